From an optimization exercise on the open Yosys and OpenROAD flow, aimed at small area and a short achievable clock period; shortcuts taken in it are not production practice.
Only simulation tests tie the RTL to the original design; equivalence was not proved.
Runs are listed by start time; runs that overlapped did not see each other's results, and the first one shown may already differ from the original design.
Some runs may be left out. An edit can pass the tests and still lose a function that they never use.
Power figures rest on the tool's default switching activity, not on a simulated workload.

File: design.v
module dp_ram #(
    DATA_WIDTH = 32,
    ADDR_WIDTH = 32) (
    input  logic clkIn,
    input  logic wrEnIn,
    input  logic [ADDR_WIDTH-1:0] wrAddrIn,
    input  logic [DATA_WIDTH-1:0] wrDataIn,
    input  logic [ADDR_WIDTH-1:0] rdAddrIn,
    output logic [DATA_WIDTH-1:0] rdDataOut);
    localparam DEPTH = 1 << ADDR_WIDTH;
    logic [DEPTH-1:0][DATA_WIDTH-1:0] dataR;
    logic [DATA_WIDTH-1:0] rdDataR;
    always @(posedge clkIn) begin
        if (wrEnIn) begin
            dataR[wrAddrIn] = wrDataIn;  
        end
        rdDataR             <= dataR[rdAddrIn];
    end
    assign rdDataOut = rdDataR;
endmodule
module fifo #(
    DATA_WIDTH = 32,
    DEPTH      = 32,
    SKID       = 0) (
    input  logic clkIn,
    input  logic rstIn,
    input  logic wrValidIn,
    output logic wrConsentOut,
    input  logic [DATA_WIDTH-1:0] wrDataIn,
    output logic rdValidOut,
    input  logic rdConsentIn,
    output logic [DATA_WIDTH-1:0] rdDataOut);
    localparam ADDR_WIDTH = $clog2(DEPTH);
    logic [ADDR_WIDTH-1:0] rdAddrR;
    logic [ADDR_WIDTH-1:0] wrAddrR;
    logic [ADDR_WIDTH:0] countR;
    logic rdValidR;
    logic wrConsentR;
    logic rstR;
    logic wrValid;
    logic rdValid;
    logic [ADDR_WIDTH-1:0] rdAddrNext;
    assign wrValid = wrValidIn & wrConsentR;
    assign rdValid = rdValidR & rdConsentIn;
    assign rdAddrNext = rdValid ? rdAddrR + 1 : rdAddrR;
    always @(posedge clkIn) begin
        rstR                    <= rstIn;
        if (rstIn) begin
            wrAddrR             <= 0;
            rdAddrR             <= 0;
            countR              <= 0;
            rdValidR            <= 0;
            wrConsentR          <= 0;
        end else begin
            if (rstR) begin
                wrConsentR      <= 1;
            end
            if (wrValid) begin
                wrAddrR         <= wrAddrR + 1;
            end
            if (rdValid) begin
                rdAddrR         <= rdAddrR + 1;
            end
            if (wrValid && !rdValid) begin
                countR          <= countR + 1;
                rdValidR        <= 1;
                if (countR == (DEPTH - SKID - 1)) begin
                    wrConsentR  <= 0;
                end
            end else if (!wrValid && rdValid) begin
                countR          <= countR - 1;
                wrConsentR      <= 1;
                if (countR == 1) begin
                    rdValidR    <= 0;
                end
            end
        end
    end
    assign rdValidOut = rdValidR;
    assign wrConsentOut = wrConsentR;
    dp_ram #(
        .ADDR_WIDTH(ADDR_WIDTH),
        .DATA_WIDTH(DATA_WIDTH))
        ram (
        .clkIn(clkIn),
        .wrEnIn(wrValid),
        .wrAddrIn(wrAddrR),
        .wrDataIn(wrDataIn),
        .rdAddrIn(rdAddrNext),
        .rdDataOut(rdDataOut));
endmodule
File: run.sh
#!/bin/bash
# synth_recipe.tcl (not shown) runs the flow's synth.tcl, then flattens the netlist and writes it again
# the make line also repeats each setting of config.mk as NAME=value (left out here)
make -C /OpenROAD-flow-scripts/flow DESIGN_CONFIG=/design/flow/config.mk WORK_HOME=/design/flow/orfs CLKGATE_MAP_FILE= SYNTH_SCRIPT=/design/flow/synth_recipe.tcl finish
File: config.mk
export PLATFORM = sky130hd
export DESIGN_NAME = fifo
export DESIGN_NICKNAME = fifo
export VERILOG_FILES = /design/flow/design.v
export SDC_FILE = /design/flow/constraint.sdc
export NUM_CORES = 4
export LEC_CHECK = 0
export CAP_MARGIN = 20
export CORE_MARGIN = 2
export CORE_UTILIZATION = 40
export SLEW_MARGIN = 20
File: constraint.sdc
create_clock -name core_clock -period 4.5 [get_ports {clkIn}]
set_input_delay 0.9000 -clock core_clock [delete_from_list [all_inputs] [get_ports {clkIn}]]
set_output_delay 0.9000 -clock core_clock [all_outputs]
set_load 0.01 [all_outputs]
==> out/metrics.csv, run 1 <==
stage;metric;value;unit
global_route;grt_pass1_wl;248000;microns
power_and_ir_drop;power-per-cell-area;395;nW/um^2
die;io_pins;70;
critical_path;start_kind;register;
global_route;grt_pass1_vias;39000;
critical_path;path_buf_inv;2;
die;initial_utilization;40.2;%
clock_network;clk_pin_slew;0.06;ns
global_route;globalRouteMet3Util;3.90;%
clock_network;cts_buffers;113;
global_route;grt.overflow.total;0;
clock_network;cts_max_level;3;
logic_synthesis;synth_edf_count;0;
clock_network;clock_path_buffers;3;
final_layout;layout-drive-gt1-share;17.9;%
timing;maxSlewViolCount;0;
logic_synthesis;ys.flop_type;dfxtp_1;
critical_path;critPathCaptureType;register;
power_and_ir_drop;vdd_drop_max;0.292;mV
timing;rsz0062_at_grt;false;
timing;fmax;236;MHz
min_path;min_path_type;register to register;
clock_network;hold_buffers;0;
logic_synthesis;yosysMostFrequentCell;nand2_1;
placed_design;io_buffers;69;
global_route;grt_max_degree;82;
critical_path;rrSetupSlack;0.27;ns
logic_synthesis;seq_area_frac_synth;45.3;%
clock_network;root_buffer;clkbuf_16;
clock_network;cts_tree;yes;
critical_path;cp-endpoint;ram.rdDataR[3]$_DFF_P_;
drt;routed_wl;163000;microns
clock_network;cts_resized;0;
power_and_ir_drop;p_leak;0.0229;uW
global_route;met1_usage;37.5;%
critical_path;crit_arrival;4.78;ns
placed_design;dp.cells;6980;
logic_synthesis;synth_nets;5702;
logic_synthesis;async_reset_ff_share;0;%
run;cap_viol_max_count;0;
drt;dr.pass1.iters;6;
placed_design;gp_congestion;0.974;
die;fp-row-count;126;
logic_synthesis;ys_ff_latch;1075;
logic_synthesis;yosys_warnings;2;
critical_path;crit_start;wrAddrR[4]$_SDFFE_PP0P_;
timing;fin_tns_setup;0;ns
timing;clock_skew;0.0273;ns
final_layout;area_growth;14.4;%
final_layout;fill_cells;11300;
drt;drt-initial-drc-count;4267;
global_route;grt_usage;26.1;%
run_status;outcome;no timing/DRC/antenna violations;
critical_path;worstSetupPathType;register to register;
timing;hold_violations;0;
drt;drc;0;
clock_network;postCtsSetupBuffers;0;
critical_path;cp.depth;10;
critical_path;cpPeakStageDelay;0.77;ns
logic_synthesis;synth_cell_types;96;
drt;num_vias;42000;
global_route;busiest_layer;met2;
critical_path;critPathMaxFanout;16;
logic_synthesis;yosysTopAreaCell;dfxtp_1;
critical_path;reg2reg_to;ram.rdDataR[3]$_DFF_P_;
critical_path;cpMostUsedCell;or3_2;
final_layout;final_nets;5604;
logic_synthesis;synthesis.area;47500;sq um
global_route;met2_usage;40.7;%
logic_synthesis;avgSynthCellArea;8.39;sq um
critical_path;worst_ep_required_time;5.05;ns
die;core_area;118000;sq um
logic_synthesis;synth_top_area_share;45.3;%
final_layout;fin_cells;7191;
critical_path;slowest_stage;or3_2;
drt;wl_per_cell;22.7;microns
logic_synthesis;synthCells;5657;
drt;vias_per_cell;5.84;
timing;period_share;94.0;%
timing;setup_viol;0;
critical_path;cp_top_family;simple AND/OR/NAND/NOR gates;
critical_path;r2r-start;wrAddrR[4]$_SDFFE_PP0P_;
drt;ant_nets;0;
die;die_h;348;microns
clock_network;clock_sinks;1075;
critical_path;r2r_cells;10;
timing;worst_pin_slew;1.02;ns
clock_network;insertion_delay;0.71;ns
timing;slew_headroom;31.6;%
die;die_w;348;microns
placed_design;place_hpwl;109000;microns
critical_path;critical_path.cell_chain;inv_1 > ha_1 > or3_2 > buf_4 > or3_2 > mux2_2 > a221oi_1 > o21ai_0 > o211ai_1 > a22oi_1;
die;fp.dieArea;121000;sq um
logic_synthesis;synth_area_leaders;dfxtp_1 (45%), nand2_1 (14%), mux2_2 (9.0%);
logic_synthesis;synth_common_cells;nand2_1 (1830), dfxtp_1 (1075), clkbuf_1 (394);
global_route;antenna_found_initial;8;
timing;fin_crit;4.23;ns
where the power goes:
group | switching (uW) | internal, uW | total (uW)
Combinational | 1040 | 661 | 1700
Sequential | 291 | 9800 | 10100
Clock | 4010 | 5640 | 9650
Total | 5340 | 16100 | 21400
registers in the layout (all words and copies together) (netlist names):
register	count
wrConsentR	1
countR	6
wrAddrR	5
rstR	1
ram.rdDataR	32
rdValidR	1
rdAddrR	5
ram.dataR	1024
routing by layer:
metal | up-vias | wire length [microns]
met5 | - | 27
li1 | 19700 | -
met2 | 1665 | 72200
met4 | 4 | 3560
met3 | 251 | 12400
met1 | 20400 | 74800
cell type report:
cell class	count	area (sq um)	area share, %
diodes	1	2.50	0.00461
repair buffers	344	3010	5.54
inverters	15	56.3	0.104
clock buffers	177	3440	6.34
clock inverters	33	388	0.714
flip-flops and latches	1075	21500	39.6
multi-input cells	4010	24000	44.1
well taps	1536	1920	3.54
worst min-delay path by stage:
| stage | depth (start not counted) | to | from | slack, ns |
|---|---|---|---|---|
| 3_5_place_dp | 2 | ram.dataR[971]$_DFF_P_ | ram.dataR[971]$_DFF_P_ | 0.42 |
| 3_3_place_gp | 2 | ram.dataR[975]$_DFF_P_ | ram.dataR[975]$_DFF_P_ | 0.42 |
| 2_1_floorplan | 2 | ram.dataR[962]$_DFF_P_ | ram.dataR[962]$_DFF_P_ | 0.41 |
| 6_report | 2 | ram.dataR[967]$_DFF_P_ | ram.dataR[967]$_DFF_P_ | 0.43 |
| 4_1_cts | 2 | ram.dataR[971]$_DFF_P_ | ram.dataR[971]$_DFF_P_ | 0.43 |
| 5_1_grt | 2 | ram.dataR[236]$_DFF_P_ | ram.dataR[236]$_DFF_P_ | 0.45 |
kinds of logic (layout without fill, tap and decap cells):
kind of cell	count (synthesis)	count (layout)	synth area share [%]
AOI/OAI and AO/OA	1117	1117	17.7
xor gates and xnor gates	18	18	0.403
adders and majority gates	9	9	0.237
buffers and inverters	572	569	4.98
DFF	1075	1075	45.3
muxes	422	422	10.1
other	0	1	0
and+or+nand+nor	2444	2444	21.2
worst min-delay path: cells and delay by family, from the launching register on:
family / cells / cell delay [ns]
DFF: 1 / 0.30
and+or+nand+nor: 2 / 0.09
per-stage QoR:
step	power [uW]	setup WS (ns)	utilization (%)	hold WS, ns	instance area (sq um)
floorplan	11000	0.809	-	0.407	47500
global placement	11900	0.0985	42.8	0.416	50500
detailed placement	11900	0.0376	42.8	0.422	50500
CTS	21500	0.346	46.0	0.434	54300
global route	22100	0.123	46.0	0.449	54300
finish	21400	0.268	46.0	0.435	54300
layout by cell type, fill, tap and decap left out, types with 11 or more instances in the layout:
cell	n
o221ai_1	249
nor2_1	251
o31ai_1	13
clkbuf_8	31
nand2_1	1829
nand3_1	133
mux2_4	14
a311o_1	20
nand4_1	17
nor3_1	53
o221a_2	49
buf_4	243
clkbuf_1	30
dfxtp_1	1075
o2111ai_1	31
o22ai_1	55
nor2b_1	24
buf_12	32
clkdlybuf4s50_1	40
mux2_1	15
inv_1	13
clkinv_2	21
a32oi_1	26
o311ai_0	24
a21oi_1	132
a31oi_1	22
buf_2	29
or3_1	26
clkbuf_16	116
a221oi_1	116
mux2i_1	11
mux2_2	378
o21ai_1	27
o21ai_0	184
o211ai_1	55
==> run 2: changes to the inputs <==
==> design.v (replaced) <==
module dp_ram #(
    DATA_WIDTH = 32,
    ADDR_WIDTH = 32) (
    input  logic clkIn,
    input  logic wrEnIn,
    input  logic [ADDR_WIDTH-1:0] wrAddrIn,
    input  logic [DATA_WIDTH-1:0] wrDataIn,
    input  logic [ADDR_WIDTH-1:0] rdAddrIn,
    output logic [DATA_WIDTH-1:0] rdDataOut);
    localparam DEPTH = 1 << ADDR_WIDTH;
    logic [DEPTH-1:0][DATA_WIDTH-1:0] dataR;
    logic [DATA_WIDTH-1:0] rdDataR;
    always @(posedge clkIn) begin
        if (wrEnIn) begin
            dataR[wrAddrIn] <= wrDataIn;
        end
        rdDataR <= dataR[rdAddrIn];
    end
    assign rdDataOut = rdDataR;
endmodule
module fifo #(
    DATA_WIDTH = 32,
    DEPTH      = 32,
    SKID       = 0) (
    input  logic clkIn,
    input  logic rstIn,
    input  logic wrValidIn,
    output logic wrConsentOut,
    input  logic [DATA_WIDTH-1:0] wrDataIn,
    output logic rdValidOut,
    input  logic rdConsentIn,
    output logic [DATA_WIDTH-1:0] rdDataOut);
    localparam MDEPTH = DEPTH - 1;
    localparam PW = $clog2(MDEPTH);
    localparam CW = $clog2(DEPTH + 1);
    logic [DATA_WIDTH-1:0] headR;
    logic [DATA_WIDTH-1:0] memR [0:MDEPTH-1];
    logic [PW-1:0] wrPtrR, rdPtrR;
    logic [CW-1:0] countR;
    logic rdValidR, wrConsentR, oneR;
    logic wr, rd, wrMem, rdMem;
    logic [CW-1:0] countNext;
    logic [DATA_WIDTH-1:0] memOut;
    assign wr = wrValidIn & wrConsentR;
    assign rd = rdConsentIn & rdValidR;
    assign wrMem = wr & rdValidR & ~(rdConsentIn & oneR);
    assign rdMem = rd & ~oneR;
    assign countNext = countR + {{(CW-1){1'b0}}, wr} - {{(CW-1){1'b0}}, rd};
    always_comb begin
        memOut = '0;
        for (int i = 0; i < MDEPTH; i++)
            memOut = memOut | (memR[i] & {DATA_WIDTH{rdPtrR == PW'(i)}});
    end
    always_ff @(posedge clkIn) begin
        if (rstIn) begin
            wrPtrR     <= '0;
            rdPtrR     <= '0;
            countR     <= '0;
            rdValidR   <= 1'b0;
            wrConsentR <= 1'b0;
            oneR       <= 1'b0;
        end else begin
            if (wrMem) wrPtrR <= (wrPtrR == PW'(MDEPTH - 1)) ? '0 : wrPtrR + 1'b1;
            if (rdMem) rdPtrR <= (rdPtrR == PW'(MDEPTH - 1)) ? '0 : rdPtrR + 1'b1;
            countR     <= countNext;
            rdValidR   <= countNext != 0;
            wrConsentR <= countNext != CW'(DEPTH);
            oneR       <= countNext == 1;
        end
    end
    always_ff @(posedge clkIn) begin
        if (~rdValidR | (rdConsentIn & oneR))
            headR <= wrDataIn;
        else if (rdConsentIn)
            headR <= memOut;
    end
    for (genvar i = 0; i < MDEPTH; i++) begin : g_mem
        always_ff @(posedge clkIn) begin
            if (wrConsentR && wrPtrR == PW'(i))
                memR[i] <= wrDataIn;
        end
    end
    assign rdValidOut = rdValidR;
    assign wrConsentOut = wrConsentR;
    assign rdDataOut = headR;
endmodule
==> run 2 against run 1 <==
Net effect:
- still clean
- cell count down 47%
- combinational power down 4%
- utilization up 0.17 points
- sequential power up 9%
==> out/metrics.csv, run 2 <==
stage;metric;value;unit;change
clock_network;hold_buffers;0;;unchanged
final_layout;final_common_cell;edfxtp_1;;was nand2_1
die;core_area;98300;sq um;was 118000 sq um
power_and_ir_drop;power-per-cell-area;456;nW/um^2;was 395 nW/um^2
final_layout;fin_cells;3779;;was 7191
critical_path;worstSetupPathType;register to register;;unchanged
timing;rsz0062_at_grt;false;;unchanged
logic_synthesis;synth_area_leaders;edfxtp_1 (78%), a22oi_1 (3.9%), mux2i_1 (2.1%);;was dfxtp_1 (45%), nand2_1 (14%), mux2_2 (9.0%)
timing;finalWorstSetupSlack;0.688;ns;was 0.268 ns
drt;wl_per_cell;39.2;microns;was 22.7 microns
logic_synthesis;yosys_warnings;2;;unchanged
min_path;min_path_type;register to register;;unchanged
final_layout;final_nets;2464;;was 5604
clock_network;clock_sinks;1043;;was 1075
clock_network;root_buffer;clkbuf_16;;unchanged
timing;slew_headroom;21.1;%;was 31.6%
timing;hold_violations;0;;unchanged
drt;drc;0;;unchanged
timing;fin_tns_setup;0;ns;unchanged
critical_path;crit_arrival;4.19;ns;was 4.78 ns
global_route;antenna_found_initial;5;;was 8
timing;fmax;262;MHz;was 236 MHz
run_status;outcome;no timing/DRC/antenna violations;;unchanged
global_route;grt.overflow.total;0;;unchanged
min_path;hold_path_depth;2;;unchanged
logic_synthesis;synth_common_cells;edfxtp_1 (1024), a22oi_1 (205), nand2_1 (102);;was nand2_1 (1830), dfxtp_1 (1075), clkbuf_1 (394)
final_layout;largest_reg_flops;992;;was 1024
drt;routed_wl;148000;microns;was 163000 microns
clock_network;cts_tree;yes;;unchanged
final_layout;multi_input_area;8090;sq um;was 24000 sq um
drt;drt-initial-drc-count;4530;;was 4267
drt;dr.pass1.iters;6;;unchanged
run;cap_viol_max_count;0;;unchanged
clock_network;clock_path_buffers;3;;unchanged
logic_synthesis;synth_edf_count;1024;;was 0
placed_design;gp_congestion;0.863;;was 0.974
critical_path;reg2reg_to;headR[0]$_DFFE_PP_;;was ram.rdDataR[3]$_DFF_P_
logic_synthesis;synth_cell_types;75;;was 96
timing;clock_skew;0.0339;ns;was 0.0273 ns
final_layout;fill_cells;8238;;was 11300
timing;period_share;84.7;%;was 94.0%
logic_synthesis;avgSynthCellArea;17.5;sq um;was 8.39 sq um
critical_path;slowest_stage;a2111oi_0;;was or3_2
logic_synthesis;seq_area_frac_synth;78.5;%;was 45.3%
timing;fin_crit;3.81;ns;was 4.23 ns
critical_path;start_kind;register;;unchanged
drt;num_vias;25200;;was 42000
power_and_ir_drop;p_leak;0.0140;uW;was 0.0229 uW
critical_path;critPathMaxFanout;23;;was 16
global_route;grt_usage;28.6;%;was 26.1%
die;die_h;319;microns;was 348 microns
logic_synthesis;synth_top_area_share;77.6;%;was 45.3%
critical_path;rrSetupSlack;0.69;ns;was 0.27 ns
final_layout;area_growth;14.6;%;was 14.4%
logic_synthesis;ys_ff_latch;1043;;was 1075
clock_network;clk_pin_slew;0.06;ns;about the same
logic_synthesis;yosysTopAreaCell;edfxtp_1;;was dfxtp_1
clock_network;cts_resized;0;;unchanged
final_layout;layout-drive-gt1-share;14.7;%;was 17.9%
placed_design;io_buffers;69;;unchanged
die;die_w;319;microns;was 348 microns
power_and_ir_drop;vdd_drop_max;0.285;mV;was 0.292 mV
final_layout;seqCellArea;31100;sq um;was 21500 sq um
critical_path;crit_start;rdPtrR[0]$_SDFFE_PP0P_;;was wrAddrR[4]$_SDFFE_PP0P_
timing;maxSlewViolCount;0;;unchanged
logic_synthesis;synthCells;2269;;was 5657
clock_network;cts_max_level;3;;unchanged
global_route;grt_max_degree;75;;was 82
logic_synthesis;synthesis.area;39600;sq um;was 47500 sq um
clock_network;postCtsSetupBuffers;0;;unchanged
die;initial_utilization;40.3;%;was 40.2%
critical_path;cp-endpoint;headR[0]$_DFFE_PP_;;was ram.rdDataR[3]$_DFF_P_
timing;setup_viol;0;;unchanged
global_route;grt_pass1_wl;200000;microns;was 248000 microns
placed_design;place_hpwl;83300;microns;was 109000 microns
die;fp.dieArea;102000;sq um;was 121000 sq um
critical_path;critical_path.cell_chain;ha_1 > and3_1 > ha_2 > buf_4 > a221o_1 > a2111oi_0 > a31oi_1;;was inv_1 > ha_1 > or3_2 > buf_4 > or3_2 > mux2_2 > a221oi_1 > o21ai_0 > o211ai_1 > a22oi_1
critical_path;cpPeakStageDelay;0.76;ns;was 0.77 ns
final_layout;final_cell_mix;edfxtp_1 (1024), a22oi_1 (205), clkbuf_16 (103);;was nand2_1 (1829), dfxtp_1 (1075), mux2_2 (378)
critical_path;r2r_cells;7;;was 10
timing;worst_pin_slew;1.18;ns;was 1.02 ns
global_route;grt_pass1_vias;24300;;was 39000
critical_path;critPathCaptureType;register;;unchanged
die;io_pins;70;;unchanged
drt;ant_nets;0;;unchanged
clock_network;cts_buffers;102;;was 113
die;fp-row-count;115;;was 126
placed_design;dp_slack;0.673;ns;was 0.0376 ns
drt;vias_per_cell;6.67;;was 5.84
critical_path;r2r-start;rdPtrR[0]$_SDFFE_PP0P_;;was wrAddrR[4]$_SDFFE_PP0P_
logic_synthesis;synth_nets;2322;;was 5702
logic_synthesis;ys.flop_type;edfxtp_1;;was dfxtp_1
logic_synthesis;async_reset_ff_share;0;%;unchanged
placed_design;dp.cells;3593;;was 6980
logic_synthesis;yosysMostFrequentCell;edfxtp_1;;was nand2_1
critical_path;worst_ep_required_time;4.88;ns;was 5.05 ns
clock_network;insertion_delay;0.69;ns;was 0.71 ns
[run 2: routing by layer]
metal | wire length [microns] | GRT usage (%)
met5 | 35 | 0
met4 | 8710 | 16.3
met3 | 18000 | 6.75
met2 | 67900 | 44.5
met1 | 53300 | 36.9
[run 2: cell families after synthesis]
kind of cell	after synthesis	synth area share, %
AOI/OAI and AO/OA	568	10.9
xor gates and xnor gates	3	0.0663
adders and majority gates	17	0.556
buffers and inverters	151	1.75
DFF	1043	78.5
muxes	121	3.18
and+or+nand+nor	366	5.00
[run 2: through the flow]
step | hold WS [ns] | utilization [%] | area (sq um) | power, uW
detailed placement | 0.564 | 43.1 | 42400 | 12800
global route | 0.608 | 46.2 | 45400 | 21100
floorplan | 0.506 | - | 39600 | 11900
global placement | 0.540 | 43.1 | 42400 | 12800
finish | 0.574 | 46.2 | 45400 | 20700
CTS | 0.576 | 46.2 | 45400 | 20600
[run 2: worst min-delay path by stage]
stage | from | to
after floorplan | wrPtrR[3]$_SDFFE_PP0P_ | wrPtrR[3]$_SDFFE_PP0P_
after global placement | wrPtrR[3]$_SDFFE_PP0P_ | wrPtrR[3]$_SDFFE_PP0P_
final | wrPtrR[1]$_SDFFE_PP0P_ | wrPtrR[1]$_SDFFE_PP0P_
after global routing | wrPtrR[1]$_SDFFE_PP0P_ | wrPtrR[1]$_SDFFE_PP0P_
after detailed placement | wrPtrR[1]$_SDFFE_PP0P_ | wrPtrR[1]$_SDFFE_PP0P_
after CTS | wrPtrR[1]$_SDFFE_PP0P_ | wrPtrR[1]$_SDFFE_PP0P_
[run 2: final cells by class]
type	instances	share of cell area [%]
clock inverter	49	0.769
inverter	18	0.149
tap	1287	3.55
sequential	1043	68.6
timing repair buffer	171	3.22
antenna	7	0.0386
multi-input combinational	1075	17.8
clock buffer	129	5.89
[run 2: power breakdown]
group          internal [uW]  switching (uW)
sequential             10900             129
clock                   4370            3660
combinational            572            1060
total                  15800            4850
[run 2: worst max-delay path, delay by kind of cell (launching register included)]
kind	cells	cell delay [ns]
adders and majority gates	2	1.09
DFF	1	0.37
buffers and inverters	1	0.35
AOI/OAI and AO/OA	3	1.29
and+or+nand+nor	1	0.39
==> run 3: changes to the inputs <==
--- a/design.v
+++ b/design.v
@@ -35,37 +35,56 @@
     localparam CW = $clog2(DEPTH + 1);
     logic [DATA_WIDTH-1:0] headR;
     logic [DATA_WIDTH-1:0] memR [0:MDEPTH-1];
-    logic [PW-1:0] wrPtrR, rdPtrR;
+    logic [PW-1:0] wrPtrR;
+    logic [MDEPTH-1:0] rdSelR;
     logic [CW-1:0] countR;
     logic rdValidR, wrConsentR, oneR;
-    logic wr, rd, wrMem, rdMem;
-    logic [CW-1:0] countNext;
+    logic wr, rd, inc, dec, wrMem, rdMem;
+    logic is2, is31, is32;
+    logic [PW-1:0] wrPtrInc;
+    logic [CW-1:0] countInc, countDec;
     logic [DATA_WIDTH-1:0] memOut;
-    assign wr = wrValidIn & wrConsentR;
-    assign rd = rdConsentIn & rdValidR;
+    assign wr  = wrValidIn & wrConsentR;
+    assign rd  = rdConsentIn & rdValidR;
+    assign inc = wr & ~rd;
+    assign dec = rd & ~wr;
     assign wrMem = wr & rdValidR & ~(rdConsentIn & oneR);
     assign rdMem = rd & ~oneR;
-    assign countNext = countR + {{(CW-1){1'b0}}, wr} - {{(CW-1){1'b0}}, rd};
+    assign is2  = countR == CW'(2);
+    assign is31 = countR == CW'(DEPTH - 1);
+    assign is32 = countR == CW'(DEPTH);
+    assign countInc = countR + 1'b1;
+    assign countDec = countR - 1'b1;
+    assign wrPtrInc = (wrPtrR == PW'(MDEPTH - 1)) ? '0 : wrPtrR + 1'b1;
     always_comb begin
         memOut = '0;
         for (int i = 0; i < MDEPTH; i++)
-            memOut = memOut | (memR[i] & {DATA_WIDTH{rdPtrR == PW'(i)}});
+            memOut = memOut | (memR[i] & {DATA_WIDTH{rdSelR[i]}});
     end
     always_ff @(posedge clkIn) begin
         if (rstIn) begin
             wrPtrR     <= '0;
-            rdPtrR     <= '0;
+            rdSelR     <= MDEPTH'(1);
             countR     <= '0;
             rdValidR   <= 1'b0;
             wrConsentR <= 1'b0;
             oneR       <= 1'b0;
         end else begin
-            if (wrMem) wrPtrR <= (wrPtrR == PW'(MDEPTH - 1)) ? '0 : wrPtrR + 1'b1;
-            if (rdMem) rdPtrR <= (rdPtrR == PW'(MDEPTH - 1)) ? '0 : rdPtrR + 1'b1;
-            countR     <= countNext;
-            rdValidR   <= countNext != 0;
-            wrConsentR <= countNext != CW'(DEPTH);
-            oneR       <= countNext == 1;
+            if (wrMem) wrPtrR <= wrPtrInc;
+            if (rdMem) rdSelR <= {rdSelR[MDEPTH-2:0], rdSelR[MDEPTH-1]};
+            if (inc) begin
+                countR     <= countInc;
+                rdValidR   <= 1'b1;
+                oneR       <= ~rdValidR;
+                wrConsentR <= ~is31;
+            end else if (dec) begin
+                countR     <= countDec;
+                rdValidR   <= ~oneR;
+                oneR       <= is2;
+                wrConsentR <= 1'b1;
+            end else begin
+                wrConsentR <= ~is32;
+            end
         end
     end
     always_ff @(posedge clkIn) begin
--- a/config.mk
+++ b/config.mk
@@ -8,4 +8,5 @@
 export CAP_MARGIN = 20
 export CORE_MARGIN = 2
 export CORE_UTILIZATION = 40
+export SETUP_SLACK_MARGIN = 2.3
 export SLEW_MARGIN = 20
==> run 3 against run 2 <==
Net effect:
- first-iteration DRC count decreased by 18%
- via count decreased by 6.5%
- clock skew increased by 0.0074 ns
- sequential share of layout area increased by 1.8 points
- global-route usage decreased by 3.1 points
- largest power group unchanged
- worst setup slack improved by 1.5 ns
- cell count decreased by 1.8%
- still clean on timing, DRC and antenna
- utilization increased by 1.2 points
- area after synthesis decreased by 2.9%
- final area decreased by 0.68%
- sequential cell count increased by 26
- combinational power decreased by 47%
==> out/metrics.csv, run 3 <==
stage;metric;value;unit;change
drt;wl_per_cell;34.3;microns;was 39.2 microns
timing;finalWorstSetupSlack;2.23;ns;was 0.688 ns
timing;fmax;441;MHz;was 262 MHz
die;die_h;314;microns;was 319 microns
placed_design;io_buffers;69;;unchanged
logic_synthesis;synth_nets;2237;;was 2322
timing;slew_headroom;21.6;%;was 21.1%
power_and_ir_drop;p_leak;0.0140;uW;about the same
logic_synthesis;ys.flop_type;edfxtp_1;;unchanged
timing;rsz0062_at_grt;true;;was false
clock_network;insertion_delay;0.69;ns;about the same
drt;drt-initial-drc-count;3707;;was 4530
logic_synthesis;yosysTopAreaCell;edfxtp_1;;unchanged
power_and_ir_drop;vdd_drop_max;0.280;mV;was 0.285 mV
min_path;hp-start;countR[5]$_SDFFE_PP0P_;;was wrPtrR[1]$_SDFFE_PP0P_
clock_network;root_buffer;clkbuf_16;;unchanged
clock_network;cts_buffers;105;;was 102
placed_design;place_hpwl;66600;microns;was 83300 microns
critical_path;rrSetupSlack;2.23;ns;was 0.69 ns
logic_synthesis;yosysMostFrequentCell;edfxtp_1;;unchanged
die;die_w;314;microns;was 319 microns
critical_path;cpPeakStageDelay;1.02;ns;was 0.76 ns
logic_synthesis;seq_area_frac_synth;82.3;%;was 78.5%
global_route;grt.overflow.total;0;;unchanged
critical_path;crit_arrival;2.76;ns;was 4.19 ns
final_layout;final_cell_mix;edfxtp_1 (1024), a22oi_1 (442), buf_4 (112);;was edfxtp_1 (1024), a22oi_1 (205), clkbuf_16 (103)
drt;vias_per_cell;6.35;;was 6.67
logic_synthesis;synth_edf_count;1024;;unchanged
critical_path;reg2reg_to;headR[25]$_DFFE_PP_;;was headR[0]$_DFFE_PP_
critical_path;r2r-start;rdSelR[13]$_SDFFE_PP0P_;;was rdPtrR[0]$_SDFFE_PP0P_
final_layout;diodes;0;;was 7
final_layout;layout-drive-gt1-share;17.2;%;was 14.7%
global_route;grt_max_degree;67;;was 75
logic_synthesis;synth_common_cells;edfxtp_1 (1024), a22oi_1 (442), clkbuf_1 (145);;was edfxtp_1 (1024), a22oi_1 (205), nand2_1 (102)
timing;worst_pin_slew;1.17;ns;was 1.18 ns
logic_synthesis;synth_area_leaders;edfxtp_1 (80%), a22oi_1 (8.6%), dfxtp_1 (2.3%);;was edfxtp_1 (78%), a22oi_1 (3.9%), mux2i_1 (2.1%)
drt;dr.pass1.iters;7;;was 6
clock_network;cts_max_level;3;;unchanged
timing;fin_tns_setup;0;ns;unchanged
run;cap_viol_max_count;0;;unchanged
critical_path;critical_path.cell_chain;buf_4 > a22oi_1 > nand4_1 > nor2_1 > a31oi_1;;was ha_1 > and3_1 > ha_2 > buf_4 > a221o_1 > a2111oi_0 > a31oi_1
critical_path;r2r_cells;5;;was 7
final_layout;final_nets;2409;;was 2464
global_route;grt_usage;25.5;%;was 28.6%
logic_synthesis;ys_ff_latch;1069;;was 1043
timing;setup_viol;0;;unchanged
clock_network;clock_sinks;1069;;was 1043
drt;ant_nets;0;;unchanged
global_route;grt_pass1_wl;176000;microns;was 200000 microns
clock_network;clock_path_buffers;3;;unchanged
run_status;outcome;no timing/DRC/antenna violations;;unchanged
logic_synthesis;yosys_warnings;2;;unchanged
logic_synthesis;synth_cell_types;48;;was 75
placed_design;gp_congestion;0.799;;was 0.863
clock_network;cts_tree;yes;;unchanged
critical_path;worst_ep_required_time;5.00;ns;was 4.88 ns
logic_synthesis;synth_top_area_share;79.9;%;was 77.6%
power_and_ir_drop;power-per-cell-area;453;nW/um^2;was 456 nW/um^2
die;fp.dieArea;98700;sq um;was 102000 sq um
logic_synthesis;synthesis.area;38500;sq um;was 39600 sq um
critical_path;critPathCaptureType;register;;unchanged
final_layout;fill_cells;7835;;was 8238
critical_path;slowest_stage;dfxtp_2;;was a2111oi_0
timing;period_share;50.3;%;was 84.7%
critical_path;critPathMaxFanout;24;;was 23
drt;drc;0;;unchanged
logic_synthesis;async_reset_ff_share;0;%;unchanged
clock_network;hold_buffers;0;;unchanged
critical_path;worstSetupPathType;register to register;;unchanged
final_layout;final_common_cell;edfxtp_1;;unchanged
logic_synthesis;avgSynthCellArea;17.6;sq um;was 17.5 sq um
global_route;antenna_found_initial;0;;was 5
final_layout;largest_reg_flops;992;;unchanged
timing;clock_skew;0.0414;ns;was 0.0339 ns
logic_synthesis;synthCells;2189;;was 2269
die;io_pins;70;;unchanged
die;initial_utilization;40.4;%;was 40.3%
drt;routed_wl;127000;microns;was 148000 microns
timing;fin_crit;2.27;ns;was 3.81 ns
final_layout;area_growth;17.2;%;was 14.6%
min_path;min_path_type;register to register;;unchanged
min_path;hold_path_depth;1;;was 2
drt;num_vias;23600;;was 25200
timing;hold_violations;0;;unchanged
min_path;whs_endpoint;wrConsentR$_SDFF_PP0_;;was wrPtrR[1]$_SDFFE_PP0P_
critical_path;start_kind;register;;unchanged
timing;maxSlewViolCount;0;;unchanged
die;fp-row-count;113;;was 115
placed_design;dp_slack;1.19;ns;was 0.673 ns
die;core_area;95200;sq um;was 98300 sq um
global_route;grt_pass1_vias;22800;;was 24300
clock_network;clk_pin_slew;0.06;ns;about the same
==> run 3: layout make-up <==
class	instances	area [sq um]	share of cell area [%]
sequential	1069	31700	70.3
timing repair buffer	215	1910	4.23
multi-input combinational	963	6570	14.6
tap	1265	1580	3.51
clock buffer	132	2790	6.19
inverter	7	36.3	0.0804
clock inverter	59	482	1.07
==> run 3: cells by family after synthesis <==
group / share of synthesized area, %
xor+xnor: 0.0683
flops: 82.3
compound gates: 11.0
buf+inv: 1.57
fa+ha+maj: 0.410
simple gates: 4.67
mux: 0.0553
==> run 3: timing repair <==
action                                  CTS  global route
setup buffers                            39            19
pin swaps                                19             9
cloned                                    1             0
endpoints found under the setup margin  783           304
endpoints found under the hold margin     0             0
gates resized for setup                 162            25
==> run 3: stage by stage <==
stage / util (%) / area [sq um] / cells / power [uW] / hold WS, ns
after detailed placement: 43.4 / 41300 / 3460 / 12200 / 0.501
after CTS: 47.3 / 45000 / 3691 / 20500 / 0.518
after floorplan: - / 38600 / 2189 / 11700 / 0.467
after global placement: 43.2 / 41200 / 3455 / 12200 / 0.501
after global routing: 47.4 / 45100 / 3710 / 20900 / 0.546
final: 47.4 / 45100 / 3710 / 20400 / 0.520
==> run 3: critical path: cells and delay by family (launching register included) <==
kind,cells,cell delay (ns)
AND/OR/NAND/NOR,2,0.23
flip-flops,1,1.02
buffers and inverters,1,0.42
AO/OA/AOI/OAI,2,0.37
==> run 3: routing by layer <==
layer	vias up	track usage [%]	part of all wire, %
li1	9328	-	-
met1	12300	33.9	37
met2	1660	42.0	48
met5	-	0	0
met3	321	4.16	11
met4	0	9.94	4.3
==> run 3: where the power goes <==
part           switching (uW)  total [uW]  internal [uW]  leakage, uW
combinational             559         870            311      0.00274
clock                    3710        8390           4680      0.00160
sequential                110       11200          11000      0.00965
==> run 3: worst max path at each step <==
stage,slack [ns],endpoint,startpoint
after floorplan,1.86,memR[20][0]$_DFFE_PP_,wrPtrR[3]$_SDFFE_PP0P_
after CTS,1.97,wrConsentOut,wrConsentR$_SDFF_PP0_
after detailed placement,1.19,countR[5]$_SDFFE_PP0P_,rdConsentIn
after global routing,2.26,wrConsentOut,wrConsentR$_SDFF_PP0_
after global placement,1.19,countR[5]$_SDFFE_PP0P_,wrValidIn
final,2.23,headR[25]$_DFFE_PP_,rdSelR[13]$_SDFFE_PP0P_
==> run 4: changes to the inputs <==
--- a/config.mk
+++ b/config.mk
@@ -7,6 +7,6 @@
 export LEC_CHECK = 0
 export CAP_MARGIN = 20
 export CORE_MARGIN = 2
-export CORE_UTILIZATION = 40
+export CORE_UTILIZATION = 65
 export SETUP_SLACK_MARGIN = 2.3
 export SLEW_MARGIN = 20
==> run 4 against run 3 <==
Net effect:
- clock skew down 0.022 ns
- maximum frequency down 0.79%
- global-route usage rose by 15 points
- worst setup slack got worse by 0.018 ns
- critical path type unchanged
- non-clock buffer count is the same
- routed wire length is 3.7% lower
- synthesized cell count unchanged
- total power barely moved
- via count rose by 0.92%
- register-to-register slack worse by 0.02 ns
- area after synthesis is the same
==> out/metrics.csv, run 4 <==
stage;metric;value;unit;change
min_path;min_path_type;register to register;;unchanged
logic_synthesis;yosys_warnings;2;;unchanged
power_and_ir_drop;p_leak;0.0140;uW;about the same
critical_path;critPathMaxFanout;23;;was 24
logic_synthesis;synth_cell_types;48;;unchanged
power_and_ir_drop;power-per-cell-area;459;nW/um^2;was 453 nW/um^2
power_and_ir_drop;vdd_drop_max;0.354;mV;was 0.280 mV
clock_network;root_buffer;clkbuf_16;;unchanged
logic_synthesis;synthCells;2189;;unchanged
placed_design;dp.cells;2964;;was 3460
min_path;hold_path_depth;2;;was 1
global_route;grt_pass1_vias;22900;;was 22800
logic_synthesis;synth_common_cells;edfxtp_1 (1024), a22oi_1 (442), clkbuf_1 (145);;unchanged
drt;routed_wl;122000;microns;was 127000 microns
drt;dr.pass1.iters;6;;was 7
critical_path;worstSetupPathType;register to register;;unchanged
drt;ant_nets;0;;unchanged
critical_path;critPathCaptureType;register;;unchanged
clock_network;cts_max_level;3;;unchanged
critical_path;crit_arrival;2.74;ns;was 2.76 ns
critical_path;start_kind;register;;unchanged
run;cap_viol_max_count;0;;unchanged
clock_network;insertion_delay;0.65;ns;was 0.69 ns
timing;worst_pin_slew;1.21;ns;was 1.17 ns
global_route;grt_max_degree;48;;was 67
placed_design;gp_congestion;0.853;;was 0.799
final_layout;fin_cells;3214;;was 3710
final_layout;final_nets;2405;;was 2409
logic_synthesis;avgSynthCellArea;17.6;sq um;unchanged
timing;fin_crit;2.28;ns;was 2.27 ns
timing;maxSlewViolCount;0;;unchanged
timing;setup_viol;0;;unchanged
final_layout;final_common_cell;edfxtp_1;;unchanged
logic_synthesis;synthesis.area;38500;sq um;unchanged
placed_design;dp_slack;1.22;ns;was 1.19 ns
final_layout;area_growth;15.6;%;was 17.2%
clock_network;cts_tree;yes;;unchanged
global_route;antenna_found_initial;6;;was 0
global_route;grt_pass1_wl;170000;microns;was 176000 microns
logic_synthesis;ys.flop_type;edfxtp_1;;unchanged
die;core_area;58800;sq um;was 95200 sq um
final_layout;layout-drive-gt1-share;16.1;%;was 17.2%
die;initial_utilization;65.4;%;was 40.4%
timing;slew_headroom;19.2;%;was 21.6%
die;fp.dieArea;61200;sq um;was 98700 sq um
logic_synthesis;seq_area_frac_synth;82.3;%;unchanged
global_route;grt.overflow.total;0;;unchanged
clock_network;hold_buffers;0;;unchanged
clock_network;clock_sinks;1069;;unchanged
placed_design;io_buffers;69;;unchanged
timing;fin_tns_setup;0;ns;unchanged
logic_synthesis;synth_area_leaders;edfxtp_1 (80%), a22oi_1 (8.6%), dfxtp_1 (2.3%);;unchanged
placed_design;place_hpwl;63200;microns;was 66600 microns
logic_synthesis;synth_nets;2237;;unchanged
drt;drc;0;;unchanged
final_layout;fill_cells;3396;;was 7835
logic_synthesis;synth_edf_count;1024;;unchanged
final_layout;largest_reg_flops;992;;unchanged
clock_network;clk_pin_slew;0.06;ns;about the same
timing;period_share;50.7;%;was 50.3%
drt;wl_per_cell;38.1;microns;was 34.3 microns
logic_synthesis;ys_ff_latch;1069;;unchanged
final_layout;final_cell_mix;edfxtp_1 (1024), a22oi_1 (442), buf_4 (120);;was edfxtp_1 (1024), a22oi_1 (442), buf_4 (112)
timing;rsz0062_at_grt;true;;unchanged
logic_synthesis;yosysTopAreaCell;edfxtp_1;;unchanged
die;fp-row-count;89;;was 113
timing;hold_violations;0;;unchanged
logic_synthesis;synth_top_area_share;79.9;%;unchanged
logic_synthesis;async_reset_ff_share;0;%;unchanged
run_status;outcome;no timing/DRC/antenna violations;;unchanged
timing;clock_skew;0.0196;ns;was 0.0414 ns
logic_synthesis;yosysMostFrequentCell;edfxtp_1;;unchanged
timing;finalWorstSetupSlack;2.22;ns;was 2.23 ns
die;die_w;247;microns;was 314 microns
die;die_h;247;microns;was 314 microns
critical_path;r2r_cells;5;;unchanged
drt;num_vias;23800;;was 23600
drt;vias_per_cell;7.40;;was 6.35
clock_network;clock_path_buffers;3;;unchanged
timing;fmax;438;MHz;was 441 MHz
critical_path;rrSetupSlack;2.22;ns;was 2.23 ns
drt;drt-initial-drc-count;3968;;was 3707
die;io_pins;70;;unchanged
global_route;grt_usage;40.8;%;was 25.5%
clock_network;cts_buffers;100;;was 105
final_layout;fin_util;75.7;%;was 47.4%
critical_path;worst_ep_required_time;4.96;ns;was 5.00 ns
-- run 4: worst max-delay path: stages (launching register included) --
cell	delay, ns
dfxtp_2	1.07
buf_4	0.44
a22oi_1	0.15
nand4_1	0.14
nor2_1	0.06
a31oi_1	0.22
-- run 4: where the power goes --
part           internal, uW  switching (uW)
clock network          4880            3530
logic                   317             538
registers             11000             106
total                 16200            4170
-- run 4: path summary, 6_finish.rpt --
kind,start,to
worst max-delay path,rdSelR[8]$_SDFFE_PP0P_,headR[1]$_DFFE_PP_
worst min-delay path,countR[2]$_SDFFE_PP0P_,countR[2]$_SDFFE_PP0P_
worst max register to register,rdSelR[8]$_SDFFE_PP0P_,headR[1]$_DFFE_PP_
worst min register to register,countR[2]$_SDFFE_PP0P_,countR[2]$_SDFFE_PP0P_
-- run 4: kinds of logic (layout without fill, tap and decap cells) --
kind of cell             after synthesis  count (layout)  share of synthesized area (%)
XOR/XNOR                               3               3                         0.0683
other                                  0               6                              0
AND/OR/NAND/NOR                      377             379                           4.67
buffers and inverters                158             402                           1.57
AO/OA/AOI/OAI                        568             568                           11.0
adder cells (fa/ha/maj)               12              12                          0.410
flip-flops                          1069            1069                           82.3
multiplexers                           2               2                         0.0553
-- run 4: what timing repair did --
item                       4_1_cts  5_1_grt
setup endpoints to repair      832      329
resized for setup              130       29
setup buffers                   45       17
cloned                           2        0
pin swaps                       22        9
-- run 4: through the flow --
stage / power, uW / cell area, sq um / hold WS [ns]
floorplan: 11700 / 38600 / 0.467
global placement: 12200 / 40500 / 0.506
detailed placement: 12200 / 40600 / 0.515
CTS: 20400 / 44300 / 0.537
global route: 20900 / 44500 / 0.575
finish: 20400 / 44500 / 0.544
-- run 4: per-layer routing --
layer	track usage, %	vias up	wire length [microns]
met5	0	-	23
met4	17.8	4	5740
met3	10.6	388	18100
met2	62.9	2172	56500
met1	56.0	11900	42000
li1	-	9350	-
-- run 4: cell type report --
class | instances | area, sq um | area share (%)
clock inverters | 56 | 563 | 1.27
multi-input cells | 964 | 6590 | 14.8
inverters | 7 | 36.3 | 0.0816
repair buffers | 215 | 1910 | 4.29
flip-flops and latches | 1069 | 31700 | 71.3
well taps | 773 | 967 | 2.17
clock buffers | 124 | 2680 | 6.02
diodes | 6 | 15.0 | 0.0337
==> run 5: changes to the inputs <==
--- a/design.v
+++ b/design.v
@@ -30,18 +30,21 @@
     output logic rdValidOut,
     input  logic rdConsentIn,
     output logic [DATA_WIDTH-1:0] rdDataOut);
-    localparam MDEPTH = DEPTH - 1;
-    localparam PW = $clog2(MDEPTH);
+    localparam MDEPTH = DEPTH - 1;               
+    localparam NLO = 4;                          
+    localparam NHI = (MDEPTH + NLO - 1) / NLO;   
+    localparam LASTLO = (MDEPTH - 1) % NLO;
+    localparam LASTHI = (MDEPTH - 1) / NLO;
     localparam CW = $clog2(DEPTH + 1);
     logic [DATA_WIDTH-1:0] headR;
     logic [DATA_WIDTH-1:0] memR [0:MDEPTH-1];
-    logic [PW-1:0] wrPtrR;
+    logic [NLO-1:0] wrLoR;
+    logic [NHI-1:0] wrHiR;
     logic [MDEPTH-1:0] rdSelR;
     logic [CW-1:0] countR;
     logic rdValidR, wrConsentR, oneR;
-    logic wr, rd, inc, dec, wrMem, rdMem;
+    logic wr, rd, inc, dec, wrMem, rdMem, wrWrap, headLoad;
     logic is2, is31, is32;
-    logic [PW-1:0] wrPtrInc;
     logic [CW-1:0] countInc, countDec;
     logic [DATA_WIDTH-1:0] memOut;
     assign wr  = wrValidIn & wrConsentR;
@@ -50,12 +53,12 @@
     assign dec = rd & ~wr;
     assign wrMem = wr & rdValidR & ~(rdConsentIn & oneR);
     assign rdMem = rd & ~oneR;
+    assign wrWrap = wrLoR[LASTLO] & wrHiR[LASTHI];
     assign is2  = countR == CW'(2);
     assign is31 = countR == CW'(DEPTH - 1);
     assign is32 = countR == CW'(DEPTH);
     assign countInc = countR + 1'b1;
     assign countDec = countR - 1'b1;
-    assign wrPtrInc = (wrPtrR == PW'(MDEPTH - 1)) ? '0 : wrPtrR + 1'b1;
     always_comb begin
         memOut = '0;
         for (int i = 0; i < MDEPTH; i++)
@@ -63,14 +66,24 @@
     end
     always_ff @(posedge clkIn) begin
         if (rstIn) begin
-            wrPtrR     <= '0;
+            wrLoR      <= NLO'(1);
+            wrHiR      <= NHI'(1);
             rdSelR     <= MDEPTH'(1);
             countR     <= '0;
             rdValidR   <= 1'b0;
             wrConsentR <= 1'b0;
             oneR       <= 1'b0;
         end else begin
-            if (wrMem) wrPtrR <= wrPtrInc;
+            if (wrMem) begin
+                if (wrWrap) begin
+                    wrLoR <= NLO'(1);
+                    wrHiR <= NHI'(1);
+                end else begin
+                    wrLoR <= {wrLoR[NLO-2:0], wrLoR[NLO-1]};
+                    if (wrLoR[NLO-1])
+                        wrHiR <= {wrHiR[NHI-2:0], wrHiR[NHI-1]};
+                end
+            end
             if (rdMem) rdSelR <= {rdSelR[MDEPTH-2:0], rdSelR[MDEPTH-1]};
             if (inc) begin
                 countR     <= countInc;
@@ -87,15 +100,16 @@
             end
         end
     end
+    assign headLoad = ~rdValidR | (rdConsentIn & oneR);
     always_ff @(posedge clkIn) begin
-        if (~rdValidR | (rdConsentIn & oneR))
+        if (headLoad)
             headR <= wrDataIn;
         else if (rdConsentIn)
             headR <= memOut;
     end
     for (genvar i = 0; i < MDEPTH; i++) begin : g_mem
         always_ff @(posedge clkIn) begin
-            if (wrConsentR && wrPtrR == PW'(i))
+            if (wrConsentR && wrLoR[i % NLO] && wrHiR[i / NLO])
                 memR[i] <= wrDataIn;
         end
     end
--- a/config.mk
+++ b/config.mk
@@ -8,5 +8,7 @@
 export CAP_MARGIN = 20
 export CORE_MARGIN = 2
 export CORE_UTILIZATION = 65
-export SETUP_SLACK_MARGIN = 2.3
+export CTS_CLUSTER_DIAMETER = 100
+export CTS_CLUSTER_SIZE = 30
+export SETUP_SLACK_MARGIN = 2.4
 export SLEW_MARGIN = 20
==> run 5 against run 4 <==
Net effect:
- worst setup slack gained 0.11 ns
- via count down 4.2%
- first-iteration DRC count up 1.1%
- final area fell by 6.5%
- combinational power rose by 4.9%
- die area is 0.38% higher
- clock skew grew 0.0088 ns
- critical path depth fell by 4
- maximum frequency up 5.2%
- hold slack got worse by 0.057 ns
- critical path type is now register to output pin
- largest power group unchanged
- highest routed layer is now met4
==> out/metrics.csv, run 5 <==
stage;metric;value;unit;change
critical_path;crit_arrival;1.27;ns;was 2.74 ns
power_and_ir_drop;vdd_drop_max;0.382;mV;was 0.354 mV
final_layout;final_common_cell;edfxtp_1;;unchanged
timing;period_share;48.2;%;was 50.7%
logic_synthesis;synth_common_cells;edfxtp_1 (1024), a22oi_1 (454), clkbuf_1 (124);;was edfxtp_1 (1024), a22oi_1 (442), clkbuf_1 (145)
drt;vias_per_cell;7.57;;was 7.40
logic_synthesis;synth_compound_area_share;11.0;%;about the same
critical_path;path_buf_inv;1;;unchanged
timing;worst_pin_slew;1.07;ns;was 1.21 ns
final_layout;largest_reg_flops;992;;unchanged
clock_network;clock_path_buffers;3;;unchanged
critical_path;critPathMaxFanout;1;;was 23
logic_synthesis;synth-adder-area-share;0.246;%;was 0.410%
timing;maxSlewViolCount;0;;unchanged
final_layout;final_cell_mix;edfxtp_1 (1024), a22oi_1 (454), nor2_1 (108);;was edfxtp_1 (1024), a22oi_1 (442), buf_4 (120)
logic_synthesis;yosysTopAreaCell;edfxtp_1;;unchanged
critical_path;r2r-start;rdSelR[13]$_SDFFE_PP0P_;;was rdSelR[8]$_SDFFE_PP0P_
timing;finalWorstSetupSlack;2.33;ns;was 2.22 ns
logic_synthesis;synthCells;2186;;was 2189
final_layout;layout-drive-gt1-share;11.2;%;was 16.1%
global_route;antenna_found_initial;2;;was 6
final_layout;fin_area;41600;sq um;was 44500 sq um
critical_path;cp-endpoint;rdDataOut[16];;was headR[1]$_DFFE_PP_
critical_path;start_kind;register;;unchanged
drt;num_vias;22800;;was 23800
critical_path;slowest_stage;edfxtp_1;;was dfxtp_2
die;fp-row-count;89;;unchanged
timing;clock_skew;0.0284;ns;was 0.0196 ns
critical_path;cp.depth;1;;was 5
clock_network;root_buffer;clkbuf_16;;unchanged
logic_synthesis;async_reset_ff_share;0;%;unchanged
placed_design;io_buffers;69;;unchanged
global_route;grt_pass1_wl;163000;microns;was 170000 microns
global_route;grt_usage;39.3;%;was 40.8%
critical_path;crit_start;headR[16]$_DFFE_PP_;;was rdSelR[8]$_SDFFE_PP0P_
die;initial_utilization;65.6;%;was 65.4%
clock_network;cts_buffers;41;;was 100
drt;dr.pass1.iters;8;;was 6
logic_synthesis;ys.flop_type;edfxtp_1;;unchanged
logic_synthesis;seq_area_frac_synth;82.3;%;about the same
global_route;grt_pass1_vias;21600;;was 22900
global_route;grt_max_degree;55;;was 48
logic_synthesis;synth_nets;2229;;was 2237
global_route;grt.overflow.total;0;;unchanged
logic_synthesis;synth_mux_area_share;0.0551;%;was 0.0553%
critical_path;critPathCaptureType;output pin;;was register
clock_network;cts_tree;yes;;unchanged
logic_synthesis;synth_cell_types;43;;was 48
die;core_area;58900;sq um;was 58800 sq um
die;io_pins;70;;unchanged
drt;ant_nets;0;;unchanged
final_layout;area_growth;7.74;%;was 15.6%
power_and_ir_drop;power;16700;uW;was 20400 uW
power_and_ir_drop;power-per-cell-area;402;nW/um^2;was 459 nW/um^2
placed_design;place_area;40400;sq um;was 40600 sq um
min_path;min_path_type;register to register;;unchanged
clock_network;clk_pin_slew;0.11;ns;was 0.06 ns
critical_path;worst_ep_required_time;3.60;ns;was 4.96 ns
final_layout;final_nets;2268;;was 2405
die;die_w;248;microns;was 247 microns
drt;drt-initial-drc-count;4012;;was 3968
logic_synthesis;yosys.area_share.xor_xnor;0.0680;%;was 0.0683%
logic_synthesis;synth_top_area_share;79.6;%;was 79.9%
placed_design;gp_congestion;0.839;;was 0.853
critical_path;critical_path.cell_chain;buf_2;;was buf_4 > a22oi_1 > nand4_1 > nor2_1 > a31oi_1
timing;fin_tns_setup;0;ns;unchanged
run;cap_viol_max_count;0;;unchanged
timing;fin_crit;2.17;ns;was 2.28 ns
timing;fmax;461;MHz;was 438 MHz
logic_synthesis;yosysMostFrequentCell;edfxtp_1;;unchanged
timing;slew_headroom;28.7;%;was 19.2%
clock_network;cts_max_level;2;;was 3
drt;wl_per_cell;39.6;microns;was 38.1 microns
logic_synthesis;yosys_warnings;2;;unchanged
die;die_h;248;microns;was 247 microns
critical_path;rrSetupSlack;2.38;ns;was 2.22 ns
critical_path;r2r_cells;5;;unchanged
clock_network;insertion_delay;0.64;ns;was 0.65 ns
logic_synthesis;ys_ff_latch;1076;;was 1069
critical_path;cp_top_family;flip-flops;;unchanged
logic_synthesis;synthesis.area;38600;sq um;was 38500 sq um
final_layout;fin_util;70.6;%;was 75.7%
clock_network;hold_buffers;0;;unchanged
logic_synthesis;yosys.area_share.simple;4.66;%;was 4.67%
drt;routed_wl;119000;microns;was 122000 microns
logic_synthesis;synth_top_family_by_area;compound AO/OA/AOI/OAI gates;;unchanged
drt;drc;0;;unchanged
timing;hold_violations;0;;unchanged
run_status;outcome;no timing/DRC/antenna violations;;unchanged
critical_path;worstSetupPathType;register to output pin;;was register to register
power_and_ir_drop;p_leak;0.0126;uW;was 0.0140 uW
placed_design;dp_slack;1.26;ns;was 1.22 ns
placed_design;place_hpwl;60300;microns;was 63200 microns
clock_network;clock_sinks;1076;;was 1069
timing;setup_viol;0;;unchanged
logic_synthesis;avgSynthCellArea;17.7;sq um;was 17.6 sq um
logic_synthesis;synth_area_leaders;edfxtp_1 (80%), a22oi_1 (8.8%), dfxtp_1 (2.7%);;was edfxtp_1 (80%), a22oi_1 (8.6%), dfxtp_1 (2.3%)
logic_synthesis;synth_edf_count;1024;;unchanged
critical_path;reg2reg_to;headR[12]$_DFFE_PP_;;was headR[1]$_DFFE_PP_
die;fp.dieArea;61400;sq um;was 61200 sq um
timing;rsz0062_at_grt;true;;unchanged
critical_path;cpPeakStageDelay;0.47;ns;was 1.07 ns
## run 5: layer usage
metal / wire length, microns / GRT usage (%) / share of wire, % / vias up
met5: 0 / 0 / 0 / -
met2: 56100 / 61.9 / 47 / 1887
met3: 16400 / 7.43 / 14 / 298
li1: - / - / - / 9019
met1: 41400 / 55.6 / 35 / 11600
met4: 5350 / 15.2 / 4.5 / 0
## run 5: cell type report
type | count | area, sq um
clock buffers | 50 | 1110
repair buffers | 146 | 1160
well taps | 773 | 967
flip-flops and latches | 1076 | 31900
clock inverters | 2 | 12.5
inverters | 6 | 37.5
multi-input cells | 954 | 6460
fillers | 3760 | 17300
diodes | 2 | 5.00
## run 5: how the worst min path moves through the flow
stage	start	to	cells past startpoint
3_5_place_dp	rdSelR[10]$_SDFFE_PP0P_	rdSelR[11]$_SDFFE_PP0P_	2
4_1_cts	rdSelR[10]$_SDFFE_PP0P_	rdSelR[11]$_SDFFE_PP0P_	2
5_1_grt	rdSelR[10]$_SDFFE_PP0P_	rdSelR[10]$_SDFFE_PP0P_	2
3_3_place_gp	rdSelR[10]$_SDFFE_PP0P_	rdSelR[11]$_SDFFE_PP0P_	2
6_report	rdSelR[10]$_SDFFE_PP0P_	rdSelR[11]$_SDFFE_PP0P_	2
2_1_floorplan	countR[5]$_SDFFE_PP0P_	wrConsentR$_SDFF_PP0_	1
## run 5: cell families after synthesis
| logic type | Yosys count |
|---|---|
| flops | 1076 |
| compound gates | 574 |
| simple gates | 367 |
| buf+inv | 157 |
| fa+ha+maj | 7 |
| xor+xnor | 3 |
| mux | 2 |
## run 5: report_power, final
group | switching (uW) | internal (uW)
Combinational | 575 | 322
Sequential | 99.1 | 11100
Clock | 2870 | 1770
## run 5: repair_timing
| action | in CTS | in global routing |
|---|---|---|
| gates resized for setup | 183 | 15 |
| pin swaps | 3 | 7 |
| endpoints found under the setup margin | 1056 | 106 |
| gates cloned | 1 | 0 |
| buffers inserted | 8 | 7 |
## run 5: stage by stage
stage / instances / hold slack (ns)
after floorplan: 2186 / 0.459
after global placement: 2939 / 0.463
after detailed placement: 2939 / 0.473
after CTS: 3000 / 0.486
after global routing: 3008 / 0.522
final: 3009 / 0.487
==> run 6: changes to the inputs <==
--- a/config.mk
+++ b/config.mk
@@ -10,5 +10,5 @@
 export CORE_UTILIZATION = 65
 export CTS_CLUSTER_DIAMETER = 100
 export CTS_CLUSTER_SIZE = 30
-export SETUP_SLACK_MARGIN = 2.4
+export SETUP_SLACK_MARGIN = 2.6
 export SLEW_MARGIN = 20
==> run 6 against run 5 <==
Net effect:
- worst setup slack worse by 0.035 ns
- final area up 2.9%
- clock skew down 0.0037 ns
- combinational power up 7.2%
- clock-buffer cell count unchanged
- non-clock buffer count up 77
- total power up 0.63%
- critical path depth unchanged
- synthesized cell count unchanged
- utilization up 2.0 points
==> out/metrics.csv, run 6 <==
stage;metric;value;unit;change
run_status;outcome;no timing/DRC/antenna violations;;unchanged
die;fp-row-count;89;;unchanged
drt;routed_wl;131000;microns;was 119000 microns
global_route;grt_usage;41.7;%;was 39.3%
timing;period_share;49.0;%;was 48.2%
clock_network;cts_buffers;41;;unchanged
global_route;grt_max_degree;55;;unchanged
die;io_pins;70;;unchanged
logic_synthesis;yosysTopAreaCell;edfxtp_1;;unchanged
timing;clock_skew;0.0247;ns;was 0.0284 ns
critical_path;path_buf_inv;1;;unchanged
clock_network;cts_max_level;2;;unchanged
clock_network;clock_sinks;1076;;unchanged
timing;fin_crit;2.21;ns;was 2.17 ns
logic_synthesis;synth_area_leaders;edfxtp_1 (80%), a22oi_1 (8.8%), dfxtp_1 (2.7%);;unchanged
timing;fmax;453;MHz;was 461 MHz
logic_synthesis;synth_edf_count;1024;;unchanged
logic_synthesis;seq_area_frac_synth;82.3;%;unchanged
power_and_ir_drop;power;16800;uW;was 16700 uW
die;die_w;248;microns;unchanged
final_layout;fill_cells;3621;;was 3760
logic_synthesis;yosysMostFrequentCell;edfxtp_1;;unchanged
logic_synthesis;synth_cell_types;43;;unchanged
logic_synthesis;synth_common_cells;edfxtp_1 (1024), a22oi_1 (454), clkbuf_1 (124);;unchanged
logic_synthesis;async_reset_ff_share;0;%;unchanged
logic_synthesis;avgSynthCellArea;17.7;sq um;unchanged
logic_synthesis;yosys_warnings;2;;unchanged
power_and_ir_drop;p_leak;0.0135;uW;was 0.0126 uW
logic_synthesis;synth_top_area_share;79.6;%;unchanged
clock_network;clock_path_buffers;3;;unchanged
global_route;grt_pass1_wl;172000;microns;was 163000 microns
final_layout;area_growth;10.8;%;was 7.74%
power_and_ir_drop;vdd_drop_max;0.344;mV;was 0.382 mV
timing;setup_viol;0;;unchanged
placed_design;gp_congestion;0.847;;was 0.839
timing;slew_headroom;25.3;%;was 28.7%
clock_network;cts_tree;yes;;unchanged
clock_network;clk_pin_slew;0.11;ns;about the same
final_layout;final_nets;2361;;was 2268
logic_synthesis;synthesis.area;38600;sq um;unchanged
timing;worst_pin_slew;1.12;ns;was 1.07 ns
power_and_ir_drop;power-per-cell-area;393;nW/um^2;was 402 nW/um^2
critical_path;critical_path.cell_chain;buf_2;;unchanged
drt;drt-initial-drc-count;4586;;was 4012
final_layout;final_common_cell;edfxtp_1;;unchanged
drt;dr.pass1.iters;7;;was 8
final_layout;final_cell_mix;edfxtp_1 (1024), a22oi_1 (454), nor2_1 (108), buf_4 (108), nand4_1 (98);;was edfxtp_1 (1024), a22oi_1 (454), nor2_1 (108)
global_route;antenna_found_initial;8;;was 2
critical_path;slowest_stage;edfxtp_1;;unchanged
die;initial_utilization;65.6;%;unchanged
critical_path;cp_top_family;flip-flops;;unchanged
placed_design;io_buffers;69;;unchanged
drt;wl_per_cell;42.2;microns;was 39.6 microns
clock_network;insertion_delay;0.64;ns;about the same
placed_design;place_hpwl;61200;microns;was 60300 microns
die;die_h;248;microns;unchanged
drt;num_vias;24200;;was 22800
logic_synthesis;synth_nets;2229;;unchanged
final_layout;largest_reg_flops;992;;unchanged
logic_synthesis;synthCells;2186;;unchanged
clock_network;root_buffer;clkbuf_16;;unchanged
logic_synthesis;ys.flop_type;edfxtp_1;;unchanged
timing;hold_ws;0.528;ns;was 0.487 ns
global_route;grt_pass1_vias;22200;;was 21600
critical_path;cpPeakStageDelay;0.49;ns;was 0.47 ns
drt;ant_nets;0;;unchanged
drt;vias_per_cell;7.78;;was 7.57
min_path;min_path_type;register to register;;unchanged
critical_path;critPathMaxFanout;1;;unchanged
logic_synthesis;ys_ff_latch;1076;;unchanged
die;core_area;58900;sq um;unchanged
die;fp.dieArea;61400;sq um;unchanged
critical_path;crit_arrival;1.31;ns;was 1.27 ns
timing;hold_violations;0;;unchanged
critical_path;critPathCaptureType;output pin;;unchanged
critical_path;worstSetupPathType;register to output pin;;unchanged
timing;maxSlewViolCount;0;;unchanged
drt;drc;0;;unchanged
timing;rsz0062_at_grt;true;;unchanged
critical_path;worst_ep_required_time;3.60;ns;about the same
final_layout;layout-drive-gt1-share;14.9;%;was 11.2%
timing;fin_tns_setup;0;ns;unchanged
critical_path;start_kind;register;;unchanged
global_route;grt.overflow.total;0;;unchanged
run;cap_viol_max_count;0;;unchanged
run 6: cell families after synthesis:
| family | Yosys count | synth area share [%] |
|---|---|---|
| muxes | 2 | 0.0551 |
| DFF | 1076 | 82.3 |
| buffers and inverters | 157 | 1.62 |
| and+or+nand+nor | 367 | 4.66 |
| AOI/OAI and AO/OA | 574 | 11.0 |
| adders and majority gates | 7 | 0.246 |
| xor gates and xnor gates | 3 | 0.0680 |
run 6: final cells by class:
type | count | area (sq um) | share of cell area [%]
multi-input cells | 970 | 6630 | 15.5
well taps | 773 | 967 | 2.26
flip-flops and latches | 1076 | 31900 | 74.5
clock buffers | 50 | 1100 | 2.57
repair buffers | 223 | 2110 | 4.93
diodes | 7 | 17.5 | 0.0409
inverters | 6 | 37.5 | 0.0877
clock inverters | 2 | 38.8 | 0.0906
run 6: repair_timing:
action	in CTS	in global routing
resized for setup	234	56
hold buffers	0	0
pin swaps	11	14
setup endpoints to repair	1085	377
setup buffers	33	54
cloned	8	10
run 6: path summary, 6_finish.rpt:
check,cells past startpoint,from,slack (ns),to
max,1,headR[16]$_DFFE_PP_,2.29,rdDataOut[16]
min,1,countR[5]$_SDFFE_PP0P_,0.53,wrConsentR$_SDFF_PP0_
max reg2reg,10,wrConsentR$_SDFF_PP0_,2.41,countR[5]$_SDFFE_PP0P_
min reg2reg,1,countR[5]$_SDFFE_PP0P_,0.53,wrConsentR$_SDFF_PP0_
run 6: where the power goes:
group	internal [uW]	leakage (uW)	switching, uW
Combinational	346	0.00320	616
Clock	1810	0.000557	2870
Sequential	11100	0.00971	107
Total	13200	0.0135	3590
run 6: per-stage QoR:
stage | utilization [%] | std cells | cell area [sq um] | worst slack, ns
6_report | 72.7 | 3107 | 42800 | 2.29
5_1_grt | 72.6 | 3101 | 42800 | 2.30
4_1_cts | 71.4 | 3036 | 42100 | 2.29
3_5_place_dp | 68.5 | 2943 | 40400 | 1.27
3_3_place_gp | 68.5 | 2943 | 40400 | 1.24
2_1_floorplan | - | 2186 | 38700 | 2.02
run 6: layer usage:
metal	track usage [%]	routed length (microns)	vias up	part of all wire (%)
met5	0	17	-	0.013
met4	17.5	7370	4	5.6
met3	10.7	21800	413	17
met2	63.4	58800	2361	45
met1	58.5	43000	12100	33
li1	-	-	9251	-
==> run 7: changes to the inputs <==
==> design.v (replaced) <==
module dp_ram #(
    DATA_WIDTH = 32,
    ADDR_WIDTH = 32) (
    input  logic clkIn,
    input  logic wrEnIn,
    input  logic [ADDR_WIDTH-1:0] wrAddrIn,
    input  logic [DATA_WIDTH-1:0] wrDataIn,
    input  logic [ADDR_WIDTH-1:0] rdAddrIn,
    output logic [DATA_WIDTH-1:0] rdDataOut);
    localparam DEPTH = 1 << ADDR_WIDTH;
    logic [DEPTH-1:0][DATA_WIDTH-1:0] dataR;
    logic [DATA_WIDTH-1:0] rdDataR;
    always @(posedge clkIn) begin
        if (wrEnIn) begin
            dataR[wrAddrIn] <= wrDataIn;
        end
        rdDataR <= dataR[rdAddrIn];
    end
    assign rdDataOut = rdDataR;
endmodule
module fifo #(
    DATA_WIDTH = 32,
    DEPTH      = 32,
    SKID       = 0) (
    input  logic clkIn,
    input  logic rstIn,
    input  logic wrValidIn,
    output logic wrConsentOut,
    input  logic [DATA_WIDTH-1:0] wrDataIn,
    output logic rdValidOut,
    input  logic rdConsentIn,
    output logic [DATA_WIDTH-1:0] rdDataOut);
    localparam MDEPTH = DEPTH - 1;   
    localparam CW = $clog2(DEPTH + 1);
    logic [DATA_WIDTH-1:0] headR;
    logic [DATA_WIDTH-1:0] memR [0:MDEPTH-1];
    logic [MDEPTH-1:0] wrEnR, rdSelR, wrPos;
    logic [CW-1:0] countR;
    logic rdValidR, wrConsentR, oneR;
    logic wr, rd, inc, dec, wrMem, rdMem, headLoad, consentNext;
    logic is2, is31, is32;
    logic [CW-1:0] countInc, countDec;
    logic [DATA_WIDTH-1:0] memOut;
    assign wr  = wrValidIn & wrConsentR;
    assign rd  = rdConsentIn & rdValidR;
    assign inc = wr & ~rd;
    assign dec = rd & ~wr;
    assign wrMem = wr & rdValidR & ~(rdConsentIn & oneR);
    assign rdMem = rd & ~oneR;
    assign is2  = countR == CW'(2);
    assign is31 = countR == CW'(DEPTH - 1);
    assign is32 = countR == CW'(DEPTH);
    assign countInc = countR + 1'b1;
    assign countDec = countR - 1'b1;
    assign consentNext = inc ? ~is31 : (dec | ~is32);
    always_comb begin
        if (!wrConsentR)
            wrPos = rdSelR;
        else if (wrMem)
            wrPos = {wrEnR[MDEPTH-2:0], wrEnR[MDEPTH-1]};
        else
            wrPos = wrEnR;
    end
    always_comb begin
        memOut = '0;
        for (int i = 0; i < MDEPTH; i++)
            memOut = memOut | (memR[i] & {DATA_WIDTH{rdSelR[i]}});
    end
    always_ff @(posedge clkIn) begin
        if (rstIn) begin
            wrEnR      <= '0;
            rdSelR     <= MDEPTH'(1);
            countR     <= '0;
            rdValidR   <= 1'b0;
            wrConsentR <= 1'b0;
            oneR       <= 1'b0;
        end else begin
            wrEnR      <= consentNext ? wrPos : '0;
            wrConsentR <= consentNext;
            if (rdMem) rdSelR <= {rdSelR[MDEPTH-2:0], rdSelR[MDEPTH-1]};
            if (inc) begin
                countR     <= countInc;
                rdValidR   <= 1'b1;
                oneR       <= ~rdValidR;
            end else if (dec) begin
                countR     <= countDec;
                rdValidR   <= ~oneR;
                oneR       <= is2;
            end
        end
    end
    assign headLoad = ~rdValidR | (rdConsentIn & oneR);
    always_ff @(posedge clkIn) begin
        if (rstIn)
            headR <= '0;
        else if (headLoad)
            headR <= wrDataIn;
        else if (rdConsentIn)
            headR <= memOut;
    end
    for (genvar i = 0; i < MDEPTH; i++) begin : g_mem
        always_ff @(posedge clkIn) begin
            if (wrEnR[i])
                memR[i] <= wrDataIn;
        end
    end
    assign rdValidOut = rdValidR;
    assign wrConsentOut = wrConsentR;
    assign rdDataOut = headR;
endmodule
--- a/config.mk
+++ b/config.mk
@@ -8,7 +8,7 @@
 export CAP_MARGIN = 20
 export CORE_MARGIN = 2
 export CORE_UTILIZATION = 65
-export CTS_CLUSTER_DIAMETER = 100
-export CTS_CLUSTER_SIZE = 30
-export SETUP_SLACK_MARGIN = 2.6
+export CTS_CLUSTER_DIAMETER = 80
+export CTS_CLUSTER_SIZE = 24
+export SETUP_SLACK_MARGIN = 2.5
 export SLEW_MARGIN = 20
==> run 7 against run 6 <==
Net effect:
- maximum frequency grew 1.5%
- total power grew 24%
- clock power grew 14%
- worst setup slack gained 0.033 ns
- largest cell class unchanged
- utilization shrank 0.16 points
- global-route usage shrank 1.3 points
- hold slack lost 0.0014 ns
- final area grew 2.2%
- still clean on timing, DRC and antenna
==> out/metrics.csv, run 7 <==
stage;metric;value;unit;change
run_status;outcome;no timing/DRC/antenna violations;;unchanged
die;io_pins;70;;unchanged
timing;rsz0062_at_grt;true;;unchanged
critical_path;critPathMaxFanout;7;;was 1
logic_synthesis;ys.flop_type;edfxtp_1;;unchanged
critical_path;cpMostUsedCell;buf_12;;
power_and_ir_drop;p_int;15400;uW;was 13300 uW
final_layout;area_growth;10.5;%;was 10.8%
critical_path;start_kind;register;;unchanged
critical_path;path_buf_inv;5;;was 1
power_and_ir_drop;p_leak;0.0139;uW;was 0.0135 uW
global_route;met2_usage;62.8;%;was 63.4%
timing;period_share;48.3;%;was 49.0%
clock_network;cts_tree;yes;;unchanged
final_layout;fin_area;43800;sq um;was 42800 sq um
critical_path;cp_top_family;simple AND/OR/NAND/NOR gates;;was flip-flops
logic_synthesis;seq_area_frac_synth;80.4;%;was 82.3%
logic_synthesis;yosys.area_share.simple;3.73;%;was 4.66%
logic_synthesis;synth_area_leaders;edfxtp_1 (75%), dfxtp_1 (5.2%), a221oi_1 (4.3%);;was edfxtp_1 (80%), a22oi_1 (8.8%), dfxtp_1 (2.7%)
drt;drt-initial-drc-count;4114;;was 4586
placed_design;gp_congestion;0.820;;was 0.847
logic_synthesis;synth-adder-area-share;0.240;%;was 0.246%
logic_synthesis;async_reset_ff_share;0;%;unchanged
critical_path;crit_start;wrConsentR$_SDFF_PP0_;;was headR[16]$_DFFE_PP_
critical_path;cp.depth;11;;was 1
die;fp.dieArea;62900;sq um;was 61400 sq um
power_and_ir_drop;combPwrFrac;9.3;%;was 5.7%
logic_synthesis;ys_ff_latch;1095;;was 1076
final_layout;largest_reg_flops;992;;unchanged
die;initial_utilization;65.6;%;about the same
global_route;busiest_layer;met2;;unchanged
global_route;grt.overflow.total;0;;unchanged
critical_path;critPathCaptureType;register;;was output pin
global_route;grt_pass1_vias;22400;;was 22200
clock_network;insertion_delay;0.66;ns;was 0.64 ns
drt;dr.pass1.iters;5;;was 7
clock_network;clock_sinks;1095;;was 1076
final_layout;fill_cells;3750;;was 3621
clock_network;hold_buffers;0;;unchanged
min_path;min_path_type;register to register;;unchanged
clock_network;cts_max_level;2;;unchanged
timing;hold_violations;0;;unchanged
power_and_ir_drop;clock_power_share;25.7;%;was 27.8%
timing;fin_crit;2.17;ns;was 2.21 ns
placed_design;place_hpwl;63100;microns;was 61200 microns
drt;drc;0;;unchanged
logic_synthesis;synth_cell_types;42;;was 43
logic_synthesis;synthesis.area;39600;sq um;was 38600 sq um
critical_path;crit_arrival;2.68;ns;was 1.31 ns
timing;clock_skew;0.0293;ns;was 0.0247 ns
critical_path;rrSetupSlack;2.33;ns;was 2.41 ns
clock_network;cts_buffers;52;;was 41
global_route;globalRouteMet3Util;7.84;%;was 10.7%
drt;vias_per_cell;7.66;;was 7.78
global_route;grt_pass1_wl;174000;microns;was 172000 microns
timing;setup_viol;0;;unchanged
power_and_ir_drop;p_seq_share;65.1;%;was 66.5%
logic_synthesis;synth_compound_area_share;12.7;%;was 11.0%
logic_synthesis;synthCells;2246;;was 2186
logic_synthesis;synth_common_cells;edfxtp_1 (992), a221oi_1 (193), a22o_1 (192);;was edfxtp_1 (1024), a22oi_1 (454), clkbuf_1 (124)
critical_path;r2r-start;wrConsentR$_SDFF_PP0_;;unchanged
drt;num_vias;24100;;was 24200
critical_path;r2r_cells;11;;was 10
die;die_w;251;microns;was 248 microns
power_and_ir_drop;power;20900;uW;was 16800 uW
logic_synthesis;yosysMostFrequentCell;edfxtp_1;;unchanged
power_and_ir_drop;switchingPower;5470;uW;was 3590 uW
logic_synthesis;synth_top_area_share;75.2;%;was 79.6%
clock_network;root_buffer;clkbuf_16;;unchanged
timing;slew_headroom;19.5;%;was 25.3%
clock_network;clock_path_buffers;3;;unchanged
logic_synthesis;synth_edf_count;992;;was 1024
logic_synthesis;synth_nets;2289;;was 2229
drt;routed_wl;127000;microns;was 131000 microns
placed_design;io_buffers;69;;unchanged
power_and_ir_drop;power-per-cell-area;478;nW/um^2;was 393 nW/um^2
run;cap_viol_max_count;0;;unchanged
critical_path;critical_path.cell_chain;buf_12 > buf_8 > nand2_8 > inv_4 > ha_4 > or4_4 > nor2_4 > a311o_2 > buf_4 > buf_12 > a211oi_2;;was buf_2
global_route;grt_max_degree;65;;was 55
logic_synthesis;yosysTopAreaCell;edfxtp_1;;unchanged
logic_synthesis;synth_mux_area_share;0.808;%;was 0.0551%
logic_synthesis;synth_top_family_by_area;compound AO/OA/AOI/OAI gates;;unchanged
critical_path;slowest_stage;or4_4;;was edfxtp_1
power_and_ir_drop;vdd_drop_max;0.460;mV;was 0.344 mV
global_route;antenna_found_initial;3;;was 8
final_layout;final_common_cell;edfxtp_1;;unchanged
critical_path;cp-endpoint;wrEnR[19]$_SDFFE_PP0P_;;was rdDataOut[16]
drt;wl_per_cell;40.4;microns;was 42.2 microns
critical_path;worst_ep_required_time;5.00;ns;was 3.60 ns
final_layout;final_cell_mix;edfxtp_1 (992), a22o_1 (192), a221oi_1 (191);;was edfxtp_1 (1024), a22oi_1 (454), nor2_1 (108), buf_4 (108), nand4_1 (98)
critical_path;reg2reg_to;wrEnR[19]$_SDFFE_PP0P_;;was countR[5]$_SDFFE_PP0P_
die;die_h;251;microns;was 248 microns
timing;fmax;460;MHz;was 453 MHz
global_route;met1_usage;57.9;%;was 58.5%
drt;ant_nets;0;;unchanged
timing;worst_pin_slew;1.21;ns;was 1.12 ns
clock_network;clk_pin_slew;0.09;ns;was 0.11 ns
critical_path;cpPeakStageDelay;0.44;ns;was 0.49 ns
power_and_ir_drop;p_sw_share;26.1;%;was 21.3%
final_layout;layout-drive-gt1-share;15.8;%;was 14.9%
logic_synthesis;yosys.area_share.xor_xnor;0.0884;%;was 0.0680%
timing;maxSlewViolCount;0;;unchanged
die;fp-row-count;90;;was 89
global_route;grt_usage;40.4;%;was 41.7%
placed_design;place_area;41300;sq um;was 40400 sq um
die;core_area;60400;sq um;was 58900 sq um
timing;fin_tns_setup;0;ns;unchanged
critical_path;worstSetupPathType;register to register;;was register to output pin
logic_synthesis;yosys_warnings;2;;unchanged
logic_synthesis;avgSynthCellArea;17.6;sq um;was 17.7 sq um
final_layout;final_nets;2365;;was 2361
-- run 7: through the flow --
step                utilization, %  worst slack [ns]  instances  hold slack (ns)
detailed placement            68.4              1.16       3002            0.530
finish                        72.5              2.33       3147            0.527
floorplan                        -              2.17       2246            0.486
global placement              68.4              1.24       3002            0.522
CTS                           72.0              2.28       3126            0.543
global route                  72.5              2.26       3144            0.531
-- run 7: per-layer routing --
layer / routed length [microns] / vias to the layer above
li1: - / 9390
met1: 44500 / 12400
met2: 58000 / 1989
met3: 18700 / 350
met4: 6090 / 4
met5: 34 / -
-- run 7: logic make-up after synthesis --
logic type      count (synthesis)
mux                            32
buf+inv                       170
simple gates                  317
fa+ha+maj                       7
xor+xnor                        4
compound gates                621
flops                        1095
-- run 7: how the worst min path moves through the flow --
stage,startpoint,endpoint,depth (start not counted)
2_1_floorplan,oneR$_SDFFE_PP0P_,oneR$_SDFFE_PP0P_,2
3_3_place_gp,countR[4]$_SDFFE_PP0P_,countR[4]$_SDFFE_PP0P_,2
3_5_place_dp,countR[4]$_SDFFE_PP0P_,countR[4]$_SDFFE_PP0P_,2
4_1_cts,rdSelR[11]$_SDFFE_PP0P_,rdSelR[11]$_SDFFE_PP0P_,2
5_1_grt,rdSelR[21]$_SDFFE_PP0P_,rdSelR[21]$_SDFFE_PP0P_,2
6_report,rdSelR[21]$_SDFFE_PP0P_,rdSelR[21]$_SDFFE_PP0P_,2
-- run 7: layout make-up --
type | count | area (sq um) | area share (%)
diodes | 4 | 10.0 | 0.0229
inverters | 6 | 32.5 | 0.0743
clock inverters | 6 | 77.6 | 0.177
multi-input cells | 981 | 7180 | 16.4
well taps | 782 | 978 | 2.24
clock buffers | 87 | 1460 | 3.34
flip-flops and latches | 1095 | 32100 | 73.3
repair buffers | 186 | 1960 | 4.48
-- run 7: tightest hold or removal path, delay by kind of cell (launching register included) --
family	cells	cell delay (ns)
AO/OA/AOI/OAI	1	0.05
flip-flops	1	0.38
AND/OR/NAND/NOR	1	0.06
-- run 7: power by group through the flow --
stage	registers [uW]	logic, uW	clock network (uW)
floorplan	13500	601	0
global placement	13700	1710	0
detailed placement	13800	1740	0
CTS	13600	1870	5360
global route	13700	2000	5700
finish	13600	1940	5370
-- run 7: repair_timing --
action | in CTS | in global routing
gates cloned | 4 | 0
setup endpoints to repair | 103 | 99
gates resized for setup | 271 | 28
endpoints found under the hold margin | 0 | 0
pin swaps | 9 | 6
setup buffers | 27 | 17
==> run 8: changes to the inputs <==
--- a/config.mk
+++ b/config.mk
@@ -7,8 +7,8 @@
 export LEC_CHECK = 0
 export CAP_MARGIN = 20
 export CORE_MARGIN = 2
-export CORE_UTILIZATION = 65
+export CORE_UTILIZATION = 75
 export CTS_CLUSTER_DIAMETER = 80
 export CTS_CLUSTER_SIZE = 24
-export SETUP_SLACK_MARGIN = 2.5
+export SETUP_SLACK_MARGIN = 2.6
 export SLEW_MARGIN = 20
==> run 8 against run 7 <==
Net effect:
- first-iteration DRC count is 18% higher
- sequential cell count stayed put
- utilization is 12 points higher
- area after synthesis stayed put
- synthesized cell count stayed put
- combinational power is 8% higher
- die area is 13% lower
- clock-buffer cell count is 2 higher
- critical path depth is 1 lower
- routed wire length is 0.61% higher
- clock skew is 0.0037 ns lower
- sequential power hardly changed
==> out/metrics.csv, run 8 <==
stage;metric;value;unit;change
power_and_ir_drop;p_sw_share;26.3;%;was 26.1%
logic_synthesis;ys.flop_type;edfxtp_1;;unchanged
power_and_ir_drop;p_seq_share;65.3;%;was 65.1%
die;io_pins;70;;unchanged
clock_network;clock_sinks;1095;;unchanged
critical_path;critPathMaxFanout;8;;was 7
die;core_area;52400;sq um;was 60400 sq um
timing;period_share;46.9;%;was 48.3%
timing;setup_viol;0;;unchanged
die;fp.dieArea;54700;sq um;was 62900 sq um
final_layout;seqCellArea;32100;sq um;about the same
power_and_ir_drop;switchingPower;5470;uW;about the same
final_layout;fill_cells;2402;;was 3750
final_layout;multi_input_area;7270;sq um;was 7180 sq um
drt;dr.pass1.iters;7;;was 5
logic_synthesis;synth_cell_types;42;;unchanged
die;die_h;234;microns;was 251 microns
clock_network;clock_path_buffers;3;;unchanged
critical_path;worstSetupPathType;register to register;;unchanged
clock_network;insertion_delay;0.65;ns;was 0.66 ns
critical_path;worst_ep_required_time;4.99;ns;was 5.00 ns
critical_path;slowest_stage;or4_4;;unchanged
logic_synthesis;async_reset_ff_share;0;%;unchanged
power_and_ir_drop;power-per-cell-area;471;nW/um^2;was 478 nW/um^2
final_layout;fin_area;44200;sq um;was 43800 sq um
clock_network;cts_buffers;51;;was 52
global_route;grt_usage;46.6;%;was 40.4%
run;cap_viol_max_count;0;;unchanged
min_path;whs_endpoint;rdSelR[20]$_SDFFE_PP0P_;;was rdSelR[21]$_SDFFE_PP0P_
clock_network;cts_tree;yes;;unchanged
timing;rsz0062_at_grt;true;;unchanged
min_path;hp-start;rdSelR[20]$_SDFFE_PP0P_;;was rdSelR[21]$_SDFFE_PP0P_
logic_synthesis;yosysTopAreaCell;edfxtp_1;;unchanged
clock_network;cts_max_level;2;;unchanged
timing;finalWorstSetupSlack;2.39;ns;was 2.33 ns
global_route;grt_pass1_vias;23200;;was 22400
global_route;grt_max_degree;63;;was 65
critical_path;start_kind;register;;unchanged
critical_path;rrSetupSlack;2.39;ns;was 2.33 ns
logic_synthesis;synth_area_leaders;edfxtp_1 (75%), dfxtp_1 (5.2%), a221oi_1 (4.3%);;unchanged
logic_synthesis;ys_ff_latch;1095;;unchanged
placed_design;place_area;41200;sq um;was 41300 sq um
power_and_ir_drop;vdd_drop_max;0.459;mV;was 0.460 mV
critical_path;critical_path.cell_chain;buf_6 > nand2_8 > inv_4 > ha_4 > or4_4 > nor2_4 > a311o_2 > buf_12 > buf_12 > a211oi_1;;was buf_12 > buf_8 > nand2_8 > inv_4 > ha_4 > or4_4 > nor2_4 > a311o_2 > buf_4 > buf_12 > a211oi_2
clock_network;root_buffer;clkbuf_16;;unchanged
drt;vias_per_cell;8.10;;was 7.66
placed_design;dp_slack;1.24;ns;was 1.16 ns
drt;num_vias;25100;;was 24100
logic_synthesis;synth_top_area_share;75.2;%;unchanged
timing;clock_skew;0.0255;ns;was 0.0293 ns
logic_synthesis;synth_common_cells;edfxtp_1 (992), a221oi_1 (193), a22o_1 (192);;unchanged
timing;fin_tns_setup;0;ns;unchanged
timing;worst_pin_slew;1.26;ns;was 1.21 ns
drt;ant_nets;0;;unchanged
timing;fin_crit;2.11;ns;was 2.17 ns
global_route;grt.overflow.total;0;;unchanged
critical_path;critPathCaptureType;register;;unchanged
die;initial_utilization;75.5;%;was 65.6%
placed_design;place_hpwl;62300;microns;was 63100 microns
logic_synthesis;synth_nets;2289;;unchanged
placed_design;gp_congestion;0.863;;was 0.820
logic_synthesis;synth_edf_count;992;;unchanged
power_and_ir_drop;combPwrFrac;10.0;%;was 9.3%
clock_network;hold_buffers;0;;unchanged
critical_path;cpPeakStageDelay;0.44;ns;about the same
final_layout;largest_reg_flops;992;;unchanged
logic_synthesis;yosys_warnings;2;;unchanged
timing;hold_violations;0;;unchanged
global_route;antenna_found_initial;4;;was 3
logic_synthesis;yosysMostFrequentCell;edfxtp_1;;unchanged
critical_path;r2r_cells;10;;was 11
critical_path;crit_arrival;2.60;ns;was 2.68 ns
die;die_w;234;microns;was 251 microns
logic_synthesis;seq_area_frac_synth;80.4;%;unchanged
power_and_ir_drop;p_leak;0.0142;uW;was 0.0139 uW
clock_network;clk_pin_slew;0.09;ns;about the same
global_route;grt_pass1_wl;172000;microns;was 174000 microns
timing;slew_headroom;16.1;%;was 19.5%
final_layout;layout-drive-gt1-share;17.5;%;was 15.8%
critical_path;r2r-start;wrConsentR$_SDFF_PP0_;;unchanged
run_status;outcome;no timing/DRC/antenna violations;;unchanged
drt;drc;0;;unchanged
final_layout;final_cell_mix;edfxtp_1 (992), a22o_1 (192), a221oi_1 (179);;was edfxtp_1 (992), a22o_1 (192), a221oi_1 (191)
critical_path;reg2reg_to;wrEnR[1]$_SDFFE_PP0P_;;was wrEnR[19]$_SDFFE_PP0P_
placed_design;io_buffers;69;;unchanged
logic_synthesis;synthCells;2246;;unchanged
power_and_ir_drop;clock_power_share;24.7;%;was 25.7%
drt;drt-initial-drc-count;4855;;was 4114
timing;maxSlewViolCount;0;;unchanged
logic_synthesis;avgSynthCellArea;17.6;sq um;unchanged
power_and_ir_drop;p_int;15300;uW;was 15400 uW
power_and_ir_drop;power;20800;uW;was 20900 uW
final_layout;final_nets;2406;;was 2365
critical_path;cpMostUsedCell;buf_12;;unchanged
min_path;min_path_type;register to register;;unchanged
final_layout;final_common_cell;edfxtp_1;;unchanged
final_layout;area_growth;11.4;%;was 10.5%
logic_synthesis;synthesis.area;39600;sq um;unchanged
drt;wl_per_cell;41.4;microns;was 40.4 microns
min_path;hold_path_depth;2;;unchanged
die;fp-row-count;84;;was 90
timing;fmax;474;MHz;was 460 MHz
drt;routed_wl;128000;microns;was 127000 microns
==> run 8: what timing repair did <==
action | in CTS | in global routing
cloned | 4 | 0
gates resized for setup | 289 | 45
pin swaps | 14 | 14
endpoints found under the setup margin | 135 | 102
setup buffers | 29 | 52
==> run 8: worst max-delay path by stage <==
| stage | cells after the start | endpoint | slack, ns | from |
|---|---|---|---|---|
| after floorplan | 11 | countR[5]$_SDFFE_PP0P_ | 2.17 | wrValidIn |
| after global placement | 9 | wrEnR[0]$_SDFFE_PP0P_ | 1.35 | wrValidIn |
| after detailed placement | 9 | wrEnR[1]$_SDFFE_PP0P_ | 1.24 | wrValidIn |
| after CTS | 1 | rdDataOut[25] | 2.45 | headR[25]$_SDFFE_PP0P_ |
| after global routing | 10 | wrEnR[1]$_SDFFE_PP0P_ | 2.39 | wrConsentR$_SDFF_PP0_ |
| final | 10 | wrEnR[1]$_SDFFE_PP0P_ | 2.39 | wrConsentR$_SDFF_PP0_ |
==> run 8: logic make-up (layout without fill, tap and decap cells) <==
group,count (synthesis),in the layout,share of synthesized area [%]
other,0,3,0
multiplexers,32,32,0.808
AO/OA/AOI/OAI,621,621,12.7
XOR/XNOR,4,4,0.0884
adder cells (fa/ha/maj),7,7,0.240
flip-flops,1095,1095,80.4
AND/OR/NAND/NOR,317,317,3.73
buffers and inverters,170,326,2.01
==> run 8: area by class of cell <==
type	count	area share, %
flip-flops and latches	1095	72.6
well taps	688	1.95
repair buffers	228	5.62
multi-input cells	981	16.5
diodes	3	0.0170
inverters	6	0.0737
clock inverters	3	0.0510
clock buffers	89	3.21
==> run 8: metrics by stage <==
step           cells  hold slack (ns)  utilization, %
2_1_floorplan   2246            0.486               -
3_5_place_dp    2913            0.517            78.5
5_1_grt         3091            0.560            84.2
6_report        3093            0.535            84.2
4_1_cts         3038            0.527            82.8
3_3_place_gp    2913            0.502            78.5
==> run 8: critical path: cells and delay by family (launching register included) <==
family / cells / cell delay (ns)
AO/OA/AOI/OAI: 2 / 0.29
adder cells (fa/ha/maj): 1 / 0.18
buffers and inverters: 4 / 0.48
flip-flops: 1 / 0.36
AND/OR/NAND/NOR: 3 / 0.63
==> run 8: layer usage <==
| metal | routed length [microns] | GRT usage, % |
|---|---|---|
| met4 | 8590 | 24.6 |
| met2 | 56300 | 68.8 |
| met3 | 23800 | 13.8 |
| met1 | 39300 | 64.1 |
| met5 | 62 | 0 |
==> run 8: power groups by stage <==
stage	sequential, uW	clock, uW	combinational (uW)
3_3_place_gp	13600	0	1710
5_1_grt	13600	5430	2120
3_5_place_dp	13700	0	1760
4_1_cts	13500	5090	1940
6_report	13600	5140	2090
2_1_floorplan	13500	0	601
==> run 9: changes to the inputs <==
--- a/design.v
+++ b/design.v
@@ -30,14 +30,20 @@
     output logic rdValidOut,
     input  logic rdConsentIn,
     output logic [DATA_WIDTH-1:0] rdDataOut);
-    localparam MDEPTH = DEPTH - 1;   
+    localparam MDEPTH = DEPTH - 1;               
+    localparam NLO = 4;                          
+    localparam NHI = (MDEPTH + NLO - 1) / NLO;   
+    localparam LASTLO = (MDEPTH - 1) % NLO;
+    localparam LASTHI = (MDEPTH - 1) / NLO;
     localparam CW = $clog2(DEPTH + 1);
     logic [DATA_WIDTH-1:0] headR;
     logic [DATA_WIDTH-1:0] memR [0:MDEPTH-1];
-    logic [MDEPTH-1:0] wrEnR, rdSelR, wrPos;
+    logic [NLO-1:0] wrLoR;
+    logic [NHI-1:0] wrHiR;
+    logic [MDEPTH-1:0] rdSelR;
     logic [CW-1:0] countR;
     logic rdValidR, wrConsentR, oneR;
-    logic wr, rd, inc, dec, wrMem, rdMem, headLoad, consentNext;
+    logic wr, rd, inc, dec, wrMem, rdMem, wrWrap, headLoad;
     logic is2, is31, is32;
     logic [CW-1:0] countInc, countDec;
     logic [DATA_WIDTH-1:0] memOut;
@@ -47,20 +53,12 @@
     assign dec = rd & ~wr;
     assign wrMem = wr & rdValidR & ~(rdConsentIn & oneR);
     assign rdMem = rd & ~oneR;
+    assign wrWrap = wrLoR[LASTLO] & wrHiR[LASTHI];
     assign is2  = countR == CW'(2);
     assign is31 = countR == CW'(DEPTH - 1);
     assign is32 = countR == CW'(DEPTH);
     assign countInc = countR + 1'b1;
     assign countDec = countR - 1'b1;
-    assign consentNext = inc ? ~is31 : (dec | ~is32);
-    always_comb begin
-        if (!wrConsentR)
-            wrPos = rdSelR;
-        else if (wrMem)
-            wrPos = {wrEnR[MDEPTH-2:0], wrEnR[MDEPTH-1]};
-        else
-            wrPos = wrEnR;
-    end
     always_comb begin
         memOut = '0;
         for (int i = 0; i < MDEPTH; i++)
@@ -68,24 +66,37 @@
     end
     always_ff @(posedge clkIn) begin
         if (rstIn) begin
-            wrEnR      <= '0;
+            wrLoR      <= NLO'(1);
+            wrHiR      <= NHI'(1);
             rdSelR     <= MDEPTH'(1);
             countR     <= '0;
             rdValidR   <= 1'b0;
             wrConsentR <= 1'b0;
             oneR       <= 1'b0;
         end else begin
-            wrEnR      <= consentNext ? wrPos : '0;
-            wrConsentR <= consentNext;
+            if (wrMem) begin
+                if (wrWrap) begin
+                    wrLoR <= NLO'(1);
+                    wrHiR <= NHI'(1);
+                end else begin
+                    wrLoR <= {wrLoR[NLO-2:0], wrLoR[NLO-1]};
+                    if (wrLoR[NLO-1])
+                        wrHiR <= {wrHiR[NHI-2:0], wrHiR[NHI-1]};
+                end
+            end
             if (rdMem) rdSelR <= {rdSelR[MDEPTH-2:0], rdSelR[MDEPTH-1]};
             if (inc) begin
                 countR     <= countInc;
                 rdValidR   <= 1'b1;
                 oneR       <= ~rdValidR;
+                wrConsentR <= ~is31;
             end else if (dec) begin
                 countR     <= countDec;
                 rdValidR   <= ~oneR;
                 oneR       <= is2;
+                wrConsentR <= 1'b1;
+            end else begin
+                wrConsentR <= ~is32;
             end
         end
     end
@@ -100,7 +111,7 @@
     end
     for (genvar i = 0; i < MDEPTH; i++) begin : g_mem
         always_ff @(posedge clkIn) begin
-            if (wrEnR[i])
+            if (wrConsentR && wrLoR[i % NLO] && wrHiR[i / NLO])
                 memR[i] <= wrDataIn;
         end
     end
--- a/config.mk
+++ b/config.mk
@@ -7,8 +7,8 @@
 export LEC_CHECK = 0
 export CAP_MARGIN = 20
 export CORE_MARGIN = 2
-export CORE_UTILIZATION = 75
-export CTS_CLUSTER_DIAMETER = 80
-export CTS_CLUSTER_SIZE = 24
-export SETUP_SLACK_MARGIN = 2.6
+export CORE_UTILIZATION = 65
+export CTS_CLUSTER_DIAMETER = 100
+export CTS_CLUSTER_SIZE = 30
+export SETUP_SLACK_MARGIN = 2.4
 export SLEW_MARGIN = 20
==> run 9 against run 8 <==
Net effect:
- clock-buffer cell count shrank 23
- die area grew 13%
- routed wire length fell by 1.8%
- clock power down 8.9%
- critical path depth decreased by 7
- critical path type unchanged
- critical endpoint is now memR[28][8]$_DFFE_PP_
==> out/metrics.csv, run 9 <==
stage;metric;value;unit;change
placed_design;dp_slack;1.20;ns;was 1.24 ns
global_route;grt_pass1_vias;22400;;was 23200
final_layout;final_cell_mix;edfxtp_1 (992), a22oi_1 (358), nand2_1 (150);;was edfxtp_1 (992), a22o_1 (192), a221oi_1 (179)
drt;routed_wl;126000;microns;was 128000 microns
clock_network;clock_path_buffers;3;;unchanged
logic_synthesis;avgSynthCellArea;17.4;sq um;was 17.6 sq um
final_layout;final_common_cell;edfxtp_1;;unchanged
timing;setup_viol;0;;unchanged
logic_synthesis;synth_edf_count;992;;unchanged
logic_synthesis;ys.flop_type;edfxtp_1;;unchanged
timing;finalWorstSetupSlack;2.33;ns;was 2.39 ns
drt;vias_per_cell;7.71;;was 8.10
drt;num_vias;23700;;was 25100
critical_path;worst_ep_required_time;4.76;ns;was 4.99 ns
final_layout;largest_reg_flops;992;;unchanged
drt;met1_length;42800;microns;was 39300 microns
critical_path;rrSetupSlack;2.33;ns;was 2.39 ns
drt;topRoutingLayerUsed;met5;;unchanged
clock_network;cts_max_level;2;;unchanged
placed_design;dp.cells;2983;;was 2913
logic_synthesis;ys_ff_latch;1076;;was 1095
logic_synthesis;synth_nets;2275;;was 2289
final_layout;layout-drive-gt1-share;12.1;%;was 17.5%
run_status;outcome;no timing/DRC/antenna violations;;unchanged
timing;maxSlewViolCount;0;;unchanged
global_route;grt_usage;40.7;%;was 46.6%
logic_synthesis;seq_area_frac_synth;80.9;%;was 80.4%
logic_synthesis;async_reset_ff_share;0;%;unchanged
die;fp-row-count;89;;was 84
clock_network;root_buffer;clkbuf_16;;unchanged
logic_synthesis;synthesis.area;38900;sq um;was 39600 sq um
logic_synthesis;synthCells;2232;;was 2246
logic_synthesis;synth_top_area_share;76.6;%;was 75.2%
critical_path;critPathCaptureType;register;;unchanged
global_route;grt.overflow.total;0;;unchanged
placed_design;gp_congestion;0.825;;was 0.863
clock_network;cts_buffers;41;;was 51
final_layout;fin_cells;3076;;was 3093
timing;clock_skew;0.0154;ns;was 0.0255 ns
critical_path;start_kind;register;;unchanged
critical_path;slowest_stage;and3_4;;was or4_4
critical_path;path_buf_inv;2;;was 4
clock_network;clock_sinks;1076;;was 1095
logic_synthesis;synth_common_cells;edfxtp_1 (992), a22oi_1 (358), nand2_1 (152);;was edfxtp_1 (992), a221oi_1 (193), a22o_1 (192)
final_layout;fill_cells;3699;;was 2402
critical_path;worstSetupPathType;register to register;;unchanged
critical_path;critPathMaxFanout;32;;was 8
timing;fin_tns_setup;0;ns;unchanged
timing;rsz0062_at_grt;true;;unchanged
die;initial_utilization;65.8;%;was 75.5%
drt;ant_nets;0;;unchanged
global_route;grt_pass1_wl;173000;microns;was 172000 microns
drt;drc;0;;unchanged
placed_design;place_hpwl;62100;microns;was 62300 microns
logic_synthesis;yosys_warnings;2;;unchanged
run;cap_viol_max_count;0;;unchanged
power_and_ir_drop;power-per-cell-area;399;nW/um^2;was 471 nW/um^2
power_and_ir_drop;power;16800;uW;was 20800 uW
logic_synthesis;synth_cell_types;44;;was 42
global_route;grt_max_degree;56;;was 63
critical_path;critical_path.cell_chain;bufbuf_16 > buf_4 > and3_4;;was buf_6 > nand2_8 > inv_4 > ha_4 > or4_4 > nor2_4 > a311o_2 > buf_12 > buf_12 > a211oi_1
logic_synthesis;synth_area_leaders;edfxtp_1 (77%), a22oi_1 (6.9%), dfxtp_1 (4.3%);;was edfxtp_1 (75%), dfxtp_1 (5.2%), a221oi_1 (4.3%)
drt;wl_per_cell;40.9;microns;was 41.4 microns
die;io_pins;70;;unchanged
critical_path;crit_arrival;2.43;ns;was 2.60 ns
timing;slew_headroom;20.8;%;was 16.1%
critical_path;cp_top_family;simple AND/OR/NAND/NOR gates;;unchanged
global_route;antenna_found_initial;2;;was 4
timing;period_share;48.1;%;was 46.9%
die;core_area;59100;sq um;was 52400 sq um
drt;drt-initial-drc-count;4174;;was 4855
min_path;min_path_type;register to register;;unchanged
timing;worst_pin_slew;1.19;ns;was 1.26 ns
clock_network;insertion_delay;0.62;ns;was 0.65 ns
drt;dr.pass1.iters;23;;was 7
timing;fin_crit;2.17;ns;was 2.11 ns
die;die_h;249;microns;was 234 microns
timing;hold_ws;0.509;ns;was 0.535 ns
logic_synthesis;yosysTopAreaCell;edfxtp_1;;unchanged
die;fp.dieArea;61800;sq um;was 54700 sq um
drt;wl_met2;59100;microns;was 56300 microns
final_layout;final_nets;2315;;was 2406
die;die_w;249;microns;was 234 microns
clock_network;clk_pin_slew;0.11;ns;was 0.09 ns
drt;wl_met3;18000;microns;was 23800 microns
placed_design;io_buffers;69;;unchanged
logic_synthesis;yosysMostFrequentCell;edfxtp_1;;unchanged
power_and_ir_drop;p_leak;0.0128;uW;was 0.0142 uW
final_layout;area_growth;8.05;%;was 11.4%
clock_network;cts_tree;yes;;unchanged
critical_path;cpPeakStageDelay;0.87;ns;was 0.44 ns
power_and_ir_drop;vdd_drop_max;0.492;mV;was 0.459 mV
timing;hold_violations;0;;unchanged
timing;fmax;462;MHz;was 474 MHz
## run 9: tightest hold or removal path, stage by stage (launching register included)
cell and delay [ns]:
dfxtp_1 0.33, nand2_1 0.07, a22oi_1 0.07
## run 9: area by class of cell
class                           count  area, sq um  share of cell area, %
Timing Repair Buffer              153         1200                   2.85
Clock buffer                       66         1160                   2.77
Tap cell                          773          967                   2.30
Antenna cell                        6         15.0                 0.0357
Inverter                            7         41.3                 0.0982
Sequential cell                  1076        31600                   75.2
Multi-Input combinational cell    993         7010                   16.7
Clock inverter                      2         13.8                 0.0327
## run 9: stage by stage
stage | utilization (%) | area [sq um]
finish | 71.1 | 42000
global route | 71.1 | 42000
CTS | 71.0 | 42000
detailed placement | 68.7 | 40600
global placement | 68.7 | 40600
floorplan | - | 39000
## run 9: worst paths after layout
kind / from / endpoint / depth (start not counted)
min reg2reg: headR[2]$_SDFFE_PP0P_ / headR[2]$_SDFFE_PP0P_ / 2
max: wrConsentR$_SDFF_PP0_ / memR[28][8]$_DFFE_PP_ / 3
max reg2reg: wrConsentR$_SDFF_PP0_ / memR[28][8]$_DFFE_PP_ / 3
min: headR[2]$_SDFFE_PP0P_ / headR[2]$_SDFFE_PP0P_ / 2
## run 9: power breakdown
part	total, uW	internal (uW)	switching (uW)
logic	945	349	596
clock network	4680	1810	2870
registers	11200	11000	127
total	16800	13200	3590
## run 9: repair_timing
action | 4_1_cts | 5_1_grt
hold buffers | 0 | 0
setup buffers | 16 | 2
resized for setup | 203 | 29
setup endpoints to repair | 1064 | 291
pin swaps | 3 | 2
gates cloned | 1 | 0
## run 9: layer usage
| layer | up-vias | global-route usage (%) |
|---|---|---|
| met1 | 12000 | 56.9 |
| met5 | - | 0 |
| met2 | 2085 | 64.7 |
| met3 | 355 | 8.05 |
| met4 | 2 | 15.5 |
| li1 | 9241 | - |
## run 9: kinds of logic after synthesis
| logic type | after synthesis | share of synthesized area, % |
|---|---|---|
| AOI/OAI and AO/OA | 575 | 11.5 |
| adders and majority gates | 7 | 0.244 |
| xor gates and xnor gates | 3 | 0.0676 |
| and+or+nand+nor | 406 | 5.51 |
| muxes | 2 | 0.0547 |
| DFF | 1076 | 80.9 |
| buffers and inverters | 163 | 1.73 |
==> run 10: changes to the inputs <==
--- a/design.v
+++ b/design.v
@@ -102,9 +102,7 @@
     end
     assign headLoad = ~rdValidR | (rdConsentIn & oneR);
     always_ff @(posedge clkIn) begin
-        if (rstIn)
-            headR <= '0;
-        else if (headLoad)
+        if (headLoad)
             headR <= wrDataIn;
         else if (rdConsentIn)
             headR <= memOut;
--- a/config.mk
+++ b/config.mk
@@ -10,5 +10,5 @@
 export CORE_UTILIZATION = 65
 export CTS_CLUSTER_DIAMETER = 100
 export CTS_CLUSTER_SIZE = 30
-export SETUP_SLACK_MARGIN = 2.4
+export SETUP_SLACK_MARGIN = 2.2
 export SLEW_MARGIN = 20
==> run 10 against run 9 <==
Net effect:
- still clean
- via count is 3.8% lower
- maximum frequency decreased by 9.0%
- hold slack gained 0.020 ns
- critical path depth is 1 lower
- sequential cell count unchanged
- sequential power hardly changed
- register-to-register slack got worse by 0.21 ns
- total power shrank 1.1%
- combinational power down about 10%
- first-iteration DRC count down 3.7%
- worst setup slack worse by 0.21 ns
- critical endpoint is now memR[6][0]$_DFFE_PP_
- highest routed layer unchanged
==> out/metrics.csv, run 10 <==
stage;metric;value;unit;change
global_route;grt_usage;39.3;%;was 40.7%
global_route;grt_pass1_vias;21500;;was 22400
logic_synthesis;synth_cell_types;43;;was 44
global_route;grt_pass1_wl;163000;microns;was 173000 microns
logic_synthesis;synthCells;2186;;was 2232
run;cap_viol_max_count;0;;unchanged
drt;routed_wl;119000;microns;was 126000 microns
min_path;min_path_type;register to register;;unchanged
run_status;outcome;no timing/DRC/antenna violations;;unchanged
logic_synthesis;synthesis.area;38600;sq um;was 38900 sq um
power_and_ir_drop;vdd_drop_max;0.398;mV;was 0.492 mV
clock_network;clk_pin_slew;0.11;ns;about the same
critical_path;critPathMaxFanout;19;;was 32
drt;wl_per_cell;39.6;microns;was 40.9 microns
clock_network;cts_max_level;2;;unchanged
final_layout;final_common_cell;edfxtp_1;;unchanged
final_layout;largest_reg_flops;992;;unchanged
final_layout;fin_util;70.4;%;was 71.1%
critical_path;worstSetupPathType;register to register;;unchanged
logic_synthesis;avgSynthCellArea;17.7;sq um;was 17.4 sq um
timing;worst_pin_slew;1.24;ns;was 1.19 ns
timing;rsz0062_at_grt;true;;unchanged
drt;dr.pass1.iters;6;;was 23
logic_synthesis;seq_area_frac_synth;82.3;%;was 80.9%
placed_design;gp_congestion;0.822;;was 0.825
timing;maxSlewViolCount;0;;unchanged
critical_path;worst_ep_required_time;4.76;ns;about the same
final_layout;layout-drive-gt1-share;8.69;%;was 12.1%
drt;num_vias;22800;;was 23700
logic_synthesis;synth_common_cells;edfxtp_1 (1024), a22oi_1 (454), clkbuf_1 (124);;was edfxtp_1 (992), a22oi_1 (358), nand2_1 (152)
critical_path;slowest_stage;and3_2;;was and3_4
power_and_ir_drop;p_leak;0.0126;uW;was 0.0128 uW
logic_synthesis;async_reset_ff_share;0;%;unchanged
timing;period_share;52.9;%;was 48.1%
critical_path;start_kind;register;;unchanged
logic_synthesis;synth_area_leaders;edfxtp_1 (80%), a22oi_1 (8.8%), dfxtp_1 (2.7%);;was edfxtp_1 (77%), a22oi_1 (6.9%), dfxtp_1 (4.3%)
logic_synthesis;synth_edf_count;1024;;was 992
drt;drt-initial-drc-count;4020;;was 4174
placed_design;io_buffers;69;;unchanged
power_and_ir_drop;power-per-cell-area;400;nW/um^2;was 399 nW/um^2
power_and_ir_drop;power;16600;uW;was 16800 uW
die;fp.dieArea;61400;sq um;was 61800 sq um
final_layout;area_growth;7.39;%;was 8.05%
drt;drc;0;;unchanged
timing;setup_viol;0;;unchanged
timing;fmax;420;MHz;was 462 MHz
critical_path;cpPeakStageDelay;0.84;ns;was 0.87 ns
placed_design;place_hpwl;60700;microns;was 62100 microns
timing;fin_crit;2.38;ns;was 2.17 ns
die;initial_utilization;65.6;%;was 65.8%
timing;clock_skew;0.0265;ns;was 0.0154 ns
die;core_area;58900;sq um;was 59100 sq um
drt;vias_per_cell;7.62;;was 7.71
final_layout;final_nets;2256;;was 2315
critical_path;crit_arrival;2.64;ns;was 2.43 ns
die;fp-row-count;89;;unchanged
timing;hold_violations;0;;unchanged
clock_network;clock_sinks;1076;;unchanged
global_route;grt.overflow.total;0;;unchanged
clock_network;insertion_delay;0.62;ns;about the same
logic_synthesis;ys_ff_latch;1076;;unchanged
clock_network;clock_path_buffers;3;;unchanged
clock_network;cts_buffers;41;;unchanged
critical_path;critPathCaptureType;register;;unchanged
critical_path;critical_path.cell_chain;and3_2 > buf_4;;was bufbuf_16 > buf_4 > and3_4
logic_synthesis;ys.flop_type;edfxtp_1;;unchanged
global_route;antenna_found_initial;2;;unchanged
die;io_pins;70;;unchanged
clock_network;root_buffer;clkbuf_16;;unchanged
logic_synthesis;yosysTopAreaCell;edfxtp_1;;unchanged
global_route;grt_max_degree;55;;was 56
timing;slew_headroom;17.5;%;was 20.8%
clock_network;cts_tree;yes;;unchanged
logic_synthesis;yosys_warnings;2;;unchanged
final_layout;final_cell_mix;edfxtp_1 (1024), a22oi_1 (454), nor2_1 (108);;was edfxtp_1 (992), a22oi_1 (358), nand2_1 (150)
logic_synthesis;synth_top_area_share;79.6;%;was 76.6%
logic_synthesis;yosysMostFrequentCell;edfxtp_1;;unchanged
die;die_h;248;microns;was 249 microns
timing;fin_tns_setup;0;ns;unchanged
die;die_w;248;microns;was 249 microns
drt;ant_nets;0;;unchanged
logic_synthesis;synth_nets;2229;;was 2275
run 10: cell types whose count changed after synthesis, moves of 17 or more:
| cell | change |
|---|---|
| a22o_1 | -64 |
| nor2_1 | +96 |
| and4_1 | -32 |
| a31oi_1 | +32 |
| buf_2 | -20 |
| nand2b_1 | -32 |
| nand2_1 | -76 |
| a22oi_1 | +96 |
| nand4_1 | +38 |
| clkbuf_1 | +17 |
| nor3_1 | -26 |
| dfxtp_1 | -32 |
| a221oi_1 | -64 |
| edfxtp_1 | +32 |
run 10: where the power goes:
| group | switching, uW | total, uW | internal [uW] | leakage, uW |
|---|---|---|---|---|
| combinational | 547 | 847 | 300 | 0.00235 |
| clock | 2800 | 4540 | 1740 | 0.000529 |
| sequential | 104 | 11200 | 11100 | 0.00970 |
run 10: cells by family after synthesis:
family          synth area share, %
xor+xnor                     0.0680
buf+inv                        1.62
mux                          0.0551
flops                          82.3
compound gates                 11.0
fa+ha+maj                     0.246
simple gates                   4.66
run 10: final cells by class:
cell class                      instances  area (sq um)
Sequential cell                      1076         31800
Multi-Input combinational cell        953          6390
Fill cell                            3732         17400
Timing Repair Buffer                  135          1170
Inverter                                6          30.0
Tap cell                              773           967
Antenna cell                            1          2.50
Clock buffer                           49          1060
Clock inverter                          1          30.0
run 10: path summary, 6_finish.rpt:
| kind | from | endpoint | slack, ns | cells after the start |
|---|---|---|---|---|
| min reg2reg | countR[2]$_SDFFE_PP0P_ | countR[2]$_SDFFE_PP0P_ | 0.53 | 2 |
| min | countR[2]$_SDFFE_PP0P_ | countR[2]$_SDFFE_PP0P_ | 0.53 | 2 |
| max reg2reg | wrLoR[2]$_SDFFE_PP0P_ | memR[6][0]$_DFFE_PP_ | 2.12 | 2 |
| max | wrLoR[2]$_SDFFE_PP0P_ | memR[6][0]$_DFFE_PP_ | 2.12 | 2 |
run 10: worst max-delay path: cells and delay by family, from the launching register on:
family,cells,cell delay [ns]
flops,1,0.59
simple gates,1,0.84
buf+inv,1,0.56
run 10: repair_timing:
action | CTS | global route
endpoints found under the setup margin | 516 | 129
pin swaps | 2 | 1
hold buffers | 0 | 0
cloned | 0 | 0
gates resized for setup | 59 | 8
buffers inserted | 6 | 0
run 10: stage by stage:
step | cell area (sq um) | std cells | hold WS [ns] | setup WS (ns)
after floorplan | 38700 | 2186 | 0.459 | 1.99
after global placement | 40300 | 2937 | 0.502 | 1.30
after detailed placement | 40300 | 2937 | 0.521 | 1.32
after CTS | 41500 | 2993 | 0.536 | 2.07
after global routing | 41500 | 2994 | 0.569 | 2.14
final | 41500 | 2994 | 0.530 | 2.12
run 10: per-layer routing:
layer / up-vias / share of wire, % / track usage, %
met1: 11600 / 36 / 57.4
li1: 8986 / - / -
met2: 1898 / 46 / 61.0
met3: 277 / 14 / 6.88
met5: - / 0.011 / 0
met4: 2 / 4.2 / 13.8
==> run 11: changes to the inputs <==
--- a/design.v
+++ b/design.v
@@ -102,7 +102,9 @@
     end
     assign headLoad = ~rdValidR | (rdConsentIn & oneR);
     always_ff @(posedge clkIn) begin
-        if (headLoad)
+        if (rstIn)
+            headR <= '0;
+        else if (headLoad)
             headR <= wrDataIn;
         else if (rdConsentIn)
             headR <= memOut;
--- a/config.mk
+++ b/config.mk
@@ -8,7 +8,7 @@
 export CAP_MARGIN = 20
 export CORE_MARGIN = 2
 export CORE_UTILIZATION = 65
-export CTS_CLUSTER_DIAMETER = 100
-export CTS_CLUSTER_SIZE = 30
-export SETUP_SLACK_MARGIN = 2.2
-export SLEW_MARGIN = 20
+export CTS_CLUSTER_DIAMETER = 90
+export CTS_CLUSTER_SIZE = 28
+export SETUP_SLACK_MARGIN = 2.4
+export SLEW_MARGIN = 70
==> run 11 against run 10 <==
Net effect:
- first-iteration DRC count grew 8.7%
- clock power increased by 6.6%
- die area increased by 0.70%
- final area up 7.2%
- sequential power hardly changed
- sequential share of layout area shrank 5.6 points
- maximum frequency increased by 11%
- largest power group unchanged
- highest routed layer is now met4
==> out/metrics.csv, run 11 <==
stage;metric;value;unit;change
logic_synthesis;synth_cell_types;44;;was 43
critical_path;r2r_cells;10;;was 2
global_route;grt_usage;41.3;%;was 39.3%
logic_synthesis;synth_nets;2275;;was 2229
critical_path;crit_arrival;1.24;ns;was 2.64 ns
timing;fmax;468;MHz;was 420 MHz
power_and_ir_drop;vdd_drop_max;0.448;mV;was 0.398 mV
clock_network;insertion_delay;0.64;ns;was 0.62 ns
timing;worst_pin_slew;0.492;ns;was 1.24 ns
timing;maxSlewViolCount;0;;unchanged
final_layout;largest_reg_flops;992;;unchanged
logic_synthesis;synth_top_area_share;76.6;%;was 79.6%
final_layout;area_growth;14.3;%;was 7.39%
placed_design;gp_congestion;0.825;;was 0.822
critical_path;reg2reg_to;countR[5]$_SDFFE_PP0P_;;was memR[6][0]$_DFFE_PP_
global_route;grt.overflow.total;0;;unchanged
final_layout;final_common_cell;edfxtp_1;;unchanged
global_route;antenna_found_initial;0;;was 2
logic_synthesis;ys_ff_latch;1076;;unchanged
final_layout;fin_area;44500;sq um;was 41500 sq um
placed_design;place_area;43000;sq um;was 40300 sq um
logic_synthesis;synth_edf_count;992;;was 1024
logic_synthesis;yosysMostFrequentCell;edfxtp_1;;unchanged
logic_synthesis;synth_area_leaders;edfxtp_1 (77%), a22oi_1 (6.9%), dfxtp_1 (4.3%);;was edfxtp_1 (80%), a22oi_1 (8.8%), dfxtp_1 (2.7%)
die;io_pins;70;;unchanged
clock_network;clk_pin_slew;0.11;ns;about the same
clock_network;root_buffer;clkbuf_16;;unchanged
placed_design;io_buffers;69;;unchanged
clock_network;cts_tree;yes;;unchanged
clock_network;cts_buffers;44;;was 41
final_layout;diodes;0;;was 1
drt;drc;0;;unchanged
timing;clock_skew;0.0476;ns;was 0.0265 ns
logic_synthesis;seq_area_frac_synth;80.9;%;was 82.3%
drt;ant_nets;0;;unchanged
critical_path;critPathCaptureType;output pin;;was register
die;fp-row-count;89;;unchanged
logic_synthesis;synthesis.area;38900;sq um;was 38600 sq um
critical_path;cpPeakStageDelay;0.37;ns;was 0.84 ns
critical_path;path_buf_inv;1;;unchanged
drt;drt-initial-drc-count;4368;;was 4020
logic_synthesis;yosysTopAreaCell;edfxtp_1;;unchanged
placed_design;dp.cells;3080;;was 2937
critical_path;cp_top_family;flip-flops;;was simple AND/OR/NAND/NOR gates
timing;hold_violations;0;;unchanged
timing;period_share;47.5;%;was 52.9%
min_path;min_path_type;register to register;;unchanged
final_layout;final_nets;2417;;was 2256
placed_design;place_hpwl;78400;microns;was 60700 microns
critical_path;r2r-start;wrConsentR$_SDFF_PP0_;;was wrLoR[2]$_SDFFE_PP0P_
critical_path;cp-endpoint;wrConsentOut;;was memR[6][0]$_DFFE_PP_
final_layout;layout-drive-gt1-share;17.0;%;was 8.69%
drt;num_vias;24300;;was 22800
timing;setup_viol;0;;unchanged
drt;wl_per_cell;40.1;microns;was 39.6 microns
critical_path;slowest_stage;dfxtp_4;;was and3_2
final_layout;final_cell_mix;edfxtp_1 (992), a22oi_1 (358), nand2_1 (150);;was edfxtp_1 (1024), a22oi_1 (454), nor2_1 (108)
critical_path;critPathMaxFanout;2;;was 19
critical_path;worstSetupPathType;register to output pin;;was register to register
logic_synthesis;synthCells;2232;;was 2186
die;die_h;249;microns;was 248 microns
clock_network;clock_path_buffers;3;;unchanged
drt;vias_per_cell;7.64;;was 7.62
die;core_area;59100;sq um;was 58900 sq um
critical_path;cp.depth;1;;was 2
min_path;hold_path_depth;2;;unchanged
die;die_w;249;microns;was 248 microns
logic_synthesis;ys.flop_type;edfxtp_1;;unchanged
critical_path;rrSetupSlack;2.37;ns;was 2.12 ns
run_status;outcome;no timing/DRC/antenna violations;;unchanged
logic_synthesis;yosys_warnings;2;;unchanged
die;initial_utilization;65.8;%;was 65.6%
global_route;grt_pass1_wl;176000;microns;was 163000 microns
timing;slew_headroom;67.2;%;was 17.5%
die;fp.dieArea;61800;sq um;was 61400 sq um
power_and_ir_drop;power;17000;uW;was 16600 uW
critical_path;worst_ep_required_time;3.60;ns;was 4.76 ns
critical_path;crit_start;wrConsentR$_SDFF_PP0_;;was wrLoR[2]$_SDFFE_PP0P_
clock_network;clock_sinks;1076;;unchanged
global_route;grt_max_degree;56;;was 55
power_and_ir_drop;power-per-cell-area;382;nW/um^2;was 400 nW/um^2
run;cap_viol_max_count;0;;unchanged
logic_synthesis;async_reset_ff_share;0;%;unchanged
global_route;grt_pass1_vias;23100;;was 21500
drt;routed_wl;127000;microns;was 119000 microns
final_layout;fill_cells;3347;;was 3732
critical_path;start_kind;register;;unchanged
power_and_ir_drop;p_leak;0.0139;uW;was 0.0126 uW
min_path;hp-start;headR[7]$_SDFFE_PP0P_;;was countR[2]$_SDFFE_PP0P_
timing;fin_tns_setup;0;ns;unchanged
timing;fin_crit;2.14;ns;was 2.38 ns
logic_synthesis;synth_common_cells;edfxtp_1 (992), a22oi_1 (358), nand2_1 (152);;was edfxtp_1 (1024), a22oi_1 (454), clkbuf_1 (124)
clock_network;cts_max_level;2;;unchanged
final_layout;fin_cells;3180;;was 2994
drt;dr.pass1.iters;26;;was 6
timing;rsz0062_at_grt;true;;unchanged
logic_synthesis;avgSynthCellArea;17.4;sq um;was 17.7 sq um
critical_path;critical_path.cell_chain;clkdlybuf4s15_1;;was and3_2 > buf_4
[run 11: changes by cell type after synthesis, moves of 20 or more]
cell | before | now
nor3_1 | 1 | 27
nand4_1 | 98 | 60
a221oi_1 | 1 | 65
nor2_1 | 109 | 13
and4_1 | 1 | 33
a31oi_1 | 33 | 1
nand2b_1 | 2 | 34
a22o_1 | 0 | 64
dfxtp_1 | 52 | 84
a22oi_1 | 454 | 358
buf_2 | 26 | 46
nand2_1 | 76 | 152
edfxtp_1 | 1024 | 992
[run 11: per-layer routing]
metal	share of wire [%]	global-route usage [%]
met1	34	56.5
met2	47	65.2
met3	14	9.26
met4	5.2	17.8
met5	0	0
[run 11: final cells by class]
| class | instances | area [sq um] | share of cell area, % |
|---|---|---|---|
| repair buffers | 252 | 3510 | 7.89 |
| clock buffers | 78 | 1250 | 2.81 |
| flip-flops and latches | 1076 | 31600 | 71.2 |
| clock inverters | 1 | 16.3 | 0.0366 |
| inverters | 7 | 46.3 | 0.104 |
| multi-input cells | 993 | 7030 | 15.8 |
| well taps | 773 | 967 | 2.17 |
[run 11: repair_timing]
item,4_1_cts,5_1_grt
hold buffers,0,0
setup endpoints to repair,64,18
setup buffers,8,11
gates resized for setup,180,14
pin swaps,2,4
hold endpoints to repair,0,0
[run 11: worst min-delay path by stage]
stage | slack (ns) | to
2_1_floorplan | 0.46 | wrConsentR$_SDFF_PP0_
3_3_place_gp | 0.49 | headR[7]$_SDFFE_PP0P_
3_5_place_dp | 0.49 | headR[23]$_SDFFE_PP0P_
4_1_cts | 0.50 | headR[7]$_SDFFE_PP0P_
5_1_grt | 0.53 | headR[23]$_SDFFE_PP0P_
6_report | 0.50 | headR[7]$_SDFFE_PP0P_
[run 11: worst register-to-register path: stages (launching register included)]
cell	delay, ns
dfxtp_4	0.37
buf_12	0.11
nand2_8	0.05
clkinv_8	0.05
ha_4	0.16
inv_8	0.05
ha_4	0.15
or4_4	0.52
a21oi_2	0.13
nand4b_1	0.14
mux2_4	0.31
[run 11: kinds of logic after synthesis]
logic type / synth area share [%]
AO/OA/AOI/OAI: 11.5
buffers and inverters: 1.73
XOR/XNOR: 0.0676
AND/OR/NAND/NOR: 5.51
multiplexers: 0.0547
flip-flops: 80.9
adder cells (fa/ha/maj): 0.244
[run 11: stage by stage]
step / worst slack [ns] / utilization [%] / hold WS (ns)
floorplan: 2.02 / - / 0.459
detailed placement: 1.23 / 72.7 / 0.491
global placement: 1.21 / 68.7 / 0.486
CTS: 2.34 / 74.9 / 0.502
global route: 2.30 / 75.2 / 0.526
finish: 2.36 / 75.2 / 0.502
[run 11: power by group]
group          switching [uW]  internal, uW  leakage [uW]
logic                     647           401       0.00361
registers                 106         11000       0.00966
clock network            2920          1920      0.000601
total                    3670         13300        0.0139
==> run 12: changes to the inputs <==
--- a/config.mk
+++ b/config.mk
@@ -11,4 +11,4 @@
 export CTS_CLUSTER_DIAMETER = 90
 export CTS_CLUSTER_SIZE = 28
 export SETUP_SLACK_MARGIN = 2.4
-export SLEW_MARGIN = 70
+export SLEW_MARGIN = 85
==> run 12 against run 11 <==
Net effect:
- maximum frequency down 4.7%
- total power up 0.76%
- hold slack worse by 0.023 ns
- still clean
- largest cell class unchanged
- critical path depth up 8
- worst setup slack worse by 0.11 ns
- synthesized cell count unchanged
- clock power about the same
- non-clock buffer count up 213
- sequential cell count unchanged
==> out/metrics.csv, run 12 <==
stage;metric;value;unit;change
logic_synthesis;yosysMostFrequentCell;edfxtp_1;;unchanged
logic_synthesis;avgSynthCellArea;17.4;sq um;unchanged
power_and_ir_drop;vdd_drop_max;0.412;mV;was 0.448 mV
critical_path;critPathMaxFanout;7;;was 2
final_layout;area_growth;18.9;%;was 14.3%
clock_network;cts_tree;yes;;unchanged
clock_network;root_buffer;clkbuf_16;;unchanged
drt;drc;0;;unchanged
final_layout;final_common_cell;edfxtp_1;;unchanged
critical_path;critical_path.cell_chain;buf_4 > buf_8 > buf_8 > a22oi_1 > nand2_1 > nor4_4 > buf_2 > clkdlybuf4s50_1 > a22oi_1;;was clkdlybuf4s15_1
timing;setup_viol;0;;unchanged
timing;fmax;445;MHz;was 468 MHz
min_path;whs_endpoint;memR[12][0]$_DFFE_PP_;;was headR[7]$_SDFFE_PP0P_
clock_network;insertion_delay;0.64;ns;about the same
final_layout;final_nets;2630;;was 2417
placed_design;gp_congestion;0.825;;unchanged
timing;clock_skew;0.0396;ns;was 0.0476 ns
final_layout;largest_reg_flops;992;;unchanged
die;die_w;249;microns;unchanged
clock_network;cts_buffers;44;;unchanged
critical_path;reg2reg_to;headR[4]$_SDFFE_PP0P_;;was countR[5]$_SDFFE_PP0P_
run_status;outcome;no timing/DRC/antenna violations;;unchanged
clock_network;clk_pin_slew;0.11;ns;about the same
logic_synthesis;synth_common_cells;edfxtp_1 (992), a22oi_1 (358), nand2_1 (152);;unchanged
logic_synthesis;yosys_warnings;2;;unchanged
logic_synthesis;ys_ff_latch;1076;;unchanged
die;fp-row-count;89;;unchanged
die;core_area;59100;sq um;unchanged
min_path;hp-start;wrDataIn[0];;was headR[7]$_SDFFE_PP0P_
die;initial_utilization;65.8;%;unchanged
global_route;grt_usage;42.0;%;was 41.3%
power_and_ir_drop;power-per-cell-area;371;nW/um^2;was 382 nW/um^2
final_layout;final_cell_mix;edfxtp_1 (992), a22oi_1 (352), buf_4 (196);;was edfxtp_1 (992), a22oi_1 (358), nand2_1 (150)
critical_path;critPathCaptureType;register;;was output pin
critical_path;crit_arrival;2.77;ns;was 1.24 ns
drt;drt-initial-drc-count;4489;;was 4368
drt;vias_per_cell;7.55;;was 7.64
critical_path;r2r-start;rdSelR[19]$_SDFFE_PP0P_;;was wrConsentR$_SDFF_PP0_
clock_network;hold_buffers;0;;unchanged
global_route;globalRouteMet3Util;8.43;%;was 9.26%
power_and_ir_drop;p_leak;0.0150;uW;was 0.0139 uW
die;die_h;249;microns;unchanged
critical_path;worst_ep_required_time;5.02;ns;was 3.60 ns
logic_synthesis;ys.flop_type;edfxtp_1;;unchanged
drt;routed_wl;131000;microns;was 127000 microns
logic_synthesis;synth_area_leaders;edfxtp_1 (77%), a22oi_1 (6.9%), dfxtp_1 (4.3%);;unchanged
timing;fin_crit;2.25;ns;was 2.14 ns
critical_path;slowest_stage;clkdlybuf4s50_1;;was dfxtp_4
critical_path;worstSetupPathType;register to register;;was register to output pin
drt;ant_nets;0;;unchanged
die;io_pins;70;;unchanged
min_path;hold_path_depth;1;;was 2
logic_synthesis;yosysTopAreaCell;edfxtp_1;;unchanged
final_layout;layout-drive-gt1-share;26.5;%;was 17.0%
timing;fin_tns_setup;0;ns;unchanged
global_route;busiest_layer;met2;;unchanged
logic_synthesis;synth_cell_types;44;;unchanged
logic_synthesis;async_reset_ff_share;0;%;unchanged
critical_path;rrSetupSlack;2.25;ns;was 2.37 ns
clock_network;clock_sinks;1076;;unchanged
placed_design;io_buffers;69;;unchanged
timing;rsz0062_at_grt;true;;unchanged
critical_path;path_buf_inv;5;;was 1
timing;slew_headroom;79.1;%;was 67.2%
logic_synthesis;synth_top_area_share;76.6;%;unchanged
power_and_ir_drop;power;17100;uW;was 17000 uW
critical_path;start_kind;register;;unchanged
critical_path;cp_top_family;buffers and inverters;;was flip-flops
global_route;grt_pass1_vias;23800;;was 23100
global_route;grt_pass1_wl;180000;microns;was 176000 microns
run;cap_viol_max_count;0;;unchanged
placed_design;place_hpwl;91500;microns;was 78400 microns
global_route;grt.overflow.total;0;;unchanged
global_route;antenna_found_initial;1;;was 0
timing;worst_pin_slew;0.314;ns;was 0.492 ns
logic_synthesis;synth_nets;2275;;unchanged
logic_synthesis;seq_area_frac_synth;80.9;%;unchanged
clock_network;cts_max_level;2;;unchanged
global_route;grt_max_degree;33;;was 56
drt;dr.pass1.iters;22;;was 26
logic_synthesis;synth_edf_count;992;;unchanged
logic_synthesis;synthCells;2232;;unchanged
min_path;min_path_type;primary input to register;;was register to register
timing;hold_violations;0;;unchanged
drt;wl_per_cell;38.6;microns;was 40.1 microns
clock_network;clock_path_buffers;3;;unchanged
die;fp.dieArea;61800;sq um;unchanged
timing;period_share;49.9;%;was 47.5%
logic_synthesis;synthesis.area;38900;sq um;unchanged
global_route;met1_usage;57.0;%;was 56.5%
global_route;met2_usage;66.6;%;was 65.2%
final_layout;diodes;0;;unchanged
drt;num_vias;25600;;was 24300
timing;maxSlewViolCount;0;;unchanged
critical_path;cpPeakStageDelay;0.48;ns;was 0.37 ns
critical_path;r2r_cells;9;;was 10
run 12: cell counts after synthesis:
Identical to the previous run, type by type.
run 12: metrics by stage:
stage / instance area (sq um) / std cells / setup slack, ns / util [%] / hold WS (ns)
finish: 46200 / 3387 / 2.25 / 78.2 / 0.479
global route: 46200 / 3387 / 2.26 / 78.2 / 0.477
CTS: 45700 / 3375 / 2.31 / 77.3 / 0.494
detailed placement: 44200 / 3276 / 1.02 / 74.7 / 0.477
global placement: 40600 / 2983 / 1.21 / 68.7 / 0.486
floorplan: 39000 / 2232 / 2.02 / - / 0.459
run 12: where the power goes:
group / switching, uW / leakage (uW) / internal, uW
Clock: 2920 / 0.000594 / 1900
Combinational: 704 / 0.00474 / 491
Sequential: 107 / 0.00966 / 11000
run 12: kinds of logic (layout without fill, tap and decap cells):
logic type | count (synthesis) | count (layout) | synth area share, %
multiplexers | 2 | 2 | 0.0547
buffers and inverters | 163 | 545 | 1.73
adder cells (fa/ha/maj) | 7 | 7 | 0.244
AND/OR/NAND/NOR | 406 | 406 | 5.51
flip-flops | 1076 | 1076 | 80.9
AO/OA/AOI/OAI | 575 | 575 | 11.5
XOR/XNOR | 3 | 3 | 0.0676
run 12: repair_timing:
action,in CTS,in global routing
setup endpoints to repair,50,22
cloned,0,0
gates resized for setup,207,18
pin swaps,13,10
buffers inserted,26,2
run 12: worst max-delay path by stage:
stage                            start                     end  slack, ns  cells past startpoint
5_1_grt        rdSelR[19]$_SDFFE_PP0P_   headR[4]$_SDFFE_PP0P_       2.26                      9
4_1_cts        rdSelR[24]$_SDFFE_PP0P_   headR[4]$_SDFFE_PP0P_       2.31                      9
3_3_place_gp               rdConsentIn  countR[5]$_SDFFE_PP0P_       1.21                      9
3_5_place_dp               rdConsentIn   headR[4]$_SDFFE_PP0P_       1.02                     10
2_1_floorplan                wrValidIn  countR[5]$_SDFFE_PP0P_       2.02                      9
6_report       rdSelR[19]$_SDFFE_PP0P_   headR[4]$_SDFFE_PP0P_       2.25                      9
run 12: area by class of cell:
class | count | area (sq um)
Clock buffer | 72 | 1230
Clock inverter | 1 | 16.3
Timing Repair Buffer | 465 | 4770
Multi-Input combinational cell | 993 | 7540
Tap cell | 773 | 967
Inverter | 7 | 41.3
Sequential cell | 1076 | 31700
Fill cell | 3173 | 12900
run 12: per-layer routing:
layer  up-vias  share of wire, %
met2      2358                47
li1       9876                 -
met3       484                14
met4         0               6.2
met1     12800                33
met5         -                 0
==> run 13: changes to the inputs <==
--- a/design.v
+++ b/design.v
@@ -36,14 +36,15 @@
     localparam LASTLO = (MDEPTH - 1) % NLO;
     localparam LASTHI = (MDEPTH - 1) / NLO;
     localparam CW = $clog2(DEPTH + 1);
+    localparam HALF = DATA_WIDTH / 2;
     logic [DATA_WIDTH-1:0] headR;
     logic [DATA_WIDTH-1:0] memR [0:MDEPTH-1];
     logic [NLO-1:0] wrLoR;
     logic [NHI-1:0] wrHiR;
-    logic [MDEPTH-1:0] rdSelR;
+    logic [MDEPTH-1:0] rdSelR, rdSelBR;
     logic [CW-1:0] countR;
     logic rdValidR, wrConsentR, oneR;
-    logic wr, rd, inc, dec, wrMem, rdMem, wrWrap, headLoad;
+    logic wr, rd, inc, dec, wrMem, rdMem, wrWrap, headLoad, consentNext;
     logic is2, is31, is32;
     logic [CW-1:0] countInc, countDec;
     logic [DATA_WIDTH-1:0] memOut;
@@ -59,16 +60,22 @@
     assign is32 = countR == CW'(DEPTH);
     assign countInc = countR + 1'b1;
     assign countDec = countR - 1'b1;
+    assign consentNext = inc ? ~is31 : (dec | ~is32);
     always_comb begin
         memOut = '0;
-        for (int i = 0; i < MDEPTH; i++)
-            memOut = memOut | (memR[i] & {DATA_WIDTH{rdSelR[i]}});
+        for (int i = 0; i < MDEPTH; i++) begin
+            memOut[HALF-1:0] = memOut[HALF-1:0] |
+                (memR[i][HALF-1:0] & {HALF{rdSelR[i]}});
+            memOut[DATA_WIDTH-1:HALF] = memOut[DATA_WIDTH-1:HALF] |
+                (memR[i][DATA_WIDTH-1:HALF] & {(DATA_WIDTH-HALF){rdSelBR[i]}});
+        end
     end
     always_ff @(posedge clkIn) begin
         if (rstIn) begin
             wrLoR      <= NLO'(1);
             wrHiR      <= NHI'(1);
             rdSelR     <= MDEPTH'(1);
+            rdSelBR    <= MDEPTH'(1);
             countR     <= '0;
             rdValidR   <= 1'b0;
             wrConsentR <= 1'b0;
@@ -84,19 +91,19 @@
                         wrHiR <= {wrHiR[NHI-2:0], wrHiR[NHI-1]};
                 end
             end
-            if (rdMem) rdSelR <= {rdSelR[MDEPTH-2:0], rdSelR[MDEPTH-1]};
+            if (rdMem) begin
+                rdSelR  <= {rdSelR[MDEPTH-2:0], rdSelR[MDEPTH-1]};
+                rdSelBR <= {rdSelBR[MDEPTH-2:0], rdSelBR[MDEPTH-1]};
+            end
+            wrConsentR <= consentNext;
             if (inc) begin
                 countR     <= countInc;
                 rdValidR   <= 1'b1;
                 oneR       <= ~rdValidR;
-                wrConsentR <= ~is31;
             end else if (dec) begin
                 countR     <= countDec;
                 rdValidR   <= ~oneR;
                 oneR       <= is2;
-                wrConsentR <= 1'b1;
-            end else begin
-                wrConsentR <= ~is32;
             end
         end
     end
--- a/config.mk
+++ b/config.mk
@@ -11,4 +11,4 @@
 export CTS_CLUSTER_DIAMETER = 90
 export CTS_CLUSTER_SIZE = 28
 export SETUP_SLACK_MARGIN = 2.4
-export SLEW_MARGIN = 85
+export SLEW_MARGIN = 20
==> run 13 against run 12 <==
Net effect:
- still clean on timing, DRC and antenna
- first-iteration DRC count fell by 8.5%
- sequential cell count rose by 31
- clock power increased by 2%
- maximum frequency rose by 0.48%
- global-route usage shrank 2.3 points
- worst setup slack improved by 0.011 ns
- final area down 6.8%
- clock skew is 0.0035 ns lower
- combinational power down 27%
- routed wire length decreased by 4.2%
- sequential power about the same
- largest cell class unchanged
- largest power group unchanged
==> out/metrics.csv, run 13 <==
stage;metric;value;unit;change
timing;hold_violations;0;;unchanged
timing;finalWorstSetupSlack;2.27;ns;was 2.25 ns
placed_design;gp_congestion;0.880;;was 0.825
critical_path;worst_ep_required_time;4.77;ns;was 5.02 ns
global_route;grt.overflow.total;0;;unchanged
logic_synthesis;ys_ff_latch;1107;;was 1076
timing;hold_ws;0.548;ns;was 0.479 ns
logic_synthesis;avgSynthCellArea;17.1;sq um;was 17.4 sq um
final_layout;layout-drive-gt1-share;12.1;%;was 26.5%
timing;fmax;447;MHz;was 445 MHz
global_route;grt_pass1_vias;22600;;was 23800
timing;rsz0062_at_grt;true;;unchanged
critical_path;crit_arrival;2.51;ns;was 2.77 ns
clock_network;insertion_delay;0.65;ns;was 0.64 ns
die;io_pins;70;;unchanged
logic_synthesis;synthCells;2325;;was 2232
global_route;grt_max_degree;72;;was 33
drt;wl_met3;15700;microns;was 18900 microns
logic_synthesis;yosysTopAreaCell;edfxtp_1;;unchanged
drt;vias_per_cell;7.49;;was 7.55
critical_path;start_kind;register;;unchanged
logic_synthesis;synth_edf_count;992;;unchanged
power_and_ir_drop;p_sw_share;21.4;%;was 21.8%
timing;fin_tns_setup;0;ns;unchanged
placed_design;dp_slack;1.38;ns;was 1.02 ns
min_path;min_path_type;register to register;;was primary input to register
placed_design;place_area;41600;sq um;was 44200 sq um
min_path;hp-start;countR[2]$_SDFFE_PP0P_;;was wrDataIn[0]
drt;met1_length;44200;microns;was 42900 microns
drt;drt-initial-drc-count;4107;;was 4489
final_layout;area_growth;8.16;%;was 18.9%
logic_synthesis;yosys.area_share.simple;4.71;%;was 5.51%
power_and_ir_drop;p_leak;0.0134;uW;was 0.0150 uW
critical_path;critPathCaptureType;register;;unchanged
run;cap_viol_max_count;0;;unchanged
clock_network;cts_buffers;45;;was 44
clock_network;cts_tree;yes;;unchanged
clock_network;root_buffer;clkbuf_16;;unchanged
logic_synthesis;synth_mux_area_share;0.0251;%;was 0.0547%
final_layout;fin_util;71.3;%;was 78.2%
timing;worst_pin_slew;1.14;ns;was 0.314 ns
drt;routed_wl;125000;microns;was 131000 microns
die;fp.dieArea;63300;sq um;was 61800 sq um
logic_synthesis;synthesis.area;39900;sq um;was 38900 sq um
final_layout;largest_reg_flops;992;;unchanged
final_layout;fin_area;43100;sq um;was 46200 sq um
drt;wl_met2;59600;microns;was 61000 microns
final_layout;final_cell_mix;edfxtp_1 (992), nand2_1 (202), a22o_1 (192), a221oi_1 (192);;was edfxtp_1 (992), a22oi_1 (352), buf_4 (196)
timing;period_share;49.7;%;was 49.9%
logic_synthesis;yosys_warnings;2;;unchanged
timing;fin_crit;2.23;ns;was 2.25 ns
logic_synthesis;async_reset_ff_share;0;%;unchanged
logic_synthesis;synth_top_area_share;74.8;%;was 76.6%
global_route;grt_usage;39.7;%;was 42.0%
power_and_ir_drop;combPwrFrac;5.1;%;was 7.0%
power_and_ir_drop;switchingPower;3680;uW;was 3730 uW
drt;drc;0;;unchanged
power_and_ir_drop;vdd_drop_max;0.301;mV;was 0.412 mV
die;initial_utilization;65.9;%;was 65.8%
drt;ant_nets;0;;unchanged
logic_synthesis;synth_nets;2368;;was 2275
drt;dr.pass1.iters;6;;was 22
clock_network;hold_buffers;0;;unchanged
clock_network;clk_pin_slew;0.10;ns;was 0.11 ns
drt;wl_per_cell;39.1;microns;was 38.6 microns
drt;topRoutingLayerUsed;met4;;unchanged
final_layout;final_common_cell;edfxtp_1;;unchanged
logic_synthesis;yosysMostFrequentCell;edfxtp_1;;unchanged
timing;maxSlewViolCount;0;;unchanged
logic_synthesis;yosys.area_share.xor_xnor;0.0879;%;was 0.0675%
clock_network;cts_max_level;2;;unchanged
logic_synthesis;synth-adder-area-share;0.239;%;was 0.244%
timing;setup_viol;0;;unchanged
clock_network;clock_path_buffers;3;;unchanged
global_route;grt_pass1_wl;172000;microns;was 180000 microns
critical_path;r2r-start;wrLoR[0]$_SDFFE_PP1P_;;was rdSelR[19]$_SDFFE_PP0P_
power_and_ir_drop;power-per-cell-area;399;nW/um^2;was 371 nW/um^2
power_and_ir_drop;p_seq_share;66.2;%;was 64.9%
final_layout;final_nets;2430;;was 2630
placed_design;place_hpwl;66900;microns;was 91500 microns
power_and_ir_drop;clock_power_share;28.7;%;was 28.2%
logic_synthesis;synth_common_cells;edfxtp_1 (992), nand2_1 (204), a221oi_1 (192), a22o_1 (192), dfxtp_1 (115);;was edfxtp_1 (992), a22oi_1 (358), nand2_1 (152)
die;fp-row-count;90;;was 89
run_status;outcome;no timing/DRC/antenna violations;;unchanged
critical_path;crit_start;wrLoR[0]$_SDFFE_PP1P_;;was rdSelR[19]$_SDFFE_PP0P_
final_layout;multi_input_area;7230;sq um;was 7540 sq um
drt;num_vias;24000;;was 25600
logic_synthesis;seq_area_frac_synth;80.5;%;was 80.9%
die;die_w;252;microns;was 249 microns
logic_synthesis;synth_area_leaders;edfxtp_1 (75%), dfxtp_1 (5.8%), a221oi_1 (4.2%);;was edfxtp_1 (77%), a22oi_1 (6.9%), dfxtp_1 (4.3%)
global_route;antenna_found_initial;2;;was 1
power_and_ir_drop;p_int;13500;uW;was 13400 uW
final_layout;fill_cells;3803;;was 3173
critical_path;worstSetupPathType;register to register;;unchanged
placed_design;io_buffers;69;;unchanged
die;core_area;60500;sq um;was 59100 sq um
die;die_h;252;microns;was 249 microns
logic_synthesis;ys.flop_type;edfxtp_1;;unchanged
logic_synthesis;synth_compound_area_share;12.3;%;was 11.5%
timing;clock_skew;0.0362;ns;was 0.0396 ns
timing;slew_headroom;23.9;%;was 79.1%
logic_synthesis;synth_top_family_by_area;compound AO/OA/AOI/OAI gates;;unchanged
critical_path;critPathMaxFanout;20;;was 7
logic_synthesis;synth_cell_types;43;;was 44
clock_network;clock_sinks;1107;;was 1076
final_layout;seqCellArea;32200;sq um;was 31700 sq um
run 13: power groups by stage:
stage	clock network [uW]	registers (uW)	logic [uW]
2_1_floorplan	0	11600	404
3_3_place_gp	0	11600	812
3_5_place_dp	0	11600	836
4_1_cts	4900	11400	840
5_1_grt	5240	11400	918
6_report	4940	11400	869
run 13: layout make-up:
type / instances / area share [%]
clock inverters: 2 / 0.0406
repair buffers: 181 / 3.32
diodes: 3 / 0.0174
multi-input cells: 1047 / 16.8
clock buffers: 79 / 2.91
well taps: 782 / 2.27
flip-flops and latches: 1107 / 74.6
inverters: 5 / 0.0668
run 13: routing by layer:
metal,vias up,global-route usage (%)
met3,318,6.53
met5,-,0
met1,12200,55.5
li1,9581,-
met4,0,15.8
met2,1890,63.7
run 13: cells by family after synthesis:
group / count (synthesis)
mux: 1
flops: 1107
xor+xnor: 4
simple gates: 399
fa+ha+maj: 7
buf+inv: 172
compound gates: 635
run 13: final timing paths:
path         slack, ns  cells past startpoint                     end
max               2.27                      2    memR[0][5]$_DFFE_PP_
min               0.55                      2  countR[2]$_SDFFE_PP0P_
max reg2reg       2.27                      2    memR[0][5]$_DFFE_PP_
min reg2reg       0.55                      2  countR[2]$_SDFFE_PP0P_
run 13: what timing repair did:
item,in CTS,in global routing
cloned,0,1
buffers inserted,11,3
setup endpoints to repair,1000,292
pin swaps,0,2
resized for setup,183,28
run 13: worst max-delay path, cell delays in order, from the launching register on:
cell and delay, ns:
dfxtp_1 0.69, and3_4 0.63, buf_4 0.53
run 13: metrics by stage:
step	cells	power [uW]
CTS	3199	17100
global placement	3106	12400
finish	3206	17200
global route	3203	17600
detailed placement	3107	12500
floorplan	2325	12000
==> run 14: changes to the inputs <==
==> design.v: back to that of run 9 <==
--- a/config.mk
+++ b/config.mk
@@ -7,7 +7,7 @@
 export LEC_CHECK = 0
 export CAP_MARGIN = 20
 export CORE_MARGIN = 2
-export CORE_UTILIZATION = 65
+export CORE_UTILIZATION = 75
 export CTS_CLUSTER_DIAMETER = 90
 export CTS_CLUSTER_SIZE = 28
 export SETUP_SLACK_MARGIN = 2.4
==> run 14 against run 13 <==
Net effect:
- via count rose by 1.2%
- die area fell by 15%
- still clean
- critical path depth is 3 higher
- sequential cell count decreased by 31
==> out/metrics.csv, run 14 <==
stage;metric;value;unit;change
final_layout;layout-drive-gt1-share;12.5;%;was 12.1%
critical_path;slowest_stage;dfxtp_2;;was dfxtp_1
power_and_ir_drop;switchingPower;3610;uW;was 3680 uW
timing;maxSlewViolCount;0;;unchanged
die;fp.dieArea;53700;sq um;was 63300 sq um
timing;fin_crit;2.25;ns;was 2.23 ns
critical_path;path_buf_inv;1;;unchanged
power_and_ir_drop;p_seq_share;65.8;%;was 66.2%
drt;routed_wl;122000;microns;was 125000 microns
die;io_pins;70;;unchanged
logic_synthesis;async_reset_ff_share;0;%;unchanged
clock_network;cts_max_level;2;;unchanged
power_and_ir_drop;p_leak;0.0129;uW;was 0.0134 uW
final_layout;fin_cells;2999;;was 3206
critical_path;critPathCaptureType;register;;unchanged
drt;drt-initial-drc-count;5133;;was 4107
logic_synthesis;synthCells;2232;;was 2325
logic_synthesis;synth_compound_area_share;11.5;%;was 12.3%
timing;period_share;50.1;%;was 49.7%
logic_synthesis;yosys.area_share.xor_xnor;0.0675;%;was 0.0879%
timing;fin_tns_setup;0;ns;unchanged
drt;drc;0;;unchanged
timing;fmax;444;MHz;was 447 MHz
clock_network;root_buffer;clkbuf_16;;unchanged
logic_synthesis;synth_cell_types;44;;was 43
global_route;grt_max_degree;57;;was 72
final_layout;final_nets;2327;;was 2430
power_and_ir_drop;power-per-cell-area;403;nW/um^2;was 399 nW/um^2
clock_network;insertion_delay;0.63;ns;was 0.65 ns
clock_network;cts_tree;yes;;unchanged
clock_network;clock_sinks;1076;;was 1107
critical_path;cp-endpoint;headR[5]$_SDFFE_PP0P_;;was memR[0][5]$_DFFE_PP_
global_route;globalRouteMet3Util;10.8;%;was 6.53%
final_layout;fin_util;82.0;%;was 71.3%
power_and_ir_drop;p_sw_share;21.3;%;was 21.4%
timing;worst_pin_slew;1.21;ns;was 1.14 ns
drt;wl_per_cell;40.8;microns;was 39.1 microns
logic_synthesis;avgSynthCellArea;17.4;sq um;was 17.1 sq um
timing;clock_skew;0.0189;ns;was 0.0362 ns
critical_path;worstSetupPathType;register to register;;unchanged
die;core_area;51300;sq um;was 60500 sq um
placed_design;io_buffers;69;;unchanged
critical_path;worst_ep_required_time;5.03;ns;was 4.77 ns
logic_synthesis;yosys_warnings;2;;unchanged
drt;dr.pass1.iters;6;;unchanged
power_and_ir_drop;clock_power_share;28.6;%;was 28.7%
global_route;met1_usage;63.5;%;was 55.5%
timing;setup_viol;0;;unchanged
critical_path;cp.depth;5;;was 2
die;initial_utilization;75.8;%;was 65.9%
timing;hold_violations;0;;unchanged
drt;vias_per_cell;8.11;;was 7.49
critical_path;rrSetupSlack;2.25;ns;was 2.27 ns
logic_synthesis;synth_top_area_share;76.6;%;was 74.8%
clock_network;clk_pin_slew;0.10;ns;about the same
logic_synthesis;synth_area_leaders;edfxtp_1 (77%), a22oi_1 (6.9%), dfxtp_1 (4.3%);;was edfxtp_1 (75%), dfxtp_1 (5.8%), a221oi_1 (4.2%)
timing;rsz0062_at_grt;true;;unchanged
logic_synthesis;synth_edf_count;992;;unchanged
global_route;met2_usage;70.6;%;was 63.7%
critical_path;r2r-start;rdSelR[1]$_SDFFE_PP0P_;;was wrLoR[0]$_SDFFE_PP1P_
clock_network;cts_buffers;44;;was 45
placed_design;dp.cells;2898;;was 3107
power_and_ir_drop;p_int;13300;uW;was 13500 uW
critical_path;r2r_cells;5;;was 2
die;die_h;232;microns;was 252 microns
final_layout;final_common_cell;edfxtp_1;;unchanged
logic_synthesis;synth_nets;2275;;was 2368
logic_synthesis;yosysTopAreaCell;edfxtp_1;;unchanged
critical_path;cpPeakStageDelay;1.15;ns;was 0.69 ns
critical_path;cp_top_family;flip-flops;;unchanged
global_route;grt_usage;46.4;%;was 39.7%
critical_path;reg2reg_to;headR[5]$_SDFFE_PP0P_;;was memR[0][5]$_DFFE_PP_
global_route;grt_pass1_vias;23100;;was 22600
critical_path;critical_path.cell_chain;buf_4 > a22o_1 > a221oi_1 > and4_1 > a22oi_1;;was and3_4 > buf_4
power_and_ir_drop;power;17000;uW;was 17200 uW
global_route;grt_pass1_wl;169000;microns;was 172000 microns
critical_path;crit_arrival;2.78;ns;was 2.51 ns
placed_design;place_hpwl;64300;microns;was 66900 microns
die;fp-row-count;83;;was 90
logic_synthesis;synth-adder-area-share;0.244;%;was 0.239%
timing;slew_headroom;19.2;%;was 23.9%
logic_synthesis;yosysMostFrequentCell;edfxtp_1;;unchanged
logic_synthesis;synth_common_cells;edfxtp_1 (992), a22oi_1 (358), nand2_1 (152);;was edfxtp_1 (992), nand2_1 (204), a221oi_1 (192), a22o_1 (192), dfxtp_1 (115)
global_route;busiest_layer;met2;;unchanged
critical_path;crit_start;rdSelR[1]$_SDFFE_PP0P_;;was wrLoR[0]$_SDFFE_PP1P_
logic_synthesis;ys_ff_latch;1076;;was 1107
min_path;min_path_type;register to register;;unchanged
final_layout;final_cell_mix;edfxtp_1 (992), a22oi_1 (358), nand2_1 (150);;was edfxtp_1 (992), nand2_1 (202), a22o_1 (192), a221oi_1 (192)
global_route;antenna_found_initial;5;;was 2
critical_path;critPathMaxFanout;27;;was 20
power_and_ir_drop;vdd_drop_max;0.498;mV;was 0.301 mV
logic_synthesis;seq_area_frac_synth;80.9;%;was 80.5%
clock_network;clock_path_buffers;3;;unchanged
logic_synthesis;yosys.area_share.simple;5.51;%;was 4.71%
drt;num_vias;24300;;was 24000
placed_design;gp_congestion;0.872;;was 0.880
critical_path;start_kind;register;;unchanged
logic_synthesis;ys.flop_type;edfxtp_1;;unchanged
logic_synthesis;synthesis.area;38900;sq um;was 39900 sq um
drt;ant_nets;0;;unchanged
final_layout;area_growth;8.18;%;was 8.16%
logic_synthesis;synth_mux_area_share;0.0547;%;was 0.0251%
run;cap_viol_max_count;0;;unchanged
logic_synthesis;synth_top_family_by_area;compound AO/OA/AOI/OAI gates;;unchanged
run_status;outcome;no timing/DRC/antenna violations;;unchanged
die;die_w;232;microns;was 252 microns
power_and_ir_drop;combPwrFrac;5.7;%;was 5.1%
global_route;grt.overflow.total;0;;unchanged
final_layout;largest_reg_flops;992;;unchanged
[run 14: per-layer routing]
metal | vias up | wire length [microns]
met5 | - | 37
met4 | 4 | 8070
met3 | 554 | 20800
met2 | 2673 | 56000
met1 | 11800 | 37400
li1 | 9252 | -
[run 14: cells by family (layout without fill, tap and decap cells)]
family                     Yosys count  in the layout
other                                0              3
buffers and inverters              163            247
adders and majority gates            7              7
and+or+nand+nor                    406            406
xor gates and xnor gates             3              3
DFF                               1076           1076
AOI/OAI and AO/OA                  575            575
muxes                                2              2
[run 14: worst min path at each step]
stage,startpoint,to,slack (ns),depth (start not counted)
CTS,rdSelR[2]$_SDFFE_PP0P_,rdSelR[2]$_SDFFE_PP0P_,0.50,2
detailed placement,rdSelR[2]$_SDFFE_PP0P_,rdSelR[2]$_SDFFE_PP0P_,0.49,2
global route,rdSelR[2]$_SDFFE_PP0P_,rdSelR[2]$_SDFFE_PP0P_,0.53,2
finish,headR[1]$_SDFFE_PP0P_,headR[1]$_SDFFE_PP0P_,0.51,2
floorplan,countR[5]$_SDFFE_PP0P_,wrConsentR$_SDFF_PP0_,0.46,1
global placement,rdSelR[2]$_SDFFE_PP0P_,rdSelR[2]$_SDFFE_PP0P_,0.48,2
[run 14: timing repair]
| item | 4_1_cts | 5_1_grt |
|---|---|---|
| hold buffers | 0 | 0 |
| pin swaps | 5 | 3 |
| resized for setup | 227 | 23 |
| cloned | 0 | 0 |
| buffers inserted | 14 | 6 |
| endpoints found under the setup margin | 1018 | 137 |
[run 14: power by group through the flow]
stage          logic (uW)  clock network, uW  registers, uW
2_1_floorplan         437                  0          11300
3_3_place_gp          841                  0          11400
3_5_place_dp          880                  0          11400
4_1_cts               903               4790          11100
5_1_grt              1010               5090          11200
6_report              966               4840          11100
[run 14: worst min-delay path: cells and delay by family (launching register included)]
kind / cells / cell delay [ns]
AOI/OAI and AO/OA: 1 / 0.07
DFF: 1 / 0.33
and+or+nand+nor: 1 / 0.06
[run 14: layout make-up]
| cell class | instances | area [sq um] |
|---|---|---|
| clock inverter | 2 | 46.3 |
| antenna | 3 | 7.51 |
| fill | 2492 | 9220 |
| sequential | 1076 | 31600 |
| clock buffer | 76 | 1240 |
| multi-input combinational | 993 | 7030 |
| tap | 680 | 851 |
| timing repair buffer | 162 | 1270 |
| inverter | 7 | 41.3 |
[run 14: stage by stage]
stage               cell area, sq um  hold slack, ns  setup slack (ns)
floorplan                      39000           0.459              2.02
CTS                            42000           0.504              2.18
finish                         42100           0.509              2.25
detailed placement             40500           0.488              1.17
global placement               40500           0.476              1.24
global route                   42100           0.526              2.35
==> run 15: changes to the inputs <==
--- a/design.v
+++ b/design.v
@@ -36,14 +36,15 @@
     localparam LASTLO = (MDEPTH - 1) % NLO;
     localparam LASTHI = (MDEPTH - 1) / NLO;
     localparam CW = $clog2(DEPTH + 1);
+    localparam HALF = DATA_WIDTH / 2;
     logic [DATA_WIDTH-1:0] headR;
     logic [DATA_WIDTH-1:0] memR [0:MDEPTH-1];
-    logic [NLO-1:0] wrLoR;
-    logic [NHI-1:0] wrHiR;
-    logic [MDEPTH-1:0] rdSelR;
+    logic [NLO-1:0] wrLoR, wrLoBR;
+    logic [NHI-1:0] wrHiR, wrHiBR;
+    logic [MDEPTH-1:0] rdSelR, rdSelBR;
     logic [CW-1:0] countR;
     logic rdValidR, wrConsentR, oneR;
-    logic wr, rd, inc, dec, wrMem, rdMem, wrWrap, headLoad;
+    logic wr, rd, inc, dec, wrMem, rdMem, wrWrap, headLoad, consentNext;
     logic is2, is31, is32;
     logic [CW-1:0] countInc, countDec;
     logic [DATA_WIDTH-1:0] memOut;
@@ -59,16 +60,24 @@
     assign is32 = countR == CW'(DEPTH);
     assign countInc = countR + 1'b1;
     assign countDec = countR - 1'b1;
+    assign consentNext = inc ? ~is31 : (dec | ~is32);
     always_comb begin
         memOut = '0;
-        for (int i = 0; i < MDEPTH; i++)
-            memOut = memOut | (memR[i] & {DATA_WIDTH{rdSelR[i]}});
+        for (int i = 0; i < MDEPTH; i++) begin
+            memOut[HALF-1:0] = memOut[HALF-1:0] |
+                (memR[i][HALF-1:0] & {HALF{rdSelR[i]}});
+            memOut[DATA_WIDTH-1:HALF] = memOut[DATA_WIDTH-1:HALF] |
+                (memR[i][DATA_WIDTH-1:HALF] & {(DATA_WIDTH-HALF){rdSelBR[i]}});
+        end
     end
     always_ff @(posedge clkIn) begin
         if (rstIn) begin
             wrLoR      <= NLO'(1);
             wrHiR      <= NHI'(1);
+            wrLoBR     <= NLO'(1);
+            wrHiBR     <= NHI'(1);
             rdSelR     <= MDEPTH'(1);
+            rdSelBR    <= MDEPTH'(1);
             countR     <= '0;
             rdValidR   <= 1'b0;
             wrConsentR <= 1'b0;
@@ -76,27 +85,32 @@
         end else begin
             if (wrMem) begin
                 if (wrWrap) begin
-                    wrLoR <= NLO'(1);
-                    wrHiR <= NHI'(1);
+                    wrLoR  <= NLO'(1);
+                    wrHiR  <= NHI'(1);
+                    wrLoBR <= NLO'(1);
+                    wrHiBR <= NHI'(1);
                 end else begin
-                    wrLoR <= {wrLoR[NLO-2:0], wrLoR[NLO-1]};
-                    if (wrLoR[NLO-1])
-                        wrHiR <= {wrHiR[NHI-2:0], wrHiR[NHI-1]};
+                    wrLoR  <= {wrLoR[NLO-2:0], wrLoR[NLO-1]};
+                    wrLoBR <= {wrLoBR[NLO-2:0], wrLoBR[NLO-1]};
+                    if (wrLoR[NLO-1]) begin
+                        wrHiR  <= {wrHiR[NHI-2:0], wrHiR[NHI-1]};
+                        wrHiBR <= {wrHiBR[NHI-2:0], wrHiBR[NHI-1]};
+                    end
                 end
             end
-            if (rdMem) rdSelR <= {rdSelR[MDEPTH-2:0], rdSelR[MDEPTH-1]};
+            if (rdMem) begin
+                rdSelR  <= {rdSelR[MDEPTH-2:0], rdSelR[MDEPTH-1]};
+                rdSelBR <= {rdSelBR[MDEPTH-2:0], rdSelBR[MDEPTH-1]};
+            end
+            wrConsentR <= consentNext;
             if (inc) begin
                 countR     <= countInc;
                 rdValidR   <= 1'b1;
                 oneR       <= ~rdValidR;
-                wrConsentR <= ~is31;
             end else if (dec) begin
                 countR     <= countDec;
                 rdValidR   <= ~oneR;
                 oneR       <= is2;
-                wrConsentR <= 1'b1;
-            end else begin
-                wrConsentR <= ~is32;
             end
         end
     end
@@ -112,7 +126,9 @@
     for (genvar i = 0; i < MDEPTH; i++) begin : g_mem
         always_ff @(posedge clkIn) begin
             if (wrConsentR && wrLoR[i % NLO] && wrHiR[i / NLO])
-                memR[i] <= wrDataIn;
+                memR[i][HALF-1:0] <= wrDataIn[HALF-1:0];
+            if (wrConsentR && wrLoBR[i % NLO] && wrHiBR[i / NLO])
+                memR[i][DATA_WIDTH-1:HALF] <= wrDataIn[DATA_WIDTH-1:HALF];
         end
     end
     assign rdValidOut = rdValidR;
--- a/config.mk
+++ b/config.mk
@@ -7,7 +7,7 @@
 export LEC_CHECK = 0
 export CAP_MARGIN = 20
 export CORE_MARGIN = 2
-export CORE_UTILIZATION = 75
+export CORE_UTILIZATION = 65
 export CTS_CLUSTER_DIAMETER = 90
 export CTS_CLUSTER_SIZE = 28
 export SETUP_SLACK_MARGIN = 2.4
==> run 15 against run 14 <==
Net effect:
- still clean on timing, DRC and antenna
- sequential share of layout area decreased by 0.74 points
- non-clock buffer count increased by 20
- first-iteration DRC count decreased by 17%
- hold slack got worse by 0.00051 ns
==> out/metrics.csv, run 15 <==
stage;metric;value;unit;change
timing;fmax;475;MHz;was 444 MHz
logic_synthesis;yosysMostFrequentCell;edfxtp_1;;unchanged
final_layout;final_nets;2488;;was 2327
global_route;grt.overflow.total;0;;unchanged
logic_synthesis;synth_mux_area_share;0.0248;%;was 0.0547%
clock_network;clk_pin_slew;0.11;ns;was 0.10 ns
placed_design;io_buffers;69;;unchanged
final_layout;multi_input_area;7470;sq um;was 7030 sq um
timing;slew_headroom;24.8;%;was 19.2%
clock_network;hold_buffers;0;;unchanged
final_layout;seqCellArea;32400;sq um;was 31600 sq um
logic_synthesis;yosys_warnings;2;;unchanged
drt;ant_nets;0;;unchanged
critical_path;critical_path.cell_chain;clkbuf_2;;was buf_4 > a22o_1 > a221oi_1 > and4_1 > a22oi_1
critical_path;start_kind;register;;unchanged
critical_path;worstSetupPathType;register to output pin;;was register to register
critical_path;cp_top_family;flip-flops;;unchanged
critical_path;reg2reg_to;memR[21][21]$_DFFE_PP_;;was headR[5]$_SDFFE_PP0P_
die;fp.dieArea;64000;sq um;was 53700 sq um
min_path;hp-start;wrHiBR[7]$_SDFFE_PP0P_;;was headR[1]$_SDFFE_PP0P_
critical_path;cpPeakStageDelay;0.41;ns;was 1.15 ns
clock_network;root_buffer;clkbuf_16;;unchanged
final_layout;layout-drive-gt1-share;12.0;%;was 12.5%
critical_path;rrSetupSlack;2.43;ns;was 2.25 ns
logic_synthesis;yosysTopAreaCell;edfxtp_1;;unchanged
drt;dr.pass1.iters;8;;was 6
timing;fin_tns_setup;0;ns;unchanged
placed_design;place_area;42300;sq um;was 40500 sq um
timing;fin_crit;2.11;ns;was 2.25 ns
global_route;antenna_found_initial;1;;was 5
global_route;grt_pass1_vias;23100;;about the same
die;initial_utilization;65.6;%;was 75.8%
critical_path;critPathCaptureType;output pin;;was register
power_and_ir_drop;power-per-cell-area;399;nW/um^2;was 403 nW/um^2
logic_synthesis;synth_top_family_by_area;compound AO/OA/AOI/OAI gates;;unchanged
critical_path;r2r-start;wrConsentR$_SDFF_PP0_;;was rdSelR[1]$_SDFFE_PP0P_
drt;num_vias;24600;;was 24300
drt;wl_per_cell;37.7;microns;was 40.8 microns
logic_synthesis;synth_edf_count;992;;unchanged
die;die_h;253;microns;was 232 microns
logic_synthesis;synth-adder-area-share;0.236;%;was 0.244%
timing;worst_pin_slew;1.13;ns;was 1.21 ns
die;io_pins;70;;unchanged
logic_synthesis;avgSynthCellArea;16.9;sq um;was 17.4 sq um
die;core_area;61500;sq um;was 51300 sq um
final_layout;area_growth;8.13;%;was 8.18%
timing;clock_skew;0.0347;ns;was 0.0189 ns
min_path;hold_path_depth;2;;unchanged
final_layout;fill_cells;3974;;was 2492
clock_network;clock_path_buffers;3;;unchanged
min_path;whs_endpoint;wrHiBR[0]$_SDFFE_PP1P_;;was headR[1]$_SDFFE_PP0P_
placed_design;place_hpwl;67300;microns;was 64300 microns
logic_synthesis;synthesis.area;40300;sq um;was 38900 sq um
logic_synthesis;ys.flop_type;edfxtp_1;;unchanged
critical_path;critPathMaxFanout;3;;was 27
clock_network;clock_sinks;1119;;was 1076
timing;period_share;46.8;%;was 50.1%
critical_path;cp.depth;1;;was 5
timing;rsz0062_at_grt;true;;unchanged
critical_path;crit_arrival;1.21;ns;was 2.78 ns
clock_network;cts_tree;yes;;unchanged
critical_path;path_buf_inv;1;;unchanged
logic_synthesis;async_reset_ff_share;0;%;unchanged
clock_network;cts_max_level;2;;unchanged
drt;vias_per_cell;7.52;;was 8.11
timing;setup_viol;0;;unchanged
drt;routed_wl;123000;microns;was 122000 microns
timing;hold_violations;0;;unchanged
final_layout;fin_util;70.9;%;was 82.0%
power_and_ir_drop;vdd_drop_max;0.309;mV;was 0.498 mV
power_and_ir_drop;p_leak;0.0138;uW;was 0.0129 uW
final_layout;largest_reg_flops;992;;unchanged
logic_synthesis;synth_common_cells;edfxtp_1 (992), a22o_1 (206), nand2_1 (206);;was edfxtp_1 (992), a22oi_1 (358), nand2_1 (152)
global_route;grt_usage;38.9;%;was 46.4%
logic_synthesis;synthCells;2388;;was 2232
timing;maxSlewViolCount;0;;unchanged
global_route;grt_max_degree;72;;was 57
critical_path;slowest_stage;dfxtp_4;;was dfxtp_2
die;die_w;253;microns;was 232 microns
run_status;outcome;no timing/DRC/antenna violations;;unchanged
die;fp-row-count;91;;was 83
logic_synthesis;synth_compound_area_share;12.5;%;was 11.5%
run;cap_viol_max_count;0;;unchanged
logic_synthesis;synth_cell_types;48;;was 44
critical_path;worst_ep_required_time;3.60;ns;was 5.03 ns
final_layout;fin_area;43600;sq um;was 42100 sq um
logic_synthesis;ys_ff_latch;1119;;was 1076
placed_design;gp_congestion;0.851;;was 0.872
clock_network;insertion_delay;0.65;ns;was 0.63 ns
min_path;min_path_type;register to register;;unchanged
global_route;grt_pass1_wl;171000;microns;was 169000 microns
logic_synthesis;seq_area_frac_synth;80.2;%;was 80.9%
final_layout;final_common_cell;edfxtp_1;;unchanged
final_layout;diodes;0;;was 3
critical_path;crit_start;wrConsentR$_SDFF_PP0_;;was rdSelR[1]$_SDFFE_PP0P_
logic_synthesis;synth_top_area_share;73.9;%;was 76.6%
logic_synthesis;synth_nets;2431;;was 2275
drt;drt-initial-drc-count;4284;;was 5133
clock_network;cts_buffers;45;;was 44
logic_synthesis;yosys.area_share.xor_xnor;0.0869;%;was 0.0675%
critical_path;r2r_cells;3;;was 5
drt;drc;0;;unchanged
logic_synthesis;yosys.area_share.simple;5.25;%;was 5.51%
final_layout;final_cell_mix;edfxtp_1 (992), a22o_1 (206), nand2_1 (205);;was edfxtp_1 (992), a22oi_1 (358), nand2_1 (150)
logic_synthesis;synth_area_leaders;edfxtp_1 (74%), dfxtp_1 (6.3%), a22o_1 (4.5%);;was edfxtp_1 (77%), a22oi_1 (6.9%), dfxtp_1 (4.3%)
-- run 15: changes by cell type in the layout (fill, tap and decap cells not counted), sizes merged, moves of 34 or more --
| cell | change |
|---|---|
| a22o | +142 |
| dfxtp | +43 |
| o21ai | +65 |
| a221oi | +127 |
| a22oi | -262 |
| a21oi | +34 |
| nand2 | +56 |
-- run 15: power breakdown --
| part | switching [uW] | total (uW) | internal, uW |
|---|---|---|---|
| clock network | 3010 | 5040 | 2020 |
| logic | 576 | 855 | 279 |
| registers | 97.5 | 11500 | 11400 |
-- run 15: how the worst max path moves through the flow --
| stage | to | slack [ns] |
|---|---|---|
| after CTS | wrConsentOut | 2.25 |
| after detailed placement | countR[5]$_SDFFE_PP0P_ | 1.49 |
| after floorplan | countR[5]$_SDFFE_PP0P_ | 2.21 |
| after global routing | rdSelR[22]$_SDFFE_PP0P_ | 2.35 |
| final | wrConsentOut | 2.39 |
| after global placement | countR[5]$_SDFFE_PP0P_ | 1.44 |
-- run 15: routing by layer --
layer / vias to the layer above / GRT usage, % / wire, microns
met5: - / 0 / 17
met4: 2 / 10.7 / 4080
met3: 278 / 9.19 / 19400
met2: 2024 / 57.4 / 54300
met1: 12500 / 59.0 / 45400
li1: 9805 / - / -
-- run 15: cells by family (layout without fill, tap and decap cells) --
group,Yosys count,in the layout
compound gates,647,647
flops,1119,1119
xor+xnor,4,4
mux,1,1
buf+inv,177,269
fa+ha+maj,7,7
simple gates,433,433
-- run 15: area by class of cell --
| type | instances | area share [%] |
|---|---|---|
| sequential | 1119 | 74.3 |
| inverter | 5 | 0.0660 |
| clock buffer | 80 | 2.98 |
| tap | 790 | 2.27 |
| clock inverter | 2 | 0.0603 |
| multi-input combinational | 1092 | 17.1 |
| timing repair buffer | 182 | 3.14 |
-- run 15: repair_timing --
| action | in CTS | in global routing |
|---|---|---|
| pin swaps | 0 | 1 |
| endpoints found under the setup margin | 400 | 148 |
| hold endpoints to repair | 0 | 0 |
| setup buffers | 2 | 2 |
| gates resized for setup | 177 | 26 |
-- run 15: per-stage QoR --
step	cells	setup slack, ns	total power (uW)	hold WS [ns]
after global routing	3270	2.35	17800	0.535
after CTS	3267	2.25	17400	0.507
after floorplan	2388	2.21	12100	0.451
final	3270	2.39	17400	0.508
after detailed placement	3183	1.49	12600	0.486
after global placement	3183	1.44	12600	0.471
==> run 16: changes to the inputs <==
==> design.v (replaced) <==
module dp_ram #(
    DATA_WIDTH = 32,
    ADDR_WIDTH = 32) (
    input  logic clkIn,
    input  logic wrEnIn,
    input  logic [ADDR_WIDTH-1:0] wrAddrIn,
    input  logic [DATA_WIDTH-1:0] wrDataIn,
    input  logic [ADDR_WIDTH-1:0] rdAddrIn,
    output logic [DATA_WIDTH-1:0] rdDataOut);
    localparam DEPTH = 1 << ADDR_WIDTH;
    logic [DEPTH-1:0][DATA_WIDTH-1:0] dataR;
    logic [DATA_WIDTH-1:0] rdDataR;
    always @(posedge clkIn) begin
        if (wrEnIn) begin
            dataR[wrAddrIn] <= wrDataIn;
        end
        rdDataR <= dataR[rdAddrIn];
    end
    assign rdDataOut = rdDataR;
endmodule
module fifo #(
    DATA_WIDTH = 32,
    DEPTH      = 32,
    SKID       = 0) (
    input  logic clkIn,
    input  logic rstIn,
    input  logic wrValidIn,
    output logic wrConsentOut,
    input  logic [DATA_WIDTH-1:0] wrDataIn,
    output logic rdValidOut,
    input  logic rdConsentIn,
    output logic [DATA_WIDTH-1:0] rdDataOut);
    localparam MDEPTH = DEPTH - 1;               
    localparam NLO = 4;                          
    localparam NHI = (MDEPTH + NLO - 1) / NLO;   
    localparam LASTLO = (MDEPTH - 1) % NLO;
    localparam LASTHI = (MDEPTH - 1) / NLO;
    localparam CW = $clog2(DEPTH + 1);
    logic [DATA_WIDTH-1:0] headR;
    logic [DATA_WIDTH-1:0] memR [0:MDEPTH-1];
    logic [NLO-1:0] wrLoR;
    logic [NHI-1:0] wrHiR;
    logic [NLO-1:0] rdLoR;
    logic [NHI-1:0] rdHiR;
    logic [CW-1:0] countR;
    logic rdValidR, wrConsentR, oneR;
    logic wr, rd, inc, dec, wrMem, rdMem, wrWrap, rdWrap, headLoad;
    logic is2, is31, is32;
    logic [CW-1:0] countInc, countDec;
    logic [DATA_WIDTH-1:0] memOut;
    assign wr  = wrValidIn & wrConsentR;
    assign rd  = rdConsentIn & rdValidR;
    assign inc = wr & ~rd;
    assign dec = rd & ~wr;
    assign wrMem = wr & rdValidR & ~(rdConsentIn & oneR);
    assign rdMem = rd & ~oneR;
    assign wrWrap = wrLoR[LASTLO] & wrHiR[LASTHI];
    assign rdWrap = rdLoR[LASTLO] & rdHiR[LASTHI];
    assign is2  = countR == CW'(2);
    assign is31 = countR == CW'(DEPTH - 1);
    assign is32 = countR == CW'(DEPTH);
    assign countInc = countR + 1'b1;
    assign countDec = countR - 1'b1;
    always_comb begin
        memOut = '0;
        for (int i = 0; i < MDEPTH; i++)
            memOut = memOut | (memR[i] & {DATA_WIDTH{rdLoR[i % NLO] & rdHiR[i / NLO]}});
    end
    always_ff @(posedge clkIn) begin
        if (rstIn) begin
            wrLoR      <= NLO'(1);
            wrHiR      <= NHI'(1);
            rdLoR      <= NLO'(1);
            rdHiR      <= NHI'(1);
            countR     <= '0;
            rdValidR   <= 1'b0;
            wrConsentR <= 1'b0;
            oneR       <= 1'b0;
        end else begin
            if (wrMem) begin
                if (wrWrap) begin
                    wrLoR <= NLO'(1);
                    wrHiR <= NHI'(1);
                end else begin
                    wrLoR <= {wrLoR[NLO-2:0], wrLoR[NLO-1]};
                    if (wrLoR[NLO-1])
                        wrHiR <= {wrHiR[NHI-2:0], wrHiR[NHI-1]};
                end
            end
            if (rdMem) begin
                if (rdWrap) begin
                    rdLoR <= NLO'(1);
                    rdHiR <= NHI'(1);
                end else begin
                    rdLoR <= {rdLoR[NLO-2:0], rdLoR[NLO-1]};
                    if (rdLoR[NLO-1])
                        rdHiR <= {rdHiR[NHI-2:0], rdHiR[NHI-1]};
                end
            end
            if (inc) begin
                countR     <= countInc;
                rdValidR   <= 1'b1;
                oneR       <= ~rdValidR;
                wrConsentR <= ~is31;
            end else if (dec) begin
                countR     <= countDec;
                rdValidR   <= ~oneR;
                oneR       <= is2;
                wrConsentR <= 1'b1;
            end else begin
                wrConsentR <= ~is32;
            end
        end
    end
    assign headLoad = ~rdValidR | (rdConsentIn & oneR);
    always_ff @(posedge clkIn) begin
        if (rstIn)
            headR <= '0;
        else if (headLoad)
            headR <= wrDataIn;
        else if (rdConsentIn)
            headR <= memOut;
    end
    for (genvar i = 0; i < MDEPTH; i++) begin : g_mem
        always_ff @(posedge clkIn) begin
            if (wrConsentR && wrLoR[i % NLO] && wrHiR[i / NLO])
                memR[i] <= wrDataIn;
        end
    end
    assign rdValidOut = rdValidR;
    assign wrConsentOut = wrConsentR;
    assign rdDataOut = headR;
endmodule
==> run 16 against run 15 <==
Net effect:
- register-to-register slack got worse by 0.15 ns
- worst setup slack got worse by 0.11 ns
- critical path depth rose by 4
- die area fell by 2.4%
- sequential cell count is 62 lower
- maximum frequency fell by 4.9%
- final area grew 0.16%
- synthesized cell count is 3.1% lower
- sequential share of layout area down 2.8 points
- via count is 4.5% higher
- largest power group unchanged
==> out/metrics.csv, run 16 <==
stage;metric;value;unit;change
final_layout;final_cell_mix;edfxtp_1 (992), a22oi_1 (318), a21oi_1 (121);;was edfxtp_1 (992), a22o_1 (206), nand2_1 (205)
die;die_w;250;microns;was 253 microns
placed_design;gp_congestion;0.856;;was 0.851
logic_synthesis;yosysMostFrequentCell;edfxtp_1;;unchanged
timing;slew_headroom;23.1;%;was 24.8%
logic_synthesis;async_reset_ff_share;0;%;unchanged
drt;dr.pass1.iters;7;;was 8
power_and_ir_drop;power-per-cell-area;394;nW/um^2;was 399 nW/um^2
global_route;grt_pass1_wl;182000;microns;was 171000 microns
final_layout;fin_area;43700;sq um;was 43600 sq um
logic_synthesis;avgSynthCellArea;17.0;sq um;was 16.9 sq um
drt;topRoutingLayerUsed;met5;;unchanged
drt;wl_per_cell;41.1;microns;was 37.7 microns
drt;vias_per_cell;7.93;;was 7.52
logic_synthesis;synth_top_area_share;75.8;%;was 73.9%
placed_design;dp_slack;1.06;ns;was 1.49 ns
final_layout;layout-drive-gt1-share;15.3;%;was 12.0%
drt;wl_met2;59000;microns;was 54300 microns
clock_network;clock_path_buffers;3;;unchanged
timing;fmax;451;MHz;was 475 MHz
drt;drc;0;;unchanged
critical_path;start_kind;register;;unchanged
global_route;antenna_found_initial;5;;was 1
clock_network;cts_max_level;2;;unchanged
logic_synthesis;seq_area_frac_synth;79.1;%;was 80.2%
logic_synthesis;ys.flop_type;edfxtp_1;;unchanged
timing;hold_violations;0;;unchanged
placed_design;io_buffers;69;;unchanged
clock_network;hold_buffers;0;;unchanged
drt;drt-initial-drc-count;4794;;was 4284
clock_network;cts_tree;yes;;unchanged
min_path;min_path_type;register to register;;unchanged
final_layout;final_nets;2468;;was 2488
timing;worst_pin_slew;1.15;ns;was 1.13 ns
logic_synthesis;synth_nets;2358;;was 2431
timing;fin_crit;2.22;ns;was 2.11 ns
logic_synthesis;synth_edf_count;992;;unchanged
global_route;grt_max_degree;66;;was 72
critical_path;slowest_stage;and3_4;;was dfxtp_4
timing;maxSlewViolCount;0;;unchanged
timing;rsz0062_at_grt;true;;unchanged
drt;num_vias;25700;;was 24600
logic_synthesis;synth_area_leaders;edfxtp_1 (76%), a22oi_1 (6.1%), dfxtp_1 (3.3%);;was edfxtp_1 (74%), dfxtp_1 (6.3%), a22o_1 (4.5%)
critical_path;critPathCaptureType;register;;was output pin
logic_synthesis;synth_cell_types;64;;was 48
placed_design;place_hpwl;61900;microns;was 67300 microns
logic_synthesis;synthCells;2315;;was 2388
die;fp-row-count;90;;was 91
global_route;grt.overflow.total;0;;unchanged
critical_path;critPathMaxFanout;21;;was 3
final_layout;final_common_cell;edfxtp_1;;unchanged
critical_path;path_buf_inv;4;;was 1
critical_path;crit_arrival;2.52;ns;was 1.21 ns
die;die_h;250;microns;was 253 microns
critical_path;worstSetupPathType;register to register;;was register to output pin
logic_synthesis;ys_ff_latch;1057;;was 1119
drt;met1_length;46000;microns;was 45400 microns
clock_network;insertion_delay;0.64;ns;was 0.65 ns
drt;wl_met3;21200;microns;was 19400 microns
logic_synthesis;yosys_warnings;2;;unchanged
placed_design;place_area;40900;sq um;was 42300 sq um
final_layout;area_growth;11.0;%;was 8.13%
clock_network;clock_sinks;1057;;was 1119
die;fp.dieArea;62500;sq um;was 64000 sq um
global_route;grt_pass1_vias;23800;;was 23100
timing;setup_viol;0;;unchanged
drt;ant_nets;0;;unchanged
timing;hold_ws;0.494;ns;was 0.508 ns
run_status;outcome;no timing/DRC/antenna violations;;unchanged
die;io_pins;70;;unchanged
timing;clock_skew;0.0322;ns;was 0.0347 ns
critical_path;worst_ep_required_time;4.80;ns;was 3.60 ns
clock_network;clk_pin_slew;0.11;ns;about the same
clock_network;cts_buffers;43;;was 45
critical_path;cp_top_family;buffers and inverters;;was flip-flops
die;core_area;60000;sq um;was 61500 sq um
timing;fin_tns_setup;0;ns;unchanged
global_route;grt_usage;42.1;%;was 38.9%
logic_synthesis;yosysTopAreaCell;edfxtp_1;;unchanged
power_and_ir_drop;vdd_drop_max;0.379;mV;was 0.309 mV
power_and_ir_drop;power;17200;uW;was 17400 uW
critical_path;cpPeakStageDelay;0.58;ns;was 0.41 ns
clock_network;root_buffer;clkbuf_16;;unchanged
critical_path;critical_path.cell_chain;buf_4 > buf_4 > bufbuf_16 > and3_4 > buf_4;;was clkbuf_2
logic_synthesis;synthesis.area;39300;sq um;was 40300 sq um
final_layout;fill_cells;3706;;was 3974
logic_synthesis;synth_common_cells;edfxtp_1 (992), a22oi_1 (319), a21oi_1 (122);;was edfxtp_1 (992), a22o_1 (206), nand2_1 (206)
power_and_ir_drop;p_leak;0.0133;uW;was 0.0138 uW
run;cap_viol_max_count;0;;unchanged
drt;routed_wl;133000;microns;was 123000 microns
timing;finalWorstSetupSlack;2.28;ns;was 2.39 ns
timing;period_share;49.2;%;was 46.8%
die;initial_utilization;65.5;%;was 65.6%
critical_path;cpMostUsedCell;buf_4;;
final_layout;largest_reg_flops;992;;unchanged
run 16: repair_timing:
item	CTS	global route
setup endpoints to repair	1064	79
gates resized for setup	270	45
pin swaps	7	8
setup buffers	68	24
cloned	5	2
run 16: final cells by class:
cell class / instances / area [sq um] / share of cell area, %
Sequential cell: 1057 / 31200 / 71.5
Multi-Input combinational cell: 1066 / 7660 / 17.6
Timing Repair Buffer: 240 / 2470 / 5.66
Clock buffer: 74 / 1200 / 2.75
Tap cell: 782 / 978 / 2.24
Inverter: 17 / 103 / 0.235
Clock inverter: 3 / 17.5 / 0.0401
Antenna cell: 3 / 7.51 / 0.0172
run 16: stage by stage:
step / instances / util (%)
6_report: 3242 / 72.7
5_1_grt: 3240 / 72.7
4_1_cts: 3212 / 72.1
3_5_place_dp: 3062 / 68.2
3_3_place_gp: 3062 / 68.2
2_1_floorplan: 2315 / -
run 16: power breakdown:
part | internal [uW] | switching, uW
Clock | 1860 | 2890
Sequential | 10900 | 125
Combinational | 561 | 897
run 16: worst min-delay path: stages, from the launching register on:
cell and delay [ns]:
dfxtp_2 0.35, nand2_1 0.06, o31ai_1 0.06
run 16: cells by family (layout without fill, tap and decap cells):
| group | after synthesis | after routing | share of synthesized area (%) |
|---|---|---|---|
| multiplexers | 3 | 3 | 0.0764 |
| other | 0 | 3 | 0 |
| buffers and inverters | 193 | 334 | 2.28 |
| AND/OR/NAND/NOR | 285 | 286 | 3.70 |
| XOR/XNOR | 4 | 4 | 0.0891 |
| AO/OA/AOI/OAI | 766 | 766 | 14.5 |
| flip-flops | 1057 | 1057 | 79.1 |
| adder cells (fa/ha/maj) | 7 | 7 | 0.242 |
run 16: final timing paths:
check / start / to / slack (ns) / cells after the start
setup / recovery: wrConsentR$_SDFF_PP0_ / memR[25][30]$_DFFE_PP_ / 2.28 / 5
hold / removal: headR[25]$_SDFFE_PP0P_ / headR[25]$_SDFFE_PP0P_ / 0.49 / 2
setup reg to reg: wrConsentR$_SDFF_PP0_ / memR[25][30]$_DFFE_PP_ / 2.28 / 5
hold reg to reg: headR[25]$_SDFFE_PP0P_ / headR[25]$_SDFFE_PP0P_ / 0.49 / 2
run 16: metal layers:
layer	global-route usage (%)	vias up
met2	62.1	2506
li1	-	9870
met3	9.72	435
met4	17.7	4
met5	0	-
met1	61.6	12900
==> run 17: changes to the inputs <==
--- a/design.v
+++ b/design.v
@@ -40,11 +40,10 @@
     logic [DATA_WIDTH-1:0] memR [0:MDEPTH-1];
     logic [NLO-1:0] wrLoR;
     logic [NHI-1:0] wrHiR;
-    logic [NLO-1:0] rdLoR;
-    logic [NHI-1:0] rdHiR;
+    logic [MDEPTH-1:0] rdSelR;
     logic [CW-1:0] countR;
     logic rdValidR, wrConsentR, oneR;
-    logic wr, rd, inc, dec, wrMem, rdMem, wrWrap, rdWrap, headLoad;
+    logic wr, rd, inc, dec, wrMem, rdMem, wrWrap, headLoad;
     logic is2, is31, is32;
     logic [CW-1:0] countInc, countDec;
     logic [DATA_WIDTH-1:0] memOut;
@@ -55,7 +54,6 @@
     assign wrMem = wr & rdValidR & ~(rdConsentIn & oneR);
     assign rdMem = rd & ~oneR;
     assign wrWrap = wrLoR[LASTLO] & wrHiR[LASTHI];
-    assign rdWrap = rdLoR[LASTLO] & rdHiR[LASTHI];
     assign is2  = countR == CW'(2);
     assign is31 = countR == CW'(DEPTH - 1);
     assign is32 = countR == CW'(DEPTH);
@@ -64,14 +62,13 @@
     always_comb begin
         memOut = '0;
         for (int i = 0; i < MDEPTH; i++)
-            memOut = memOut | (memR[i] & {DATA_WIDTH{rdLoR[i % NLO] & rdHiR[i / NLO]}});
+            memOut = memOut | (memR[i] & {DATA_WIDTH{rdSelR[i]}});
     end
     always_ff @(posedge clkIn) begin
         if (rstIn) begin
             wrLoR      <= NLO'(1);
             wrHiR      <= NHI'(1);
-            rdLoR      <= NLO'(1);
-            rdHiR      <= NHI'(1);
+            rdSelR     <= MDEPTH'(1);
             countR     <= '0;
             rdValidR   <= 1'b0;
             wrConsentR <= 1'b0;
@@ -87,16 +84,7 @@
                         wrHiR <= {wrHiR[NHI-2:0], wrHiR[NHI-1]};
                 end
             end
-            if (rdMem) begin
-                if (rdWrap) begin
-                    rdLoR <= NLO'(1);
-                    rdHiR <= NHI'(1);
-                end else begin
-                    rdLoR <= {rdLoR[NLO-2:0], rdLoR[NLO-1]};
-                    if (rdLoR[NLO-1])
-                        rdHiR <= {rdHiR[NHI-2:0], rdHiR[NHI-1]};
-                end
-            end
+            if (rdMem) rdSelR <= {rdSelR[MDEPTH-2:0], rdSelR[MDEPTH-1]};
             if (inc) begin
                 countR     <= countInc;
                 rdValidR   <= 1'b1;
@@ -114,9 +102,7 @@
     end
     assign headLoad = ~rdValidR | (rdConsentIn & oneR);
     always_ff @(posedge clkIn) begin
-        if (rstIn)
-            headR <= '0;
-        else if (headLoad)
+        if (headLoad)
             headR <= wrDataIn;
         else if (rdConsentIn)
             headR <= memOut;
==> run 17 against run 16 <==
Net effect:
- still clean on timing, DRC and antenna
- sequential power is essentially flat
- routed wire length shrank 10%
- area after synthesis shrank 1.7%
- cell count shrank 6.7%
- first-iteration DRC count shrank 21%
- global-route usage shrank 2.7 points
- hold slack lost 0.0050 ns
==> out/metrics.csv, run 17 <==
stage;metric;value;unit;change
run_status;outcome;no timing/DRC/antenna violations;;unchanged
drt;wl_per_cell;39.6;microns;was 41.1 microns
placed_design;place_area;40400;sq um;was 40900 sq um
global_route;grt_pass1_vias;21600;;was 23800
logic_synthesis;synth_area_leaders;edfxtp_1 (80%), a22oi_1 (8.8%), dfxtp_1 (2.7%);;was edfxtp_1 (76%), a22oi_1 (6.1%), dfxtp_1 (3.3%)
logic_synthesis;synth_common_cells;edfxtp_1 (1024), a22oi_1 (454), clkbuf_1 (124);;was edfxtp_1 (992), a22oi_1 (319), a21oi_1 (122)
min_path;min_path_type;register to register;;unchanged
final_layout;final_common_cell;edfxtp_1;;unchanged
logic_synthesis;synth_top_area_share;79.6;%;was 75.8%
clock_network;clk_pin_slew;0.11;ns;about the same
logic_synthesis;avgSynthCellArea;17.7;sq um;was 17.0 sq um
timing;period_share;48.7;%;was 49.2%
final_layout;fin_area;41800;sq um;was 43700 sq um
critical_path;r2r-start;wrConsentR$_SDFF_PP0_;;unchanged
drt;num_vias;22900;;was 25700
timing;maxSlewViolCount;0;;unchanged
final_layout;layout-drive-gt1-share;11.8;%;was 15.3%
final_layout;fin_util;71.0;%;was 72.7%
critical_path;r2r_cells;4;;was 5
final_layout;area_growth;8.30;%;was 11.0%
timing;hold_violations;0;;unchanged
clock_network;root_buffer;clkbuf_16;;unchanged
drt;drc;0;;unchanged
logic_synthesis;ys_ff_latch;1076;;was 1057
placed_design;place_hpwl;60300;microns;was 61900 microns
drt;vias_per_cell;7.57;;was 7.93
critical_path;critPathMaxFanout;1;;was 21
logic_synthesis;synth_edf_count;1024;;was 992
final_layout;fin_cells;3026;;was 3242
critical_path;slowest_stage;edfxtp_1;;was and3_4
die;die_w;248;microns;was 250 microns
global_route;grt_usage;39.5;%;was 42.1%
drt;routed_wl;120000;microns;was 133000 microns
critical_path;reg2reg_to;memR[13][26]$_DFFE_PP_;;was memR[25][30]$_DFFE_PP_
final_layout;fill_cells;3762;;was 3706
logic_synthesis;synth_nets;2229;;was 2358
die;fp.dieArea;61400;sq um;was 62500 sq um
logic_synthesis;yosysTopAreaCell;edfxtp_1;;unchanged
clock_network;clock_sinks;1076;;was 1057
global_route;grt.overflow.total;0;;unchanged
min_path;hold_path_depth;2;;unchanged
logic_synthesis;synthCells;2186;;was 2315
critical_path;rrSetupSlack;2.35;ns;was 2.28 ns
placed_design;gp_congestion;0.839;;was 0.856
die;fp-row-count;89;;was 90
clock_network;clock_path_buffers;3;;unchanged
critical_path;critical_path.cell_chain;buf_2;;was buf_4 > buf_4 > bufbuf_16 > and3_4 > buf_4
placed_design;dp.cells;2939;;was 3062
global_route;met1_usage;55.8;%;was 61.6%
timing;clock_skew;0.0252;ns;was 0.0322 ns
min_path;hp-start;rdSelR[10]$_SDFFE_PP0P_;;was headR[25]$_SDFFE_PP0P_
global_route;antenna_found_initial;1;;was 5
final_layout;largest_reg_flops;992;;unchanged
global_route;globalRouteMet3Util;7.76;%;was 9.72%
drt;drt-initial-drc-count;3805;;was 4794
die;io_pins;70;;unchanged
global_route;grt_max_degree;55;;was 66
critical_path;path_buf_inv;1;;was 4
timing;hold_ws;0.489;ns;was 0.494 ns
global_route;met2_usage;61.8;%;was 62.1%
logic_synthesis;async_reset_ff_share;0;%;unchanged
logic_synthesis;yosysMostFrequentCell;edfxtp_1;;unchanged
timing;fin_tns_setup;0;ns;unchanged
timing;rsz0062_at_grt;true;;unchanged
logic_synthesis;seq_area_frac_synth;82.3;%;was 79.1%
logic_synthesis;ys.flop_type;edfxtp_1;;unchanged
logic_synthesis;yosys_warnings;2;;unchanged
critical_path;worstSetupPathType;register to output pin;;was register to register
clock_network;cts_max_level;2;;unchanged
global_route;grt_pass1_wl;164000;microns;was 182000 microns
timing;worst_pin_slew;1.08;ns;was 1.15 ns
critical_path;worst_ep_required_time;3.60;ns;was 4.80 ns
timing;slew_headroom;28.0;%;was 23.1%
power_and_ir_drop;vdd_drop_max;0.479;mV;was 0.379 mV
global_route;busiest_layer;met2;;unchanged
run;cap_viol_max_count;0;;unchanged
timing;fmax;456;MHz;was 451 MHz
logic_synthesis;synthesis.area;38600;sq um;was 39300 sq um
die;die_h;248;microns;was 250 microns
critical_path;critPathCaptureType;output pin;;was register
die;initial_utilization;65.6;%;was 65.5%
critical_path;cpPeakStageDelay;0.48;ns;was 0.58 ns
critical_path;crit_arrival;1.29;ns;was 2.52 ns
drt;dr.pass1.iters;9;;was 7
critical_path;cp_top_family;flip-flops;;was buffers and inverters
timing;fin_crit;2.19;ns;was 2.22 ns
timing;setup_viol;0;;unchanged
drt;ant_nets;0;;unchanged
die;core_area;58900;sq um;was 60000 sq um
clock_network;cts_buffers;44;;was 43
final_layout;final_cell_mix;edfxtp_1 (1024), a22oi_1 (454), nor2_1 (108);;was edfxtp_1 (992), a22oi_1 (318), a21oi_1 (121)
clock_network;insertion_delay;0.64;ns;about the same
logic_synthesis;synth_cell_types;43;;was 64
final_layout;final_nets;2284;;was 2468
power_and_ir_drop;power-per-cell-area;404;nW/um^2;was 394 nW/um^2
critical_path;start_kind;register;;unchanged
power_and_ir_drop;p_leak;0.0128;uW;was 0.0133 uW
placed_design;io_buffers;69;;unchanged
clock_network;cts_tree;yes;;unchanged
min_path;whs_endpoint;rdSelR[11]$_SDFFE_PP0P_;;was headR[25]$_SDFFE_PP0P_
==> run 17: cell types whose count changed in the layout (fill, tap and decap cells not counted), moves of 38 or more <==
cell | previous run | this run
a22o_1 | 60 | 0
nand4_1 | 15 | 98
nor2_1 | 64 | 108
a22oi_1 | 318 | 454
buf_4 | 116 | 78
a21oi_1 | 121 | 37
==> run 17: how the worst max path moves through the flow <==
stage                                startpoint                     end  slack, ns  cells after the start
final                       headR[16]$_DFFE_PP_           rdDataOut[16]       2.31                      1
after global routing        headR[16]$_DFFE_PP_           rdDataOut[16]       2.31                      1
after CTS                 wrLoR[3]$_SDFFE_PP0P_  memR[27][29]$_DFFE_PP_       2.19                      2
after detailed placement              wrValidIn  countR[5]$_SDFFE_PP0P_       1.26                     10
after global placement                wrValidIn  countR[5]$_SDFFE_PP0P_       1.23                     10
after floorplan                       wrValidIn  countR[5]$_SDFFE_PP0P_       2.02                      9
==> run 17: layer usage <==
layer  wire (microns)  share of wire, %
met3            16500                14
met1            41800                35
met2            56100                47
met5                0                 0
met4             5350               4.5
==> run 17: kinds of logic after synthesis <==
group | count (synthesis) | synth area share, %
adders and majority gates | 7 | 0.246
and+or+nand+nor | 367 | 4.66
AOI/OAI and AO/OA | 574 | 11.0
muxes | 2 | 0.0551
buffers and inverters | 157 | 1.62
DFF | 1076 | 82.3
xor gates and xnor gates | 3 | 0.0680
==> run 17: through the flow <==
stage | worst slack, ns | power (uW)
2_1_floorplan | 2.02 | 11800
3_3_place_gp | 1.23 | 12300
3_5_place_dp | 1.26 | 12300
4_1_cts | 2.19 | 16800
5_1_grt | 2.31 | 17300
6_report | 2.31 | 16900
==> run 17: layout make-up <==
cell class | instances | area [sq um] | area share (%)
Inverter | 6 | 37.5 | 0.0897
Sequential cell | 1076 | 31900 | 76.2
Clock buffer | 53 | 1160 | 2.76
Antenna cell | 2 | 5.00 | 0.0120
Multi-Input combinational cell | 954 | 6460 | 15.4
Clock inverter | 3 | 45.0 | 0.108
Tap cell | 773 | 967 | 2.31
Timing Repair Buffer | 159 | 1290 | 3.09
==> run 17: timing repair <==
item,CTS,global route
setup buffers,7,19
gates resized for setup,180,18
pin swaps,3,5
gates cloned,3,0
hold buffers,0,0
endpoints found under the setup margin,1055,116
==> run 17: power breakdown <==
group,leakage (uW),total [uW],switching [uW],internal [uW]
Combinational,0.00247,907,573,334
Clock,0.000586,4780,2880,1900
Sequential,0.00970,11200,100,11100
Total,0.0128,16900,3550,13300
==> run 18: changes to the inputs <==
==> design.v: back to that of run 15 <==
--- a/config.mk
+++ b/config.mk
@@ -10,5 +10,5 @@
 export CORE_UTILIZATION = 65
 export CTS_CLUSTER_DIAMETER = 90
 export CTS_CLUSTER_SIZE = 28
-export SETUP_SLACK_MARGIN = 2.4
+export SETUP_SLACK_MARGIN = 2.5
 export SLEW_MARGIN = 20
==> run 18 against run 17 <==
Net effect:
- still clean on timing, DRC and antenna
- critical path depth unchanged
- synthesized cell count increased by 9.2%
- routed wire length increased by 1.9%
- register-to-register slack improved by 0.12 ns
- worst setup slack improved by 0.15 ns
- total power increased by 3.4%
- sequential cell count increased by 43
- maximum frequency increased by 7.5%
- largest power group unchanged
- highest routed layer unchanged
==> out/metrics.csv, run 18 <==
stage;metric;value;unit;change
run_status;outcome;no timing/DRC/antenna violations;;unchanged
drt;num_vias;24500;;was 22900
final_layout;largest_reg_flops;992;;unchanged
drt;routed_wl;122000;microns;was 120000 microns
timing;rsz0062_at_grt;true;;unchanged
clock_network;cts_buffers;45;;was 44
final_layout;final_common_cell;edfxtp_1;;unchanged
logic_synthesis;synthCells;2388;;was 2186
logic_synthesis;ys_ff_latch;1119;;was 1076
placed_design;gp_congestion;0.876;;was 0.839
timing;fin_tns_setup;0;ns;unchanged
logic_synthesis;synth_nets;2431;;was 2229
die;die_w;253;microns;was 248 microns
timing;hold_ws;0.484;ns;was 0.489 ns
critical_path;worst_ep_required_time;3.60;ns;about the same
logic_synthesis;yosysTopAreaCell;edfxtp_1;;unchanged
logic_synthesis;synth_edf_count;992;;was 1024
logic_synthesis;synth_common_cells;edfxtp_1 (992), a22o_1 (206), nand2_1 (206);;was edfxtp_1 (1024), a22oi_1 (454), clkbuf_1 (124)
critical_path;critical_path.cell_chain;buf_6;;was buf_2
drt;vias_per_cell;7.46;;was 7.57
global_route;antenna_found_initial;1;;unchanged
die;die_h;253;microns;was 248 microns
final_layout;final_nets;2503;;was 2284
timing;worst_pin_slew;1.09;ns;was 1.08 ns
die;fp-row-count;91;;was 89
clock_network;root_buffer;clkbuf_16;;unchanged
critical_path;start_kind;register;;unchanged
critical_path;crit_arrival;1.14;ns;was 1.29 ns
timing;fin_crit;2.04;ns;was 2.19 ns
timing;setup_viol;0;;unchanged
logic_synthesis;async_reset_ff_share;0;%;unchanged
logic_synthesis;synthesis.area;40300;sq um;was 38600 sq um
logic_synthesis;yosys_warnings;2;;unchanged
global_route;grt_usage;38.2;%;was 39.5%
clock_network;clock_sinks;1119;;was 1076
drt;drt-initial-drc-count;4322;;was 3805
final_layout;layout-drive-gt1-share;13.2;%;was 11.8%
drt;wl_per_cell;37.1;microns;was 39.6 microns
final_layout;area_growth;9.04;%;was 8.30%
clock_network;insertion_delay;0.64;ns;about the same
clock_network;cts_max_level;2;;unchanged
logic_synthesis;ys.flop_type;edfxtp_1;;unchanged
timing;hold_violations;0;;unchanged
clock_network;cts_tree;yes;;unchanged
critical_path;cpPeakStageDelay;0.38;ns;was 0.48 ns
logic_synthesis;seq_area_frac_synth;80.2;%;was 82.3%
drt;dr.pass1.iters;6;;was 9
placed_design;dp_slack;1.43;ns;was 1.26 ns
critical_path;slowest_stage;dfxtp_4;;was edfxtp_1
critical_path;worstSetupPathType;register to output pin;;unchanged
global_route;grt_pass1_vias;22700;;was 21600
critical_path;cp_top_family;flip-flops;;unchanged
timing;clock_skew;0.0170;ns;was 0.0252 ns
timing;fmax;490;MHz;was 456 MHz
die;core_area;61500;sq um;was 58900 sq um
logic_synthesis;yosysMostFrequentCell;edfxtp_1;;unchanged
placed_design;io_buffers;69;;unchanged
placed_design;place_hpwl;66900;microns;was 60300 microns
logic_synthesis;synth_area_leaders;edfxtp_1 (74%), dfxtp_1 (6.3%), a22o_1 (4.5%);;was edfxtp_1 (80%), a22oi_1 (8.8%), dfxtp_1 (2.7%)
power_and_ir_drop;vdd_drop_max;0.309;mV;was 0.479 mV
die;fp.dieArea;64000;sq um;was 61400 sq um
critical_path;critPathCaptureType;output pin;;unchanged
timing;slew_headroom;26.8;%;was 28.0%
run;cap_viol_max_count;0;;unchanged
die;io_pins;70;;unchanged
global_route;grt.overflow.total;0;;unchanged
global_route;grt_pass1_wl;168000;microns;was 164000 microns
final_layout;final_cell_mix;edfxtp_1 (992), a22o_1 (206), nand2_1 (205);;was edfxtp_1 (1024), a22oi_1 (454), nor2_1 (108)
clock_network;clk_pin_slew;0.11;ns;about the same
logic_synthesis;synth_cell_types;48;;was 43
power_and_ir_drop;power-per-cell-area;397;nW/um^2;was 404 nW/um^2
critical_path;path_buf_inv;1;;unchanged
logic_synthesis;avgSynthCellArea;16.9;sq um;was 17.7 sq um
drt;ant_nets;0;;unchanged
power_and_ir_drop;p_leak;0.0140;uW;was 0.0128 uW
global_route;grt_max_degree;63;;was 55
clock_network;clock_path_buffers;3;;unchanged
final_layout;fin_util;71.5;%;was 71.0%
clock_network;hold_buffers;0;;unchanged
critical_path;critPathMaxFanout;2;;was 1
timing;maxSlewViolCount;0;;unchanged
timing;finalWorstSetupSlack;2.46;ns;was 2.31 ns
final_layout;fill_cells;3934;;was 3762
min_path;min_path_type;register to register;;unchanged
timing;period_share;45.3;%;was 48.7%
drt;drc;0;;unchanged
logic_synthesis;synth_top_area_share;73.9;%;was 79.6%
final_layout;diodes;0;;was 2
die;initial_utilization;65.6;%;about the same
-- run 18: report_power, final --
group | internal, uW | switching, uW | total [uW]
clock network | 2010 | 2980 | 4990
logic | 350 | 596 | 946
registers | 11400 | 106 | 11500
-- run 18: final timing paths --
kind,start,end,slack (ns),cells after the start
worst min-delay path,rdSelR[27]$_SDFFE_PP0P_,rdSelR[27]$_SDFFE_PP0P_,0.48,2
worst min register to register,rdSelR[27]$_SDFFE_PP0P_,rdSelR[27]$_SDFFE_PP0P_,0.48,2
worst max-delay path,headR[13]$_SDFFE_PP0P_,rdDataOut[13],2.46,1
worst max register to register,wrConsentR$_SDFF_PP0_,countR[5]$_SDFFE_PP0P_,2.47,11
-- run 18: layer usage --
metal / wire length [microns] / global-route usage [%]
met5: 0 / 0
met4: 3850 / 10.1
met3: 18100 / 8.29
met1: 46100 / 58.6
met2: 53900 / 56.5
-- run 18: cells by family (layout without fill, tap and decap cells) --
| logic type | after synthesis | in the layout | synth area share, % |
|---|---|---|---|
| buffers and inverters | 177 | 286 | 1.72 |
| flip-flops | 1119 | 1119 | 80.2 |
| multiplexers | 1 | 1 | 0.0248 |
| AO/OA/AOI/OAI | 647 | 647 | 12.5 |
| AND/OR/NAND/NOR | 433 | 433 | 5.25 |
| XOR/XNOR | 4 | 4 | 0.0869 |
| adder cells (fa/ha/maj) | 7 | 7 | 0.236 |
-- run 18: metrics by stage --
stage	cells	instance area, sq um	total power (uW)
finish	3287	43900	17500
global route	3287	43900	17800
CTS	3277	43800	17400
detailed placement	3188	42300	12600
global placement	3188	42300	12600
floorplan	2388	40400	12100
-- run 18: final cells by class --
type | instances | area [sq um] | share of cell area [%]
timing repair buffer | 197 | 1710 | 3.88
multi-input combinational | 1092 | 7470 | 17.0
tap | 790 | 988 | 2.25
inverter | 5 | 36.3 | 0.0826
sequential | 1119 | 32400 | 73.8
clock buffer | 83 | 1310 | 2.98
clock inverter | 1 | 8.76 | 0.0199
-- run 18: timing repair --
| action | 4_1_cts | 5_1_grt |
|---|---|---|
| pin swaps | 0 | 13 |
| gates cloned | 0 | 0 |
| endpoints found under the setup margin | 744 | 53 |
| setup buffers | 5 | 9 |
| resized for setup | 230 | 35 |
==> run 19: changes to the inputs <==
--- a/config.mk
+++ b/config.mk
@@ -10,5 +10,5 @@
 export CORE_UTILIZATION = 65
 export CTS_CLUSTER_DIAMETER = 90
 export CTS_CLUSTER_SIZE = 28
-export SETUP_SLACK_MARGIN = 2.5
+export SETUP_SLACK_MARGIN = 2.45
 export SLEW_MARGIN = 20
==> run 19 against run 18 <==
Net effect:
- maximum frequency is 3.2% lower
- combinational power is 5.8% lower
- worst setup slack worse by 0.067 ns
- utilization is 0.26 points lower
- register-to-register slack worse by 0.05 ns
- die area stayed put
- sequential power hardly changed
- critical path type unchanged
- largest cell class unchanged
==> out/metrics.csv, run 19 <==
stage;metric;value;unit;change
min_path;min_path_type;register to register;;unchanged
power_and_ir_drop;p_leak;0.0139;uW;was 0.0140 uW
clock_network;cts_max_level;2;;unchanged
die;fp-row-count;91;;unchanged
critical_path;crit_arrival;1.21;ns;was 1.14 ns
timing;period_share;46.8;%;was 45.3%
placed_design;place_area;42300;sq um;about the same
global_route;grt_pass1_wl;171000;microns;was 168000 microns
placed_design;io_buffers;69;;unchanged
global_route;grt.overflow.total;0;;unchanged
final_layout;final_common_cell;edfxtp_1;;unchanged
logic_synthesis;synthCells;2388;;unchanged
logic_synthesis;synthesis.area;40300;sq um;unchanged
clock_network;clock_sinks;1119;;unchanged
final_layout;fin_area;43800;sq um;was 43900 sq um
logic_synthesis;yosys_warnings;2;;unchanged
critical_path;r2r_cells;3;;was 11
timing;slew_headroom;26.6;%;was 26.8%
logic_synthesis;yosysMostFrequentCell;edfxtp_1;;unchanged
power_and_ir_drop;power-per-cell-area;398;nW/um^2;was 397 nW/um^2
logic_synthesis;avgSynthCellArea;16.9;sq um;unchanged
clock_network;root_buffer;clkbuf_16;;unchanged
die;io_pins;70;;unchanged
die;die_h;253;microns;unchanged
logic_synthesis;yosys.area_share.xor_xnor;0.0869;%;unchanged
drt;dr.pass1.iters;6;;unchanged
final_layout;diodes;0;;unchanged
global_route;antenna_found_initial;1;;unchanged
logic_synthesis;yosysTopAreaCell;edfxtp_1;;unchanged
global_route;grt_usage;38.9;%;was 38.2%
placed_design;gp_congestion;0.851;;was 0.876
die;core_area;61500;sq um;unchanged
critical_path;critPathCaptureType;output pin;;unchanged
critical_path;slowest_stage;dfxtp_4;;unchanged
logic_synthesis;async_reset_ff_share;0;%;unchanged
drt;drt-initial-drc-count;4347;;was 4322
final_layout;final_nets;2491;;was 2503
clock_network;hold_buffers;0;;unchanged
logic_synthesis;synth_compound_area_share;12.5;%;unchanged
critical_path;critPathMaxFanout;3;;was 2
timing;fin_crit;2.11;ns;was 2.04 ns
critical_path;start_kind;register;;unchanged
global_route;grt_pass1_vias;23100;;was 22700
final_layout;fin_util;71.2;%;was 71.5%
logic_synthesis;synth-adder-area-share;0.236;%;unchanged
timing;fin_tns_setup;0;ns;unchanged
timing;clock_skew;0.0359;ns;was 0.0170 ns
clock_network;insertion_delay;0.66;ns;was 0.64 ns
critical_path;critical_path.cell_chain;clkbuf_2;;was buf_6
clock_network;cts_buffers;45;;unchanged
logic_synthesis;synth_top_area_share;73.9;%;unchanged
die;initial_utilization;65.6;%;unchanged
final_layout;largest_reg_flops;992;;unchanged
die;fp.dieArea;64000;sq um;unchanged
logic_synthesis;synth_nets;2431;;unchanged
critical_path;path_buf_inv;1;;unchanged
clock_network;clk_pin_slew;0.11;ns;about the same
critical_path;cpPeakStageDelay;0.41;ns;was 0.38 ns
global_route;grt_max_degree;72;;was 63
critical_path;r2r-start;wrConsentR$_SDFF_PP0_;;unchanged
critical_path;cp-endpoint;wrConsentOut;;was rdDataOut[13]
drt;vias_per_cell;7.57;;was 7.46
logic_synthesis;yosys.area_share.simple;5.25;%;unchanged
timing;rsz0062_at_grt;true;;unchanged
placed_design;place_hpwl;67300;microns;was 66900 microns
timing;maxSlewViolCount;0;;unchanged
final_layout;final_cell_mix;edfxtp_1 (992), a22o_1 (206), nand2_1 (205);;unchanged
drt;drc;0;;unchanged
drt;num_vias;24800;;was 24500
clock_network;cts_tree;yes;;unchanged
critical_path;rrSetupSlack;2.42;ns;was 2.47 ns
run_status;outcome;no timing/DRC/antenna violations;;unchanged
clock_network;clock_path_buffers;3;;unchanged
critical_path;worstSetupPathType;register to output pin;;unchanged
logic_synthesis;synth_top_family_by_area;compound AO/OA/AOI/OAI gates;;unchanged
logic_synthesis;ys.flop_type;edfxtp_1;;unchanged
critical_path;reg2reg_to;memR[21][21]$_DFFE_PP_;;was countR[5]$_SDFFE_PP0P_
logic_synthesis;synth_area_leaders;edfxtp_1 (74%), dfxtp_1 (6.3%), a22o_1 (4.5%);;unchanged
timing;hold_violations;0;;unchanged
timing;fmax;475;MHz;was 490 MHz
die;die_w;253;microns;unchanged
power_and_ir_drop;power;17400;uW;was 17500 uW
critical_path;cp_top_family;flip-flops;;unchanged
critical_path;worst_ep_required_time;3.60;ns;about the same
drt;wl_per_cell;37.7;microns;was 37.1 microns
critical_path;cp.depth;1;;unchanged
critical_path;crit_start;wrConsentR$_SDFF_PP0_;;was headR[13]$_SDFFE_PP0P_
logic_synthesis;synth_edf_count;992;;unchanged
logic_synthesis;ys_ff_latch;1119;;unchanged
power_and_ir_drop;vdd_drop_max;0.309;mV;about the same
timing;setup_viol;0;;unchanged
logic_synthesis;synth_mux_area_share;0.0248;%;unchanged
run;cap_viol_max_count;0;;unchanged
final_layout;area_growth;8.64;%;was 9.04%
logic_synthesis;synth_cell_types;48;;unchanged
logic_synthesis;seq_area_frac_synth;80.2;%;unchanged
drt;routed_wl;123000;microns;was 122000 microns
logic_synthesis;synth_common_cells;edfxtp_1 (992), a22o_1 (206), nand2_1 (206);;unchanged
final_layout;layout-drive-gt1-share;12.4;%;was 13.2%
timing;worst_pin_slew;1.10;ns;was 1.09 ns
drt;ant_nets;0;;unchanged
-- run 19: layer usage --
metal / GRT usage, % / wire length (microns)
met1: 59.0 / 45800
met2: 57.2 / 54600
met3: 9.20 / 19000
met4: 11.1 / 4040
met5: 0 / 16
-- run 19: worst register-to-register path, cell delays in order, from the launching register on --
cell,delay (ns)
dfxtp_4,0.41
buf_4,0.44
and3_2,0.57
buf_4,0.34
-- run 19: area by class of cell --
class	instances	area, sq um
inverter	5	28.8
multi-input combinational	1093	7540
sequential	1119	32400
timing repair buffer	184	1490
tap	790	988
clock buffer	80	1300
fill	3953	17700
clock inverter	2	26.3
-- run 19: cells by family (layout without fill, tap and decap cells) --
logic type / after synthesis / in the layout
buffers and inverters: 177 / 271
adder cells (fa/ha/maj): 7 / 7
AND/OR/NAND/NOR: 433 / 434
AO/OA/AOI/OAI: 647 / 647
flip-flops: 1119 / 1119
multiplexers: 1 / 1
XOR/XNOR: 4 / 4
-- run 19: what timing repair did --
action	CTS	global route
pin swaps	0	2
gates cloned	0	1
resized for setup	202	43
endpoints found under the setup margin	441	337
setup buffers	3	3
-- run 19: through the flow --
step | hold WS (ns) | setup slack [ns] | instances
floorplan | 0.451 | 2.21 | 2388
global placement | 0.471 | 1.44 | 3183
detailed placement | 0.486 | 1.49 | 3183
CTS | 0.507 | 2.25 | 3268
global route | 0.535 | 2.37 | 3273
finish | 0.507 | 2.39 | 3273
-- run 19: worst min-delay path by stage --
stage,start,to,slack [ns],cells after the start
2_1_floorplan,wrHiBR[7]$_SDFFE_PP0P_,wrHiBR[0]$_SDFFE_PP1P_,0.45,2
3_3_place_gp,wrHiBR[7]$_SDFFE_PP0P_,wrHiBR[0]$_SDFFE_PP1P_,0.47,2
3_5_place_dp,wrHiBR[7]$_SDFFE_PP0P_,wrHiBR[0]$_SDFFE_PP1P_,0.49,2
4_1_cts,wrHiBR[7]$_SDFFE_PP0P_,wrHiBR[0]$_SDFFE_PP1P_,0.51,2
5_1_grt,rdSelBR[7]$_SDFFE_PP0P_,rdSelBR[7]$_SDFFE_PP0P_,0.53,2
6_report,rdSelBR[7]$_SDFFE_PP0P_,rdSelBR[8]$_SDFFE_PP0P_,0.51,2
-- run 19: power by group --
part	internal (uW)	switching (uW)	total, uW
registers	11400	102	11500
logic	306	585	891
clock network	2020	3010	5030
total	13700	3690	17400
==> run 20: changes to the inputs <==
--- a/config.mk
+++ b/config.mk
@@ -10,5 +10,5 @@
 export CORE_UTILIZATION = 65
 export CTS_CLUSTER_DIAMETER = 90
 export CTS_CLUSTER_SIZE = 28
-export SETUP_SLACK_MARGIN = 2.45
+export SETUP_SLACK_MARGIN = 2.6
 export SLEW_MARGIN = 20
==> run 20 against run 19 <==
Net effect:
- sequential power hardly changed
- clock skew fell by 0.011 ns
- first-iteration DRC count is 0.55% lower
- via count is 0.20% lower
- highest routed layer unchanged
- area after synthesis unchanged
- still clean on timing, DRC and antenna
- maximum frequency rose by 3.1%
- critical path type unchanged
- clock-buffer cell count decreased by 1
==> out/metrics.csv, run 20 <==
stage;metric;value;unit;change
final_layout;final_nets;2515;;was 2491
critical_path;critPathCaptureType;output pin;;unchanged
min_path;hp-start;rdSelR[9]$_SDFFE_PP0P_;;was rdSelBR[7]$_SDFFE_PP0P_
final_layout;final_common_cell;edfxtp_1;;unchanged
die;fp.dieArea;64000;sq um;unchanged
clock_network;cts_max_level;2;;unchanged
drt;ant_nets;0;;unchanged
timing;hold_violations;0;;unchanged
timing;fin_tns_setup;0;ns;unchanged
die;core_area;61500;sq um;unchanged
final_layout;fill_cells;3852;;was 3953
logic_synthesis;synth_edf_count;992;;unchanged
clock_network;clock_path_buffers;3;;unchanged
timing;fmax;489;MHz;was 475 MHz
drt;drc;0;;unchanged
placed_design;io_buffers;69;;unchanged
critical_path;r2r-start;wrConsentR$_SDFF_PP0_;;unchanged
timing;finalWorstSetupSlack;2.46;ns;was 2.39 ns
power_and_ir_drop;p_sw_share;21.4;%;was 21.2%
timing;maxSlewViolCount;0;;unchanged
final_layout;layout-drive-gt1-share;15.0;%;was 12.4%
die;die_w;253;microns;unchanged
critical_path;worstSetupPathType;register to output pin;;unchanged
timing;worst_pin_slew;1.15;ns;was 1.10 ns
power_and_ir_drop;clock_power_share;28.3;%;was 28.9%
power_and_ir_drop;combPwrFrac;5.8;%;was 5.1%
placed_design;gp_congestion;0.871;;was 0.851
logic_synthesis;seq_area_frac_synth;80.2;%;unchanged
logic_synthesis;ys_ff_latch;1119;;unchanged
timing;clock_skew;0.0247;ns;was 0.0359 ns
die;io_pins;70;;unchanged
logic_synthesis;synth_cell_types;48;;unchanged
run;cap_viol_max_count;0;;unchanged
critical_path;critPathMaxFanout;2;;was 3
placed_design;place_area;42300;sq um;about the same
drt;wl_per_cell;37.7;microns;about the same
global_route;antenna_found_initial;2;;was 1
critical_path;cp_top_family;flip-flops;;unchanged
critical_path;worst_ep_required_time;3.60;ns;about the same
power_and_ir_drop;vdd_drop_max;0.336;mV;was 0.309 mV
logic_synthesis;synth_nets;2431;;unchanged
critical_path;crit_arrival;1.14;ns;was 1.21 ns
global_route;grt_usage;38.9;%;about the same
timing;rsz0062_at_grt;true;;unchanged
run_status;outcome;no timing/DRC/antenna violations;;unchanged
logic_synthesis;synth_top_area_share;73.9;%;unchanged
global_route;grt_pass1_vias;22800;;was 23100
critical_path;slowest_stage;dfxtp_4;;unchanged
clock_network;root_buffer;clkbuf_16;;unchanged
critical_path;start_kind;register;;unchanged
drt;routed_wl;124000;microns;was 123000 microns
final_layout;final_cell_mix;edfxtp_1 (992), a22o_1 (206), nand2_1 (205);;unchanged
critical_path;path_buf_inv;1;;unchanged
die;fp-row-count;91;;unchanged
power_and_ir_drop;power-per-cell-area;395;nW/um^2;was 398 nW/um^2
logic_synthesis;yosys_warnings;2;;unchanged
critical_path;cpPeakStageDelay;0.41;ns;about the same
clock_network;clock_sinks;1119;;unchanged
critical_path;crit_start;headR[0]$_SDFFE_PP0P_;;was wrConsentR$_SDFF_PP0_
logic_synthesis;yosysTopAreaCell;edfxtp_1;;unchanged
logic_synthesis;synthCells;2388;;unchanged
drt;vias_per_cell;7.50;;was 7.57
placed_design;place_hpwl;67300;microns;about the same
power_and_ir_drop;p_seq_share;65.8;%;was 66.0%
drt;dr.pass1.iters;5;;was 6
timing;slew_headroom;23.4;%;was 26.6%
clock_network;clk_pin_slew;0.11;ns;about the same
global_route;grt_max_degree;77;;was 72
min_path;min_path_type;register to register;;unchanged
drt;drt-initial-drc-count;4323;;was 4347
die;die_h;253;microns;unchanged
final_layout;fin_area;44300;sq um;was 43800 sq um
clock_network;cts_buffers;45;;unchanged
logic_synthesis;yosysMostFrequentCell;edfxtp_1;;unchanged
placed_design;dp_slack;1.41;ns;was 1.49 ns
logic_synthesis;synthesis.area;40300;sq um;unchanged
logic_synthesis;async_reset_ff_share;0;%;unchanged
power_and_ir_drop;p_leak;0.0141;uW;was 0.0139 uW
logic_synthesis;synth_area_leaders;edfxtp_1 (74%), dfxtp_1 (6.3%), a22o_1 (4.5%);;unchanged
timing;setup_viol;0;;unchanged
power_and_ir_drop;p_int;13800;uW;was 13700 uW
global_route;grt.overflow.total;0;;unchanged
logic_synthesis;ys.flop_type;edfxtp_1;;unchanged
final_layout;largest_reg_flops;992;;unchanged
critical_path;critical_path.cell_chain;buf_6;;was clkbuf_2
timing;period_share;45.4;%;was 46.8%
logic_synthesis;avgSynthCellArea;16.9;sq um;unchanged
clock_network;cts_tree;yes;;unchanged
timing;fin_crit;2.04;ns;was 2.11 ns
drt;num_vias;24700;;was 24800
logic_synthesis;synth_common_cells;edfxtp_1 (992), a22o_1 (206), nand2_1 (206);;unchanged
power_and_ir_drop;switchingPower;3750;uW;was 3690 uW
clock_network;hold_buffers;0;;unchanged
final_layout;area_growth;9.94;%;was 8.64%
global_route;grt_pass1_wl;171000;microns;about the same
die;initial_utilization;65.6;%;unchanged
clock_network;insertion_delay;0.64;ns;was 0.66 ns
[run 20: final cells by class]
type	count	area [sq um]	share of cell area [%]
diodes	1	2.50	0.00565
repair buffers	208	1890	4.26
multi-input cells	1093	7670	17.3
flip-flops and latches	1119	32500	73.2
clock buffers	79	1250	2.83
clock inverters	1	17.5	0.0395
well taps	790	988	2.23
inverters	5	31.3	0.0706
[run 20: per-layer routing]
metal	vias to the layer above	routed length, microns	global-route usage, %
li1	9864	-	-
met1	12600	46600	58.8
met2	2011	54700	56.9
met3	259	19400	10.4
met4	2	3720	10.9
met5	-	13	0
[run 20: timing repair]
| item | 4_1_cts | 5_1_grt |
|---|---|---|
| setup buffers | 17 | 8 |
| pin swaps | 14 | 12 |
| endpoints found under the setup margin | 1118 | 166 |
| gates cloned | 0 | 1 |
| resized for setup | 269 | 70 |
[run 20: metrics by stage]
step	total power [uW]	util [%]	hold WS (ns)	cells
global route	17900	72.1	0.505	3296
detailed placement	12600	68.8	0.479	3189
global placement	12600	68.8	0.454	3189
finish	17500	72.1	0.496	3296
floorplan	12100	-	0.451	2388
CTS	17400	71.5	0.492	3286
[run 20: path summary, 6_finish.rpt]
path	depth (start not counted)	to	slack, ns
worst max-delay path	1	rdDataOut[0]	2.46
worst min-delay path	2	rdSelR[9]$_SDFFE_PP0P_	0.50
worst max register to register	12	countR[4]$_SDFFE_PP0P_	2.54
worst min register to register	2	rdSelR[9]$_SDFFE_PP0P_	0.50
[run 20: power by group through the flow]
stage / logic (uW) / clock network, uW / registers [uW]
after floorplan: 426 / 0 / 11700
after global placement: 816 / 0 / 11700
after detailed placement: 849 / 0 / 11700
after CTS: 939 / 4930 / 11500
after global routing: 1070 / 5260 / 11500
final: 1020 / 4960 / 11500
[run 20: logic make-up (layout without fill, tap and decap cells)]
family                   Yosys count  after routing  synth area share (%)
AND/OR/NAND/NOR                  433            434                  5.25
XOR/XNOR                           4              4                0.0869
adder cells (fa/ha/maj)            7              7                 0.236
AO/OA/AOI/OAI                    647            647                  12.5
multiplexers                       1              1                0.0248
buffers and inverters            177            293                  1.72
other                              0              1                     0
flip-flops                      1119           1119                  80.2
==> run 21: changes to the inputs <==
--- a/config.mk
+++ b/config.mk
@@ -7,8 +7,8 @@
 export LEC_CHECK = 0
 export CAP_MARGIN = 20
 export CORE_MARGIN = 2
-export CORE_UTILIZATION = 65
+export CORE_UTILIZATION = 70
 export CTS_CLUSTER_DIAMETER = 90
 export CTS_CLUSTER_SIZE = 28
-export SETUP_SLACK_MARGIN = 2.6
+export SETUP_SLACK_MARGIN = 2.5
 export SLEW_MARGIN = 20
==> run 21 against run 20 <==
Net effect:
- synthesized cell count stayed put
- worst setup slack worse by 0.063 ns
- via count rose by 1.3%
- area after synthesis is the same
- total power fell by 0.38%
- sequential share of layout area increased by 0.38 points
- largest power group unchanged
- highest routed layer unchanged
==> out/metrics.csv, run 21 <==
stage;metric;value;unit;change
logic_synthesis;ys.flop_type;edfxtp_1;;unchanged
global_route;grt.overflow.total;0;;unchanged
final_layout;final_nets;2515;;unchanged
timing;period_share;46.8;%;was 45.4%
die;die_h;244;microns;was 253 microns
logic_synthesis;synth_common_cells;edfxtp_1 (992), a22o_1 (206), nand2_1 (206);;unchanged
final_layout;diodes;0;;was 1
placed_design;gp_congestion;0.876;;was 0.871
critical_path;worstSetupPathType;primary input to register;;was register to output pin
global_route;grt_max_degree;65;;was 77
placed_design;place_hpwl;66100;microns;was 67300 microns
logic_synthesis;yosys_warnings;2;;unchanged
timing;slew_headroom;25.4;%;was 23.4%
logic_synthesis;yosysTopAreaCell;edfxtp_1;;unchanged
power_and_ir_drop;vdd_drop_max;0.447;mV;was 0.336 mV
die;core_area;56600;sq um;was 61500 sq um
power_and_ir_drop;p_leak;0.0140;uW;was 0.0141 uW
drt;vias_per_cell;7.67;;was 7.50
final_layout;fin_cells;3263;;was 3296
critical_path;worst_ep_required_time;4.99;ns;was 3.60 ns
drt;ant_nets;0;;unchanged
logic_synthesis;synth_edf_count;992;;unchanged
timing;maxSlewViolCount;0;;unchanged
timing;fmax;475;MHz;was 489 MHz
die;initial_utilization;71.2;%;was 65.6%
clock_network;clock_sinks;1119;;unchanged
logic_synthesis;synth_cell_types;48;;unchanged
logic_synthesis;synth_area_leaders;edfxtp_1 (74%), dfxtp_1 (6.3%), a22o_1 (4.5%);;unchanged
global_route;grt_pass1_wl;172000;microns;was 171000 microns
timing;worst_pin_slew;1.12;ns;was 1.15 ns
clock_network;cts_tree;yes;;unchanged
placed_design;dp.cells;3158;;was 3189
logic_synthesis;yosysMostFrequentCell;edfxtp_1;;unchanged
critical_path;start_kind;primary input;;was register
clock_network;cts_max_level;2;;unchanged
clock_network;clk_pin_slew;0.11;ns;about the same
logic_synthesis;avgSynthCellArea;16.9;sq um;unchanged
logic_synthesis;synth_top_area_share;73.9;%;unchanged
die;die_w;244;microns;was 253 microns
die;fp.dieArea;59500;sq um;was 64000 sq um
logic_synthesis;async_reset_ff_share;0;%;unchanged
timing;hold_violations;0;;unchanged
final_layout;fill_cells;3166;;was 3852
clock_network;root_buffer;clkbuf_16;;unchanged
critical_path;rrSetupSlack;2.40;ns;was 2.54 ns
run;cap_viol_max_count;0;;unchanged
drt;routed_wl;123000;microns;was 124000 microns
clock_network;cts_buffers;45;;unchanged
global_route;grt_pass1_vias;23500;;was 22800
power_and_ir_drop;power;17400;uW;was 17500 uW
critical_path;crit_arrival;2.60;ns;was 1.14 ns
final_layout;seqCellArea;32400;sq um;was 32500 sq um
critical_path;critPathCaptureType;register;;was output pin
global_route;antenna_found_initial;3;;was 2
die;io_pins;70;;unchanged
logic_synthesis;synth_nets;2431;;unchanged
global_route;grt_usage;41.7;%;was 38.9%
timing;fin_tns_setup;0;ns;unchanged
drt;num_vias;25000;;was 24700
logic_synthesis;synthCells;2388;;unchanged
run_status;outcome;no timing/DRC/antenna violations;;unchanged
clock_network;insertion_delay;0.63;ns;was 0.64 ns
final_layout;final_cell_mix;edfxtp_1 (992), a22o_1 (206), nand2_1 (205);;unchanged
timing;setup_viol;0;;unchanged
die;fp-row-count;87;;was 91
clock_network;clock_path_buffers;3;;unchanged
final_layout;layout-drive-gt1-share;13.0;%;was 15.0%
power_and_ir_drop;power-per-cell-area;396;nW/um^2;was 395 nW/um^2
drt;drc;0;;unchanged
timing;clock_skew;0.0185;ns;was 0.0247 ns
logic_synthesis;seq_area_frac_synth;80.2;%;unchanged
timing;fin_crit;2.11;ns;was 2.04 ns
timing;rsz0062_at_grt;true;;unchanged
drt;drt-initial-drc-count;4703;;was 4323
final_layout;largest_reg_flops;992;;unchanged
final_layout;final_common_cell;edfxtp_1;;unchanged
logic_synthesis;synthesis.area;40300;sq um;unchanged
critical_path;critPathMaxFanout;8;;was 2
clock_network;hold_buffers;0;;unchanged
drt;dr.pass1.iters;6;;was 5
placed_design;io_buffers;69;;unchanged
final_layout;multi_input_area;7510;sq um;was 7670 sq um
drt;wl_per_cell;37.5;microns;was 37.7 microns
logic_synthesis;ys_ff_latch;1119;;unchanged
min_path;min_path_type;register to register;;unchanged
final_layout;area_growth;9.28;%;was 9.94%
[run 21: cell counts after synthesis]
Identical to the previous run, type by type.
[run 21: layout make-up]
type | instances | share of cell area [%]
tap | 756 | 2.15
clock inverter | 1 | 0.0199
sequential | 1119 | 73.6
timing repair buffer | 207 | 4.13
inverter | 5 | 0.0653
multi-input combinational | 1094 | 17.1
clock buffer | 81 | 2.96
[run 21: per-stage QoR]
step / instance area (sq um) / utilization (%) / worst slack [ns] / hold WS [ns]
finish: 44000 / 77.8 / 2.39 / 0.503
global route: 44000 / 77.8 / 2.34 / 0.527
CTS: 43900 / 77.5 / 2.32 / 0.501
detailed placement: 42300 / 74.7 / 1.43 / 0.477
global placement: 42300 / 74.7 / 1.47 / 0.464
floorplan: 40400 / - / 2.21 / 0.451
[run 21: kinds of logic after synthesis]
kind of cell               synth area share, %
xor gates and xnor gates                0.0869
DFF                                       80.2
AOI/OAI and AO/OA                         12.5
and+or+nand+nor                           5.25
buffers and inverters                     1.72
muxes                                   0.0248
adders and majority gates                0.236
[run 21: routing by layer]
metal,up-vias,global-route usage [%],wire length (microns)
met4,6,13.7,4960
li1,9862,-,-
met1,12500,61.7,42500
met5,-,0,46
met2,2335,59.7,53300
met3,348,13.7,21600
[run 21: power by group]
group	switching (uW)	total (uW)	internal, uW	leakage [uW]
logic	590	950	359	0.00342
clock network	2970	4970	2000	0.000624
registers	107	11500	11400	0.00999
total	3670	17400	13800	0.0140
[run 21: worst paths after layout]
| kind | startpoint | endpoint | cells after the start |
|---|---|---|---|
| max | wrValidIn | countR[5]$_SDFFE_PP0P_ | 11 |
| min | wrHiBR[7]$_SDFFE_PP0P_ | wrHiBR[0]$_SDFFE_PP1P_ | 2 |
| max reg2reg | wrConsentR$_SDFF_PP0_ | countR[5]$_SDFFE_PP0P_ | 11 |
| min reg2reg | wrHiBR[7]$_SDFFE_PP0P_ | wrHiBR[0]$_SDFFE_PP1P_ | 2 |
[run 21: critical path, stage by stage]
cell	delay (ns)
clkdlybuf4s15_1	0.26
nand2_8	0.07
inv_4	0.07
ha_4	0.17
inv_8	0.06
ha_4	0.28
nand3b_1	0.08
or3_1	0.40
nand3_1	0.12
xnor2_1	0.12
nor2_1	0.06
[run 21: timing repair]
| action | in CTS | in global routing |
|---|---|---|
| pin swaps | 3 | 2 |
| endpoints found under the setup margin | 741 | 162 |
| buffers inserted | 11 | 10 |
| resized for setup | 229 | 30 |
| gates cloned | 2 | 0 |
==> run 22: changes to the inputs <==
--- a/config.mk
+++ b/config.mk
@@ -7,8 +7,9 @@
 export LEC_CHECK = 0
 export CAP_MARGIN = 20
 export CORE_MARGIN = 2
-export CORE_UTILIZATION = 70
+export CORE_UTILIZATION = 65
 export CTS_CLUSTER_DIAMETER = 90
 export CTS_CLUSTER_SIZE = 28
-export SETUP_SLACK_MARGIN = 2.5
+export SETUP_SLACK_MARGIN = 2.6
 export SLEW_MARGIN = 20
+export TNS_END_PERCENT = 10
==> run 22 against run 21 <==
Net effect:
- hold slack got worse by 0.00054 ns
- clock skew decreased by 0.0046 ns
- maximum frequency increased by 3.2%
- sequential share of layout area increased by 0.051 points
- area after synthesis unchanged
- combinational power increased by 0.4%
- critical path type is now register to output pin
- highest routed layer is now met4
==> out/metrics.csv, run 22 <==
stage;metric;value;unit;change
logic_synthesis;yosysTopAreaCell;edfxtp_1;;unchanged
global_route;met1_usage;55.3;%;was 61.7%
logic_synthesis;avgSynthCellArea;16.9;sq um;unchanged
timing;clock_skew;0.0139;ns;was 0.0185 ns
critical_path;crit_arrival;1.14;ns;was 2.60 ns
final_layout;final_cell_mix;edfxtp_1 (992), a22o_1 (206), nand2_1 (205);;unchanged
placed_design;dp_slack;1.47;ns;was 1.43 ns
clock_network;cts_tree;yes;;unchanged
timing;fmax;490;MHz;was 475 MHz
final_layout;largest_reg_flops;992;;unchanged
critical_path;critical_path.cell_chain;buf_6;;was clkdlybuf4s15_1 > nand2_8 > inv_4 > ha_4 > inv_8 > ha_4 > nand3b_1 > or3_1 > nand3_1 > xnor2_1 > nor2_1
power_and_ir_drop;p_seq_share;65.7;%;was 66.1%
power_and_ir_drop;clock_power_share;28.8;%;was 28.5%
timing;rsz0062_at_grt;true;;unchanged
drt;wl_per_cell;37.1;microns;was 37.5 microns
timing;finalWorstSetupSlack;2.46;ns;was 2.39 ns
die;die_h;253;microns;was 244 microns
logic_synthesis;synth_cell_types;48;;unchanged
critical_path;worst_ep_required_time;3.60;ns;was 4.99 ns
clock_network;clk_pin_slew;0.10;ns;was 0.11 ns
die;die_w;253;microns;was 244 microns
timing;fin_crit;2.04;ns;was 2.11 ns
global_route;busiest_layer;met1;;unchanged
logic_synthesis;ys_ff_latch;1119;;unchanged
global_route;grt_pass1_vias;22800;;was 23500
die;core_area;61500;sq um;was 56600 sq um
die;fp-row-count;91;;was 87
critical_path;slowest_stage;dfxtp_4;;was or3_1
clock_network;insertion_delay;0.64;ns;was 0.63 ns
logic_synthesis;synth_area_leaders;edfxtp_1 (74%), dfxtp_1 (6.3%), a22o_1 (4.5%);;unchanged
critical_path;cp_top_family;flip-flops;;was simple AND/OR/NAND/NOR gates
power_and_ir_drop;p_leak;0.0140;uW;about the same
logic_synthesis;synth_edf_count;992;;unchanged
power_and_ir_drop;p_int;13800;uW;about the same
global_route;grt_pass1_wl;167000;microns;was 172000 microns
run;cap_viol_max_count;0;;unchanged
logic_synthesis;yosys_warnings;2;;unchanged
global_route;grt_usage;38.4;%;was 41.7%
drt;dr.pass1.iters;6;;unchanged
die;initial_utilization;65.6;%;was 71.2%
placed_design;place_area;42300;sq um;about the same
clock_network;cts_max_level;2;;unchanged
final_layout;area_growth;9.19;%;was 9.28%
die;fp.dieArea;64000;sq um;was 59500 sq um
timing;hold_violations;0;;unchanged
die;io_pins;70;;unchanged
placed_design;dp.cells;3191;;was 3158
timing;worst_pin_slew;1.11;ns;was 1.12 ns
logic_synthesis;synthCells;2388;;unchanged
power_and_ir_drop;switchingPower;3720;uW;was 3670 uW
logic_synthesis;synthesis.area;40300;sq um;unchanged
logic_synthesis;yosysMostFrequentCell;edfxtp_1;;unchanged
placed_design;io_buffers;69;;unchanged
logic_synthesis;async_reset_ff_share;0;%;unchanged
clock_network;root_buffer;clkbuf_16;;unchanged
logic_synthesis;seq_area_frac_synth;80.2;%;unchanged
power_and_ir_drop;combPwrFrac;5.4;%;about the same
global_route;antenna_found_initial;1;;was 3
critical_path;start_kind;register;;was primary input
placed_design;gp_congestion;0.846;;was 0.876
global_route;grt.overflow.total;0;;unchanged
power_and_ir_drop;vdd_drop_max;0.272;mV;was 0.447 mV
global_route;grt_max_degree;65;;unchanged
logic_synthesis;ys.flop_type;edfxtp_1;;unchanged
timing;fin_tns_setup;0;ns;unchanged
power_and_ir_drop;p_sw_share;21.2;%;was 21.0%
clock_network;hold_buffers;0;;unchanged
drt;ant_nets;0;;unchanged
final_layout;layout-drive-gt1-share;13.3;%;was 13.0%
global_route;met2_usage;55.2;%;was 59.7%
timing;maxSlewViolCount;0;;unchanged
logic_synthesis;synth_common_cells;edfxtp_1 (992), a22o_1 (206), nand2_1 (206);;unchanged
clock_network;clock_path_buffers;3;;unchanged
critical_path;worstSetupPathType;register to output pin;;was primary input to register
critical_path;critPathMaxFanout;2;;was 8
critical_path;cpPeakStageDelay;0.38;ns;was 0.40 ns
final_layout;final_common_cell;edfxtp_1;;unchanged
logic_synthesis;synth_nets;2431;;unchanged
critical_path;critPathCaptureType;output pin;;was register
final_layout;fin_cells;3302;;was 3263
drt;drc;0;;unchanged
run_status;outcome;no timing/DRC/antenna violations;;unchanged
global_route;globalRouteMet3Util;13.6;%;was 13.7%
timing;period_share;45.4;%;was 46.8%
placed_design;place_hpwl;65900;microns;was 66100 microns
critical_path;path_buf_inv;1;;was 3
timing;slew_headroom;25.4;%;about the same
final_layout;final_nets;2518;;was 2515
drt;vias_per_cell;7.43;;was 7.67
logic_synthesis;synth_top_area_share;73.9;%;unchanged
drt;routed_wl;122000;microns;was 123000 microns
drt;drt-initial-drc-count;4146;;was 4703
clock_network;cts_buffers;45;;unchanged
timing;setup_viol;0;;unchanged
min_path;min_path_type;register to register;;unchanged
final_layout;fin_area;44000;sq um;about the same
clock_network;clock_sinks;1119;;unchanged
drt;num_vias;24500;;was 25000
power_and_ir_drop;power-per-cell-area;398;nW/um^2;was 396 nW/um^2
[run 22: cell counts after synthesis]
Identical to the previous run, type by type.
[run 22: cell families (layout without fill, tap and decap cells)]
| family | count (synthesis) | after routing | synth area share, % |
|---|---|---|---|
| multiplexers | 1 | 1 | 0.0248 |
| AO/OA/AOI/OAI | 647 | 647 | 12.5 |
| other | 0 | 1 | 0 |
| flip-flops | 1119 | 1119 | 80.2 |
| XOR/XNOR | 4 | 4 | 0.0869 |
| adder cells (fa/ha/maj) | 7 | 7 | 0.236 |
| AND/OR/NAND/NOR | 433 | 434 | 5.25 |
| buffers and inverters | 177 | 299 | 1.72 |
[run 22: metal layers]
| metal | routed length (microns) | share of wire [%] |
|---|---|---|
| met5 | 0 | 0 |
| met4 | 4490 | 3.7 |
| met3 | 19100 | 16 |
| met2 | 53200 | 43 |
| met1 | 45600 | 37 |
[run 22: cell type report]
| type | count | area, sq um |
|---|---|---|
| flip-flops and latches | 1119 | 32400 |
| fillers | 3924 | 17500 |
| multi-input cells | 1093 | 7490 |
| repair buffers | 211 | 1750 |
| clock buffers | 81 | 1300 |
| well taps | 790 | 988 |
| inverters | 5 | 31.3 |
| clock inverters | 2 | 26.3 |
| diodes | 1 | 2.50 |
[run 22: path summary, 6_finish.rpt]
kind | start | end | slack [ns] | cells after the start
worst max-delay path | headR[11]$_SDFFE_PP0P_ | rdDataOut[11] | 2.46 | 1
worst min-delay path | countR[5]$_SDFFE_PP0P_ | wrConsentR$_SDFF_PP0_ | 0.50 | 1
worst max register to register | rdSelBR[21]$_SDFFE_PP0P_ | headR[20]$_SDFFE_PP0P_ | 2.48 | 6
worst min register to register | countR[5]$_SDFFE_PP0P_ | wrConsentR$_SDFF_PP0_ | 0.50 | 1
[run 22: what timing repair did]
| item | in CTS | in global routing |
|---|---|---|
| endpoints found under the setup margin | 1112 | 214 |
| gates resized for setup | 182 | 64 |
| setup buffers | 20 | 6 |
| cloned | 0 | 1 |
| pin swaps | 10 | 6 |
[run 22: stage by stage]
| stage | utilization, % | hold WS (ns) | power [uW] |
|---|---|---|---|
| global route | 71.6 | 0.524 | 17900 |
| CTS | 71.4 | 0.500 | 17400 |
| floorplan | - | 0.451 | 12100 |
| detailed placement | 68.8 | 0.484 | 12600 |
| global placement | 68.8 | 0.479 | 12600 |
| finish | 71.6 | 0.503 | 17500 |
[run 22: power groups by stage]
| stage | combinational [uW] | clock (uW) | sequential, uW |
|---|---|---|---|
| 2_1_floorplan | 426 | 0 | 11700 |
| 3_3_place_gp | 816 | 0 | 11700 |
| 3_5_place_dp | 844 | 0 | 11700 |
| 4_1_cts | 913 | 5030 | 11500 |
| 5_1_grt | 1020 | 5340 | 11500 |
| 6_report | 954 | 5050 | 11500 |
==> run 23: changes to the inputs <==
--- a/config.mk
+++ b/config.mk
@@ -10,6 +10,6 @@
 export CORE_UTILIZATION = 65
 export CTS_CLUSTER_DIAMETER = 90
 export CTS_CLUSTER_SIZE = 28
-export SETUP_SLACK_MARGIN = 2.6
+export SETUP_SLACK_MARGIN = 2.7
 export SLEW_MARGIN = 20
 export TNS_END_PERCENT = 10
==> run 23 against run 22 <==
Net effect:
- still clean
- combinational power increased by 3.0%
- routed wire length increased by 1.9%
- worst setup slack got worse by 0.011 ns
- hold slack improved by 0.0056 ns
- critical path type unchanged
- critical endpoint is now rdDataOut[27]
- largest power group unchanged
- highest routed layer is now met5
==> out/metrics.csv, run 23 <==
stage;metric;value;unit;change
timing;hold_violations;0;;unchanged
critical_path;rrSetupSlack;2.52;ns;was 2.48 ns
logic_synthesis;synth-adder-area-share;0.236;%;unchanged
power_and_ir_drop;p_sw_share;21.4;%;was 21.2%
die;die_w;253;microns;unchanged
logic_synthesis;synth_edf_count;992;;unchanged
logic_synthesis;synthCells;2388;;unchanged
global_route;grt_pass1_wl;171000;microns;was 167000 microns
logic_synthesis;avgSynthCellArea;16.9;sq um;unchanged
drt;ant_nets;0;;unchanged
global_route;grt_pass1_vias;23100;;was 22800
min_path;whs_endpoint;rdSelR[17]$_SDFFE_PP0P_;;was wrConsentR$_SDFF_PP0_
timing;setup_viol;0;;unchanged
critical_path;critPathCaptureType;output pin;;unchanged
timing;maxSlewViolCount;0;;unchanged
timing;clock_skew;0.0227;ns;was 0.0139 ns
min_path;hold_path_depth;2;;was 1
power_and_ir_drop;vdd_drop_max;0.338;mV;was 0.272 mV
critical_path;worst_ep_required_time;3.60;ns;about the same
global_route;antenna_found_initial;1;;unchanged
logic_synthesis;yosysMostFrequentCell;edfxtp_1;;unchanged
run_status;outcome;no timing/DRC/antenna violations;;unchanged
placed_design;io_buffers;69;;unchanged
logic_synthesis;synth_nets;2431;;unchanged
drt;vias_per_cell;7.52;;was 7.43
placed_design;gp_congestion;0.841;;was 0.846
global_route;grt_max_degree;83;;was 65
drt;wl_per_cell;37.8;microns;was 37.1 microns
critical_path;crit_arrival;1.15;ns;was 1.14 ns
clock_network;cts_tree;yes;;unchanged
final_layout;final_nets;2518;;unchanged
die;fp-row-count;91;;unchanged
power_and_ir_drop;power-per-cell-area;393;nW/um^2;was 398 nW/um^2
power_and_ir_drop;p_leak;0.0143;uW;was 0.0140 uW
drt;routed_wl;125000;microns;was 122000 microns
critical_path;path_buf_inv;1;;unchanged
placed_design;place_hpwl;67300;microns;was 65900 microns
drt;dr.pass1.iters;6;;unchanged
logic_synthesis;yosys.area_share.simple;5.25;%;unchanged
critical_path;start_kind;register;;unchanged
drt;num_vias;24900;;was 24500
critical_path;cp_top_family;flip-flops;;unchanged
critical_path;critical_path.cell_chain;buf_6;;unchanged
run;cap_viol_max_count;0;;unchanged
clock_network;cts_max_level;2;;unchanged
timing;fin_tns_setup;0;ns;unchanged
power_and_ir_drop;p_int;13800;uW;about the same
final_layout;area_growth;10.7;%;was 9.19%
clock_network;cts_buffers;45;;unchanged
logic_synthesis;synth_top_area_share;73.9;%;unchanged
logic_synthesis;synth_common_cells;edfxtp_1 (992), a22o_1 (206), nand2_1 (206);;unchanged
min_path;min_path_type;register to register;;unchanged
die;initial_utilization;65.6;%;unchanged
clock_network;clk_pin_slew;0.11;ns;was 0.10 ns
timing;fmax;487;MHz;was 490 MHz
logic_synthesis;yosys_warnings;2;;unchanged
timing;hold_ws;0.508;ns;was 0.503 ns
logic_synthesis;synth_mux_area_share;0.0248;%;unchanged
final_layout;final_cell_mix;edfxtp_1 (992), a22o_1 (206), nand2_1 (205);;unchanged
final_layout;final_common_cell;edfxtp_1;;unchanged
logic_synthesis;synthesis.area;40300;sq um;unchanged
clock_network;hold_buffers;0;;unchanged
placed_design;place_area;42300;sq um;about the same
drt;drc;0;;unchanged
power_and_ir_drop;power;17500;uW;about the same
timing;fin_crit;2.05;ns;was 2.04 ns
logic_synthesis;synth_top_family_by_area;compound AO/OA/AOI/OAI gates;;unchanged
power_and_ir_drop;clock_power_share;28.7;%;was 28.8%
final_layout;fin_area;44600;sq um;was 44000 sq um
drt;drt-initial-drc-count;4429;;was 4146
critical_path;critPathMaxFanout;2;;unchanged
critical_path;cpPeakStageDelay;0.40;ns;was 0.38 ns
timing;period_share;45.6;%;was 45.4%
critical_path;r2r_cells;11;;was 6
logic_synthesis;seq_area_frac_synth;80.2;%;unchanged
clock_network;clock_sinks;1119;;unchanged
timing;slew_headroom;25.3;%;was 25.4%
final_layout;largest_reg_flops;992;;unchanged
logic_synthesis;ys_ff_latch;1119;;unchanged
die;core_area;61500;sq um;unchanged
logic_synthesis;async_reset_ff_share;0;%;unchanged
die;io_pins;70;;unchanged
logic_synthesis;synth_compound_area_share;12.5;%;unchanged
critical_path;slowest_stage;dfxtp_4;;unchanged
clock_network;insertion_delay;0.65;ns;was 0.64 ns
final_layout;fin_cells;3303;;was 3302
critical_path;reg2reg_to;countR[5]$_SDFFE_PP0P_;;was headR[20]$_SDFFE_PP0P_
global_route;grt.overflow.total;0;;unchanged
timing;rsz0062_at_grt;true;;unchanged
min_path;hp-start;rdSelR[17]$_SDFFE_PP0P_;;was countR[5]$_SDFFE_PP0P_
global_route;grt_usage;39.0;%;was 38.4%
logic_synthesis;synth_cell_types;48;;unchanged
timing;worst_pin_slew;1.12;ns;was 1.11 ns
placed_design;dp.cells;3190;;was 3191
logic_synthesis;ys.flop_type;edfxtp_1;;unchanged
critical_path;cp.depth;1;;unchanged
clock_network;clock_path_buffers;3;;unchanged
final_layout;layout-drive-gt1-share;15.8;%;was 13.3%
die;die_h;253;microns;unchanged
die;fp.dieArea;64000;sq um;unchanged
power_and_ir_drop;p_seq_share;65.7;%;about the same
logic_synthesis;yosys.area_share.xor_xnor;0.0869;%;unchanged
logic_synthesis;synth_area_leaders;edfxtp_1 (74%), dfxtp_1 (6.3%), a22o_1 (4.5%);;unchanged
clock_network;root_buffer;clkbuf_16;;unchanged
critical_path;r2r-start;wrConsentR$_SDFF_PP0_;;was rdSelBR[21]$_SDFFE_PP0P_
power_and_ir_drop;switchingPower;3750;uW;was 3720 uW
power_and_ir_drop;combPwrFrac;5.6;%;was 5.4%
logic_synthesis;yosysTopAreaCell;edfxtp_1;;unchanged
critical_path;worstSetupPathType;register to output pin;;unchanged
-- run 23: cell counts after synthesis --
Identical to the previous run, type by type.
-- run 23: area by class of cell --
type	count	area, sq um
well taps	790	988
clock buffers	83	1310
fillers	3855	16900
multi-input cells	1093	7750
clock inverters	1	8.76
diodes	1	2.50
repair buffers	211	2020
flip-flops and latches	1119	32500
inverters	5	28.8
-- run 23: cells by family after synthesis --
kind of cell	count (synthesis)
AOI/OAI and AO/OA	647
xor gates and xnor gates	4
adders and majority gates	7
buffers and inverters	177
DFF	1119
muxes	1
and+or+nand+nor	433
-- run 23: through the flow --
step | utilization (%) | worst slack (ns)
3_5_place_dp | 68.9 | 1.43
4_1_cts | 71.4 | 2.44
6_report | 72.5 | 2.45
2_1_floorplan | - | 2.21
3_3_place_gp | 68.8 | 1.42
5_1_grt | 72.5 | 2.43
-- run 23: worst max path at each step --
stage,endpoint,start
after floorplan,countR[5]$_SDFFE_PP0P_,wrValidIn
after global routing,rdDataOut[27],headR[27]$_SDFFE_PP0P_
final,rdDataOut[27],headR[27]$_SDFFE_PP0P_
after detailed placement,countR[5]$_SDFFE_PP0P_,wrValidIn
after CTS,rdDataOut[11],headR[11]$_SDFFE_PP0P_
after global placement,countR[5]$_SDFFE_PP0P_,wrValidIn
-- run 23: repair_timing --
item / CTS / global route
resized for setup: 238 / 152
endpoints found under the setup margin: 1169 / 754
setup buffers: 11 / 14
gates cloned: 1 / 1
pin swaps: 6 / 13
-- run 23: routing by layer --
metal,track usage (%),up-vias,wire length [microns]
met2,57.9,2066,55300
li1,-,9884,-
met5,0,-,18
met3,8.61,263,19200
met1,59.2,12600,46400
met4,10.5,2,3740
-- run 23: power by group through the flow --
| stage | registers (uW) | clock network [uW] | logic (uW) |
|---|---|---|---|
| 2_1_floorplan | 11700 | 0 | 426 |
| 3_3_place_gp | 11700 | 0 | 818 |
| 3_5_place_dp | 11700 | 0 | 860 |
| 4_1_cts | 11500 | 5010 | 917 |
| 5_1_grt | 11500 | 5350 | 1050 |
| 6_report | 11500 | 5040 | 983 |
==> run 24: changes to the inputs <==
--- a/config.mk
+++ b/config.mk
@@ -7,9 +7,8 @@
 export LEC_CHECK = 0
 export CAP_MARGIN = 20
 export CORE_MARGIN = 2
-export CORE_UTILIZATION = 65
+export CORE_UTILIZATION = 60
 export CTS_CLUSTER_DIAMETER = 90
 export CTS_CLUSTER_SIZE = 28
-export SETUP_SLACK_MARGIN = 2.7
+export SETUP_SLACK_MARGIN = 2.6
 export SLEW_MARGIN = 20
-export TNS_END_PERCENT = 10
==> run 24 against run 23 <==
Net effect:
- synthesized cell count is the same
- clock skew shrank 0.0063 ns
- sequential share of layout area grew 0.11 points
- still clean on timing, DRC and antenna
- final area shrank 0.29%
- sequential power is essentially flat
- critical path depth grew 1
- clock-buffer cell count shrank 2
- utilization shrank 6.0 points
- maximum frequency shrank 3.0%
- sequential cell count is the same
- critical path type unchanged
- area after synthesis is the same
==> out/metrics.csv, run 24 <==
stage;metric;value;unit;change
critical_path;reg2reg_to;countR[5]$_SDFFE_PP0P_;;unchanged
critical_path;r2r_cells;12;;was 11
clock_network;cts_buffers;45;;unchanged
global_route;grt.overflow.total;0;;unchanged
global_route;antenna_found_initial;1;;unchanged
timing;setup_viol;0;;unchanged
drt;dr.pass1.iters;6;;unchanged
power_and_ir_drop;combPwrFrac;5.8;%;was 5.6%
logic_synthesis;yosysMostFrequentCell;edfxtp_1;;unchanged
global_route;grt_pass1_vias;23000;;was 23100
timing;fin_crit;2.12;ns;was 2.05 ns
run;cap_viol_max_count;0;;unchanged
die;core_area;66800;sq um;was 61500 sq um
logic_synthesis;ys_ff_latch;1119;;unchanged
logic_synthesis;yosys.area_share.simple;5.25;%;unchanged
die;io_pins;70;;unchanged
logic_synthesis;synth_edf_count;992;;unchanged
critical_path;rrSetupSlack;2.41;ns;was 2.52 ns
min_path;whs_endpoint;wrHiBR[0]$_SDFFE_PP1P_;;was rdSelR[17]$_SDFFE_PP0P_
drt;drt-initial-drc-count;4136;;was 4429
critical_path;start_kind;register;;unchanged
drt;drc;0;;unchanged
placed_design;place_hpwl;67900;microns;was 67300 microns
global_route;grt_pass1_wl;174000;microns;was 171000 microns
timing;clock_skew;0.0164;ns;was 0.0227 ns
power_and_ir_drop;switchingPower;3750;uW;about the same
logic_synthesis;synth-adder-area-share;0.236;%;unchanged
logic_synthesis;synthesis.area;40300;sq um;unchanged
power_and_ir_drop;p_sw_share;21.4;%;about the same
logic_synthesis;avgSynthCellArea;16.9;sq um;unchanged
timing;hold_violations;0;;unchanged
global_route;grt_max_degree;65;;was 83
clock_network;clk_pin_slew;0.11;ns;about the same
final_layout;final_common_cell;edfxtp_1;;unchanged
critical_path;critPathMaxFanout;2;;unchanged
clock_network;cts_max_level;2;;unchanged
logic_synthesis;synth_compound_area_share;12.5;%;unchanged
logic_synthesis;async_reset_ff_share;0;%;unchanged
run_status;outcome;no timing/DRC/antenna violations;;unchanged
timing;period_share;47.0;%;was 45.6%
placed_design;gp_congestion;0.865;;was 0.841
drt;ant_nets;0;;unchanged
min_path;min_path_type;register to register;;unchanged
logic_synthesis;synth_area_leaders;edfxtp_1 (74%), dfxtp_1 (6.3%), a22o_1 (4.5%);;unchanged
timing;fin_tns_setup;0;ns;unchanged
final_layout;fill_cells;4584;;was 3855
clock_network;root_buffer;clkbuf_16;;unchanged
drt;routed_wl;126000;microns;was 125000 microns
power_and_ir_drop;p_leak;0.0141;uW;was 0.0143 uW
critical_path;critPathCaptureType;output pin;;unchanged
critical_path;r2r-start;wrConsentR$_SDFF_PP0_;;unchanged
die;fp-row-count;95;;was 91
logic_synthesis;synth_common_cells;edfxtp_1 (992), a22o_1 (206), nand2_1 (206);;unchanged
logic_synthesis;yosys_warnings;2;;unchanged
power_and_ir_drop;power-per-cell-area;393;nW/um^2;about the same
logic_synthesis;yosys.area_share.xor_xnor;0.0869;%;unchanged
timing;worst_pin_slew;1.10;ns;was 1.12 ns
die;fp.dieArea;69300;sq um;was 64000 sq um
timing;slew_headroom;26.8;%;was 25.3%
final_layout;final_cell_mix;edfxtp_1 (992), a22o_1 (206), nand2_1 (205);;unchanged
drt;vias_per_cell;7.26;;was 7.52
die;die_w;263;microns;was 253 microns
logic_synthesis;synth_top_family_by_area;compound AO/OA/AOI/OAI gates;;unchanged
logic_synthesis;ys.flop_type;edfxtp_1;;unchanged
final_layout;area_growth;10.3;%;was 10.7%
clock_network;cts_tree;yes;;unchanged
logic_synthesis;synth_nets;2431;;unchanged
power_and_ir_drop;vdd_drop_max;0.325;mV;was 0.338 mV
timing;maxSlewViolCount;0;;unchanged
critical_path;worstSetupPathType;register to output pin;;unchanged
clock_network;clock_path_buffers;3;;unchanged
critical_path;worst_ep_required_time;3.60;ns;about the same
min_path;hold_path_depth;2;;unchanged
timing;fmax;473;MHz;was 487 MHz
power_and_ir_drop;clock_power_share;28.3;%;was 28.7%
final_layout;largest_reg_flops;992;;unchanged
critical_path;crit_arrival;1.22;ns;was 1.15 ns
placed_design;io_buffers;69;;unchanged
drt;wl_per_cell;37.3;microns;was 37.8 microns
logic_synthesis;synth_cell_types;48;;unchanged
logic_synthesis;seq_area_frac_synth;80.2;%;unchanged
die;die_h;263;microns;was 253 microns
logic_synthesis;synth_mux_area_share;0.0248;%;unchanged
final_layout;layout-drive-gt1-share;14.8;%;was 15.8%
final_layout;final_nets;2524;;was 2518
power_and_ir_drop;p_int;13700;uW;was 13800 uW
logic_synthesis;synthCells;2388;;unchanged
clock_network;insertion_delay;0.63;ns;was 0.65 ns
clock_network;clock_sinks;1119;;unchanged
power_and_ir_drop;power;17500;uW;about the same
min_path;hp-start;wrHiBR[7]$_SDFFE_PP0P_;;was rdSelR[17]$_SDFFE_PP0P_
clock_network;hold_buffers;0;;unchanged
timing;rsz0062_at_grt;true;;unchanged
logic_synthesis;yosysTopAreaCell;edfxtp_1;;unchanged
logic_synthesis;synth_top_area_share;73.9;%;unchanged
global_route;grt_usage;36.2;%;was 39.0%
drt;num_vias;24700;;was 24900
power_and_ir_drop;p_seq_share;65.9;%;was 65.7%
die;initial_utilization;60.3;%;was 65.6%
==> run 24: how the worst max path moves through the flow <==
stage                        endpoint  slack (ns)                  start
2_1_floorplan  countR[5]$_SDFFE_PP0P_        2.21              wrValidIn
4_1_cts                  wrConsentOut        2.30  wrConsentR$_SDFF_PP0_
3_5_place_dp   countR[5]$_SDFFE_PP0P_        1.47              wrValidIn
6_report                 wrConsentOut        2.38  wrConsentR$_SDFF_PP0_
5_1_grt        countR[4]$_SDFFE_PP0P_        2.32  wrConsentR$_SDFF_PP0_
3_3_place_gp   countR[5]$_SDFFE_PP0P_        1.44              wrValidIn
==> run 24: final cells by class <==
| cell class | instances | area (sq um) | share of cell area [%] |
|---|---|---|---|
| timing repair buffer | 216 | 1980 | 4.44 |
| clock buffer | 81 | 1260 | 2.84 |
| antenna | 7 | 17.5 | 0.0394 |
| inverter | 5 | 36.3 | 0.0816 |
| tap | 873 | 1090 | 2.46 |
| sequential | 1119 | 32400 | 73.0 |
| multi-input combinational | 1094 | 7640 | 17.2 |
==> run 24: layer usage <==
layer,part of all wire [%],vias to the layer above,GRT usage [%]
met2,44,1782,53.0
met5,0,-,0
met3,14,232,7.81
li1,-,9898,-
met1,39,12700,55.3
met4,3.0,0,10.9
==> run 24: cells by family (layout without fill, tap and decap cells) <==
group / Yosys count / in the layout
AOI/OAI and AO/OA: 647 / 647
xor gates and xnor gates: 4 / 4
adders and majority gates: 7 / 7
buffers and inverters: 177 / 302
DFF: 1119 / 1119
muxes: 1 / 1
other: 0 / 7
and+or+nand+nor: 433 / 435
==> run 24: timing repair <==
| action | CTS | global route |
|---|---|---|
| resized for setup | 265 | 63 |
| pin swaps | 3 | 17 |
| setup endpoints to repair | 1074 | 226 |
| buffers inserted | 15 | 22 |
| cloned | 2 | 0 |
==> run 24: power groups by stage <==
stage | sequential [uW] | clock [uW] | combinational, uW
floorplan | 11700 | 0 | 426
global placement | 11700 | 0 | 820
detailed placement | 11700 | 0 | 844
CTS | 11500 | 4940 | 928
global route | 11500 | 5280 | 1080
finish | 11500 | 4940 | 1020
==> run 24: through the flow <==
stage,util (%),hold WS [ns],instances,area (sq um),setup WS (ns)
final,66.6,0.501,3395,44500,2.38
after global routing,66.6,0.533,3389,44500,2.32
after CTS,65.9,0.490,3365,44000,2.30
after detailed placement,63.4,0.475,3267,42400,1.47
after global placement,63.4,0.480,3267,42400,1.44
after floorplan,-,0.451,2388,40400,2.21
==> run 24: critical path, cell delays in order (launching register included) <==
cell,delay (ns)
dfxtp_4,0.36
buf_6,0.12
buf_6,0.11
==> run 25: changes to the inputs <==
--- a/config.mk
+++ b/config.mk
@@ -7,8 +7,8 @@
 export LEC_CHECK = 0
 export CAP_MARGIN = 20
 export CORE_MARGIN = 2
-export CORE_UTILIZATION = 60
-export CTS_CLUSTER_DIAMETER = 90
-export CTS_CLUSTER_SIZE = 28
+export CORE_UTILIZATION = 65
+export CTS_CLUSTER_DIAMETER = 100
+export CTS_CLUSTER_SIZE = 30
 export SETUP_SLACK_MARGIN = 2.6
 export SLEW_MARGIN = 20
==> run 25 against run 24 <==
Net effect:
- still clean on timing, DRC and antenna
- routed wire length decreased by 1.4%
- global-route usage increased by 2.8 points
- clock-buffer cell count decreased by 7
- clock power increased by 1%
- non-clock buffer count decreased by 10
- critical path depth decreased by 1
- combinational power about the same
- via count increased by 0.71%
- synthesized cell count unchanged
- cell count decreased by 3.1%
- sequential cell count unchanged
- largest cell class unchanged
==> out/metrics.csv, run 25 <==
stage;metric;value;unit;change
timing;setup_viol;0;;unchanged
critical_path;worstSetupPathType;register to output pin;;unchanged
clock_network;clock_path_buffers;3;;unchanged
die;core_area;61500;sq um;was 66800 sq um
drt;drc;0;;unchanged
logic_synthesis;yosysTopAreaCell;edfxtp_1;;unchanged
critical_path;start_kind;register;;unchanged
global_route;grt_pass1_wl;171000;microns;was 174000 microns
power_and_ir_drop;p_int;13800;uW;was 13700 uW
die;die_h;253;microns;was 263 microns
power_and_ir_drop;p_sw_share;21.4;%;about the same
critical_path;cp_top_family;flip-flops;;unchanged
drt;vias_per_cell;7.55;;was 7.26
logic_synthesis;synth_top_area_share;73.9;%;unchanged
clock_network;clk_pin_slew;0.11;ns;about the same
critical_path;crit_arrival;1.15;ns;was 1.22 ns
drt;wl_per_cell;37.9;microns;was 37.3 microns
min_path;min_path_type;register to register;;unchanged
timing;fin_tns_setup;0;ns;unchanged
critical_path;path_buf_inv;1;;was 2
timing;maxSlewViolCount;0;;unchanged
logic_synthesis;synthCells;2388;;unchanged
power_and_ir_drop;p_leak;0.0141;uW;about the same
logic_synthesis;ys_ff_latch;1119;;unchanged
placed_design;place_area;42300;sq um;was 42400 sq um
placed_design;io_buffers;69;;unchanged
critical_path;critical_path.cell_chain;buf_6;;was buf_6 > buf_6
power_and_ir_drop;combPwrFrac;5.8;%;about the same
run_status;outcome;no timing/DRC/antenna violations;;unchanged
die;io_pins;70;;unchanged
global_route;antenna_found_initial;2;;was 1
clock_network;insertion_delay;0.63;ns;about the same
timing;period_share;45.6;%;was 47.0%
final_layout;area_growth;9.93;%;was 10.3%
timing;rsz0062_at_grt;true;;unchanged
power_and_ir_drop;p_seq_share;65.7;%;was 65.9%
logic_synthesis;synth_edf_count;992;;unchanged
power_and_ir_drop;vdd_drop_max;0.367;mV;was 0.325 mV
final_layout;largest_reg_flops;992;;unchanged
global_route;grt_pass1_vias;22700;;was 23000
die;die_w;253;microns;was 263 microns
logic_synthesis;synth_common_cells;edfxtp_1 (992), a22o_1 (206), nand2_1 (206);;unchanged
drt;drt-initial-drc-count;4769;;was 4136
drt;dr.pass1.iters;6;;unchanged
drt;ant_nets;0;;unchanged
critical_path;cpPeakStageDelay;0.41;ns;was 0.36 ns
die;fp.dieArea;64000;sq um;was 69300 sq um
power_and_ir_drop;switchingPower;3750;uW;about the same
final_layout;final_cell_mix;edfxtp_1 (992), a22o_1 (206), nand2_1 (205);;unchanged
global_route;grt.overflow.total;0;;unchanged
timing;slew_headroom;22.9;%;was 26.8%
logic_synthesis;synth_nets;2431;;unchanged
drt;routed_wl;125000;microns;was 126000 microns
timing;hold_ws;0.496;ns;was 0.501 ns
timing;clock_skew;0.0233;ns;was 0.0164 ns
clock_network;hold_buffers;0;;unchanged
timing;hold_violations;0;;unchanged
placed_design;gp_congestion;0.871;;was 0.865
clock_network;root_buffer;clkbuf_16;;unchanged
final_layout;final_nets;2512;;was 2524
clock_network;cts_max_level;2;;unchanged
global_route;grt_max_degree;77;;was 65
timing;fin_crit;2.05;ns;was 2.12 ns
clock_network;clock_sinks;1119;;unchanged
logic_synthesis;seq_area_frac_synth;80.2;%;unchanged
logic_synthesis;synthesis.area;40300;sq um;unchanged
logic_synthesis;ys.flop_type;edfxtp_1;;unchanged
power_and_ir_drop;clock_power_share;28.5;%;was 28.3%
die;fp-row-count;91;;was 95
critical_path;critPathCaptureType;output pin;;unchanged
placed_design;place_hpwl;67300;microns;was 67900 microns
timing;worst_pin_slew;1.15;ns;was 1.10 ns
drt;num_vias;24800;;was 24700
logic_synthesis;synth_cell_types;48;;unchanged
logic_synthesis;avgSynthCellArea;16.9;sq um;unchanged
global_route;grt_usage;38.9;%;was 36.2%
critical_path;worst_ep_required_time;3.60;ns;about the same
final_layout;layout-drive-gt1-share;14.9;%;was 14.8%
run;cap_viol_max_count;0;;unchanged
logic_synthesis;synth_area_leaders;edfxtp_1 (74%), dfxtp_1 (6.3%), a22o_1 (4.5%);;unchanged
power_and_ir_drop;power-per-cell-area;396;nW/um^2;was 393 nW/um^2
clock_network;cts_buffers;43;;was 45
logic_synthesis;yosysMostFrequentCell;edfxtp_1;;unchanged
final_layout;final_common_cell;edfxtp_1;;unchanged
critical_path;slowest_stage;dfxtp_4;;unchanged
logic_synthesis;async_reset_ff_share;0;%;unchanged
die;initial_utilization;65.6;%;was 60.3%
clock_network;cts_tree;yes;;unchanged
final_layout;fin_area;44300;sq um;was 44500 sq um
logic_synthesis;yosys_warnings;2;;unchanged
critical_path;critPathMaxFanout;2;;unchanged
timing;fmax;488;MHz;was 473 MHz
==> run 25: cell counts after synthesis <==
Identical to the previous run, type by type.
==> run 25: cell families (layout without fill, tap and decap cells) <==
group                      Yosys count  count (layout)  share of synthesized area, %
xor gates and xnor gates             4               4                        0.0869
adders and majority gates            7               7                         0.236
buffers and inverters              177             287                          1.72
DFF                               1119            1119                          80.2
and+or+nand+nor                    433             435                          5.25
AOI/OAI and AO/OA                  647             647                          12.5
muxes                                1               1                        0.0248
other                                0               1                             0
==> run 25: final cells by class <==
type / count / area (sq um)
diodes: 1 / 2.50
flip-flops and latches: 1119 / 32500
repair buffers: 206 / 1890
multi-input cells: 1094 / 7650
fillers: 3833 / 17200
clock inverters: 2 / 50.0
clock buffers: 74 / 1230
inverters: 5 / 31.3
well taps: 790 / 988
==> run 25: metrics by stage <==
stage | util, % | cells | total power [uW] | worst slack [ns]
floorplan | - | 2388 | 12100 | 2.21
global placement | 68.8 | 3189 | 12600 | 1.41
detailed placement | 68.8 | 3189 | 12600 | 1.41
CTS | 71.5 | 3283 | 17400 | 2.44
global route | 72.1 | 3291 | 17900 | 2.41
finish | 72.1 | 3291 | 17500 | 2.45
==> run 25: worst paths after layout <==
kind / slack [ns] / start / cells past startpoint / endpoint
max: 2.45 / headR[0]$_SDFFE_PP0P_ / 1 / rdDataOut[0]
min: 0.50 / rdSelR[9]$_SDFFE_PP0P_ / 2 / rdSelR[10]$_SDFFE_PP0P_
max reg2reg: 2.54 / rdSelBR[2]$_SDFFE_PP0P_ / 6 / headR[19]$_SDFFE_PP0P_
min reg2reg: 0.50 / rdSelR[9]$_SDFFE_PP0P_ / 2 / rdSelR[10]$_SDFFE_PP0P_
==> run 25: what timing repair did <==
action / 4_1_cts / 5_1_grt
cloned: 1 / 1
setup endpoints to repair: 1119 / 152
gates resized for setup: 268 / 67
pin swaps: 13 / 9
setup buffers: 17 / 5
==> run 25: layer usage <==
layer / GRT usage, % / wire length [microns] / vias to the layer above
li1: - / - / 9850
met2: 57.2 / 55200 / 2003
met4: 9.89 / 3610 / 2
met5: 0 / 13 / -
met3: 9.71 / 19300 / 259
met1: 59.3 / 46500 / 12700
==> run 25: power by group through the flow <==
stage / sequential [uW] / clock, uW / combinational, uW
3_3_place_gp: 11700 / 0 / 816
4_1_cts: 11500 / 4960 / 941
6_report: 11500 / 4990 / 1020
3_5_place_dp: 11700 / 0 / 849
2_1_floorplan: 11700 / 0 / 426
5_1_grt: 11500 / 5300 / 1080

-- what the ideal ports hide --
The results above use ideal ports. As a check the final layouts listed here were re-extracted and re-timed, cells and wires unchanged. Step 1 sets driving cells, clkbuf_16 on the clock port and buf_2 on the other inputs (assumed; they add their load-dependent delay and slew). Step 2 times the ports against the registers' clock, not the clock port: input delays grow and output delays shrink by t, the midpoint of the rising clock arrivals with the driver on. Slacks: no drivers / after step 1 / after step 2; pairs: no drivers / after step 1.
run | t, ns | slack for setup (ns) | worst setup path after step 2 | slew at the worst register clock pin (ns)
run 1 | 0.778 | 0.268 / 0.268 / -0.051 | input to register | 0.07 / 0.07
run 2 | 0.740 | 0.688 / 0.688 / 0.607 | input to register | 0.07 / 0.07
run 3 | 0.734 | 2.235 / 2.217 / 1.624 | input to register | 0.07 / 0.07
run 4 | 0.708 | 2.217 / 2.164 / 1.740 | input to register | 0.06 / 0.06
run 5 | 0.688 | 2.329 / 2.267 / 1.774 | input to register | 0.12 / 0.12
run 6 | 0.691 | 2.294 / 2.231 / 1.830 | input to register | 0.12 / 0.12
run 7 | 0.712 | 2.327 / 2.278 / 1.685 | input to register | 0.10 / 0.10
run 8 | 0.699 | 2.391 / 2.383 / 1.715 | input to register | 0.10 / 0.10
run 9 | 0.684 | 2.333 / 2.333 / 1.782 | input to register | 0.12 / 0.12
run 10 | 0.676 | 2.119 / 2.119 / 1.645 | input to register | 0.12 / 0.12
run 11 | 0.689 | 2.361 / 2.292 / 1.775 | input to register | 0.11 / 0.11
run 12 | 0.695 | 2.254 / 2.254 / 1.628 | input to register | 0.11 / 0.11
run 13 | 0.698 | 2.265 / 2.225 / 1.668 | input to register | 0.11 / 0.11
run 14 | 0.686 | 2.247 / 2.247 / 1.754 | input to register | 0.11 / 0.11
run 15 | 0.702 | 2.394 / 2.329 / 1.660 | input to register | 0.11 / 0.11
run 16 | 0.693 | 2.285 / 2.279 / 1.685 | input to register | 0.11 / 0.11
run 17 | 0.691 | 2.307 / 2.245 / 1.720 | input to register | 0.11 / 0.11
run 18 | 0.692 | 2.460 / 2.393 / 1.874 | input to register | 0.11 / 0.11
run 19 | 0.703 | 2.393 / 2.328 / 1.748 | input to register | 0.11 / 0.11
run 20 | 0.694 | 2.456 / 2.392 / 1.874 | input to register | 0.11 / 0.11
run 21 | 0.688 | 2.393 / 2.391 / 1.747 | input to register | 0.11 / 0.11
run 22 | 0.702 | 2.458 / 2.389 / 1.903 | input to register | 0.11 / 0.11
run 23 | 0.703 | 2.447 / 2.381 / 1.865 | input to register | 0.11 / 0.11
run 24 | 0.691 | 2.384 / 2.317 / 1.776 | input to register | 0.11 / 0.11
run 25 | 0.689 | 2.450 / 2.384 / 1.900 | input to register | 0.12 / 0.12
With both steps, setup timing fails in run 1, where it was met with ideal ports. The setup slack of run 15, which loses most, moves by -0.065 ns with the drivers and by -0.734 ns with both steps.
